Background: an optimization exercise with open tools, aiming at small area. Do not read the settings as production practice.
Where RTL was checked, it was by simulation tests only, not by an equivalence proof against the original.
Order is by start time. A run may have started before the one above it ended, and the first run may already hold edits.
The series may have gaps, and a smaller design here may also do less where the tests do not look.
Function not checked in runs 3 to 5, 8 to 13, 15 to 17 and 26: the RTL went through the layout flow alone.
Power is estimated from default activity; no workload was simulated.

## design/flow/config.mk

```make
export PLATFORM = sky130hd
export DESIGN_NAME = car
export DESIGN_NICKNAME = car
export VERILOG_FILES = /design/flow/design.v
export SDC_FILE = /design/flow/constraint.sdc
export NUM_CORES = 4
export LEC_CHECK = 0
export CAP_MARGIN = 20
export CORE_MARGIN = 2
export CORE_UTILIZATION = 40
export SLEW_MARGIN = 20
```

## design/flow/constraint.sdc

```tcl
create_clock -name core_clock -period 20.0 [get_ports {clk}]
set_input_delay 4.0000 -clock core_clock [delete_from_list [all_inputs] [get_ports {clk}]]
set_output_delay 4.0000 -clock core_clock [all_outputs]
set_load 0.01 [all_outputs]
```

## design/flow/design.v

```verilog
module distribute(clk,out1,out2);
input clk;
output reg[3:0] out1;
output reg[3:0] out2;
always @(posedge clk)
begin
out1 <= 4'b1111;
out2 <= 4'b0000;
end
endmodule
module ultrasonic_new(iclk,rst,trigcenter,centerecho,data6,data7,distance);
input iclk,rst,centerecho;
output trigcenter;
output [3:0]data6;
output [7:0]data7;
reg trigcenter;
reg [20:0]centerdistance;
output reg [20:0]distance;
reg [9:0]cnt;               
reg [16:0] cnt1;            
reg [10:0]cntcenter3;
reg [3:0]                   
datacenter1,
datacenter2,
datacenter3,
datacenter4;
reg [3:0]data6;             
reg [7:0]data7;             
reg[1:0]cnt4;               
reg
echo_buf_center,
echo_rising_center,
echo_falling_center;
reg
flagcenter1;                
reg clk;                    
reg[19:0] cnt5;             
reg [3:0] qian,bai,shi,ge;
reg [12:0]cnt61,cnt62;
reg clk61,clk62;
wire en61   = (cnt61 == 1) && !clk61;           
wire en62   = en61 && (cnt62 == 4) && !clk62;   
wire endisp = (cnt5 == 20000) && !clk;          
function [7:0] dis;
input [3:0] d;
begin
case(d)
4'd0: dis = 8'b11111100;
4'd1: dis = 8'b01100000;
4'd2: dis = 8'b11011010;
4'd3: dis = 8'b11110010;
4'd4: dis = 8'b01100110;
4'd5: dis = 8'b10110110;
4'd6: dis = 8'b10111110;
4'd7: dis = 8'b11100000;
4'd8: dis = 8'b11111110;
4'd9: dis = 8'b11110110;
default: dis = 8'b00000000;
endcase
end
endfunction
always @(posedge iclk)
	 begin
	 if(rst)
		begin
		cnt61 <= 0;
		clk61 <= 0;
		end
	 else
		begin
		cnt61 <= cnt61 + 1;
		if(cnt61 == 1)
			begin
			clk61 <= ~clk61;
			cnt61 <= 0;
			end
		end
	 end
always @(posedge iclk)
	 begin
	 if(rst)
		begin
		cnt62 <= 0;
		clk62 <= 0;
		end
	 else if(en61)
		begin
		cnt62 <= cnt62 + 1;
		if(cnt62 == 4)
			begin
			clk62 <= ~clk62;
			cnt62 <= 0;
			end
		end
	 end
always @(posedge iclk)
	 begin
	 if(rst)
		distance <= 0;
	 else if(en62)
		distance <= centerdistance;
	 end
always@(posedge iclk)
	begin
		if(rst)
			cnt <= 0;
		else if(cnt == 624)
			cnt <= 1'b0;
		else
			cnt <= cnt +1;
	end
always@(posedge iclk)
	begin
		if(rst)
			begin
			trigcenter <= 1'b0;
			cnt1 <= 0;
			end
		else if(cnt == 624)
			if(cnt1 == 39999)
				begin
				trigcenter <= 1'b1;
				cnt1 <= 1'b0;
				end
			else
				begin
				trigcenter <= 1'b0;
				cnt1 <= cnt1 + 1'b1;
				end
	end
always@(posedge iclk)
begin
if(rst)
	begin
	echo_buf_center <= 1'b0;
	echo_rising_center <= 1'b0;
	echo_falling_center <= 1'b0;
	end
else
	begin
	echo_buf_center <= centerecho;
	echo_rising_center <= centerecho & (~echo_buf_center);
	echo_falling_center <= (~centerecho) & echo_buf_center;
	end
end
always@(posedge iclk)
begin
if(rst)
	flagcenter1 <= 1'b0;
else if(echo_rising_center == 1'b1)
	flagcenter1 <= 1'b1;
else if(echo_falling_center == 1'b1)
	flagcenter1 <= 1'b0;
end
always@(posedge iclk)
begin
if(rst)
cntcenter3 <= 0;
else if(flagcenter1 == 1'b1)
begin
if(cntcenter3 == 288)                      
cntcenter3 <= 1'b0;
else
cntcenter3 <= cntcenter3 + 1'b1;
end
else if(echo_rising_center == 1'b1)
cntcenter3 <= 1'b0;
end
always@(posedge iclk)
begin
if(rst)
datacenter1 <= 0;
else if(flagcenter1 == 1'b1)
begin
if(cntcenter3 == 288)
if(datacenter1 == 9)                       
datacenter1 <= 4'd0;
else
datacenter1 <= datacenter1 + 1'b1;
end
else if(echo_rising_center == 1'b1)
datacenter1 <= 1'b0;
end
always@(posedge iclk)
begin
if(rst)
datacenter2 <= 0;
else if(flagcenter1 == 1'b1)
begin
if(datacenter1 == 9 && cntcenter3 == 288)
if(datacenter2 == 9)                      
datacenter2 <= 1'b0;
else
datacenter2 <= datacenter2 + 1'b1;
end
else if(echo_rising_center == 1'b1)
datacenter2 <= 1'b0;
end
always@(posedge iclk)
begin
if(rst)
datacenter3 <= 0;
else if(flagcenter1 == 1'b1)
begin
if(datacenter2 == 9 && datacenter1 == 9 && cntcenter3 == 288)
if(datacenter3 == 9)                     
datacenter3 <= 1'b0;
else
datacenter3 <= datacenter3 + 1'b1;
end
else if(echo_rising_center == 1'b1)
datacenter3 <= 1'b0;
end
always@(posedge iclk)
begin
if(rst)
datacenter4 <= 0;
else if(flagcenter1 == 1'b1)
begin
if(datacenter3 == 9 && datacenter2 == 9 && datacenter1 == 9 && cntcenter3 == 288)
if(datacenter4 == 9)
datacenter4 <= 1'b0;
else
datacenter4 <= datacenter4 + 1'b1;
end
else if(echo_rising_center == 1'b1)
datacenter4 <= 1'b0;
end
always@(posedge iclk)
begin
if(rst)
	begin
	clk <= 1'b0;
	cnt5 <= 0;
	end
else if(cnt5 == 20000)
	begin
	clk <= ~clk;
	cnt5 <= 1'b0;
	end
else
	cnt5 <= cnt5 + 1'b1;
end
always@(posedge iclk)
begin
if(rst)
	cnt4 <= 2'b00;
else if(endisp)
	cnt4 <= cnt4 + 1'b1;
end
always @(*)
begin
ge  = ((centerdistance % 1000) % 100) % 10;
shi = ((centerdistance % 1000) % 100)/10;
bai = (centerdistance % 1000)/100;
qian = datacenter4;
end
always@(posedge iclk)
begin
	if(rst)
	begin
		data7 <= 8'b00000000;
		data6 <= 4'b0000;
		centerdistance <= 0;
	end
	else if(endisp)
	begin
	if(flagcenter1 == 1'b0)
	begin
		case(cnt4)
		2'b00:
			begin
			data7 <= dis(ge);
			data6 <= 4'b0001;
			end
		2'b01:
			begin
			data7 <= dis(shi);
			data6 <= 4'b0010;
			end
		2'b10:
			begin
			data7 <= dis(bai);
			data6 <= 4'b0100;
			end
		2'b11:
			begin
			centerdistance <= 1000 * datacenter4 + 100 * datacenter3 + 10 * datacenter2 + datacenter1;
			data7 <= dis(qian);
			data6 <= 4'b1000;
			end
		default: ;
		endcase
	end
	else
		begin
		data7 <= dis(4'd0);
		data6 <= 4'b1111;
		centerdistance <= 0;
		end
	end
end
endmodule
module bizhang(clk,rst,left_wheel_PWM_OUT,right_wheel_PWM_OUT,left_echo,right_echo,mid_echo,fire,steering_engine_PWM_OUT,switch);
		input		clk;
		input		rst;
		input		[20:0]left_echo;
		input 	[20:0]right_echo;
		input    [20:0]mid_echo;
		input		[3:0]switch;
		input		[3:0]fire;
		output reg right_wheel_PWM_OUT;
		output reg left_wheel_PWM_OUT;
		output reg steering_engine_PWM_OUT;
		reg   [19:0] 	steering_PWM_counter;
		reg   [19:0] 	steering_PWM_counter_out;
		reg   [9:0]		wheel_PWM_OUT;
always @(posedge clk)
begin
	if(rst)
		begin
		wheel_PWM_OUT <= 10'b0;
		right_wheel_PWM_OUT <= 1'b0;
		left_wheel_PWM_OUT  <= 1'b0;
		end
	else if(wheel_PWM_OUT <= 10'd904 )
		begin
		wheel_PWM_OUT <= wheel_PWM_OUT + 1'b1;
		if((mid_echo< 150) || (fire == 4'b1111))
			begin
			if(wheel_PWM_OUT<=10'd300)
					begin
						right_wheel_PWM_OUT <= 1'b0;
						left_wheel_PWM_OUT  <= 1'b1;
					end
				else
					begin
						right_wheel_PWM_OUT <= 1'b0;
						left_wheel_PWM_OUT  <= 1'b0;
					end
			end
			else
				begin
					if(switch==4'b0000)
					begin
							if(wheel_PWM_OUT<=10'd440)
								begin
									right_wheel_PWM_OUT <= 1'b1;
									left_wheel_PWM_OUT  <= 1'b0;
								end
							else
								begin
								right_wheel_PWM_OUT <=1'b0;
								left_wheel_PWM_OUT  <= 1'b0;
								end
					end
					else if(switch==4'b0001)
					begin
							if(wheel_PWM_OUT<=10'd450)
								begin
									right_wheel_PWM_OUT <= 1'b1;
									left_wheel_PWM_OUT  <= 1'b0;
								end
							else
								begin
								right_wheel_PWM_OUT <=1'b0;
								left_wheel_PWM_OUT  <= 1'b0;
								end
					end
					else if(switch==4'b0011)
					begin
							if(wheel_PWM_OUT<=10'd460)
								begin
									right_wheel_PWM_OUT <= 1'b1;
									left_wheel_PWM_OUT  <= 1'b0;
								end
							else
								begin
								right_wheel_PWM_OUT <=1'b0;
								left_wheel_PWM_OUT  <= 1'b0;
								end
					end
					else if(switch==4'b0111)
					begin
							if(wheel_PWM_OUT<=10'd470)
								begin
									right_wheel_PWM_OUT <= 1'b1;
									left_wheel_PWM_OUT  <= 1'b0;
								end
							else
								begin
								right_wheel_PWM_OUT <=1'b0;
								left_wheel_PWM_OUT  <= 1'b0;
								end
					end
					else if(switch==4'b1111)
					begin
							if(wheel_PWM_OUT<=10'd480)
								begin
									right_wheel_PWM_OUT <= 1'b1;
									left_wheel_PWM_OUT  <= 1'b0;
								end
							else
								begin
								right_wheel_PWM_OUT <=1'b0;
								left_wheel_PWM_OUT  <= 1'b0;
								end
					end
					else
					begin
						if(wheel_PWM_OUT<=10'd200)
							begin
								right_wheel_PWM_OUT <= 1'b1;
								left_wheel_PWM_OUT  <= 1'b0;
							end
						else begin
							right_wheel_PWM_OUT <= 1'b0;
							left_wheel_PWM_OUT  <= 1'b0;
						end
				end
			end
			end
			else
			wheel_PWM_OUT <= 10'b0;
		 end
always @(posedge clk)
	begin
	if(rst)
		begin
		steering_PWM_counter <= 20'b0;
		steering_PWM_counter_out <= 20'b0;
		steering_engine_PWM_OUT <= 1'b0;
		end
	else if(steering_PWM_counter <=20'd100_0000)
			begin
				steering_PWM_counter <= steering_PWM_counter + 1'b1;
				if((left_echo>150) && (right_echo>150))
					begin
						steering_PWM_counter_out <= 20'd72000	;
					if(steering_PWM_counter <= steering_PWM_counter_out)
						steering_engine_PWM_OUT <= 1'b1;
					else
						steering_engine_PWM_OUT <= 1'b0;
				if(fire[1]==1'b0 || fire[2]==1'b0)
					begin
						steering_PWM_counter_out <= 20'd70000	;
					if(steering_PWM_counter <= steering_PWM_counter_out)
						steering_engine_PWM_OUT <= 1'b1;
					else
						steering_engine_PWM_OUT <= 1'b0;
					end
				else if(fire[0]==1'b0)
					begin
						steering_PWM_counter_out <= 20'd80000	;
						if(steering_PWM_counter <= steering_PWM_counter_out)
							steering_engine_PWM_OUT <= 1'b1;
						else
							steering_engine_PWM_OUT <= 1'b0;
						end
				else if(fire[3]==1'b0)
					begin
						steering_PWM_counter_out <= 20'd55000	;
						if(steering_PWM_counter <= steering_PWM_counter_out)
							steering_engine_PWM_OUT <= 1'b1;
						else
							steering_engine_PWM_OUT <= 1'b0;
					end
					else
					begin
						steering_PWM_counter_out <= 20'd70000	;
						if(steering_PWM_counter <= steering_PWM_counter_out)
							steering_engine_PWM_OUT <= 1'b1;
						else
							steering_engine_PWM_OUT <= 1'b0;
					end
					end
				else if((left_echo<150) && (right_echo<150) )
					begin
						steering_PWM_counter_out <= 20'd55000	;
					if(steering_PWM_counter <= steering_PWM_counter_out)
						steering_engine_PWM_OUT <= 1'b1;
					else
						steering_engine_PWM_OUT <= 1'b0;
					end
				else if((left_echo<150) && (right_echo>=150))
						begin
						steering_PWM_counter_out <= 20'd55000	;
						if(steering_PWM_counter <= steering_PWM_counter_out)
							steering_engine_PWM_OUT <= 1'b1;
						else
							steering_engine_PWM_OUT <= 1'b0;
						end
				else if((left_echo>=150) && (right_echo<150))
							begin
							steering_PWM_counter_out <= 20'd85000	;
							if(steering_PWM_counter <= steering_PWM_counter_out)
								steering_engine_PWM_OUT <= 1'b1;
							else
								steering_engine_PWM_OUT <= 1'b0;
							end
			end
		else
				steering_PWM_counter  <= 20'b0;
		end
endmodule
module car(
	input        clk,
	input        rst,
	input        left_echo,
	input        right_echo,
	input        mid_echo,
	input  [3:0] switch,
	input  [3:0] fire,
	output       left_trig,
	output       right_trig,
	output       mid_trig,
	output       left_pwm,
	output       right_pwn,
	output       duoji,
	output [3:0] select,
	output [7:0] digit,
	output [3:0] pin_name1,
	output [7:0] pin_name2,
	output [3:0] pin_name3,
	output [7:0] pin_name4,
	output [3:0] out1,
	output [3:0] out2
);
wire [20:0] left_distance, right_distance, mid_distance;
ultrasonic_new inst8(
	.iclk(clk), .rst(rst), .trigcenter(left_trig), .centerecho(left_echo),
	.data6(pin_name1), .data7(pin_name2), .distance(left_distance));
ultrasonic_new inst11(
	.iclk(clk), .rst(rst), .trigcenter(right_trig), .centerecho(right_echo),
	.data6(pin_name3), .data7(pin_name4), .distance(right_distance));
ultrasonic_new inst(
	.iclk(clk), .rst(rst), .trigcenter(mid_trig), .centerecho(mid_echo),
	.data6(select), .data7(digit), .distance(mid_distance));
distribute inst1(.clk(clk), .out1(out1), .out2(out2));
bizhang inst2(
	.clk(clk), .rst(rst),
	.left_wheel_PWM_OUT(left_pwm), .right_wheel_PWM_OUT(right_pwn),
	.left_echo(left_distance), .right_echo(right_distance), .mid_echo(mid_distance),
	.fire(fire), .steering_engine_PWM_OUT(duoji), .switch(switch));
endmodule
```

## design/flow/run.sh

```bash
#!/bin/bash
# synth_recipe.tcl (not shown) runs the flow's synth.tcl, then flattens the netlist and writes it again
# the make line also repeats each setting of config.mk as NAME=value (left out here)
make -C /OpenROAD-flow-scripts/flow DESIGN_CONFIG=/design/flow/config.mk WORK_HOME=/design/flow/orfs CLKGATE_MAP_FILE= SYNTH_SCRIPT=/design/flow/synth_recipe.tcl finish
```

==> results of run 1 <==
[worst reg2reg max path: cells and delay by family, from the launching register on]
kind	cells	cell delay (ns)
AOI/OAI and AO/OA	19	5.65
xor gates and xnor gates	3	1.42
adders and majority gates	2	0.56
buffers and inverters	1	0.11
DFF	1	0.51
muxes	4	1.75
and+or+nand+nor	9	2.31
[metal layers]
| metal | up-vias | global-route usage, % | share of wire [%] |
|---|---|---|---|
| met5 | - | 0 | 0 |
| met4 | 0 | 3.86 | 1.7 |
| met3 | 119 | 1.87 | 3.7 |
| met2 | 655 | 29.0 | 45 |
| met1 | 16400 | 24.4 | 49 |
| li1 | 17900 | - | - |
[path summary, 6_finish.rpt]
kind	start	to	slack, ns	cells past startpoint
setup / recovery	inst8.centerdistance[11]$_SDFFE_PP0P_	inst8.data7[3]$_SDFFE_PP0P_	7.61	38
hold / removal	inst8.echo_buf_center$_SDFF_PP0_	inst8.echo_rising_center$_SDFF_PP0_	0.40	1
setup reg to reg	inst8.centerdistance[11]$_SDFFE_PP0P_	inst8.data7[3]$_SDFFE_PP0P_	7.61	38
hold reg to reg	inst8.echo_buf_center$_SDFF_PP0_	inst8.echo_rising_center$_SDFF_PP0_	0.40	1
[registers in the layout, summed over array words and instances, names as in the netlist, 17 cells and up, named ones only]
name / cells
inst2.steering_PWM_counter: 20
inst11.cnt1: 17
inst.cnt1: 17
inst8.cnt1: 17
inst8.cnt5: 20
inst11.cnt5: 20
inst.cnt5: 20
[placed cells by master (no fill, tap or decap), types with 51 or more instances in the layout]
cell type,netlist,routed
dfxtp_1,515,515
nand3_1,205,205
fa_1,51,51
and2_1,54,54
nor2_1,683,681
xnor2_1,195,195
mux2i_1,101,101
a21o_1,53,53
xor2_1,176,176
nand2b_1,68,68
nor3_1,119,118
inv_1,276,276
and3_1,84,84
ha_1,298,298
nand4_1,83,83
a21oi_1,296,296
a31oi_1,63,63
o21ai_0,203,203
nand2_1,380,380
clkbuf_16,0,61
[power by group through the flow]
stage / logic, mW / clock network (mW) / registers [mW]
2_1_floorplan: 0.0772 / 0 / 1.08
3_3_place_gp: 0.0977 / 0 / 1.08
3_5_place_dp: 0.0987 / 0 / 1.08
4_1_cts: 0.0997 / 1.24 / 1.06
5_1_grt: 0.113 / 1.28 / 1.06
6_report: 0.0974 / 1.20 / 1.06
[cell families after synthesis]
logic type,after synthesis,share of synthesized area (%)
flops,515,25.9
compound gates,1220,21.7
mux,120,3.12
other cells,2,0.0188
buf+inv,499,5.20
xor+xnor,376,8.37
simple gates,1953,23.6
fa+ha+maj,359,12.2
[cell type report]
class	instances	area [sq um]	area share, %
tap	1287	1610	3.71
timing repair buffer	75	696	1.60
clock inverter	34	487	1.12
multi-input combinational	4039	27600	63.5
clock buffer	78	1710	3.94
sequential	515	10300	23.8
inverter	276	1040	2.39
==> summary.txt, run 1 <==
status=complete, no violations; most common cell in the netlist=nor2_1; maxcap violations=0; startpoint types=register; number of fill cells in the layout=9924; Net Sw Frac=22.6%; Comb pwr share=4.1%; synth warn=3; setup ws final=7.61 ns; worst rel slew slack=29.8%; synthesized cell area=39900 sq um; Ports=63; Crit Path Class=reg -> reg; H-tree depth=2; Post-synth EDFFs=0; Vias=35000; fin nets=5328; number of global-route vias before repair=32100; clock sinks=515; Row Count=115; hold slack=0.402 ns; unrepaired setup endpoints after global routing=false; first-pass GRT wire length=157 mm; slowest CP cell=mux2i_1; final instance area=43400 sq um; die span in x=320 um; post-synthesis sequential area ratio=25.9%; share of flip-flops with an asynchronous set or reset=0%; gr ovfl total=0; min cycle time layout=12.39 ns; fmax=0.0807 GHz; cts bufs inserted=59; fin. max-slew vios=0; Detailed Route Iter0 Violations=2180; Cell variety after synth=143; clk slew on worst S/H paths=0.06 ns; CP endpoint kind=register; wire per inst=14.7 um; dpl hpwl=68.6 mm; Final Util=44.0%; Die H=320 um; Worst Path Buf+Inv=1; Final Cycle Share=61.9%; I/O Buffers=51; flops & latches, synth=515; layout cell share with drive strength beyond 1=6.34%; largest net degree at the start of global routing=86; Worst EP required=20.51 ns; Cells after Synth=5044; overall power=2.35 mW; CTS resizes=0; RePlAce Congestion=0.881; initial antenna violation count=1; Post-CTS Setup Inserts=0; Post-Route WL=92.9 mm; Initial Util=40.5%; clock skew=0.0252 ns; Detail Route Antenna Nets=0; number of remaining DRC errors=0; top post-synthesis cells by area=dfxtp_1 (26%), ha_1 (9.3%), nor2_1 (6.4%); worst hold path class=reg -> reg; DR vias/cell=5.56; VDD IR max=0.0000770 V; Place WS=7.95 ns; Synth area leader=dfxtp_1; Worst Max-Slew Pin Slew=1.02 ns; Power Density=54.2 nW/um^2; Worst Path Arrival=12.90 ns; fin cells=6304; Final Hold Fails=0; clk latency of the worst-skew pair=0.63 ns; clk root buf=clkbuf_16; Tot GR Track Use=17.5%; setup TNS=0 ns; clock network power share=50.9%; Placed Area=41200 sq um; Setup Viol. Count Final=0; Max clock buf depth=3; area of the die=102000 sq um; syn avg cell area=7.91 sq um; Post-CTS Hold Buffers=0; switching power total=0.531 mW; internal power contribution=1.82 mW; n_diodes=0; core box area=98600 sq um; Most used DFF post-synth=dfxtp_1; Placed Cells=6192; Worst Path Max Fanout=14; top cells by count, synth=nor2_1 (683), dfxtp_1 (515), nand2_1 (380), ha_1 (298), a21oi_1 (296); delay-heaviest family, CP=compound AO/OA/AOI/OAI gates; TritonCTS clock tree=yes; post-synth top area share=25.9%; area grow syn2layout=8.84%; Seq pwr share=44.9%; drt pass-1 iters=6; Pleak=17.1 nW; biggest cell delay along the critical path=0.88 ns
==> run 2: changes to the inputs <==
==> design/flow/design.v (replaced) <==
module distribute(out1,out2);
output [3:0] out1;
output [3:0] out2;
assign out1 = 4'b1111;
assign out2 = 4'b0000;
endmodule
module ultrasonic_new(clk,rst,echo,en62,endisp,latch,cur,valid,sel,seg,lt,eq);
input        clk, rst, echo;
input        en62;         
input        endisp;       
input        latch;        
input  [1:0] cur;          
input        valid;        
output [3:0] sel;
output [7:0] seg;
output reg   lt;           
output reg   eq;           
function [7:0] dis;
input [3:0] d;
begin
case(d)
4'd0: dis = 8'b11111100;
4'd1: dis = 8'b01100000;
4'd2: dis = 8'b11011010;
4'd3: dis = 8'b11110010;
4'd4: dis = 8'b01100110;
4'd5: dis = 8'b10110110;
4'd6: dis = 8'b10111110;
4'd7: dis = 8'b11100000;
4'd8: dis = 8'b11111110;
4'd9: dis = 8'b11110110;
default: dis = 8'b00000000;
endcase
end
endfunction
reg ebuf, flag;
always @(posedge clk)
	if (rst) begin
		ebuf <= 1'b0;
		flag <= 1'b0;
	end else begin
		ebuf <= echo;
		flag <= ebuf;
	end
wire rising = ebuf & ~flag;
reg  [8:0] c289;
wire       mm = (c289 == 9'h080);
always @(posedge clk)
	if (rising | mm) c289 <= 9'h0;
	else             c289 <= {c289[7:0], ~(c289[8] ^ c289[4])};
reg [3:0] d1, d2, d3, d4;
wire i1 = flag & mm;
wire i2 = i1 & (d1 == 4'd9);
wire i3 = i2 & (d2 == 4'd9);
wire i4 = i3 & (d3 == 4'd9);
always @(posedge clk)
	if (rst | rising) begin
		d1 <= 4'd0; d2 <= 4'd0; d3 <= 4'd0; d4 <= 4'd0;
	end else begin
		if (i1) d1 <= (d1 == 4'd9) ? 4'd0 : d1 + 4'd1;
		if (i2) d2 <= (d2 == 4'd9) ? 4'd0 : d2 + 4'd1;
		if (i3) d3 <= (d3 == 4'd9) ? 4'd0 : d3 + 4'd1;
		if (i4) d4 <= (d4 == 4'd9) ? 4'd0 : d4 + 4'd1;
	end
reg [3:0] l1, l2, l3, l4;
reg       all;
always @(posedge clk)
	if (rst) begin
		l1 <= 4'd0; l2 <= 4'd0; l3 <= 4'd0; l4 <= 4'd0;
		all <= 1'b0;
	end else if (endisp) begin
		all <= flag;
		if (flag) begin
			l1 <= 4'd0; l2 <= 4'd0; l3 <= 4'd0; l4 <= 4'd0;
		end else if (latch) begin
			l1 <= d1; l2 <= d2; l3 <= d3; l4 <= d4;
		end
	end
wire clt = (l4 == 4'd0) && ((l3 == 4'd0) || ((l3 == 4'd1) && (l2 < 4'd5)));
wire ceq = (l4 == 4'd0) && (l3 == 4'd1) && (l2 == 4'd5) && (l1 == 4'd0);
always @(posedge clk)
	if (rst) begin
		lt <= 1'b1;
		eq <= 1'b0;
	end else if (en62) begin
		lt <= clt;
		eq <= ceq;
	end
reg [3:0] shown;
always @(*)
	case (cur)
	2'd0: shown = l1;
	2'd1: shown = l2;
	2'd2: shown = l3;
	default: shown = l4;
	endcase
assign seg = valid ? dis(shown) : 8'b0;
assign sel = valid ? (all ? 4'b1111 : (4'b0001 << cur)) : 4'b0000;
endmodule
module bizhang(clk,rst,left_wheel_PWM_OUT,right_wheel_PWM_OUT,l_lt,l_eq,r_lt,r_eq,m_lt,fire,steering_engine_PWM_OUT,switch);
		input		clk;
		input		rst;
		input		l_lt, l_eq;      
		input		r_lt, r_eq;      
		input		m_lt;            
		input		[3:0]switch;
		input		[3:0]fire;
		output reg right_wheel_PWM_OUT;
		output reg left_wheel_PWM_OUT;
		output reg steering_engine_PWM_OUT;
reg [9:0] w;
reg [9:0] wlim;
always @(*)
	case (switch)
	4'b0000: wlim = 10'd440;
	4'b0001: wlim = 10'd450;
	4'b0011: wlim = 10'd460;
	4'b0111: wlim = 10'd470;
	4'b1111: wlim = 10'd480;
	default: wlim = 10'd200;
	endcase
wire rev = m_lt || (fire == 4'b1111);
always @(posedge clk)
	if (rst) begin
		w <= 10'd0;
		right_wheel_PWM_OUT <= 1'b0;
		left_wheel_PWM_OUT  <= 1'b0;
	end else if (w <= 10'd904) begin
		w <= w + 10'd1;
		right_wheel_PWM_OUT <= ~rev & (w <= wlim);
		left_wheel_PWM_OUT  <= rev & (w <= 10'd300);
	end else
		w <= 10'd0;
localparam K0 = 3'd0, K55 = 3'd1, K70 = 3'd2, K80 = 3'd3, K85 = 3'd4;
reg [19:0] s;
reg [2:0]  k;
reg        hi;
always @(*)
	case (k)
	K55:     hi = (s <= 20'd55000);
	K70:     hi = (s <= 20'd70000);
	K80:     hi = (s <= 20'd80000);
	K85:     hi = (s <= 20'd85000);
	default: hi = (s == 20'd0);
	endcase
wire l_gt = ~l_lt & ~l_eq;
wire r_gt = ~r_lt & ~r_eq;
always @(posedge clk)
	if (rst) begin
		s <= 20'd0;
		k <= K0;
		steering_engine_PWM_OUT <= 1'b0;
	end else if (s <= 20'd1000000) begin
		s <= s + 20'd1;
		if (l_lt) begin
			k <= K55;
			steering_engine_PWM_OUT <= hi;
		end else if (r_lt) begin
			k <= K85;
			steering_engine_PWM_OUT <= hi;
		end else if (l_gt && r_gt) begin
			if (~fire[1] | ~fire[2]) k <= K70;
			else if (~fire[0])       k <= K80;
			else if (~fire[3])       k <= K55;
			else                     k <= K70;
			steering_engine_PWM_OUT <= hi;
		end
	end else
		s <= 20'd0;
endmodule
module car(
	input        clk,
	input        rst,
	input        left_echo,
	input        right_echo,
	input        mid_echo,
	input  [3:0] switch,
	input  [3:0] fire,
	output       left_trig,
	output       right_trig,
	output       mid_trig,
	output       left_pwm,
	output       right_pwn,
	output       duoji,
	output [3:0] select,
	output [7:0] digit,
	output [3:0] pin_name1,
	output [7:0] pin_name2,
	output [3:0] pin_name3,
	output [7:0] pin_name4,
	output [3:0] out1,
	output [3:0] out2
);
reg  [5:0] p40;
wire       en62 = (p40 == 6'h1d);                  
always @(posedge clk)
	if (rst)       p40 <= 6'h00;
	else if (en62) p40 <= 6'h34;                   
	else           p40 <= {p40[4:0], ~(p40[5] ^ p40[4])};
reg [24:0] tcnt;
reg        trig;
wire       twrap = (tcnt == 25'h1e83f9b);          
wire       tfall = (tcnt == 25'h05fff34);          
always @(posedge clk)
	if (rst | twrap) tcnt <= 25'h0;
	else             tcnt <= {tcnt[23:0], ~(tcnt[24] ^ tcnt[21])};
always @(posedge clk)
	if (rst)        trig <= 1'b0;
	else if (twrap) trig <= 1'b1;
	else if (tfall) trig <= 1'b0;
assign left_trig  = trig;
assign right_trig = trig;
assign mid_trig   = trig;
reg [15:0] dcnt;
wire       endisp = (dcnt == 16'h36c8);            
always @(posedge clk)
	if (rst)         dcnt <= 16'h0;
	else if (endisp) dcnt <= 16'ha692;             
	else             dcnt <= {dcnt[14:0], ~(dcnt[15] ^ dcnt[14] ^ dcnt[12] ^ dcnt[3])};
reg [1:0] cur;
reg       valid;
always @(posedge clk)
	if (rst) begin
		cur   <= 2'd3;
		valid <= 1'b0;
	end else if (endisp) begin
		cur   <= cur + 2'd1;
		valid <= 1'b1;
	end
wire latch = endisp & (cur == 2'd2);
wire l_lt, l_eq, r_lt, r_eq, m_lt, m_eq;
ultrasonic_new inst8(
	.clk(clk), .rst(rst), .echo(left_echo), .en62(en62), .endisp(endisp),
	.latch(latch), .cur(cur), .valid(valid),
	.sel(pin_name1), .seg(pin_name2), .lt(l_lt), .eq(l_eq));
ultrasonic_new inst11(
	.clk(clk), .rst(rst), .echo(right_echo), .en62(en62), .endisp(endisp),
	.latch(latch), .cur(cur), .valid(valid),
	.sel(pin_name3), .seg(pin_name4), .lt(r_lt), .eq(r_eq));
ultrasonic_new inst(
	.clk(clk), .rst(rst), .echo(mid_echo), .en62(en62), .endisp(endisp),
	.latch(latch), .cur(cur), .valid(valid),
	.sel(select), .seg(digit), .lt(m_lt), .eq(m_eq));
distribute inst1(.out1(out1), .out2(out2));
bizhang inst2(
	.clk(clk), .rst(rst),
	.left_wheel_PWM_OUT(left_pwm), .right_wheel_PWM_OUT(right_pwn),
	.l_lt(l_lt), .l_eq(l_eq), .r_lt(r_lt), .r_eq(r_eq), .m_lt(m_lt),
	.fire(fire), .steering_engine_PWM_OUT(duoji), .switch(switch));
endmodule
==> run 2 against run 1 <==
Net effect:
- still clean on timing, DRC and antenna
- setup slack better by 4.5 ns
- critical path depth is 29 lower
- utilization is 1.9 points higher
- via count is 76% lower
- sequential cell count is 291 lower
- die area is 73% lower
- fmax is 56% higher
- largest cell class unchanged
- largest power group is now sequential cells
==> summary.txt, run 2 <==
drt pass-1 iters=8; status=complete, no violations; Power Density=79.8 nW/um^2; Most used DFF post-synth=dfxtp_1; Setup Viol. Count Final=0; largest net degree at the start of global routing=88; Cell variety after synth=67; Placed Area=11000 sq um; min cycle time layout=7.92 ns; hold endpoint=inst11.c289[8]$_SDFF_PP0_; final instance area=11800 sq um; multiplexer share of the synthesized area=1.83%; clk root buf=clkbuf_16; layout cell share with drive strength beyond 1=4.77%; Place WS=12.62 ns; most common cell after layout, fill and taps aside=dfxtp_1; area of the die=27300 sq um; Worst EP required=16.00 ns; startpoint types=register; worst rel slew slack=28.4%; Detail Route Antenna Nets=0; Detailed Route Iter0 Violations=562; top post-synthesis cells by area=dfxtp_1 (43%), nor2_1 (6.0%), ha_1 (3.8%); synthesized cell area=10400 sq um; Post-Synth XOR/XNOR Area=4.63%; CP endpoint kind=output pin; clk latency of the worst-skew pair=0.51 ns; synth warn=3; post-synthesis simple-gate area fraction=26.4%; fin. max-slew vios=0; Cells after Synth=1203; fin nets=1265; Post-synth EDFFs=0; cell count of the worst reg-to-reg path=8; flops & latches, synth=224; Post-CTS Setup Inserts=0; dpl hpwl=15.5 mm; Worst Max-Slew Pin Slew=1.07 ns; Pleak=4.58 nW; TritonCTS clock tree=yes; Row Count=59; share of flip-flops with an asynchronous set or reset=0%; syn avg cell area=8.65 sq um; Synth Area in Adders=3.85%; Critical R2R Capture=inst11.l4[0]$_SDFFE_PP0P_; maxcap violations=0; top cells by count, synth=dfxtp_1 (224), nor2_1 (165), nand2_1 (74), nor2b_1 (58), clkbuf_1 (55); Post-Route WL=22.7 mm; Initial Util=40.4%; most common cell in the netlist=dfxtp_1; clock skew=0.00898 ns; H-tree depth=1; area grow syn2layout=13.8%; gr ovfl total=0; setup TNS=0 ns; reg2reg setup slack=17.15 ns; biggest regs=tcnt (25), inst2.s (20), dcnt (16); DR vias/cell=5.31; I/O Buffers=51; unrepaired setup endpoints after global routing=false; n_diodes=0; number of global-route vias before repair=7717; Hold Crit Start=inst11.c289[7]$_SDFF_PP0_; Synth Area in Compound Gates=15.3%; VDD IR max=0.0000622 V; Synth area leader=dfxtp_1; Final Hold Fails=0; wire per inst=14.4 um; initial antenna violation count=0; most frequent cells in the layout=dfxtp_1 (223), nor2_1 (165), nand2_1 (74), nor2b_1 (58), a22oi_1 (51); largest family of logic cells by synthesized area=simple AND/OR/NAND/NOR gates; cts bufs inserted=25; origin of the critical flop-to-flop path=dcnt[14]$_SDFF_PP0_; Max clock buf depth=3; die span in x=165 um; Hold Path Stages=1; Ports=63; CTS resizes=0; first-pass GRT wire length=38.5 mm; Crit Path Class=reg -> out; RePlAce Congestion=0.860; Tot GR Track Use=17.0%; Post-CTS Hold Buffers=0; Vias=8344; setup ws final=12.08 ns; Placed Cells=1528; clock sinks=224; Top reg by flops=tcnt; Worst Path Max Fanout=18; core box area=25800 sq um; Die H=165 um; fin cells=1572; number of flip-flops in the largest register=25; Worst Path Arrival=3.92 ns; post-synthesis sequential area ratio=43.1%; number of fill cells in the layout=2517; number of remaining DRC errors=0; worst hold path class=reg -> reg; Final Cycle Share=39.6%; post-synth top area share=43.1%; fmax=0.126 GHz; clk slew on worst S/H paths=0.06 ns
run 2: report_power, final:
| group | switching [mW] | internal, mW |
|---|---|---|
| Clock | 0.178 | 0.264 |
| Combinational | 0.0197 | 0.0159 |
| Sequential | 0.00822 | 0.459 |
| Total | 0.206 | 0.739 |
run 2: area by class of cell:
type	instances	area, sq um	area share [%]
clock inverters	9	78.8	0.666
repair buffers	55	536	4.52
flip-flops and latches	224	4490	37.9
well taps	335	419	3.54
inverters	38	143	1.21
clock buffers	35	723	6.11
multi-input cells	876	5450	46.1
run 2: worst max-delay path by stage:
| stage | cells after the start | slack, ns | startpoint | to |
|---|---|---|---|---|
| after detailed placement | 9 | 12.62 | cur[0]$_SDFFE_PP1P_ | digit[2] |
| after CTS | 9 | 12.05 | cur[0]$_SDFFE_PP1P_ | digit[2] |
| final | 9 | 12.08 | cur[0]$_SDFFE_PP1P_ | digit[2] |
| after floorplan | 10 | 13.67 | cur[0]$_SDFFE_PP1P_ | digit[2] |
| after global routing | 9 | 11.84 | cur[0]$_SDFFE_PP1P_ | digit[2] |
| after global placement | 9 | 12.81 | cur[0]$_SDFFE_PP1P_ | digit[2] |
run 2: metal layers:
metal	up-vias	wire, um	global-route usage (%)	part of all wire [%]
li1	4263	-	-	-
met1	3899	11200	23.7	49
met2	147	9970	27.2	44
met3	35	1060	3.17	4.7
met4	0	410	3.91	1.8
met5	-	0	0	0
run 2: cells by family after synthesis:
| kind of cell | count (synthesis) |
|---|---|
| xor gates and xnor gates | 55 |
| DFF | 224 |
| other | 2 |
| adders and majority gates | 32 |
| buffers and inverters | 112 |
| muxes | 19 |
| and+or+nand+nor | 525 |
| AOI/OAI and AO/OA | 234 |
run 2: metrics by stage:
step                total power [mW]  utilization, %  hold slack, ns
detailed placement             0.513            42.8           0.442
global placement               0.512            42.8           0.436
global route                   0.984            45.9           0.466
finish                         0.945            45.9           0.454
CTS                            0.959            45.9           0.456
floorplan                      0.503               -           0.421
run 2: critical path, stage by stage (launching register included):
cell	delay [ns]
dfxtp_1	0.38
ha_1	0.42
clkinv_1	0.49
o21ai_0	0.76
inv_1	0.15
ha_1	0.25
o21ai_0	0.16
a21oi_1	0.09
nor2b_1	0.16
clkdlybuf4s50_1	0.55
==> run 3: changes to the inputs <==
--- a/design/flow/design.v
+++ b/design/flow/design.v
@@ -132,26 +132,36 @@
 	end else
 		w <= 10'd0;
 localparam K0 = 3'd0, K55 = 3'd1, K70 = 3'd2, K80 = 3'd3, K85 = 3'd4;
-reg [19:0] s;
+reg [9:0]  sh;
+reg [9:0]  sl;
 reg [2:0]  k;
 reg        hi;
+wire       sl0   = (sl == 10'h000);
+wire       swrap = (sh == 10'd1001);               
 always @(*)
 	case (k)
-	K55:     hi = (s <= 20'd55000);
-	K70:     hi = (s <= 20'd70000);
-	K80:     hi = (s <= 20'd80000);
-	K85:     hi = (s <= 20'd85000);
-	default: hi = (s == 20'd0);
+	K55:     hi = (sh <= 10'd55);
+	K70:     hi = (sh <= 10'd70);
+	K80:     hi = (sh <= 10'd80);
+	K85:     hi = (sh <= 10'd85);
+	default: hi = (sh == 10'd0);
 	endcase
 wire l_gt = ~l_lt & ~l_eq;
 wire r_gt = ~r_lt & ~r_eq;
 always @(posedge clk)
-	if (rst) begin
-		s <= 20'd0;
+	if (rst | swrap) begin
+		sh <= 10'd0;
+		sl <= 10'h0;
+	end else if (sl0) begin
+		sh <= sh + 10'd1;
+		sl <= 10'h008;
+	end else
+		sl <= {sl[8:0], ~(sl[9] ^ sl[6])};
+always @(posedge clk)
+	if (rst) begin
 		k <= K0;
 		steering_engine_PWM_OUT <= 1'b0;
-	end else if (s <= 20'd1000000) begin
-		s <= s + 20'd1;
+	end else if (~swrap) begin
 		if (l_lt) begin
 			k <= K55;
 			steering_engine_PWM_OUT <= hi;
@@ -165,8 +175,7 @@
 			else                     k <= K70;
 			steering_engine_PWM_OUT <= hi;
 		end
-	end else
-		s <= 20'd0;
+	end
 endmodule
 module car(
 	input        clk,
--- a/design/flow/config.mk
+++ b/design/flow/config.mk
@@ -8,4 +8,6 @@
 export CAP_MARGIN = 20
 export CORE_MARGIN = 2
 export CORE_UTILIZATION = 40
+export CTS_BUF_LIST = sky130_fd_sc_hd__clkbuf_2
+export CTS_CLUSTER_SIZE = 30
 export SLEW_MARGIN = 20
==> run 3 against run 2 <==
Net effect:
- still clean on timing, DRC and antenna
- utilization down 0.86 points
- wire length up 7.9%
- hold slack better by 0.010 ns
- global-route usage up 0.41 points
- combinational power up about 70%
- setup slack worse by 0.19 ns
- sequential share of layout area up 0.49 points
- fmax down 2.4%
- register-to-register slack better by 0.06 ns
- synthesized cell count down 2.2%
- cell count up 2.3%
==> summary.txt, run 3 <==
status=complete, no violations; flops & latches, synth=224; core box area=25900 sq um; clock network power share=36.6%; Crit Path Class=reg -> out; clk slew on worst S/H paths=0.10 ns; Power Density=72.2 nW/um^2; Max clock buf depth=3; clock skew=0.0414 ns; Cell variety after synth=65; synthesized cell area=10500 sq um; internal power contribution=0.608 mW; unrepaired setup endpoints after global routing=false; Final Hold Fails=0; dpl hpwl=16.2 mm; most common cell after layout, fill and taps aside=dfxtp_1; Worst Max-Slew Pin Slew=1.05 ns; Worst Path Arrival=4.12 ns; number of flip-flops in the largest register=25; fin. max-slew vios=0; wire per inst=15.2 um; Worst Path Max Fanout=20; Worst EP required=16.00 ns; I/O Buffers=51; worst rel slew slack=29.7%; Row Count=59; clk root buf=clkbuf_2; Post-Route WL=24.4 mm; min cycle time layout=8.12 ns; most common cell in the netlist=dfxtp_1; H-tree depth=2; TritonCTS clock tree=yes; number of remaining DRC errors=0; Detailed Route Iter0 Violations=610; synth warn=3; top post-synthesis cells by area=dfxtp_1 (43%), nor2_1 (4.6%), ha_1 (4.1%); post-synth top area share=42.7%; Initial Util=40.5%; Synth area leader=dfxtp_1; Final Cycle Share=40.6%; slowest CP cell=ha_1; DR vias/cell=5.37; number of global-route vias before repair=8194; Tot GR Track Use=17.4%; multi-input logic area=5450 sq um; Cells after Synth=1177; delay-heaviest family, CP=adder cells; drt pass-1 iters=7; clock sinks=224; Post-CTS Hold Buffers=0; syn avg cell area=8.92 sq um; RePlAce Congestion=0.804; Pleak=4.66 nW; biggest cell delay along the critical path=0.89 ns; largest net degree at the start of global routing=84; Net Sw Frac=27.9%; Post-CTS Setup Inserts=0; VDD IR max=0.0000375 V; overall power=0.844 mW; biggest regs=tcnt (25), dcnt (16); initial antenna violation count=1; critical path cell sequence=ha_1 -> mux2i_1 -> inv_1 -> ha_1 -> mux2i_1 -> a21oi_1 -> nor2b_1 -> clkdlybuf4s50_1; most frequent cells in the layout=dfxtp_1 (224), nor2_1 (129), clkbuf_2 (78), inv_1 (69), and3_1 (58); Storage cell area=4480 sq um; Detail Route Antenna Nets=0; startpoint types=register; top cells by count, synth=dfxtp_1 (224), nor2_1 (129), inv_1 (69), and3_1 (58), nand2_1 (49); cts bufs inserted=58; maxcap violations=0; Vias=8638; first-pass GRT wire length=40.7 mm; final instance area=11700 sq um; layout cell share with drive strength beyond 1=8.96%; clk latency of the worst-skew pair=0.84 ns; area grow syn2layout=11.3%; hold slack=0.465 ns; CTS resizes=0; number of fill cells in the layout=2533; area of the die=27500 sq um; Top reg by flops=tcnt; share of flip-flops with an asynchronous set or reset=0%; Ports=63; post-synthesis sequential area ratio=42.7%; die span in x=166 um; setup TNS=0 ns; Worst Path Buf+Inv=2; fmax=0.123 GHz; switching power total=0.236 mW; Placed Area=11200 sq um; worst hold path class=reg -> reg; Die H=166 um; Seq pwr share=56.3%; Most used DFF post-synth=dfxtp_1; gr ovfl total=0; Setup Viol. Count Final=0; fin nets=1276; CP endpoint kind=output pin; Comb pwr share=7.2%; Post-synth EDFFs=0
[run 3: cell count changes after synthesis, moves of 8 or more]
cell,change
o32ai_1,+23
nor2_1,-36
inv_1,+32
and2_1,-8
mux2i_1,+17
a22o_1,-12
and3_1,+14
nand4_1,+9
nor2b_1,-12
o21ai_0,-16
nand2_1,-25
buf_2,+8
[run 3: power groups by stage]
stage | sequential [mW] | combinational [mW] | clock, mW
2_1_floorplan | 0.481 | 0.0478 | 0
3_3_place_gp | 0.485 | 0.0595 | 0
3_5_place_dp | 0.485 | 0.0607 | 0
4_1_cts | 0.475 | 0.0610 | 0.322
5_1_grt | 0.477 | 0.0679 | 0.347
6_report | 0.475 | 0.0604 | 0.308
[run 3: final timing paths]
path,start,endpoint,slack [ns],cells past startpoint
max,cur[0]$_SDFFE_PP1P_,pin_name4[4],11.88,8
min,inst.c289[0]$_SDFF_PP0_,inst.c289[1]$_SDFF_PP0_,0.46,1
max reg2reg,cur[0]$_SDFFE_PP1P_,inst.l1[1]$_SDFFE_PP0P_,17.21,6
min reg2reg,inst.c289[0]$_SDFF_PP0_,inst.c289[1]$_SDFF_PP0_,0.46,1
[run 3: metal layers]
| layer | vias up | share of wire, % | GRT usage [%] |
|---|---|---|---|
| li1 | 4344 | - | - |
| met1 | 4057 | 48 | 23.8 |
| met2 | 185 | 44 | 26.9 |
| met3 | 52 | 6.0 | 4.27 |
| met4 | 0 | 2.1 | 5.82 |
| met5 | - | 0 | 0 |
[run 3: through the flow]
stage / util [%] / setup slack [ns] / instances
after floorplan: - / 13.77 / 1186
after global placement: 43.1 / 12.83 / 1504
after detailed placement: 43.1 / 12.74 / 1504
after CTS: 45.1 / 11.80 / 1607
after global routing: 45.1 / 11.55 / 1608
final: 45.1 / 11.88 / 1608
[run 3: final cells by class]
cell class	count	share of cell area, %
flip-flops and latches	224	38.4
diodes	1	0.0214
multi-input cells	818	46.6
inverters	70	2.25
well taps	335	3.59
clock buffers	78	3.34
clock inverters	25	1.06
repair buffers	57	4.71
[run 3: cell families after synthesis]
group | count (synthesis) | synth area share (%)
fa+ha+maj | 34 | 4.05
simple gates | 469 | 24.8
compound gates | 214 | 14.5
buf+inv | 144 | 5.71
mux | 43 | 4.19
other cells | 2 | 0.0716
xor+xnor | 47 | 3.92
flops | 224 | 42.7
[run 3: worst register-to-register path, cell delays in order (launching register included)]
cell and delay (ns):
dfxtp_1 0.36, inv_1 0.09, ha_1 0.66, inv_2 0.47, nor3_2 0.87, a22oi_1 0.14
nor2_1 0.13
==> run 4: changes to the inputs <==
--- a/design/flow/design.v
+++ b/design/flow/design.v
@@ -4,32 +4,45 @@
 assign out1 = 4'b1111;
 assign out2 = 4'b0000;
 endmodule
-module ultrasonic_new(clk,rst,echo,en62,endisp,latch,cur,valid,sel,seg,lt,eq);
+module ultrasonic_new(clk,rst,echo,en62,endisp,latch,cur,oh,sel,seg,lt,eq);
 input        clk, rst, echo;
 input        en62;         
 input        endisp;       
 input        latch;        
 input  [1:0] cur;          
-input        valid;        
+input  [3:0] oh;           
 output [3:0] sel;
 output [7:0] seg;
 output reg   lt;           
 output reg   eq;           
+function [3:0] inc;
+input [3:0] d;
+inc = {d[3] ^ (d[2] & ~d[0]), d[1] & d[0], d[0], ~d[2]};
+endfunction
+function is9;
+input [3:0] d;
+is9 = d[3] & d[2] & ~d[0];
+endfunction
 function [7:0] dis;
 input [3:0] d;
 begin
 case(d)
-4'd0: dis = 8'b11111100;
-4'd1: dis = 8'b01100000;
-4'd2: dis = 8'b11011010;
-4'd3: dis = 8'b11110010;
-4'd4: dis = 8'b01100110;
-4'd5: dis = 8'b10110110;
-4'd6: dis = 8'b10111110;
-4'd7: dis = 8'b11100000;
-4'd8: dis = 8'b11111110;
-4'd9: dis = 8'b11110110;
-default: dis = 8'b00000000;
+4'b0000: dis = 8'b11111100;
+4'b0001: dis = 8'b01100000;
+4'b0010: dis = 8'b00000000;
+4'b0011: dis = 8'b11011010;
+4'b0100: dis = 8'b11111110;
+4'b0101: dis = 8'b01100010;
+4'b0110: dis = 8'b01100110;
+4'b0111: dis = 8'b11110010;
+4'b1000: dis = 8'b10110110;
+4'b1001: dis = 8'b10111110;
+4'b1010: dis = 8'b10100000;
+4'b1011: dis = 8'b11100000;
+4'b1100: dis = 8'b11110110;
+4'b1101: dis = 8'b11111110;
+4'b1110: dis = 8'b11110110;
+4'b1111: dis = 8'b11111110;
 endcase
 end
 endfunction
@@ -44,40 +57,43 @@
 	end
 wire rising = ebuf & ~flag;
 reg  [8:0] c289;
-wire       mm = (c289 == 9'h080);
+wire       mm = (c289 == 9'h07f);
 always @(posedge clk)
 	if (rising | mm) c289 <= 9'h0;
-	else             c289 <= {c289[7:0], ~(c289[8] ^ c289[4])};
+	else             c289 <= {~c289[7:0], ~(c289[8] ^ c289[4])};
 reg [3:0] d1, d2, d3, d4;
 wire i1 = flag & mm;
-wire i2 = i1 & (d1 == 4'd9);
-wire i3 = i2 & (d2 == 4'd9);
-wire i4 = i3 & (d3 == 4'd9);
+wire i2 = i1 & is9(d1);
+wire i3 = i2 & is9(d2);
+wire i4 = i3 & is9(d3);
 always @(posedge clk)
 	if (rst | rising) begin
-		d1 <= 4'd0; d2 <= 4'd0; d3 <= 4'd0; d4 <= 4'd0;
+		d1 <= 4'b0000; d2 <= 4'b0000; d3 <= 4'b0000; d4 <= 4'b0000;
 	end else begin
-		if (i1) d1 <= (d1 == 4'd9) ? 4'd0 : d1 + 4'd1;
-		if (i2) d2 <= (d2 == 4'd9) ? 4'd0 : d2 + 4'd1;
-		if (i3) d3 <= (d3 == 4'd9) ? 4'd0 : d3 + 4'd1;
-		if (i4) d4 <= (d4 == 4'd9) ? 4'd0 : d4 + 4'd1;
+		if (i1) d1 <= inc(d1);
+		if (i2) d2 <= inc(d2);
+		if (i3) d3 <= inc(d3);
+		if (i4) d4 <= inc(d4);
 	end
 reg [3:0] l1, l2, l3, l4;
 reg       all;
 always @(posedge clk)
 	if (rst) begin
-		l1 <= 4'd0; l2 <= 4'd0; l3 <= 4'd0; l4 <= 4'd0;
+		l1 <= 4'b0000; l2 <= 4'b0000; l3 <= 4'b0000; l4 <= 4'b0010;
 		all <= 1'b0;
 	end else if (endisp) begin
 		all <= flag;
 		if (flag) begin
-			l1 <= 4'd0; l2 <= 4'd0; l3 <= 4'd0; l4 <= 4'd0;
+			l1 <= 4'b0000; l2 <= 4'b0000; l3 <= 4'b0000; l4 <= 4'b0000;
 		end else if (latch) begin
 			l1 <= d1; l2 <= d2; l3 <= d3; l4 <= d4;
 		end
 	end
-wire clt = (l4 == 4'd0) && ((l3 == 4'd0) || ((l3 == 4'd1) && (l2 < 4'd5)));
-wire ceq = (l4 == 4'd0) && (l3 == 4'd1) && (l2 == 4'd5) && (l1 == 4'd0);
+wire l4z  = ~l4[3] & ~l4[2] & ~l4[0];              
+wire l3lo = ~l3[3] & ~l3[2] & ~l3[1];              
+wire clt  = l4z & l3lo & (~l3[0] | ~l2[3]);        
+wire ceq  = l4z & l3lo & l3[0] & l2[3] & ~l2[2] & ~l2[0]
+            & ~l1[3] & ~l1[2] & ~l1[0];            
 always @(posedge clk)
 	if (rst) begin
 		lt <= 1'b1;
@@ -94,8 +110,8 @@
 	2'd2: shown = l3;
 	default: shown = l4;
 	endcase
-assign seg = valid ? dis(shown) : 8'b0;
-assign sel = valid ? (all ? 4'b1111 : (4'b0001 << cur)) : 4'b0000;
+assign seg = dis(shown);
+assign sel = {4{all}} | oh;
 endmodule
 module bizhang(clk,rst,left_wheel_PWM_OUT,right_wheel_PWM_OUT,l_lt,l_eq,r_lt,r_eq,m_lt,fire,steering_engine_PWM_OUT,switch);
 		input		clk;
@@ -154,9 +170,9 @@
 		sl <= 10'h0;
 	end else if (sl0) begin
 		sh <= sh + 10'd1;
-		sl <= 10'h008;
+		sl <= 10'h3f0;
 	end else
-		sl <= {sl[8:0], ~(sl[9] ^ sl[6])};
+		sl <= {~sl[8:0], sl[9] ^ sl[6]};
 always @(posedge clk)
 	if (rst) begin
 		k <= K0;
@@ -201,18 +217,18 @@
 	output [3:0] out2
 );
 reg  [5:0] p40;
-wire       en62 = (p40 == 6'h1d);                  
+wire       en62 = (p40 == 6'h16);                  
 always @(posedge clk)
 	if (rst)       p40 <= 6'h00;
-	else if (en62) p40 <= 6'h34;                   
-	else           p40 <= {p40[4:0], ~(p40[5] ^ p40[4])};
+	else if (en62) p40 <= 6'h27;                   
+	else           p40 <= {~p40[4:0], p40[5] ^ p40[4]};
 reg [24:0] tcnt;
 reg        trig;
-wire       twrap = (tcnt == 25'h1e83f9b);          
-wire       tfall = (tcnt == 25'h05fff34);          
+wire       twrap = (tcnt == 25'h0b02aed);          
+wire       tfall = (tcnt == 25'h06aaa27);          
 always @(posedge clk)
 	if (rst | twrap) tcnt <= 25'h0;
-	else             tcnt <= {tcnt[23:0], ~(tcnt[24] ^ tcnt[21])};
+	else             tcnt <= {~tcnt[23:0], tcnt[24] ^ tcnt[21]};
 always @(posedge clk)
 	if (rst)        trig <= 1'b0;
 	else if (twrap) trig <= 1'b1;
@@ -221,11 +237,11 @@
 assign right_trig = trig;
 assign mid_trig   = trig;
 reg [15:0] dcnt;
-wire       endisp = (dcnt == 16'h36c8);            
+wire       endisp = (dcnt == 16'h1247);            
 always @(posedge clk)
 	if (rst)         dcnt <= 16'h0;
-	else if (endisp) dcnt <= 16'ha692;             
-	else             dcnt <= {dcnt[14:0], ~(dcnt[15] ^ dcnt[14] ^ dcnt[12] ^ dcnt[3])};
+	else if (endisp) dcnt <= 16'h6271;             
+	else             dcnt <= {~dcnt[14:0], ~(dcnt[15] ^ dcnt[14] ^ dcnt[12] ^ dcnt[3])};
 reg [1:0] cur;
 reg       valid;
 always @(posedge clk)
@@ -237,18 +253,19 @@
 		valid <= 1'b1;
 	end
 wire latch = endisp & (cur == 2'd2);
+wire [3:0] oh = valid ? (4'b0001 << cur) : 4'b0000;
 wire l_lt, l_eq, r_lt, r_eq, m_lt, m_eq;
 ultrasonic_new inst8(
 	.clk(clk), .rst(rst), .echo(left_echo), .en62(en62), .endisp(endisp),
-	.latch(latch), .cur(cur), .valid(valid),
+	.latch(latch), .cur(cur), .oh(oh),
 	.sel(pin_name1), .seg(pin_name2), .lt(l_lt), .eq(l_eq));
 ultrasonic_new inst11(
 	.clk(clk), .rst(rst), .echo(right_echo), .en62(en62), .endisp(endisp),
-	.latch(latch), .cur(cur), .valid(valid),
+	.latch(latch), .cur(cur), .oh(oh),
 	.sel(pin_name3), .seg(pin_name4), .lt(r_lt), .eq(r_eq));
 ultrasonic_new inst(
 	.clk(clk), .rst(rst), .echo(mid_echo), .en62(en62), .endisp(endisp),
-	.latch(latch), .cur(cur), .valid(valid),
+	.latch(latch), .cur(cur), .oh(oh),
 	.sel(select), .seg(digit), .lt(m_lt), .eq(m_eq));
 distribute inst1(.out1(out1), .out2(out2));
 bizhang inst2(
==> design/flow/flow/run.sh (new file) <==
#!/bin/bash
# Own layout flow: the standard synthesis, then the combinational logic
# between the (unchanged) registers is re-mapped by ABC for area, then the
# standard ORFS layout steps. Each tool's output goes to a log file here.
set -euo pipefail
W=$(pwd)
R=$W/orfs/results/$FLOW_PLATFORM/car/base
LIB=$FLOW_HOME/platforms/$FLOW_PLATFORM/lib/sky130_fd_sc_hd__tt_025C_1v80.lib

# 1. standard synthesis
bash standard.sh synth > $W/flow_synth.log 2>&1

# 2. area re-mapping of the logic; registers and tie cells are kept as they are
DU=$(sed -n '/^export DONT_USE_CELLS/,/^$/p' $FLOW_HOME/platforms/$FLOW_PLATFORM/config.mk \
     | tr -d '\\' | tr ' \t' '\n\n' | grep '^sky130' | sed 's/^/-dont_use /' | tr '\n' ' ')
cp $R/1_2_yosys.v $W/std_synth.v
cat > $W/remap.ys <<EOT
read_liberty -ignore_miss_func $LIB
blackbox sky130_fd_sc_hd__df* sky130_fd_sc_hd__conb_1
read_verilog $W/std_synth.v
hierarchy -top $FLOW_TOP
flatten
delete t:\$scopeinfo
opt_clean
opt
abc -liberty $LIB $DU
opt_clean -purge
read_liberty -lib -overwrite $LIB
hilomap -singleton -hicell sky130_fd_sc_hd__conb_1 HI -locell sky130_fd_sc_hd__conb_1 LO
splitnets
opt_clean -purge
tee -o $W/remap_stat.txt stat -liberty $LIB
check -assert -mapped
write_verilog -noattr -nohex -nodec $W/remap.v
EOT
yosys -s $W/remap.ys > $W/flow_remap.log 2>&1
cp $W/remap.v $R/1_2_yosys.v
touch $R/1_2_yosys.v

# 3. layout
export BUFFER_PORTS_ARGS="-buffer_cell sky130_fd_sc_hd__buf_1"
export CTS_ARGS="-sink_clustering_enable -repair_clock_nets -dont_use_dummy_load -buf_list sky130_fd_sc_hd__clkbuf_4 -sink_clustering_size 10 -sink_clustering_max_diameter 40"
bash standard.sh finish > $W/flow_finish.log 2>&1
==> design/flow/standard.sh (new file) <==
#!/bin/bash
# synth_recipe.tcl (not shown) runs the flow's synth.tcl, then flattens the netlist and writes it again
# the make line also repeats each setting of config.mk as NAME=value (left out here)
make -C /OpenROAD-flow-scripts/flow DESIGN_CONFIG=/design/flow/config.mk WORK_HOME=/design/flow/orfs CLKGATE_MAP_FILE= SYNTH_SCRIPT=/design/flow/synth_recipe.tcl "${@:-finish}"
--- a/design/flow/config.mk
+++ b/design/flow/config.mk
@@ -8,6 +8,4 @@
 export CAP_MARGIN = 20
 export CORE_MARGIN = 2
 export CORE_UTILIZATION = 40
-export CTS_BUF_LIST = sky130_fd_sc_hd__clkbuf_2
-export CTS_CLUSTER_SIZE = 30
 export SLEW_MARGIN = 20
removed: design/flow/run.sh
==> run 4 against run 3 <==
Net effect:
- setup slack better by 0.53 ns
- non-clock buffer count increased by 1
- via count decreased by 20%
- hold slack worse by 0.069 ns
- utilization grew 0.12 points
- power is 12% lower
- count of clock-buffer cells in the layout decreased by 47
- critical endpoint is now digit[3]
- fmax grew 7.0%
- highest routed layer unchanged
- sequential share of layout area increased by 10 points
==> summary.txt, run 4 <==
Setup Viol. Count Final=0; Initial Util=41.0%; cts bufs inserted=31; Ports=63; Cells after Synth=910; H-tree depth=1; gr ovfl total=0; critical path cell sequence=nor2b_2 -> a22oi_1 -> a21oi_1 -> and2_0 -> nor2_1 -> a21oi_1 -> a21oi_1 -> buf_1; most common cell after layout, fill and taps aside=dfxtp_1; Top reg by flops=tcnt; most frequent cells in the layout=dfxtp_1 (224), nor2_1 (155), a21oi_1 (60), nand2_1 (57), buf_1 (50); biggest regs=tcnt (25), dcnt (16); overall power=0.745 mW; Final Cycle Share=37.9%; clk root buf=clkbuf_4; worst hold path class=reg -> reg; Pleak=3.52 nW; I/O Buffers=51; number of remaining DRC errors=0; Power Density=80.9 nW/um^2; Final Util=45.2%; die span in x=149 um; fin. max-slew vios=0; biggest cell delay along the critical path=0.85 ns; Row Count=52; startpoint types=register; clock sinks=224; setup TNS=0 ns; status=complete, no violations; fin nets=1023; Post-Route WL=18.8 mm; clk latency of the worst-skew pair=0.68 ns; drt pass-1 iters=5; syn avg cell area=9.18 sq um; Post-CTS Setup Inserts=0; synthesized cell area=8350 sq um; VDD IR max=0.0000484 V; Detail Route Antenna Nets=0; CP dominant cell by count=a21oi_1; busiest grt layer=met2; initial antenna violation count=1; largest net degree at the start of global routing=46; Worst Path Max Fanout=24; Tot GR Track Use=16.9%; number of flip-flops in the largest register=25; Storage cell area=4480 sq um; wire per inst=14.7 um; unrepaired setup endpoints after global routing=false; Crit Path Class=reg -> out; Die H=149 um; multi-input logic area=3810 sq um; fmax=0.132 GHz; core box area=20400 sq um; synth warn=3; number of fill cells in the layout=2034; RePlAce Congestion=0.796; DR vias/cell=5.43; first-pass GRT wire length=31.2 mm; number of global-route vias before repair=6165; Worst EP required=16.00 ns; area of the die=22100 sq um; met2 GRT Util=25.5%; Post-CTS Hold Buffers=0; CP endpoint kind=output pin; clk slew on worst S/H paths=0.11 ns; area grow syn2layout=10.2%; TritonCTS clock tree=yes; Vias=6948; Worst Max-Slew Pin Slew=0.990 ns; worst rel slew slack=33.4%; layout cell share with drive strength beyond 1=3.97%; Final Hold Fails=0; Detailed Route Iter0 Violations=442; CTS resizes=0; grt met1 use=25.1%; dpl hpwl=13.1 mm; slowest CP cell=nor2b_2; GRT met3 Usage=2.91%; Max clock buf depth=3; Worst Path Arrival=3.59 ns; maxcap violations=0; min cycle time layout=7.59 ns; clock skew=0.0581 ns
## run 4: layout make-up
class                      instances  share of cell area (%)
antenna                            1                  0.0272
tap                              270                    3.67
inverter                          26                    1.06
timing repair buffer              58                    2.64
sequential                       224                    48.7
multi-input combinational        669                    41.4
clock buffer                      31                    2.53
## run 4: critical path: cells and delay by family (launching register included)
family | cells | cell delay, ns
AO/OA/AOI/OAI | 4 | 0.89
buffers and inverters | 1 | 0.17
flip-flops | 1 | 0.63
AND/OR/NAND/NOR | 3 | 1.20
## run 4: power breakdown
part | leakage [nW] | total [mW] | internal [mW] | switching [mW]
Clock | 0.143 | 0.210 | 0.0706 | 0.140
Sequential | 1.84 | 0.484 | 0.468 | 0.0153
Combinational | 1.54 | 0.0510 | 0.0198 | 0.0311
## run 4: path summary, 6_finish.rpt
path | startpoint | end | slack (ns) | cells past startpoint
hold / removal | tcnt[2]$_SDFF_PP0_ | tcnt[3]$_SDFF_PP0_ | 0.40 | 1
setup reg to reg | inst.flag$_SDFF_PP0_ | inst.d4[2]$_SDFFE_PP0P_ | 16.97 | 7
hold reg to reg | tcnt[2]$_SDFF_PP0_ | tcnt[3]$_SDFF_PP0_ | 0.40 | 1
setup / recovery | cur[1]$_SDFFE_PP1P_ | digit[3] | 12.41 | 8
## run 4: metal layers
| layer | up-vias | wire (um) |
|---|---|---|
| met5 | - | 0 |
| li1 | 3529 | - |
| met4 | 0 | 385 |
| met1 | 3219 | 9520 |
| met3 | 36 | 911 |
| met2 | 164 | 8010 |
## run 4: metrics by stage
stage	cell area [sq um]	hold slack, ns	setup slack [ns]	std cells
floorplan	8390	0.380	13.53	919
global placement	8960	0.391	13.35	1246
detailed placement	8960	0.393	13.21	1246
CTS	9200	0.398	12.44	1277
global route	9210	0.416	12.09	1279
finish	9210	0.395	12.41	1279
==> run 5: changes to the inputs <==
--- a/design/flow/flow/run.sh
+++ b/design/flow/flow/run.sh
@@ -39,5 +39,5 @@
 
 # 3. layout
 export BUFFER_PORTS_ARGS="-buffer_cell sky130_fd_sc_hd__buf_1"
-export CTS_ARGS="-sink_clustering_enable -repair_clock_nets -dont_use_dummy_load -buf_list sky130_fd_sc_hd__clkbuf_4 -sink_clustering_size 10 -sink_clustering_max_diameter 40"
+export CTS_ARGS="-sink_clustering_enable -repair_clock_nets -dont_use_dummy_load -buf_list sky130_fd_sc_hd__clkbuf_8 -sink_clustering_size 20 -sink_clustering_max_diameter 50"
 bash standard.sh finish > $W/flow_finish.log 2>&1
==> run 5 against run 4 <==
Net effect:
- still clean on timing, DRC and antenna
- clock skew fell by 0.014 ns
- critical path depth did not move
- clock power rose by 16%
- sequential share of layout area fell by 0.43 points
- count of clock-buffer cells in the layout fell by 8
- cell area rose by 0.88%
- non-clock buffer count did not move
- synthesized cell count did not move
- critical endpoint unchanged
==> summary.txt, run 5 <==
VDD IR max=0.0000472 V; Row Count=52; final instance area=9290 sq um; syn avg cell area=9.18 sq um; core box area=20400 sq um; drt pass-1 iters=5; Max clock buf depth=3; fin nets=1015; synth warn=3; number of remaining DRC errors=0; Pleak=3.55 nW; Critical R2R Capture=inst.d4[2]$_SDFFE_PP0P_; most common cell after layout, fill and taps aside=dfxtp_1; Final Hold Fails=0; gr ovfl total=0; biggest regs=tcnt (25), dcnt (16); maxcap violations=0; Die H=149 um; cts bufs inserted=23; Initial Util=41.0%; area of the die=22100 sq um; Worst Path Max Fanout=24; min cycle time layout=7.41 ns; Worst Max-Slew Pin Slew=0.991 ns; wire per inst=14.8 um; DR vias/cell=5.41; initial antenna violation count=0; Crit Path Class=reg -> out; overall power=0.778 mW; Post-Route WL=18.8 mm; clk root buf=clkbuf_8; Worst EP required=16.00 ns; switching power total=0.187 mW; n_diodes=0; Comb pwr share=6.6%; Placed Area=8960 sq um; Detailed Route Iter0 Violations=460; die span in x=149 um; cell count of the worst reg-to-reg path=7; largest net degree at the start of global routing=46; clk latency of the worst-skew pair=0.53 ns; Net Sw Frac=24.1%; reg2reg setup slack=16.95 ns; CTS resizes=0; Post-CTS Setup Inserts=0; clock sinks=224; Critical path origin=cur[1]$_SDFFE_PP1P_; origin of the critical flop-to-flop path=inst.flag$_SDFF_PP0_; worst hold path class=reg -> reg; status=complete, no violations; crit path to=digit[3]; Ports=63; area grow syn2layout=11.2%; Top reg by flops=tcnt; first-pass GRT wire length=30.9 mm; synthesized cell area=8350 sq um; Cells after Synth=910; number of global-route vias before repair=6121; TritonCTS clock tree=yes; startpoint types=register; number of flip-flops in the largest register=25; number of fill cells in the layout=2009; layout cell share with drive strength beyond 1=3.20%; setup TNS=0 ns; Tot GR Track Use=16.8%; Post-CTS Hold Buffers=0; unrepaired setup endpoints after global routing=false; Vias=6877; I/O Buffers=51; RePlAce Congestion=0.796; fin. max-slew vios=0; Detail Route Antenna Nets=0; Hold Crit Start=tcnt[2]$_SDFF_PP0_; Final Util=45.6%; clock network power share=31.3%; fmax=0.135 GHz; worst rel slew slack=33.3%; Seq pwr share=62.2%; Final Cycle Share=37.0%; dpl hpwl=13.1 mm; internal power contribution=0.591 mW; clock skew=0.0437 ns; Power Density=83.8 nW/um^2; most frequent cells in the layout=dfxtp_1 (224), nor2_1 (155), a21oi_1 (60), nand2_1 (57), buf_1 (50); Worst Path Arrival=3.41 ns; hold slack=0.392 ns; Setup Viol. Count Final=0; CP endpoint kind=output pin; clk slew on worst S/H paths=0.10 ns; H-tree depth=1
run 5: area by class of cell:
type	count	area [sq um]	area share, %
timing repair buffer	58	243	2.61
sequential	224	4480	48.3
clock buffer	23	317	3.41
multi-input combinational	669	3810	41.0
inverter	26	97.6	1.05
tap	270	338	3.64
run 5: per-stage QoR:
stage | setup slack [ns] | instances
floorplan | 13.53 | 919
global placement | 13.35 | 1246
detailed placement | 13.21 | 1246
CTS | 12.62 | 1269
global route | 12.28 | 1270
finish | 12.59 | 1270
run 5: critical path, cell delays in order, from the launching register on:
cell and delay, ns:
dfxtp_1 0.63, nor2b_2 0.85, a22oi_1 0.23, a21oi_1 0.46, and2_0 0.28, nor2_1 0.07, a21oi_1 0.14, a21oi_1 0.05
buf_1 0.17
run 5: metal layers:
| layer | GRT usage (%) | vias to the layer above | part of all wire, % | wire length (um) |
|---|---|---|---|---|
| met2 | 25.6 | 162 | 43 | 7990 |
| met4 | 3.90 | 0 | 1.6 | 301 |
| met3 | 2.70 | 28 | 5.4 | 1020 |
| li1 | - | 3489 | - | - |
| met1 | 25.1 | 3198 | 50 | 9490 |
| met5 | 0 | - | 0 | 0 |
run 5: worst min-delay path by stage:
| stage | endpoint | cells past startpoint |
|---|---|---|
| global placement | tcnt[14]$_SDFF_PP0_ | 1 |
| CTS | tcnt[3]$_SDFF_PP0_ | 1 |
| global route | inst8.c289[3]$_SDFF_PP0_ | 1 |
| floorplan | p40[1]$_SDFF_PP0_ | 1 |
| detailed placement | p40[1]$_SDFF_PP0_ | 1 |
| finish | tcnt[3]$_SDFF_PP0_ | 1 |
run 5: power by group through the flow:
stage / sequential [mW] / combinational, mW / clock [mW]
floorplan: 0.490 / 0.0365 / 0
global placement: 0.494 / 0.0506 / 0
detailed placement: 0.494 / 0.0511 / 0
CTS: 0.484 / 0.0514 / 0.254
global route: 0.487 / 0.0584 / 0.272
finish: 0.484 / 0.0510 / 0.243
==> run 6: changes to the inputs <==
--- a/design/flow/design.v
+++ b/design/flow/design.v
@@ -147,7 +147,7 @@
 		left_wheel_PWM_OUT  <= rev & (w <= 10'd300);
 	end else
 		w <= 10'd0;
-localparam K0 = 3'd0, K55 = 3'd1, K70 = 3'd2, K80 = 3'd3, K85 = 3'd4;
+localparam K0 = 3'd6, K55 = 3'd0, K70 = 3'd1, K80 = 3'd3, K85 = 3'd2;
 reg [9:0]  sh;
 reg [9:0]  sl;
 reg [2:0]  k;
--- a/design/flow/flow/run.sh
+++ b/design/flow/flow/run.sh
@@ -23,7 +23,7 @@
 delete t:\$scopeinfo
 opt_clean
 opt
-abc -liberty $LIB $DU
+abc -script $W/flow/area.abc -liberty $LIB $DU
 opt_clean -purge
 read_liberty -lib -overwrite $LIB
 hilomap -singleton -hicell sky130_fd_sc_hd__conb_1 HI -locell sky130_fd_sc_hd__conb_1 LO
@@ -39,5 +39,5 @@
 
 # 3. layout
 export BUFFER_PORTS_ARGS="-buffer_cell sky130_fd_sc_hd__buf_1"
-export CTS_ARGS="-sink_clustering_enable -repair_clock_nets -dont_use_dummy_load -buf_list sky130_fd_sc_hd__clkbuf_8 -sink_clustering_size 20 -sink_clustering_max_diameter 50"
+export CTS_ARGS="$(cat $W/flow/cts.args)"
 bash standard.sh finish > $W/flow_finish.log 2>&1
==> design/flow/flow/area.abc (new file) <==
strash
&get -n
&fraig -x
&put
scorr
dc2
strash
&get -n
&dch -f
&nf -R 1000
&put
strash
&get -n
&dch -f
&nf -R 1000
&put
==> design/flow/flow/cts.args (new file) <==
-sink_clustering_enable -repair_clock_nets -dont_use_dummy_load -buf_list sky130_fd_sc_hd__clkbuf_4 -sink_clustering_size 10 -sink_clustering_max_diameter 40
==> run 6 against run 5 <==
Net effect:
- clock skew is 0.012 ns higher
- utilization is essentially flat
- cell count fell by 2.4%
- power is 4.4% lower
- first-iteration DRC count is 16% lower
- largest power group unchanged
==> summary.txt, run 6 <==
Detail Route Antenna Nets=0; largest net degree at the start of global routing=51; startpoint types=register; CP endpoint kind=output pin; Pleak=3.50 nW; most frequent cells in the layout=dfxtp_1 (224), nor2_1 (172), nand2_1 (56), a21oi_1 (54), buf_1 (50); Placed Area=8650 sq um; Final Cycle Share=36.3%; area of the die=21300 sq um; synthesized cell area=8040 sq um; Power Density=83.4 nW/um^2; Final Util=45.6%; Initial Util=41.0%; syn avg cell area=9.22 sq um; n_diodes=0; reg2reg setup slack=16.78 ns; origin of the critical flop-to-flop path=inst8.flag$_SDFF_PP0_; Post-CTS Hold Buffers=0; Die H=146 um; Post-Route WL=17.8 mm; Hold Crit Start=dcnt[9]$_SDFF_PP0_; drt pass-1 iters=5; Post-CTS Setup Inserts=0; Critical R2R Capture=inst8.d4[3]$_SDFFE_PP0P_; clock skew=0.0556 ns; area grow syn2layout=11.0%; fmax=0.138 GHz; fin cells=1240; clk root buf=clkbuf_4; I/O Buffers=51; initial antenna violation count=0; Vias=6598; cell count of the worst reg-to-reg path=11; Worst Path Max Fanout=14; clk slew on worst S/H paths=0.10 ns; Max clock buf depth=3; Tot GR Track Use=16.6%; DR vias/cell=5.32; unrepaired setup endpoints after global routing=false; Final Hold Fails=0; Top reg by flops=tcnt; clock sinks=224; VDD IR max=0.0000575 V; status=complete, no violations; Metal-1 WL=8.66 mm; maxcap violations=0; dpl hpwl=12.4 mm; fin nets=990; core box area=19600 sq um; number of fill cells in the layout=1984; Worst EP required=16.00 ns; RePlAce Congestion=0.859; TritonCTS clock tree=yes; Cells after Synth=872; Ports=63; setup TNS=0 ns; Worst Path Arrival=3.26 ns; number of remaining DRC errors=0; first-pass GRT wire length=29.7 mm; die span in x=146 um; cts bufs inserted=36; number of global-route vias before repair=6196; worst rel slew slack=28.8%; biggest regs=tcnt (25), dcnt (16); wire per inst=14.3 um; hold endpoint=dcnt[10]$_SDFF_PP0_; gr ovfl total=0; final instance area=8920 sq um; DR WL met2=7.79 mm; min cycle time layout=7.26 ns; layout cell share with drive strength beyond 1=4.62%; Placed Cells=1204; met3 routed wirelength=900 um; hold slack=0.381 ns; Crit Path Class=reg -> out; worst hold path class=reg -> reg; most common cell after layout, fill and taps aside=dfxtp_1; Setup Viol. Count Final=0; Detailed Route Iter0 Violations=385; Worst Max-Slew Pin Slew=1.06 ns; H-tree depth=2; clk latency of the worst-skew pair=0.62 ns; Hold Path Stages=1; synth warn=3; Row Count=51; uppermost layer routed=met4; CTS resizes=0; fin. max-slew vios=0; number of flip-flops in the largest register=25
==> run 6: power by group <==
group	leakage (nW)	internal [mW]	switching, mW	total, mW
Clock	0.166	0.0832	0.144	0.227
Combinational	1.50	0.0136	0.0197	0.0334
Sequential	1.84	0.469	0.0147	0.484
Total	3.50	0.566	0.179	0.744
==> run 6: critical path, cell delays in order, from the launching register on <==
cell and delay [ns]:
dfxtp_1 0.51, nor2b_1 0.86, a22oi_1 0.15, a22oi_1 0.41
nand2_1 0.12, nand2_1 0.10, o21bai_1 0.13, a21boi_0 0.22
buf_1 0.17
==> run 6: worst max path at each step <==
stage	slack, ns	endpoint	start
finish	12.74	digit[4]	cur[0]$_SDFFE_PP1P_
floorplan	13.85	pin_name4[4]	cur[1]$_SDFFE_PP1P_
CTS	12.70	digit[4]	cur[0]$_SDFFE_PP1P_
detailed placement	13.38	digit[4]	cur[0]$_SDFFE_PP1P_
global route	12.39	digit[4]	cur[0]$_SDFFE_PP1P_
global placement	13.50	digit[4]	cur[0]$_SDFFE_PP1P_
==> run 6: per-stage QoR <==
step                      worst slack (ns)  total power, mW
final                                12.74            0.744
after detailed placement             13.38            0.528
after floorplan                      13.85            0.514
after CTS                            12.70            0.756
after global placement               13.50            0.527
after global routing                 12.39            0.783
==> run 6: final cells by class <==
type                       instances  area (sq um)  share of cell area (%)
inverter                          14          52.6                   0.589
multi-input combinational        643          3540                    39.7
clock buffer                      36           270                    3.03
timing repair buffer              58           245                    2.75
sequential                       224          4480                    50.3
tap                              265           332                    3.72
==> run 6: metal layers <==
metal	GRT usage, %	up-vias
met3	3.45	38
met1	22.8	3046
li1	-	3363
met4	5.64	0
met5	0	-
met2	26.0	151
==> run 7: changes to the inputs <==
==> design/flow/flow/cts.args (replaced) <==
-sink_clustering_enable -repair_clock_nets -dont_use_dummy_load -buf_list sky130_fd_sc_hd__clkbuf_8 -sink_clustering_size 16 -sink_clustering_max_diameter 40
==> run 7 against run 6 <==
Net effect:
- still clean
- utilization up 1.1 points
- power up 12%
- sequential share of layout area down 1.2 points
- setup slack better by 0.090 ns
- synthesized cell count unchanged
- sequential power about the same
- critical path depth unchanged
- global-route usage about the same
- largest cell class unchanged
==> summary.txt, run 7 <==
synthesized cell area=8040 sq um; synth warn=3; n_diodes=0; fmax=0.140 GHz; Net Sw Frac=22.7%; DR vias/cell=5.28; CTS resizes=0; dpl hpwl=12.4 mm; Cells after Synth=872; Worst Max-Slew Pin Slew=1.10 ns; Setup Viol. Count Final=0; Placed Cells=1204; Max clock buf depth=3; Power Density=90.9 nW/um^2; Post-CTS Setup Inserts=0; status=complete, no violations; Worst Path Buf+Inv=1; RePlAce Congestion=0.859; Initial Util=41.0%; internal power contribution=0.643 mW; area of the die=21300 sq um; clock network power share=37.7%; Worst EP required=16.00 ns; Post-Route WL=17.8 mm; Worst Path Max Fanout=14; Row Count=51; maxcap violations=0; VDD IR max=0.0000536 V; Final Cycle Share=35.8%; clock skew=0.0287 ns; startpoint types=register; unrepaired setup endpoints after global routing=false; fin. max-slew vios=0; setup TNS=0 ns; Hold Crit Start=dcnt[11]$_SDFF_PP0_; clk root buf=clkbuf_8; Die H=146 um; clock sinks=224; layout cell share with drive strength beyond 1=4.62%; origin of the critical flop-to-flop path=inst8.flag$_SDFF_PP0_; Seq pwr share=58.3%; delay-heaviest family, CP=simple AND/OR/NAND/NOR gates; biggest regs=tcnt (25), dcnt (16); Vias=6553; Comb pwr share=4.0%; Crit Path Class=reg -> out; cts bufs inserted=36; drt pass-1 iters=5; fin nets=990; core box area=19600 sq um; die span in x=146 um; critical path cell sequence=nor2b_1 -> a22oi_1 -> a22oi_1 -> nand2_1 -> nand2_1 -> o21bai_1 -> a21boi_0 -> buf_1; I/O Buffers=51; TritonCTS clock tree=yes; number of remaining DRC errors=0; fin cells=1240; wire per inst=14.4 um; Critical path origin=cur[0]$_SDFFE_PP1P_; biggest cell delay along the critical path=0.85 ns; initial antenna violation count=0; Worst Path Arrival=3.17 ns; Pleak=3.59 nW; Tot GR Track Use=16.6%; area grow syn2layout=13.8%; min cycle time layout=7.17 ns; worst rel slew slack=26.7%; switching power total=0.189 mW; number of flip-flops in the largest register=25; number of global-route vias before repair=6198; most frequent cells in the layout=dfxtp_1 (224), nor2_1 (172), nand2_1 (56), a21oi_1 (54), buf_1 (50); CP endpoint kind=output pin; Detail Route Antenna Nets=0; Final Hold Fails=0; H-tree depth=2; Detailed Route Iter0 Violations=391; clk latency of the worst-skew pair=0.52 ns; first-pass GRT wire length=29.6 mm; gr ovfl total=0; Ports=63; slowest CP cell=nor2b_1; largest net degree at the start of global routing=51; Post-CTS Hold Buffers=0; most common cell after layout, fill and taps aside=dfxtp_1; worst hold path class=reg -> reg; reg2reg setup slack=16.79 ns; Top reg by flops=tcnt; clk slew on worst S/H paths=0.07 ns; number of fill cells in the layout=1961; syn avg cell area=9.22 sq um
==> run 7: layer usage <==
metal	GRT usage (%)	share of wire, %
met1	22.7	49
met2	26.0	44
met3	3.35	4.8
met4	6.03	2.0
met5	0	0
==> run 7: cell type report <==
| class | instances | area (sq um) | share of cell area (%) |
|---|---|---|---|
| Timing Repair Buffer | 58 | 245 | 2.68 |
| Sequential cell | 224 | 4480 | 49.0 |
| Clock buffer | 36 | 495 | 5.42 |
| Multi-Input combinational cell | 643 | 3540 | 38.7 |
| Inverter | 14 | 52.6 | 0.574 |
| Tap cell | 265 | 332 | 3.62 |
==> run 7: worst paths after layout <==
check	endpoint	cells after the start
worst min-delay path	dcnt[12]$_SDFF_PP0_	1
worst max-delay path	digit[4]	8
worst max register to register	inst8.d4[3]$_SDFFE_PP0P_	11
worst min register to register	dcnt[12]$_SDFF_PP0_	1
==> run 7: per-stage QoR <==
step	util, %	hold WS (ns)	setup slack (ns)	power [mW]	area [sq um]
3_3_place_gp	44.2	0.391	13.50	0.527	8650
5_1_grt	46.7	0.415	12.50	0.870	9150
3_5_place_dp	44.2	0.396	13.38	0.528	8650
6_report	46.7	0.386	12.83	0.831	9150
2_1_floorplan	-	0.377	13.85	0.514	8070
4_1_cts	46.7	0.387	12.81	0.845	9150
==> run 7: worst reg2reg max path, stage by stage, from the launching register on <==
cell      delay (ns)
dfxtp_1         0.41
clkinv_1        0.14
nor4_1          0.63
nand2_1         0.11
nor2_1          0.13
and2_0          0.30
and3_1          0.22
and2_0          0.29
and3_1          0.24
and2_0          0.32
and4_1          0.24
nor3_1          0.04
==> run 7: power groups by stage <==
stage / registers, mW / clock network [mW] / logic, mW
3_5_place_dp: 0.494 / 0 / 0.0339
4_1_cts: 0.485 / 0.326 / 0.0339
6_report: 0.485 / 0.313 / 0.0334
2_1_floorplan: 0.490 / 0 / 0.0244
3_3_place_gp: 0.494 / 0 / 0.0330
5_1_grt: 0.488 / 0.344 / 0.0386
==> run 8: changes to the inputs <==
--- a/design/flow/design.v
+++ b/design/flow/design.v
@@ -224,10 +224,11 @@
 	else           p40 <= {~p40[4:0], p40[5] ^ p40[4]};
 reg [24:0] tcnt;
 reg        trig;
-wire       twrap = (tcnt == 25'h0b02aed);          
-wire       tfall = (tcnt == 25'h06aaa27);          
-always @(posedge clk)
-	if (rst | twrap) tcnt <= 25'h0;
+wire       tmatch = ({tcnt[24:23], tcnt[21:0]} == {2'b11, 22'h04bceb});
+wire       twrap  = tmatch & ~tcnt[22];            
+wire       tfall  = tmatch &  tcnt[22];            
+always @(posedge clk)
+	if (rst | twrap) tcnt <= 25'h15f2a82;
 	else             tcnt <= {~tcnt[23:0], tcnt[24] ^ tcnt[21]};
 always @(posedge clk)
 	if (rst)        trig <= 1'b0;
--- a/design/flow/flow/run.sh
+++ b/design/flow/flow/run.sh
@@ -39,5 +39,6 @@
 
 # 3. layout
 export BUFFER_PORTS_ARGS="-buffer_cell sky130_fd_sc_hd__buf_1"
+export SKIP_REPAIR_TIE_FANOUT=1
 export CTS_ARGS="$(cat $W/flow/cts.args)"
 bash standard.sh finish > $W/flow_finish.log 2>&1
==> design/flow/flow/cts.args (replaced) <==
-sink_clustering_enable -repair_clock_nets -dont_use_dummy_load -buf_list sky130_fd_sc_hd__clkbuf_4 -sink_clustering_size 10 -sink_clustering_max_diameter 40
--- a/design/flow/config.mk
+++ b/design/flow/config.mk
@@ -8,4 +8,5 @@
 export CAP_MARGIN = 20
 export CORE_MARGIN = 2
 export CORE_UTILIZATION = 40
+export GPL_TIMING_DRIVEN = 0
 export SLEW_MARGIN = 20
==> run 8 against run 7 <==
Net effect:
- still clean on timing, DRC and antenna
- register-to-register slack improved by 0.10 ns
- hold slack got worse by 0.044 ns
- non-clock buffer count shrank 1
- power shrank 14%
- count of clock-buffer cells in the layout shrank 6
- die area up 1.2%
- combinational power decreased by 3%
- cell area down 1.5%
- first-iteration DRC count is 1.5% lower
- sequential cell count did not move
- critical endpoint is now pin_name2[4]
- highest routed layer unchanged
==> summary.txt, run 8 <==
status=complete, no violations; fmax=0.134 GHz; Worst Max-Slew Pin Slew=1.02 ns; setup TNS=0 ns; Vias=6584; Worst Path Max Fanout=18; CP endpoint kind=output pin; most frequent cells in the layout=dfxtp_1 (224), nor2_1 (158), nand2_1 (93), a21oi_1 (57), o21ai_0 (53); Detail Route Antenna Nets=0; Worst EP required=16.00 ns; synthesized cell area=8140 sq um; worst hold path class=reg -> reg; clk root buf=clkbuf_4; clk latency of the worst-skew pair=0.67 ns; Top reg by flops=tcnt; VDD IR max=0.0000392 V; Power Density=79.6 nW/um^2; initial antenna violation count=1; area of the die=21500 sq um; multi-input logic area=3650 sq um; H-tree depth=1; I/O Buffers=51; clock sinks=224; Storage cell area=4480 sq um; number of flip-flops in the largest register=25; most common cell after layout, fill and taps aside=dfxtp_1; startpoint types=register; Initial Util=40.5%; area grow syn2layout=10.7%; CTS resizes=0; dpl hpwl=12.3 mm; Cells after Synth=901; Seq pwr share=66.8%; Pleak=3.48 nW; largest net degree at the start of global routing=42; wire per inst=14.2 um; Setup Viol. Count Final=0; Die H=147 um; layout cell share with drive strength beyond 1=4.55%; cts bufs inserted=30; TritonCTS clock tree=yes; min cycle time layout=7.47 ns; Post-CTS Setup Inserts=0; Ports=63; die span in x=147 um; RePlAce Congestion=0.797; reg2reg setup slack=16.89 ns; synth warn=3; Final Hold Fails=0; clock skew=0.0585 ns; Post-CTS Hold Buffers=0; Post-Route WL=17.8 mm; drt pass-1 iters=4; switching power total=0.169 mW; syn avg cell area=9.03 sq um; Placed Area=8780 sq um; internal power contribution=0.548 mW; Worst Path Arrival=3.47 ns; unrepaired setup endpoints after global routing=false; final instance area=9010 sq um; Detailed Route Iter0 Violations=385; gr ovfl total=0; Row Count=52; Net Sw Frac=23.6%; Comb pwr share=4.5%; Max clock buf depth=3; worst rel slew slack=31.5%; first-pass GRT wire length=29.8 mm; Tot GR Track Use=16.6%; number of fill cells in the layout=1985; DR vias/cell=5.23; fin. max-slew vios=0; number of global-route vias before repair=6024; clk slew on worst S/H paths=0.10 ns; Final Cycle Share=37.4%; Crit Path Class=reg -> out; maxcap violations=0; biggest regs=tcnt (25), dcnt (16); fin nets=1003; clock network power share=28.7%; core box area=20100 sq um; number of remaining DRC errors=0
==> run 8: routing by layer <==
layer  global-route usage (%)  routed length [um]
met2                     26.5                8000
met3                     3.66                 831
met4                     4.71                 395
met5                        0                   0
met1                     22.6                8600
==> run 8: critical path, cell delays in order (launching register included) <==
cell and delay [ns]:
dfxtp_1 0.69, and2_0 0.86, a222oi_1 0.38, nand2_1 0.23
nor2_1 0.07, o21ai_0 0.23, and2_0 0.20, buf_1 0.17
==> run 8: power by group through the flow <==
stage	sequential (mW)	combinational, mW	clock (mW)
2_1_floorplan	0.486	0.0224	0
4_1_cts	0.479	0.0330	0.215
6_report	0.479	0.0325	0.206
5_1_grt	0.482	0.0376	0.234
3_3_place_gp	0.489	0.0315	0
3_5_place_dp	0.489	0.0329	0
==> run 8: path summary, 6_finish.rpt <==
check                            from                        to  depth (start not counted)
min reg2reg       tcnt[16]$_SDFF_PP1_       tcnt[17]$_SDFF_PP1_                          1
max               cur[0]$_SDFFE_PP1P_              pin_name2[4]                          7
min               tcnt[16]$_SDFF_PP1_       tcnt[17]$_SDFF_PP1_                          1
max reg2reg  inst8.c289[7]$_SDFF_PP0_  inst8.d4[3]$_SDFFE_PP0P_                         14
==> run 8: area by class of cell <==
cell class | instances | share of cell area, %
antenna | 1 | 0.0278
clock buffer | 30 | 2.50
inverter | 12 | 0.500
multi-input combinational | 665 | 40.5
sequential | 224 | 49.8
tap | 270 | 3.75
timing repair buffer | 57 | 2.94
==> run 8: per-stage QoR <==
stage                     worst slack [ns]  std cells  utilization, %  hold slack, ns  power, mW
after floorplan                      13.66        901               -           0.353      0.508
after detailed placement             13.21       1228            43.7           0.369      0.522
after global routing                 12.25       1259            44.8           0.356      0.754
after CTS                            12.47       1258            44.8           0.352      0.727
after global placement               11.67       1222            43.1           0.366      0.521
final                                12.53       1259            44.8           0.342      0.717
==> run 9: changes to the inputs <==
--- a/design/flow/config.mk
+++ b/design/flow/config.mk
@@ -7,6 +7,6 @@
 export LEC_CHECK = 0
 export CAP_MARGIN = 20
 export CORE_MARGIN = 2
-export CORE_UTILIZATION = 40
+export CORE_UTILIZATION = 65
 export GPL_TIMING_DRIVEN = 0
 export SLEW_MARGIN = 20
==> run 9 against run 8 <==
Net effect:
- still clean on timing, DRC and antenna
- synthesized cell count stayed put
- register-to-register slack got worse by 0.09 ns
- power down 0.54%
- first-iteration DRC count up 73%
- wire length decreased by 0.84%
- critical endpoint is now digit[3]
- largest cell class unchanged
==> summary.txt, run 9 <==
VDD IR max=0.0000656 V; min cycle time layout=7.47 ns; number of remaining DRC errors=0; first-pass GRT wire length=29.1 mm; maxcap violations=0; TritonCTS clock tree=yes; setup TNS=0 ns; Ports=63; DR vias/cell=6.03; area of the die=13400 sq um; Vias=6975; multi-input logic area=3630 sq um; biggest cell delay along the critical path=0.88 ns; most common cell after layout, fill and taps aside=dfxtp_1; fin. max-slew vios=0; RePlAce Congestion=0.909; Tot GR Track Use=26.4%; die span in x=116 um; Die H=116 um; Worst Path Max Fanout=18; synth warn=3; Setup Viol. Count Final=0; Post-Route WL=17.7 mm; Worst Max-Slew Pin Slew=1.07 ns; largest net degree at the start of global routing=36; gr ovfl total=0; Post-CTS Hold Buffers=0; Worst Path Buf+Inv=1; Crit Path Class=reg -> out; delay-heaviest family, CP=simple AND/OR/NAND/NOR gates; Top reg by flops=tcnt; Worst EP required=16.00 ns; Max clock buf depth=3; number of fill cells in the layout=973; dpl hpwl=12.6 mm; CTS resizes=0; clk root buf=clkbuf_4; clock skew=0.0700 ns; layout cell share with drive strength beyond 1=4.05%; I/O Buffers=51; fmax=0.134 GHz; Final Cycle Share=37.4%; unrepaired setup endpoints after global routing=false; cts bufs inserted=29; Worst Path Arrival=3.47 ns; clk latency of the worst-skew pair=0.65 ns; area grow syn2layout=8.90%; CP endpoint kind=output pin; Placed Area=8640 sq um; final instance area=8860 sq um; Storage cell area=4480 sq um; Cells after Synth=901; number of flip-flops in the largest register=25; biggest regs=tcnt (25), dcnt (16); core box area=12100 sq um; Detailed Route Iter0 Violations=667; Detail Route Antenna Nets=0; startpoint types=register; worst hold path class=reg -> reg; wire per inst=15.3 um; number of global-route vias before repair=6395; Power Density=80.4 nW/um^2; syn avg cell area=9.03 sq um; worst rel slew slack=28.3%; Post-CTS Setup Inserts=0; synthesized cell area=8140 sq um; fin nets=1002; slowest CP cell=nor2b_1; H-tree depth=1; Row Count=40; clk slew on worst S/H paths=0.10 ns; status=complete, no violations; Initial Util=67.2%; drt pass-1 iters=5; clock sinks=224; critical path cell sequence=nor2b_1 -> a222oi_1 -> a21boi_0 -> and2_0 -> a221oi_1 -> buf_1; most frequent cells in the layout=dfxtp_1 (224), nor2_1 (160), nand2_1 (93), a21oi_1 (57), o21ai_0 (53); initial antenna violation count=1; Pleak=3.47 nW; Final Hold Fails=0
-- run 9: final timing paths --
path                               endpoint  cells after the start  slack [ns]                       from
hold / removal      inst.c289[4]$_SDFF_PP0_                      1        0.37    inst.c289[3]$_SDFF_PP0_
setup / recovery                   digit[3]                      6       12.53        cur[0]$_SDFFE_PP1P_
hold reg to reg     inst.c289[4]$_SDFF_PP0_                      1        0.37    inst.c289[3]$_SDFF_PP0_
setup reg to reg  inst11.d4[3]$_SDFFE_PP0P_                     14       16.80  inst11.c289[7]$_SDFF_PP0_
-- run 9: report_power, final --
part	switching [mW]	internal [mW]	leakage (nW)	total [mW]
clock network	0.134	0.0664	0.133	0.201
registers	0.0129	0.467	1.83	0.479
logic	0.0199	0.0132	1.50	0.0331
total	0.167	0.546	3.47	0.713
-- run 9: stage by stage --
stage          util, %  total power, mW  cells  worst slack, ns  hold WS, ns
5_1_grt           73.2            0.742   1156            12.31        0.401
6_report          73.2            0.713   1156            12.53        0.369
2_1_floorplan        -            0.508    901            13.66        0.353
3_3_place_gp      70.5            0.518   1120            12.10        0.361
3_5_place_dp      71.4            0.523   1126            13.28        0.367
4_1_cts           73.2            0.717   1155            12.56        0.374
-- run 9: area by class of cell --
cell class	count	share of cell area, %
Tap cell	168	2.37
Timing Repair Buffer	57	3.11
Clock buffer	29	2.46
Multi-Input combinational cell	665	40.9
Inverter	12	0.508
Sequential cell	224	50.6
Antenna cell	1	0.0282
-- run 9: layer usage --
| metal | vias up | wire, um | part of all wire [%] | global-route usage, % |
|---|---|---|---|---|
| li1 | 3415 | - | - | - |
| met1 | 3269 | 7860 | 44 | 34.2 |
| met2 | 248 | 8260 | 47 | 45.2 |
| met3 | 43 | 1130 | 6.4 | 3.92 |
| met4 | 0 | 418 | 2.4 | 9.13 |
| met5 | - | 0 | 0 | 0 |
==> run 10: changes to the inputs <==
==> design/flow/flow/run.sh (replaced) <==
#!/bin/bash
# Own layout flow: the standard synthesis; then the combinational logic
# between the (unchanged) registers is re-mapped by ABC for area (several
# ABC runs in parallel, the smallest result kept); then the standard ORFS
# layout steps with 1x port buffers, no tie-cell fanout repair and the
# clock tree settings in cts.args. Each tool's output goes to a log file here.
set -euo pipefail
W=$(pwd)
R=$W/orfs/results/$FLOW_PLATFORM/car/base
LIB=$FLOW_HOME/platforms/$FLOW_PLATFORM/lib/sky130_fd_sc_hd__tt_025C_1v80.lib

# 1. standard synthesis
bash standard.sh synth > $W/flow_synth.log 2>&1

# 2. area re-mapping of the logic; registers and tie cells are kept as they are
DU=$(sed -n '/^export DONT_USE_CELLS/,/^$/p' $FLOW_HOME/platforms/$FLOW_PLATFORM/config.mk \
     | tr -d '\\' | tr ' \t' '\n\n' | grep '^sky130' | sed 's/^/-dont_use /' | tr '\n' ' ')
cp $R/1_2_yosys.v $W/std_synth.v
for i in 0 1 2 3; do
  if [[ $i == 3 ]]; then cp $W/flow/area_fast.abc $W/area_$i.abc
  else sed "s/@SEED@/$i/" $W/flow/area.abc > $W/area_$i.abc; fi
  cat > $W/remap_$i.ys <<EOT
read_liberty -ignore_miss_func $LIB
blackbox sky130_fd_sc_hd__df* sky130_fd_sc_hd__conb_1
read_verilog $W/std_synth.v
hierarchy -top $FLOW_TOP
flatten
delete t:\$scopeinfo
opt_clean
opt
abc -script $W/area_$i.abc -liberty $LIB $DU
opt_clean -purge
read_liberty -lib -overwrite $LIB
hilomap -singleton -hicell sky130_fd_sc_hd__conb_1 HI -locell sky130_fd_sc_hd__conb_1 LO
splitnets
opt_clean -purge
tee -o $W/remap_stat_$i.txt stat -liberty $LIB
check -assert -mapped
write_verilog -noattr -nohex -nodec $W/remap_$i.v
EOT
  yosys -s $W/remap_$i.ys > $W/flow_remap_$i.log 2>&1 &
done
wait
best=""; barea=""
for i in 0 1 2 3; do
  if [[ -s $W/remap_$i.v ]] && grep -q "Chip area" $W/remap_stat_$i.txt; then
    a=$(grep "Chip area" $W/remap_stat_$i.txt | awk '{print $NF}')
    echo "remap $i: $a" >> $W/remap_choice.txt
    if [[ -z "$best" ]] || awk -v a="$a" -v b="$barea" 'BEGIN{exit !(a<b)}'; then best=$i; barea=$a; fi
  fi
done
echo "kept remap $best ($barea)" >> $W/remap_choice.txt
cp $W/remap_$best.v $R/1_2_yosys.v
touch $R/1_2_yosys.v

# 3. layout
export BUFFER_PORTS_ARGS="-buffer_cell sky130_fd_sc_hd__buf_1"
export SKIP_REPAIR_TIE_FANOUT=1
export CTS_ARGS="$(cat $W/flow/cts.args)"
bash standard.sh finish > $W/flow_finish.log 2>&1
==> design/flow/flow/area.abc (replaced) <==
strash
&get -n
&fraig -x
&put
scorr
dc2
strash
&get -n
&deepsyn -T 90 -S @SEED@
&put
strash
&get -n
&dch -f
&nf -R 1000
&put
==> design/flow/flow/area_fast.abc (new file) <==
strash
&get -n
&fraig -x
&put
scorr
dc2
strash
&get -n
&dch -f
&nf -R 1000
&put
strash
&get -n
&dch -f
&nf -R 1000
&put
--- a/design/flow/config.mk
+++ b/design/flow/config.mk
@@ -7,6 +7,6 @@
 export LEC_CHECK = 0
 export CAP_MARGIN = 20
 export CORE_MARGIN = 2
-export CORE_UTILIZATION = 65
+export CORE_UTILIZATION = 60
 export GPL_TIMING_DRIVEN = 0
 export SLEW_MARGIN = 20
==> run 10 against run 9 <==
Net effect:
- sequential power barely moved
- sequential cell count unchanged
- non-clock buffer count fell by 2
- via count down 10%
- cell count shrank 6.1%
- critical path type unchanged
- largest cell class unchanged
==> summary.txt, run 10 <==
status=complete, no violations; Worst Path Buf+Inv=1; Final Hold Fails=0; Top reg by flops=tcnt; delay-heaviest family, CP=compound AO/OA/AOI/OAI gates; Tot GR Track Use=23.2%; fin nets=929; layout cell share with drive strength beyond 1=4.27%; gr ovfl total=0; die span in x=119 um; Place WS=13.27 ns; RePlAce Congestion=0.823; number of flip-flops in the largest register=25; Post-CTS Hold Buffers=0; Power Density=83.2 nW/um^2; most common cell after layout, fill and taps aside=dfxtp_1; CP endpoint kind=output pin; min cycle time layout=7.08 ns; Worst Path Max Fanout=10; syn avg cell area=9.51 sq um; number of fill cells in the layout=1086; cell count of the worst reg-to-reg path=16; wire per inst=15.1 um; worst rel slew slack=25.0%; unrepaired setup endpoints after global routing=false; slowest CP cell=or2_0; setup ws final=12.92 ns; critical path cell sequence=or2_0 -> o22a_1 -> o221ai_1 -> and2_0 -> a21oi_1 -> a21oi_1 -> a21o_1 -> o211ai_1 -> buf_1; reg2reg setup slack=16.87 ns; Cells after Synth=829; first-pass GRT wire length=27.6 mm; clk slew on worst S/H paths=0.10 ns; Die H=119 um; biggest cell delay along the critical path=0.56 ns; Worst Max-Slew Pin Slew=1.12 ns; Critical R2R Capture=inst8.d4[3]$_SDFFE_PP0P_; Worst Path Arrival=3.08 ns; clk root buf=clkbuf_4; n_diodes=0; crit path to=digit[1]; Crit Path Class=reg -> out; Setup Viol. Count Final=0; CP dominant cell by count=a21oi_1; Worst EP required=16.00 ns; Critical path origin=cur[0]$_SDFFE_PP1P_; startpoint types=register; clock sinks=224; fmax=0.141 GHz; biggest regs=tcnt (25), dcnt (16); setup TNS=0 ns; multi-input logic area=3370 sq um; Initial Util=62.0%; TritonCTS clock tree=yes; number of global-route vias before repair=6059; Detailed Route Iter0 Violations=369; critical path depth=9; I/O Buffers=51; clk latency of the worst-skew pair=0.63 ns; Post-Route WL=16.4 mm; Storage cell area=4480 sq um; DR vias/cell=5.76; Vias=6256; maxcap violations=0; Ports=63; Hold Crit Start=tcnt[6]$_SDFF_PP0_; area of the die=14100 sq um; Final Cycle Share=35.4%; dpl hpwl=11.8 mm; origin of the critical flop-to-flop path=inst8.c289[7]$_SDFF_PP0_; Detail Route Antenna Nets=0; number of remaining DRC errors=0; CTS resizes=0; most frequent cells in the layout=dfxtp_1 (224), nor2_1 (135), nand2_1 (93), a22o_1 (51), buf_1 (50); VDD IR max=0.0000589 V; Pleak=3.51 nW; synthesized cell area=7890 sq um; fin. max-slew vios=0; Post-CTS Setup Inserts=0; synth warn=3; largest net degree at the start of global routing=35; clock skew=0.0416 ns; initial antenna violation count=0; Row Count=41; H-tree depth=1; drt pass-1 iters=5; worst hold path class=reg -> reg; cts bufs inserted=30; area grow syn2layout=8.74%; Max clock buf depth=3; core box area=12700 sq um
run 10: where the power goes:
part / leakage, nW / total, mW / internal [mW] / switching, mW
Combinational: 1.54 / 0.0350 / 0.0136 / 0.0215
Sequential: 1.83 / 0.480 / 0.467 / 0.0125
Clock: 0.138 / 0.199 / 0.0686 / 0.130
run 10: worst min-delay path by stage:
stage | cells after the start | end | slack [ns]
finish | 1 | tcnt[7]$_SDFF_PP1_ | 0.39
global route | 1 | tcnt[7]$_SDFF_PP1_ | 0.41
CTS | 1 | tcnt[1]$_SDFF_PP1_ | 0.39
detailed placement | 1 | tcnt[7]$_SDFF_PP1_ | 0.37
global placement | 1 | tcnt[7]$_SDFF_PP1_ | 0.36
floorplan | 1 | tcnt[17]$_SDFF_PP1_ | 0.35
run 10: worst register-to-register path: cells and delay by family (launching register included):
| kind | cells | cell delay, ns |
|---|---|---|
| AND/OR/NAND/NOR | 14 | 2.55 |
| flip-flops | 1 | 0.31 |
| AO/OA/AOI/OAI | 2 | 0.23 |
run 10: through the flow:
step / power [mW] / std cells / utilization [%] / area, sq um / hold WS (ns)
2_1_floorplan: 0.511 / 829 / - / 7890 / 0.353
3_3_place_gp: 0.522 / 1052 / 65.2 / 8290 / 0.364
3_5_place_dp: 0.525 / 1056 / 65.6 / 8350 / 0.366
4_1_cts: 0.723 / 1086 / 67.4 / 8570 / 0.393
5_1_grt: 0.751 / 1086 / 67.4 / 8580 / 0.408
6_report: 0.714 / 1086 / 67.4 / 8580 / 0.390
run 10: final cells by class:
class                      instances  share of cell area (%)
multi-input combinational        591                    39.3
sequential                       224                    52.3
timing repair buffer              55                    2.66
clock buffer                      30                    2.63
tap                              172                    2.51
inverter                          14                   0.613
run 10: routing by layer:
| metal | wire, um | share of wire, % | global-route usage (%) |
|---|---|---|---|
| met5 | 0 | 0 | 0 |
| met1 | 7380 | 45 | 29.0 |
| met4 | 478 | 2.9 | 8.04 |
| met3 | 653 | 4.0 | 4.05 |
| met2 | 7850 | 48 | 40.4 |
==> run 11: changes to the inputs <==
==> design/flow/config.mk (replaced) <==
export PLATFORM = sky130hd
export DESIGN_NAME = car
export DESIGN_NICKNAME = car
export VERILOG_FILES = /design/flow/design.v
export SDC_FILE = /design/flow/constraint.sdc
export NUM_CORES = 4
export LEC_CHECK = 0
export CAP_MARGIN = 0
export CORE_MARGIN = 2
export CORE_UTILIZATION = 60
export GPL_TIMING_DRIVEN = 0
export SLEW_MARGIN = 0
==> run 11 against run 10 <==
Net effect:
- first-iteration DRC count rose by 4.9%
- cell count shrank 0.37%
- sequential power about the same
- setup slack improved by 0.057 ns
- synthesized cell count unchanged
- sequential cell count unchanged
- register-to-register slack is essentially flat
- synthesized area stayed put
- count of clock-buffer cells in the layout shrank 2
- critical path type unchanged
- largest cell class unchanged
==> summary.txt, run 11 <==
Row Count=41; clock skew=0.0263 ns; setup ws final=12.98 ns; area of the die=14100 sq um; setup TNS=0 ns; Worst Max-Slew Pin Slew=1.17 ns; number of global-route vias before repair=6014; maxcap violations=0; origin of the critical flop-to-flop path=inst8.c289[7]$_SDFF_PP0_; Tot GR Track Use=23.3%; Die H=119 um; VDD IR max=0.0000524 V; most common cell after layout, fill and taps aside=dfxtp_1; Max clock buf depth=3; Vias=6321; clk slew on worst S/H paths=0.10 ns; wire per inst=15.2 um; area grow syn2layout=8.20%; initial antenna violation count=0; clk latency of the worst-skew pair=0.63 ns; I/O Buffers=51; Detailed Route Iter0 Violations=387; Setup Viol. Count Final=0; Post-CTS Hold Buffers=0; dpl hpwl=11.8 mm; TritonCTS clock tree=yes; Final Cycle Share=35.1%; number of flip-flops in the largest register=25; cts bufs inserted=28; clk root buf=clkbuf_4; H-tree depth=1; Power Density=83.1 nW/um^2; Final Hold Fails=0; Detail Route Antenna Nets=0; number of remaining DRC errors=0; clock sinks=224; multi-input logic area=3360 sq um; worst hold path class=reg -> reg; Pleak=3.49 nW; Worst EP required=16.00 ns; fmax=0.142 GHz; unrepaired setup endpoints after global routing=false; fin. max-slew vios=0; Critical R2R Capture=inst8.d4[3]$_SDFFE_PP0P_; Crit Path Class=reg -> out; syn avg cell area=9.51 sq um; hold endpoint=tcnt[7]$_SDFF_PP1_; fin nets=925; Post-Route WL=16.5 mm; Storage cell area=4480 sq um; biggest regs=tcnt (25), dcnt (16); Cells after Synth=829; status=complete, no violations; gr ovfl total=0; Place WS=13.23 ns; cell count of the worst reg-to-reg path=16; min cycle time layout=7.02 ns; reg2reg setup slack=16.86 ns; number of fill cells in the layout=1103; n_diodes=0; largest net degree at the start of global routing=42; RePlAce Congestion=0.823; synth warn=3; synthesized cell area=7890 sq um; CTS resizes=0; Hold Path Stages=1; DR vias/cell=5.84; Post-CTS Setup Inserts=0; core box area=12700 sq um; worst rel slew slack=21.8%; most frequent cells in the layout=dfxtp_1 (224), nor2_1 (135), nand2_1 (93), a22o_1 (51), buf_1 (50); Top reg by flops=tcnt; first-pass GRT wire length=27.6 mm; Worst Path Max Fanout=10; Ports=63; layout cell share with drive strength beyond 1=3.63%; die span in x=119 um; CP endpoint kind=output pin; Hold Crit Start=tcnt[6]$_SDFF_PP0_; drt pass-1 iters=6; Initial Util=62.0%; Worst Path Arrival=3.02 ns; startpoint types=register
[run 11: power breakdown]
group	internal, mW	switching (mW)	total [mW]
registers	0.467	0.0125	0.480
logic	0.0132	0.0213	0.0345
clock network	0.0643	0.131	0.195
[run 11: routing by layer]
metal,wire (um),up-vias,share of wire (%),GRT usage (%)
li1,-,3141,-,-
met1,7250,2961,44,28.9
met2,7960,175,48,40.2
met3,781,44,4.7,4.01
met4,467,0,2.8,9.00
met5,0,-,0,0
[run 11: cell type report]
type	count	share of cell area [%]
flip-flops and latches	224	52.6
multi-input cells	591	39.4
well taps	172	2.52
clock buffers	28	2.46
repair buffers	53	2.43
inverters	14	0.616
[run 11: how the worst max path moves through the flow]
stage,endpoint,startpoint
detailed placement,inst11.l3[2]$_SDFFE_PP0P_,rst
global route,pin_name2[1],cur[0]$_SDFFE_PP1P_
finish,digit[1],cur[0]$_SDFFE_PP1P_
CTS,digit[1],cur[0]$_SDFFE_PP1P_
global placement,inst11.l2[0]$_SDFFE_PP0P_,rst
floorplan,inst.l4[1]$_SDFFE_PP1P_,rst
[run 11: critical path: stages, from the launching register on]
cell	delay, ns
dfxtp_1	0.47
or2_0	0.54
o22a_1	0.24
o221ai_1	0.15
and2_0	0.25
a21oi_1	0.19
a21oi_1	0.08
a21o_1	0.20
o211ai_1	0.09
buf_1	0.19
[run 11: stage by stage]
stage / utilization (%) / power, mW / instance area [sq um] / std cells / hold slack, ns
6_report: 67.1 / 0.709 / 8530 / 1082 / 0.390
5_1_grt: 67.1 / 0.743 / 8530 / 1082 / 0.404
4_1_cts: 67.1 / 0.716 / 8530 / 1082 / 0.391
3_5_place_dp: 65.4 / 0.525 / 8320 / 1054 / 0.367
3_3_place_gp: 65.2 / 0.522 / 8290 / 1052 / 0.364
2_1_floorplan: - / 0.511 / 7890 / 829 / 0.353
==> run 12: changes to the inputs <==
--- a/design/flow/design.v
+++ b/design/flow/design.v
@@ -59,7 +59,7 @@
 reg  [8:0] c289;
 wire       mm = (c289 == 9'h07f);
 always @(posedge clk)
-	if (rising | mm) c289 <= 9'h0;
+	if (rst | rising | mm) c289 <= 9'h0;
 	else             c289 <= {~c289[7:0], ~(c289[8] ^ c289[4])};
 reg [3:0] d1, d2, d3, d4;
 wire i1 = flag & mm;
==> design/flow/flow/cts.args (replaced) <==
-sink_clustering_enable -repair_clock_nets -dont_use_dummy_load -buf_list sky130_fd_sc_hd__clkbuf_4 -sink_clustering_size 12 -sink_clustering_max_diameter 45
==> run 12 against run 11 <==
Net effect:
- cell area fell by 0.57%
- register-to-register slack worse by 0.13 ns
- clock skew up 0.020 ns
- critical endpoint is now digit[4]
- sequential cell count unchanged
- sequential power shrank 3%
- power fell by 4.1%
==> summary.txt, run 12 <==
status=complete, no violations; Worst Max-Slew Pin Slew=1.21 ns; synth warn=3; wire per inst=14.8 um; biggest regs=tcnt (25), dcnt (16); Post-Route WL=16.1 mm; Worst EP required=16.00 ns; VDD IR max=0.0000708 V; area grow syn2layout=7.65%; drt pass-1 iters=6; min cycle time layout=7.38 ns; Final Hold Fails=0; I/O Buffers=51; Cells after Synth=839; most common cell after layout, fill and taps aside=dfxtp_1; clock network power share=27.3%; DR vias/cell=5.74; gr ovfl total=0; CP dominant cell by count=a21boi_0; maxcap violations=0; Top reg by flops=tcnt; Worst Path Max Fanout=11; number of flip-flops in the largest register=25; fin nets=930; Place WS=13.12 ns; switching power total=0.156 mW; Final Cycle Share=36.9%; Crit Path Class=reg -> out; overall power=0.680 mW; Setup Viol. Count Final=0; syn avg cell area=9.39 sq um; Hold Path Stages=1; number of remaining DRC errors=0; internal power contribution=0.524 mW; fmax=0.136 GHz; slowest CP cell=a21boi_0; Final Util=66.7%; critical path cell sequence=nor2b_1 -> a222oi_1 -> a21boi_0 -> clkinv_1 -> nand2_1 -> o21ai_0 -> o211ai_1 -> a21boi_0 -> buf_1; Detail Route Antenna Nets=0; Post-CTS Setup Inserts=0; initial antenna violation count=0; Worst Path Arrival=3.37 ns; Placed Area=8300 sq um; die span in x=119 um; Storage cell area=4480 sq um; startpoint types=register; Net Sw Frac=22.9%; Pleak=3.37 nW; CTS resizes=0; number of global-route vias before repair=5761; worst hold path class=reg -> reg; cts bufs inserted=24; setup ws final=12.63 ns; final instance area=8480 sq um; dpl hpwl=11.3 mm; H-tree depth=1; Row Count=41; biggest cell delay along the critical path=0.57 ns; worst rel slew slack=19.3%; TritonCTS clock tree=yes; largest net degree at the start of global routing=39; Max clock buf depth=3; Ports=63; Initial Util=61.9%; synthesized cell area=7880 sq um; first-pass GRT wire length=27.3 mm; Post-CTS Hold Buffers=0; Vias=6244; setup TNS=0 ns; unrepaired setup endpoints after global routing=false; Tot GR Track Use=23.0%; Power Density=80.1 nW/um^2; clock sinks=224; clk root buf=clkbuf_4; layout cell share with drive strength beyond 1=2.95%; number of fill cells in the layout=1108; Die H=119 um; Detailed Route Iter0 Violations=407; CP endpoint kind=output pin; Seq pwr share=68.9%; cell count of the worst reg-to-reg path=15; core box area=12700 sq um; clock skew=0.0463 ns; n_diodes=0; clk slew on worst S/H paths=0.12 ns; most frequent cells in the layout=dfxtp_1 (224), nor2_1 (129), nand2_1 (95), buf_1 (50); Comb pwr share=3.8%; multi-input logic area=3310 sq um; RePlAce Congestion=0.873; clk latency of the worst-skew pair=0.62 ns; fin. max-slew vios=0; area of the die=14100 sq um
## run 12: changes by cell type in the layout (fill, tap and decap cells not counted), sizes merged, moves of 6 or more
| cell | delta |
|---|---|
| nor2 | -6 |
| nand2b | +7 |
| clkinv | +11 |
| nor4 | -6 |
| nand3 | +9 |
| a21oi | +7 |
| a22o | -6 |
## run 12: layout make-up
type | instances | share of cell area, %
Timing Repair Buffer | 52 | 2.36
Multi-Input combinational cell | 590 | 39.0
Clock buffer | 24 | 2.12
Tap cell | 172 | 2.54
Inverter | 25 | 1.11
Sequential cell | 224 | 52.9
## run 12: path summary, 6_finish.rpt
path | from | slack (ns) | to
worst max register to register | inst.c289[7]$_SDFF_PP0_ | 16.73 | inst.d4[3]$_SDFFE_PP0P_
worst min register to register | dcnt[8]$_SDFF_PP0_ | 0.34 | dcnt[9]$_SDFF_PP0_
worst max-delay path | cur[0]$_SDFFE_PP1P_ | 12.63 | digit[4]
worst min-delay path | dcnt[8]$_SDFF_PP0_ | 0.34 | dcnt[9]$_SDFF_PP0_
## run 12: critical path, delay by kind of cell, from the launching register on
family,cells,cell delay [ns]
compound gates,5,1.57
flops,1,0.49
simple gates,2,0.39
buf+inv,2,0.31
## run 12: layer usage
layer | track usage, % | vias up | routed length [um] | share of wire [%]
li1 | - | 3139 | - | -
met1 | 31.8 | 2922 | 7530 | 47
met2 | 37.0 | 156 | 7370 | 46
met3 | 4.05 | 27 | 888 | 5.5
met4 | 7.07 | 0 | 338 | 2.1
met5 | 0 | - | 0 | 0
## run 12: per-stage QoR
step | instances | hold slack [ns]
after floorplan | 839 | 0.353
after CTS | 1087 | 0.335
final | 1087 | 0.344
after detailed placement | 1063 | 0.366
after global routing | 1087 | 0.376
after global placement | 1062 | 0.362
## run 12: power by group through the flow
stage | Sequential [mW] | Combinational [mW] | Clock (mW)
3_3_place_gp | 0.478 | 0.0243 | 0
6_report | 0.468 | 0.0258 | 0.186
2_1_floorplan | 0.476 | 0.0180 | 0
3_5_place_dp | 0.478 | 0.0258 | 0
4_1_cts | 0.468 | 0.0258 | 0.192
5_1_grt | 0.470 | 0.0293 | 0.209
==> run 13: changes to the inputs <==
==> design/flow/flow/cts.args (replaced) <==
-sink_clustering_enable -repair_clock_nets -dont_use_dummy_load -buf_list sky130_fd_sc_hd__clkbuf_2 -sink_clustering_size 6 -sink_clustering_max_diameter 30
==> run 13 against run 12 <==
Net effect:
- synthesized area stayed put
- highest routed layer unchanged
- non-clock buffer count stayed put
- global-route usage is 0.72 points higher
- count of clock-buffer cells in the layout is 24 higher
- synthesized cell count stayed put
- cell count is 2.2% higher
- sequential share of layout area is 0.37 points lower
- sequential cell count stayed put
- still clean on timing, DRC and antenna
- critical path depth stayed put
- register-to-register slack better by 0.02 ns
- setup slack worse by 0.16 ns
- utilization is 0.47 points higher
==> summary.txt, run 13 <==
status=complete, no violations; critical path cell sequence=nor2b_1 -> a222oi_1 -> a21boi_0 -> clkinv_1 -> nand2_1 -> o21ai_0 -> o211ai_1 -> a21boi_0 -> buf_1; Row Count=41; biggest regs=tcnt (25), dcnt (16); GRT met3 Usage=4.83%; DR vias/cell=5.76; I/O Buffers=51; number of remaining DRC errors=0; reg2reg setup slack=16.75 ns; CP endpoint kind=output pin; most common cell after layout, fill and taps aside=dfxtp_1; clock skew=0.0461 ns; clk slew on worst S/H paths=0.11 ns; clk root buf=clkbuf_2; origin of the critical flop-to-flop path=inst11.c289[7]$_SDFF_PP0_; area grow syn2layout=8.41%; Comb pwr share=3.7%; switching power total=0.171 mW; Setup Viol. Count Final=0; maxcap violations=0; Pleak=3.46 nW; Cells after Synth=839; Worst Path Max Fanout=11; Worst Path Arrival=3.53 ns; worst hold path class=reg -> reg; Post-CTS Setup Inserts=0; Crit Path Class=reg -> out; startpoint types=register; Tot GR Track Use=23.8%; Top reg by flops=tcnt; Final Cycle Share=37.7%; Vias=6400; area of the die=14100 sq um; clock network power share=29.6%; number of global-route vias before repair=6004; CP dominant cell by count=a21boi_0; wire per inst=14.7 um; Worst EP required=16.00 ns; met2 GRT Util=37.6%; syn avg cell area=9.39 sq um; Initial Util=61.9%; Net Sw Frac=24.4%; layout cell share with drive strength beyond 1=5.43%; fin nets=954; number of fill cells in the layout=1106; Detailed Route Iter0 Violations=310; slowest CP cell=a21boi_0; grt met1 use=31.5%; Storage cell area=4480 sq um; unrepaired setup endpoints after global routing=false; Seq pwr share=66.7%; number of flip-flops in the largest register=25; Hold Crit Start=tcnt[19]$_SDFF_PP1_; min cycle time layout=7.53 ns; cts bufs inserted=48; Worst Max-Slew Pin Slew=1.20 ns; gr ovfl total=0; worst rel slew slack=20.3%; core box area=12700 sq um; Power Density=82.1 nW/um^2; Detail Route Antenna Nets=0; Post-Route WL=16.4 mm; VDD IR max=0.0000466 V; initial antenna violation count=0; Max clock buf depth=3; fin. max-slew vios=0; first-pass GRT wire length=27.8 mm; RePlAce Congestion=0.873; Critical path origin=cur[0]$_SDFFE_PP1P_; internal power contribution=0.531 mW; largest net degree at the start of global routing=39; dpl hpwl=11.3 mm; H-tree depth=2; multi-input logic area=3310 sq um; fmax=0.133 GHz; clock sinks=224; TritonCTS clock tree=yes; setup TNS=0 ns; busiest grt layer=met2; drt pass-1 iters=5; synthesized cell area=7880 sq um; Ports=63; biggest cell delay along the critical path=0.61 ns; clk latency of the worst-skew pair=0.74 ns; Die H=119 um; Post-CTS Hold Buffers=0; CTS resizes=0; die span in x=119 um; n_diodes=0; synth warn=3; most frequent cells in the layout=dfxtp_1 (224), nor2_1 (129), nand2_1 (95), buf_1 (50), clkbuf_2 (48); Final Hold Fails=0; overall power=0.702 mW
## run 13: cell count changes in the layout (fill, tap and decap cells not counted)
cell      delta
clkbuf_4    -24
clkbuf_2    +48
## run 13: worst max-delay path: cells and delay by family (launching register included)
kind                   cells  cell delay (ns)
AOI/OAI and AO/OA          5             1.60
DFF                        1             0.49
and+or+nand+nor            2             0.39
buffers and inverters      2             0.31
## run 13: routing by layer
layer  vias to the layer above  wire (um)
met5                         -          0
li1                       3193          -
met1                      2970       7530
met3                        41        987
met4                         0        401
met2                       196       7450
## run 13: layout make-up
cell class                      instances  area share [%]
Multi-Input combinational cell        590            38.7
Tap cell                              172            2.52
Clock buffer                           48            2.81
Timing Repair Buffer                   52            2.34
Sequential cell                       224            52.5
Inverter                               25            1.10
## run 13: worst paths after layout
kind,end,cells after the start
worst min register to register,tcnt[20]$_SDFF_PP1_,1
worst min-delay path,tcnt[20]$_SDFF_PP1_,1
worst max register to register,inst11.d4[3]$_SDFFE_PP0P_,15
worst max-delay path,digit[4],9
## run 13: power by group through the flow
stage,clock (mW),combinational [mW],sequential (mW)
after CTS,0.216,0.0259,0.468
final,0.208,0.0258,0.468
after global routing,0.237,0.0293,0.470
after detailed placement,0,0.0258,0.478
after global placement,0,0.0243,0.478
after floorplan,0,0.0180,0.476
## run 13: metrics by stage
step                      instance area (sq um)  utilization, %  std cells  hold slack, ns  worst slack (ns)
after CTS                                  8540            67.2       1111           0.372             12.49
after global placement                     8290            65.1       1062           0.362             12.25
final                                      8540            67.2       1111           0.372             12.47
after detailed placement                   8300            65.3       1063           0.366             13.12
after floorplan                            7880               -        839           0.353             13.71
after global routing                       8540            67.2       1111           0.378             12.21
==> run 14: changes to the inputs <==
--- a/design/flow/design.v
+++ b/design/flow/design.v
@@ -124,29 +124,38 @@
 		output reg right_wheel_PWM_OUT;
 		output reg left_wheel_PWM_OUT;
 		output reg steering_engine_PWM_OUT;
-reg [9:0] w;
-reg [9:0] wlim;
+reg [3:0] wl;
+reg [6:0] wh;
+reg [6:0] wlim;
 always @(*)
 	case (switch)
-	4'b0000: wlim = 10'd440;
-	4'b0001: wlim = 10'd450;
-	4'b0011: wlim = 10'd460;
-	4'b0111: wlim = 10'd470;
-	4'b1111: wlim = 10'd480;
-	default: wlim = 10'd200;
+	4'b0000: wlim = 7'd44;
+	4'b0001: wlim = 7'd45;
+	4'b0011: wlim = 7'd46;
+	4'b0111: wlim = 7'd47;
+	4'b1111: wlim = 7'd48;
+	default: wlim = 7'd20;
 	endcase
-wire rev = m_lt || (fire == 4'b1111);
-always @(posedge clk)
-	if (rst) begin
-		w <= 10'd0;
+wire rev   = m_lt || (fire == 4'b1111);
+wire wl0   = (wl == 4'h0);
+wire wwrap = (wh == 7'd91) & (wl == 4'hc);         
+always @(posedge clk)
+	if (rst | wwrap) begin
+		wl <= 4'h0;
+		wh <= 7'd0;
+	end else if (wl0) begin
+		wl <= 4'hd;
+		wh <= wh + 7'd1;
+	end else
+		wl <= {~wl[2:0], wl[3] ^ wl[2]};
+always @(posedge clk)
+	if (rst) begin
 		right_wheel_PWM_OUT <= 1'b0;
 		left_wheel_PWM_OUT  <= 1'b0;
-	end else if (w <= 10'd904) begin
-		w <= w + 10'd1;
-		right_wheel_PWM_OUT <= ~rev & (w <= wlim);
-		left_wheel_PWM_OUT  <= rev & (w <= 10'd300);
-	end else
-		w <= 10'd0;
+	end else if (~wwrap) begin
+		right_wheel_PWM_OUT <= ~rev & (wh <= wlim);
+		left_wheel_PWM_OUT  <= rev & (wh <= 7'd30);
+	end
 localparam K0 = 3'd6, K55 = 3'd0, K70 = 3'd1, K80 = 3'd3, K85 = 3'd2;
 reg [9:0]  sh;
 reg [9:0]  sl;
==> design/flow/flow/cts.args (replaced) <==
-sink_clustering_enable -repair_clock_nets -dont_use_dummy_load -buf_list sky130_fd_sc_hd__clkbuf_4 -sink_clustering_size 10 -sink_clustering_max_diameter 40
==> run 14 against run 13 <==
Net effect:
- still clean
- hold slack gained 0.017 ns
- cell count shrank 2.3%
- combinational power grew 5%
- global-route usage shrank 0.57 points
- sequential share of layout area grew 0.80 points
- die area shrank 0.88%
- count of clock-buffer cells in the layout shrank 18
- synthesized cell count shrank 0.83%
- clock skew grew 0.0086 ns
- sequential power grew 0.9%
- first-iteration DRC count grew 58%
- cell area shrank 1.1%
- highest routed layer unchanged
==> summary.txt, run 14 <==
Final Util=66.7%; Final Cycle Share=37.3%; Comb pwr share=3.9%; setup TNS=0 ns; CP endpoint kind=output pin; fin. max-slew vios=0; delay-heaviest family, CP=simple AND/OR/NAND/NOR gates; Final Hold Fails=0; number of flip-flops in the largest register=25; critical path cell sequence=nor2b_1 -> a222oi_1 -> a21boi_0 -> nor2b_1 -> a21o_1 -> nand3b_1 -> nor2b_1 -> buf_1; hold endpoint=tcnt[18]$_SDFF_PP1_; Worst EP required=16.00 ns; n_diodes=0; synth warn=3; worst hold path class=reg -> reg; core box area=12700 sq um; CTS resizes=0; Setup Viol. Count Final=0; setup ws final=12.54 ns; Vias=6294; slowest CP cell=nor2b_1; fmax=0.134 GHz; origin of the critical flop-to-flop path=inst8.flag$_SDFF_PP0_; area of the die=13900 sq um; Power Density=83.2 nW/um^2; overall power=0.703 mW; number of fill cells in the layout=1076; Max clock buf depth=3; Initial Util=61.6%; clock network power share=29.0%; I/O Buffers=51; layout cell share with drive strength beyond 1=3.50%; switching power total=0.163 mW; most common cell after layout, fill and taps aside=dfxtp_1; wire per inst=14.8 um; Worst Path Max Fanout=15; TritonCTS clock tree=yes; maxcap violations=0; Hold Path Stages=1; Post-CTS Hold Buffers=0; dpl hpwl=11.4 mm; Worst Max-Slew Pin Slew=1.24 ns; Worst Path Buf+Inv=1; H-tree depth=1; Critical R2R Capture=inst8.d4[3]$_SDFFE_PP0P_; gr ovfl total=0; worst rel slew slack=16.2%; number of remaining DRC errors=0; clock skew=0.0547 ns; Net Sw Frac=23.1%; internal power contribution=0.541 mW; Tot GR Track Use=23.2%; status=complete, no violations; startpoint types=register; DR vias/cell=5.80; largest net degree at the start of global routing=41; biggest cell delay along the critical path=0.97 ns; Crit Path Class=reg -> out; fin nets=929; VDD IR max=0.0000496 V; cts bufs inserted=30; Top reg by flops=tcnt; clk latency of the worst-skew pair=0.66 ns; clk root buf=clkbuf_4; Seq pwr share=67.2%; number of global-route vias before repair=6021; initial antenna violation count=0; syn avg cell area=9.39 sq um; Hold Crit Start=tcnt[17]$_SDFF_PP1_; Worst Path Arrival=3.46 ns; Post-Route WL=16.0 mm; Detail Route Antenna Nets=0; Post-CTS Setup Inserts=0; CP dominant cell by count=nor2b_1; reg2reg setup slack=16.76 ns; drt pass-1 iters=7; cell count of the worst reg-to-reg path=14; Place WS=13.22 ns; area grow syn2layout=8.25%; Cells after Synth=832; first-pass GRT wire length=27.4 mm; min cycle time layout=7.46 ns; clk slew on worst S/H paths=0.11 ns; RePlAce Congestion=0.832; synthesized cell area=7810 sq um; Detailed Route Iter0 Violations=491; unrepaired setup endpoints after global routing=false; die span in x=118 um; Ports=63; Die H=118 um; Pleak=3.46 nW; clock sinks=225; biggest regs=tcnt (25), dcnt (16); hold slack=0.389 ns; Row Count=41; most frequent cells in the layout=dfxtp_1 (225), nor2_1 (132), nand2_1 (117), buf_1 (50), a22o_1 (48)
-- run 14: cell count changes in the layout (fill, tap and decap cells not counted), sizes merged, moves of 4 or more --
cell	before	now
clkbuf	48	30
nand3	22	17
nand2b	13	1
o21ai	35	31
a222oi	7	12
o22a	6	0
nand2	95	117
a21o	14	7
o22ai	6	1
o211a	0	4
or2	6	2
-- run 14: worst max-delay path by stage --
stage | cells past startpoint | to | from | slack [ns]
after detailed placement | 6 | inst11.l3[1]$_SDFFE_PP0P_ | rst | 13.22
final | 8 | digit[4] | cur[1]$_SDFFE_PP1P_ | 12.54
after global routing | 8 | digit[4] | cur[1]$_SDFFE_PP1P_ | 12.32
after floorplan | 7 | pin_name2[4] | cur[1]$_SDFFE_PP1P_ | 13.95
after CTS | 8 | digit[4] | cur[1]$_SDFFE_PP1P_ | 12.61
after global placement | 7 | inst2.k[0]$_SDFFE_PP0P_ | rst | 11.99
-- run 14: area by class of cell --
cell class                      count  area, sq um  share of cell area (%)
Timing Repair Buffer               52          204                    2.41
Tap cell                          172          215                    2.55
Inverter                           28          105                    1.24
Clock buffer                       30          225                    2.66
Sequential cell                   225         4500                    53.3
Multi-Input combinational cell    579         3200                    37.9
-- run 14: per-layer routing --
metal,vias to the layer above,GRT usage (%),part of all wire (%)
li1,3121,-,-
met1,2959,29.5,45
met2,180,39.8,48
met3,34,4.51,5.4
met4,0,7.00,2.1
met5,-,0,0
-- run 14: per-stage QoR --
step	instance area (sq um)	cells
after floorplan	7810	832
after global placement	8220	1055
after detailed placement	8230	1056
after CTS	8450	1086
after global routing	8450	1086
final	8450	1086
-- run 14: power groups by stage --
stage,Clock (mW),Sequential (mW),Combinational [mW]
after floorplan,0,0.480,0.0194
after global placement,0,0.482,0.0257
after detailed placement,0,0.483,0.0273
after CTS,0.208,0.472,0.0274
after global routing,0.227,0.474,0.0310
final,0.204,0.472,0.0272
==> run 15: changes to the inputs <==
--- a/design/flow/design.v
+++ b/design/flow/design.v
@@ -124,38 +124,29 @@
 		output reg right_wheel_PWM_OUT;
 		output reg left_wheel_PWM_OUT;
 		output reg steering_engine_PWM_OUT;
-reg [3:0] wl;
-reg [6:0] wh;
-reg [6:0] wlim;
+reg [9:0] w;
+reg [9:0] wlim;
 always @(*)
 	case (switch)
-	4'b0000: wlim = 7'd44;
-	4'b0001: wlim = 7'd45;
-	4'b0011: wlim = 7'd46;
-	4'b0111: wlim = 7'd47;
-	4'b1111: wlim = 7'd48;
-	default: wlim = 7'd20;
+	4'b0000: wlim = 10'd440;
+	4'b0001: wlim = 10'd450;
+	4'b0011: wlim = 10'd460;
+	4'b0111: wlim = 10'd470;
+	4'b1111: wlim = 10'd480;
+	default: wlim = 10'd200;
 	endcase
-wire rev   = m_lt || (fire == 4'b1111);
-wire wl0   = (wl == 4'h0);
-wire wwrap = (wh == 7'd91) & (wl == 4'hc);         
-always @(posedge clk)
-	if (rst | wwrap) begin
-		wl <= 4'h0;
-		wh <= 7'd0;
-	end else if (wl0) begin
-		wl <= 4'hd;
-		wh <= wh + 7'd1;
-	end else
-		wl <= {~wl[2:0], wl[3] ^ wl[2]};
-always @(posedge clk)
-	if (rst) begin
+wire rev = m_lt || (fire == 4'b1111);
+always @(posedge clk)
+	if (rst) begin
+		w <= 10'd0;
 		right_wheel_PWM_OUT <= 1'b0;
 		left_wheel_PWM_OUT  <= 1'b0;
-	end else if (~wwrap) begin
-		right_wheel_PWM_OUT <= ~rev & (wh <= wlim);
-		left_wheel_PWM_OUT  <= rev & (wh <= 7'd30);
-	end
+	end else if (w <= 10'd904) begin
+		w <= w + 10'd1;
+		right_wheel_PWM_OUT <= ~rev & (w <= wlim);
+		left_wheel_PWM_OUT  <= rev & (w <= 10'd300);
+	end else
+		w <= 10'd0;
 localparam K0 = 3'd6, K55 = 3'd0, K70 = 3'd1, K80 = 3'd3, K85 = 3'd2;
 reg [9:0]  sh;
 reg [9:0]  sl;
==> run 15 against run 14 <==
Net effect:
- still clean
- non-clock buffer count unchanged
- hold slack worse by 0.032 ns
- power down 0.49%
- sequential share of layout area down 0.77 points
- cell area up 1.0%
- utilization up 0.40 points
- critical path depth unchanged
- fmax up 4.9%
- synthesized cell count unchanged
- critical path type unchanged
- critical endpoint is now digit[3]
- largest cell class unchanged
- largest power group unchanged
==> summary.txt, run 15 <==
most common cell after layout, fill and taps aside=dfxtp_1; Ports=63; most frequent cells in the layout=dfxtp_1 (224), nor2_1 (132), nand2_1 (87), a22o_1 (51), buf_1 (50); clk latency of the worst-skew pair=0.63 ns; VDD IR max=0.0000569 V; unrepaired setup endpoints after global routing=false; Detail Route Antenna Nets=0; biggest cell delay along the critical path=0.72 ns; hold slack=0.357 ns; fmax=0.141 GHz; CTS resizes=0; Metal-1 WL=7.40 mm; layout cell share with drive strength beyond 1=3.61%; Final Cycle Share=35.6%; Post-Route WL=16.4 mm; clk root buf=clkbuf_4; wire per inst=15.1 um; DR vias/cell=5.91; DR WL met2=7.81 mm; critical path cell sequence=or2_0 -> o22ai_1 -> or2_0 -> o21ai_0 -> o21ai_0 -> nand2_1 -> nand2_1 -> buf_1; Post-CTS Hold Buffers=0; Post-CTS Setup Inserts=0; drt pass-1 iters=5; clock sinks=224; Placed Area=8320 sq um; final instance area=8540 sq um; Pleak=3.44 nW; number of global-route vias before repair=6055; number of fill cells in the layout=1080; Vias=6408; Detailed Route Iter0 Violations=361; number of flip-flops in the largest register=25; Comb pwr share=4.5%; Cells after Synth=832; cts bufs inserted=29; clock network power share=28.5%; Max clock buf depth=3; Place WS=12.91 ns; area of the die=14100 sq um; Worst EP required=16.00 ns; number of remaining DRC errors=0; H-tree depth=1; die span in x=119 um; Net Sw Frac=23.2%; uppermost layer routed=met4; fin nets=928; clock skew=0.0586 ns; fin cells=1085; Seq pwr share=67.0%; biggest regs=tcnt (25), dcnt (16); internal power contribution=0.538 mW; switching power total=0.162 mW; CP endpoint kind=output pin; initial antenna violation count=0; TritonCTS clock tree=yes; Worst Path Arrival=3.11 ns; maxcap violations=0; first-pass GRT wire length=27.5 mm; Crit Path Class=reg -> out; n_diodes=0; fin. max-slew vios=0; largest net degree at the start of global routing=40; Placed Cells=1056; status=complete, no violations; RePlAce Congestion=0.839; Top reg by flops=tcnt; min cycle time layout=7.11 ns; Final Hold Fails=0; startpoint types=register; overall power=0.700 mW; Die H=119 um; worst hold path class=reg -> reg; dpl hpwl=11.6 mm; setup ws final=12.89 ns; setup TNS=0 ns; Setup Viol. Count Final=0; synth warn=3; Tot GR Track Use=23.2%; Worst Max-Slew Pin Slew=1.25 ns; Initial Util=62.0%; gr ovfl total=0; worst rel slew slack=16.7%; Final Util=67.1%; slowest CP cell=or2_0; syn avg cell area=9.49 sq um; synthesized cell area=7890 sq um; area grow syn2layout=8.20%; met3 routed wirelength=869 um; core box area=12700 sq um; Row Count=41; I/O Buffers=51; Power Density=82.0 nW/um^2; Worst Path Max Fanout=12; clk slew on worst S/H paths=0.10 ns
-- run 15: worst paths after layout --
path	slack, ns	from	cells after the start	to
max	12.89	cur[1]$_SDFFE_PP1P_	8	digit[3]
min	0.36	inst.c289[1]$_SDFF_PP0_	1	inst.c289[2]$_SDFF_PP0_
max reg2reg	16.82	dcnt[4]$_SDFF_PP0_	7	inst.l4[1]$_SDFFE_PP1P_
min reg2reg	0.36	inst.c289[1]$_SDFF_PP0_	1	inst.c289[2]$_SDFF_PP0_
-- run 15: worst max-delay path: cells and delay by family, from the launching register on --
family / cells / cell delay, ns
flops: 1 / 0.51
simple gates: 4 / 1.22
compound gates: 3 / 0.63
buf+inv: 1 / 0.12
-- run 15: area by class of cell --
type                       count  area, sq um  share of cell area (%)
sequential                   224         4480                    52.5
multi-input combinational    590         3350                    39.3
clock buffer                  29          218                    2.55
tap                          172          215                    2.52
timing repair buffer          52          200                    2.34
inverter                      18         67.6                   0.791
-- run 15: routing by layer --
layer | track usage (%) | vias to the layer above
met3 | 4.01 | 28
met1 | 30.1 | 3038
li1 | - | 3175
met2 | 39.5 | 167
met5 | 0 | -
met4 | 6.85 | 0
-- run 15: power groups by stage --
stage | Clock (mW) | Sequential, mW | Combinational [mW]
floorplan | 0 | 0.477 | 0.0221
global placement | 0 | 0.478 | 0.0300
detailed placement | 0 | 0.479 | 0.0317
CTS | 0.204 | 0.469 | 0.0318
global route | 0.225 | 0.471 | 0.0356
finish | 0.200 | 0.469 | 0.0317
==> run 16: changes to the inputs <==
--- a/design/flow/design.v
+++ b/design/flow/design.v
@@ -4,12 +4,11 @@
 assign out1 = 4'b1111;
 assign out2 = 4'b0000;
 endmodule
-module ultrasonic_new(clk,rst,echo,en62,endisp,latch,cur,oh,sel,seg,lt,eq);
+module ultrasonic_new(clk,rst,echo,en62,endisp,latch,oh,sel,seg,lt,eq);
 input        clk, rst, echo;
 input        en62;         
 input        endisp;       
 input        latch;        
-input  [1:0] cur;          
 input  [3:0] oh;           
 output [3:0] sel;
 output [7:0] seg;
@@ -17,28 +16,33 @@
 output reg   eq;           
 function [3:0] inc;
 input [3:0] d;
-inc = {d[3] ^ (d[2] & ~d[0]), d[1] & d[0], d[0], ~d[2]};
+begin : incb
+reg [3:0] r, n;
+r = d ^ 4'd2;
+n = {r[3] ^ (r[2] & ~r[0]), r[1] & r[0], r[0], ~r[2]};
+inc = n ^ 4'd2;
+end
 endfunction
 function is9;
 input [3:0] d;
-is9 = d[3] & d[2] & ~d[0];
+is9 = (d ^ 4'd2) == 4'b1110;
 endfunction
 function [7:0] dis;
 input [3:0] d;
 begin
 case(d)
-4'b0000: dis = 8'b11111100;
-4'b0001: dis = 8'b01100000;
-4'b0010: dis = 8'b00000000;
-4'b0011: dis = 8'b11011010;
-4'b0100: dis = 8'b11111110;
-4'b0101: dis = 8'b01100010;
-4'b0110: dis = 8'b01100110;
-4'b0111: dis = 8'b11110010;
-4'b1000: dis = 8'b10110110;
-4'b1001: dis = 8'b10111110;
-4'b1010: dis = 8'b10100000;
-4'b1011: dis = 8'b11100000;
+4'b0000: dis = 8'b00000000;
+4'b0001: dis = 8'b11011010;
+4'b0010: dis = 8'b11111100;
+4'b0011: dis = 8'b01100000;
+4'b0100: dis = 8'b01100110;
+4'b0101: dis = 8'b11110010;
+4'b0110: dis = 8'b11111110;
+4'b0111: dis = 8'b01100010;
+4'b1000: dis = 8'b10100000;
+4'b1001: dis = 8'b11100000;
+4'b1010: dis = 8'b10110110;
+4'b1011: dis = 8'b10111110;
 4'b1100: dis = 8'b11110110;
 4'b1101: dis = 8'b11111110;
 4'b1110: dis = 8'b11110110;
@@ -68,7 +72,7 @@
 wire i4 = i3 & is9(d3);
 always @(posedge clk)
 	if (rst | rising) begin
-		d1 <= 4'b0000; d2 <= 4'b0000; d3 <= 4'b0000; d4 <= 4'b0000;
+		d1 <= 4'd2; d2 <= 4'd2; d3 <= 4'd2; d4 <= 4'd2;
 	end else begin
 		if (i1) d1 <= inc(d1);
 		if (i2) d2 <= inc(d2);
@@ -79,21 +83,22 @@
 reg       all;
 always @(posedge clk)
 	if (rst) begin
-		l1 <= 4'b0000; l2 <= 4'b0000; l3 <= 4'b0000; l4 <= 4'b0010;
+		l1 <= 4'd2; l2 <= 4'd2; l3 <= 4'd2; l4 <= 4'd2;
 		all <= 1'b0;
 	end else if (endisp) begin
 		all <= flag;
 		if (flag) begin
-			l1 <= 4'b0000; l2 <= 4'b0000; l3 <= 4'b0000; l4 <= 4'b0000;
+			l1 <= 4'd2; l2 <= 4'd2; l3 <= 4'd2; l4 <= 4'd2;
 		end else if (latch) begin
 			l1 <= d1; l2 <= d2; l3 <= d3; l4 <= d4;
 		end
 	end
-wire l4z  = ~l4[3] & ~l4[2] & ~l4[0];              
-wire l3lo = ~l3[3] & ~l3[2] & ~l3[1];              
-wire clt  = l4z & l3lo & (~l3[0] | ~l2[3]);        
-wire ceq  = l4z & l3lo & l3[0] & l2[3] & ~l2[2] & ~l2[0]
-            & ~l1[3] & ~l1[2] & ~l1[0];            
+wire [3:0] r1 = l1 ^ 4'd2, r2 = l2 ^ 4'd2, r3 = l3 ^ 4'd2, r4 = l4 ^ 4'd2;
+wire l4z  = ~r4[3] & ~r4[2] & ~r4[0];              
+wire l3lo = ~r3[3] & ~r3[2] & ~r3[1];              
+wire clt  = l4z & l3lo & (~r3[0] | ~r2[3]);        
+wire ceq  = l4z & l3lo & r3[0] & r2[3] & ~r2[2] & ~r2[0]
+            & ~r1[3] & ~r1[2] & ~r1[0];            
 always @(posedge clk)
 	if (rst) begin
 		lt <= 1'b1;
@@ -102,14 +107,7 @@
 		lt <= clt;
 		eq <= ceq;
 	end
-reg [3:0] shown;
-always @(*)
-	case (cur)
-	2'd0: shown = l1;
-	2'd1: shown = l2;
-	2'd2: shown = l3;
-	default: shown = l4;
-	endcase
+wire [3:0] shown = ({4{oh[0]}} & l1) | ({4{oh[1]}} & l2) | ({4{oh[2]}} & l3) | ({4{oh[3]}} & l4);
 assign seg = dis(shown);
 assign sel = {4{all}} | oh;
 endmodule
@@ -124,29 +122,38 @@
 		output reg right_wheel_PWM_OUT;
 		output reg left_wheel_PWM_OUT;
 		output reg steering_engine_PWM_OUT;
-reg [9:0] w;
-reg [9:0] wlim;
+reg [3:0] wl;
+reg [6:0] wh;
+reg [6:0] wlim;
 always @(*)
 	case (switch)
-	4'b0000: wlim = 10'd440;
-	4'b0001: wlim = 10'd450;
-	4'b0011: wlim = 10'd460;
-	4'b0111: wlim = 10'd470;
-	4'b1111: wlim = 10'd480;
-	default: wlim = 10'd200;
+	4'b0000: wlim = 7'd44;
+	4'b0001: wlim = 7'd45;
+	4'b0011: wlim = 7'd46;
+	4'b0111: wlim = 7'd47;
+	4'b1111: wlim = 7'd48;
+	default: wlim = 7'd20;
 	endcase
-wire rev = m_lt || (fire == 4'b1111);
-always @(posedge clk)
-	if (rst) begin
-		w <= 10'd0;
+wire rev   = m_lt || (fire == 4'b1111);
+wire wl0   = (wl == 4'h0);
+wire wwrap = (wh == 7'd91) & (wl == 4'hc);         
+always @(posedge clk)
+	if (rst | wwrap) begin
+		wl <= 4'h0;
+		wh <= 7'd0;
+	end else if (wl0) begin
+		wl <= 4'hd;
+		wh <= wh + 7'd1;
+	end else
+		wl <= {~wl[2:0], wl[3] ^ wl[2]};
+always @(posedge clk)
+	if (rst) begin
 		right_wheel_PWM_OUT <= 1'b0;
 		left_wheel_PWM_OUT  <= 1'b0;
-	end else if (w <= 10'd904) begin
-		w <= w + 10'd1;
-		right_wheel_PWM_OUT <= ~rev & (w <= wlim);
-		left_wheel_PWM_OUT  <= rev & (w <= 10'd300);
-	end else
-		w <= 10'd0;
+	end else if (~wwrap) begin
+		right_wheel_PWM_OUT <= ~rev & (wh <= wlim);
+		left_wheel_PWM_OUT  <= rev & (wh <= 7'd30);
+	end
 localparam K0 = 3'd6, K55 = 3'd0, K70 = 3'd1, K80 = 3'd3, K85 = 3'd2;
 reg [9:0]  sh;
 reg [9:0]  sl;
@@ -258,15 +265,15 @@
 wire l_lt, l_eq, r_lt, r_eq, m_lt, m_eq;
 ultrasonic_new inst8(
 	.clk(clk), .rst(rst), .echo(left_echo), .en62(en62), .endisp(endisp),
-	.latch(latch), .cur(cur), .oh(oh),
+	.latch(latch), .oh(oh),
 	.sel(pin_name1), .seg(pin_name2), .lt(l_lt), .eq(l_eq));
 ultrasonic_new inst11(
 	.clk(clk), .rst(rst), .echo(right_echo), .en62(en62), .endisp(endisp),
-	.latch(latch), .cur(cur), .oh(oh),
+	.latch(latch), .oh(oh),
 	.sel(pin_name3), .seg(pin_name4), .lt(r_lt), .eq(r_eq));
 ultrasonic_new inst(
 	.clk(clk), .rst(rst), .echo(mid_echo), .en62(en62), .endisp(endisp),
-	.latch(latch), .cur(cur), .oh(oh),
+	.latch(latch), .oh(oh),
 	.sel(select), .seg(digit), .lt(m_lt), .eq(m_eq));
 distribute inst1(.out1(out1), .out2(out2));
 bizhang inst2(
==> run 16 against run 15 <==
Net effect:
- highest routed layer unchanged
- critical endpoint is now pin_name4[3]
- sequential share of layout area rose by 0.30 points
- setup slack lost 0.28 ns
- largest cell class unchanged
- wire length rose by 0.69%
- critical path type unchanged
- hold slack worse by 0.0035 ns
- synthesized area increased by 0.13%
==> summary.txt, run 16 <==
Row Count=41; drt pass-1 iters=5; fin. max-slew vios=0; most frequent cells in the layout=dfxtp_1 (225), nor2_1 (143), nand2_1 (87), o21ai_0 (60), a21oi_1 (58); clk slew on worst S/H paths=0.11 ns; met2 GRT Util=40.9%; syn avg cell area=9.30 sq um; n_diodes=0; Worst Max-Slew Pin Slew=1.05 ns; Initial Util=62.1%; Vias=6430; most common cell after layout, fill and taps aside=dfxtp_1; initial antenna violation count=0; area grow syn2layout=7.92%; area of the die=14100 sq um; Placed Cells=1073; fin nets=945; TritonCTS clock tree=yes; layout cell share with drive strength beyond 1=3.23%; Crit Path Class=reg -> out; startpoint types=register; die span in x=119 um; dpl hpwl=11.8 mm; wire per inst=15.0 um; GRT met3 Usage=3.96%; origin of the critical flop-to-flop path=inst8.c289[8]$_SDFF_PP0_; hold endpoint=inst.c289[1]$_SDFF_PP0_; Hold Path Stages=1; Detail Route Antenna Nets=0; I/O Buffers=51; Top reg by flops=tcnt; number of flip-flops in the largest register=25; VDD IR max=0.0000498 V; H-tree depth=1; cts bufs inserted=29; worst rel slew slack=29.7%; maxcap violations=0; Hold Crit Start=inst.c289[0]$_SDFF_PP0_; setup ws final=12.61 ns; CTS resizes=0; Die H=119 um; Cells after Synth=850; cell count of the worst reg-to-reg path=18; RePlAce Congestion=0.841; core box area=12700 sq um; Worst EP required=16.00 ns; Post-Route WL=16.5 mm; reg2reg setup slack=16.26 ns; largest net degree at the start of global routing=54; fin cells=1102; Worst Path Arrival=3.39 ns; unrepaired setup endpoints after global routing=false; first-pass GRT wire length=28.0 mm; synthesized cell area=7900 sq um; Critical R2R Capture=inst8.d4[3]$_SDFFE_PP0P_; number of global-route vias before repair=6052; CP endpoint kind=output pin; Setup Viol. Count Final=0; fmax=0.135 GHz; Post-CTS Hold Buffers=0; biggest cell delay along the critical path=0.83 ns; Pleak=3.20 nW; clk root buf=clkbuf_4; Post-CTS Setup Inserts=0; grt met1 use=30.6%; Tot GR Track Use=23.7%; number of fill cells in the layout=1064; Place WS=13.27 ns; setup TNS=0 ns; Ports=63; busiest grt layer=met2; Worst Path Max Fanout=15; Detailed Route Iter0 Violations=376; number of remaining DRC errors=0; multi-input logic area=3340 sq um; DR vias/cell=5.83; Final Cycle Share=37.0%; status=complete, no violations; worst hold path class=reg -> reg; gr ovfl total=0; synth warn=3; clk latency of the worst-skew pair=0.66 ns; critical path cell sequence=or2_0 -> o22ai_1 -> nor2_1 -> or2_0 -> o21ai_0 -> a21oi_1 -> o21ai_0 -> a31oi_1 -> buf_1; min cycle time layout=7.39 ns; clock sinks=225; Power Density=82.0 nW/um^2; Final Hold Fails=0; Storage cell area=4500 sq um; Max clock buf depth=3; overall power=0.699 mW; clock skew=0.0475 ns; slowest CP cell=or2_0; biggest regs=tcnt (25), dcnt (16)
run 16: power by group:
group	internal (mW)	switching, mW
clock network	0.0663	0.133
registers	0.463	0.00918
logic	0.00992	0.0176
total	0.539	0.160
run 16: metrics by stage:
stage	util (%)	hold slack (ns)	area, sq um
after floorplan	-	0.354	7900
after global placement	65.3	0.360	8310
after detailed placement	65.3	0.364	8310
after CTS	67.0	0.368	8530
after global routing	67.0	0.387	8530
final	67.0	0.353	8530
run 16: worst max-delay path: cells and delay by family (launching register included):
family	cells	cell delay, ns
buffers and inverters	1	0.17
and+or+nand+nor	3	1.36
AOI/OAI and AO/OA	5	0.80
DFF	1	0.42
run 16: how the worst max path moves through the flow:
stage                        start  slack (ns)                         to
2_1_floorplan  cur[0]$_SDFFE_PP1P_       13.88               pin_name4[3]
3_3_place_gp                   rst       12.49  inst11.l2[0]$_SDFFE_PP0P_
3_5_place_dp   cur[0]$_SDFFE_PP1P_       13.27               pin_name4[3]
4_1_cts        cur[0]$_SDFFE_PP1P_       12.57               pin_name4[3]
5_1_grt        cur[0]$_SDFFE_PP1P_       12.32               pin_name2[1]
6_report       cur[0]$_SDFFE_PP1P_       12.61               pin_name4[3]
run 16: final cells by class:
cell class	count	area share, %
inverters	15	0.660
clock buffers	29	2.55
flip-flops and latches	225	52.8
well taps	172	2.52
multi-input cells	610	39.2
repair buffers	51	2.26
run 16: routing by layer:
metal	routed length [um]	vias up
li1	-	3230
met1	7300	3014
met2	7980	150
met3	839	36
met4	394	0
met5	0	-
==> run 17: changes to the inputs <==
--- a/design/flow/design.v
+++ b/design/flow/design.v
@@ -223,20 +223,27 @@
 	output [3:0] out1,
 	output [3:0] out2
 );
-reg  [5:0] p40;
-wire       en62 = (p40 == 6'h16);                  
-always @(posedge clk)
-	if (rst)       p40 <= 6'h00;
-	else if (en62) p40 <= 6'h27;                   
-	else           p40 <= {~p40[4:0], p40[5] ^ p40[4]};
-reg [24:0] tcnt;
+reg [5:0]  c64;
+reg [2:0]  c5;
+always @(posedge clk)
+	if (rst) begin
+		c64 <= 6'd0;
+		c5  <= 3'b000;
+	end else begin
+		c64 <= c64 + 6'd1;
+		c5  <= {c5[1] & c5[0], c5[0], ~c5[2]};
+	end
+wire       en62 = (c64[2:0] == 3'd1) & (c5 == 3'b011);   
+reg [18:0] b19;
+wire       bmatch = ({b19[18:3], b19[1:0]} == {16'ha502, 2'b01});
+wire       bwrap  = bmatch & ~b19[2];              
+wire       b624   = bmatch &  b19[2];              
+always @(posedge clk)
+	if (rst | bwrap) b19 <= 19'h1dbb2;
+	else             b19 <= {~b19[17:0], ~(b19[18] ^ b19[5] ^ b19[1] ^ b19[0])};
 reg        trig;
-wire       tmatch = ({tcnt[24:23], tcnt[21:0]} == {2'b11, 22'h04bceb});
-wire       twrap  = tmatch & ~tcnt[22];            
-wire       tfall  = tmatch &  tcnt[22];            
-always @(posedge clk)
-	if (rst | twrap) tcnt <= 25'h15f2a82;
-	else             tcnt <= {~tcnt[23:0], tcnt[24] ^ tcnt[21]};
+wire       twrap = bwrap & (c64 == 6'd63);         
+wire       tfall = b624  & (c64 == 6'd48);         
 always @(posedge clk)
 	if (rst)        trig <= 1'b0;
 	else if (twrap) trig <= 1'b1;
@@ -244,12 +251,12 @@
 assign left_trig  = trig;
 assign right_trig = trig;
 assign mid_trig   = trig;
-reg [15:0] dcnt;
-wire       endisp = (dcnt == 16'h1247);            
-always @(posedge clk)
-	if (rst)         dcnt <= 16'h0;
-	else if (endisp) dcnt <= 16'h6271;             
-	else             dcnt <= {~dcnt[14:0], ~(dcnt[15] ^ dcnt[14] ^ dcnt[12] ^ dcnt[3])};
+reg [14:0] d15;
+wire       dwrap  = (d15 == 15'h06bb);             
+wire       endisp = dwrap & ~c64[0];
+always @(posedge clk)
+	if (rst | dwrap) d15 <= 15'h0;
+	else             d15 <= {~d15[13:0], d15[14] ^ d15[13]};
 reg [1:0] cur;
 reg       valid;
 always @(posedge clk)
--- a/design/flow/flow/run.sh
+++ b/design/flow/flow/run.sh
@@ -16,8 +16,10 @@
 DU=$(sed -n '/^export DONT_USE_CELLS/,/^$/p' $FLOW_HOME/platforms/$FLOW_PLATFORM/config.mk \
      | tr -d '\\' | tr ' \t' '\n\n' | grep '^sky130' | sed 's/^/-dont_use /' | tr '\n' ' ')
 cp $R/1_2_yosys.v $W/std_synth.v
-for i in 0 1 2 3; do
-  if [[ $i == 3 ]]; then cp $W/flow/area_fast.abc $W/area_$i.abc
+NR=8
+remap_one() {
+  local i=$1
+  if [[ $i == 0 ]]; then cp $W/flow/area_fast.abc $W/area_$i.abc
   else sed "s/@SEED@/$i/" $W/flow/area.abc > $W/area_$i.abc; fi
   cat > $W/remap_$i.ys <<EOT
 read_liberty -ignore_miss_func $LIB
@@ -38,11 +40,16 @@
 check -assert -mapped
 write_verilog -noattr -nohex -nodec $W/remap_$i.v
 EOT
-  yosys -s $W/remap_$i.ys > $W/flow_remap_$i.log 2>&1 &
+  yosys -s $W/remap_$i.ys > $W/flow_remap_$i.log 2>&1 || true
+}
+# ABC runs, four at a time (run 0 is a quick fixed script, the others use
+# &deepsyn with different seeds)
+for wave in "0 1 2 3" "4 5 6 7"; do
+  for i in $wave; do remap_one $i & done
+  wait
 done
-wait
 best=""; barea=""
-for i in 0 1 2 3; do
+for i in $(seq 0 $((NR-1))); do
   if [[ -s $W/remap_$i.v ]] && grep -q "Chip area" $W/remap_stat_$i.txt; then
     a=$(grep "Chip area" $W/remap_stat_$i.txt | awk '{print $NF}')
     echo "remap $i: $a" >> $W/remap_choice.txt
==> design/flow/config.mk (replaced) <==
export PLATFORM = sky130hd
export DESIGN_NAME = car
export DESIGN_NICKNAME = car
export VERILOG_FILES = /design/flow/design.v
export SDC_FILE = /design/flow/constraint.sdc
export NUM_CORES = 4
export LEC_CHECK = 0
export CAP_MARGIN = 20
export CORE_MARGIN = 2
export CORE_UTILIZATION = 60
export GPL_TIMING_DRIVEN = 0
export SLEW_MARGIN = 20
==> run 17 against run 16 <==
Net effect:
- cell area rose by 0.10%
- register-to-register slack barely moved
- global-route usage is 0.18 points lower
- hold slack better by 0.034 ns
- wire length about the same
- sequential share of layout area decreased by 0.99 points
- fmax down 4.3%
- combinational power rose by 6%
- synthesized cell count down 0.47%
- count of clock-buffer cells in the layout is 2 lower
- critical path type unchanged
==> summary.txt, run 17 <==
Final Util=67.1%; synth warn=3; CP endpoint kind=output pin; clk slew on worst S/H paths=0.11 ns; unrepaired setup endpoints after global routing=false; layout cell share with drive strength beyond 1=4.09%; Placed Cells=1074; clock skew=0.0589 ns; worst hold path class=reg -> reg; Crit Path Class=reg -> out; Setup Viol. Count Final=0; Worst Path Arrival=3.72 ns; Place WS=13.05 ns; setup ws final=12.28 ns; Post-CTS Hold Buffers=0; Detailed Route Iter0 Violations=470; min cycle time layout=7.72 ns; number of global-route vias before repair=6103; Cells after Synth=846; number of remaining DRC errors=0; overall power=0.686 mW; Vias=6419; synthesized cell area=7850 sq um; Power Density=80.4 nW/um^2; fin. max-slew vios=0; origin of the critical flop-to-flop path=inst8.c289[7]$_SDFF_PP0_; biggest cell delay along the critical path=0.69 ns; I/O Buffers=51; VDD IR max=0.0000517 V; clk latency of the worst-skew pair=0.64 ns; Post-CTS Setup Inserts=0; Die H=118 um; fin cells=1102; drt pass-1 iters=8; syn avg cell area=9.28 sq um; area of the die=14000 sq um; CTS resizes=0; TritonCTS clock tree=yes; Worst Max-Slew Pin Slew=1.04 ns; Ports=63; most frequent cells in the layout=dfxtp_1 (221), nor2_1 (139), nand2_1 (97), a21oi_1 (52); dpl hpwl=11.7 mm; Critical path origin=cur[0]$_SDFFE_PP1P_; Final Cycle Share=38.6%; cts bufs inserted=27; maxcap violations=0; Hold Crit Start=c5[2]$_SDFF_PP0_; Tot GR Track Use=23.5%; Max clock buf depth=3; fmax=0.129 GHz; area grow syn2layout=8.72%; H-tree depth=1; DR vias/cell=5.82; fin nets=944; Worst EP required=16.00 ns; reg2reg setup slack=16.25 ns; core box area=12700 sq um; final instance area=8540 sq um; Top reg by flops=b19; Placed Area=8330 sq um; number of flip-flops in the largest register=19; hold slack=0.388 ns; most common cell after layout, fill and taps aside=dfxtp_1; startpoint types=register; first-pass GRT wire length=28.0 mm; RePlAce Congestion=0.849; die span in x=118 um; gr ovfl total=0; setup TNS=0 ns; clk root buf=clkbuf_4; Final Hold Fails=0; critical path cell sequence=and2_0 -> a222oi_1 -> a21boi_0 -> clkinv_1 -> o31ai_1 -> clkinv_1 -> buf_1; clock sinks=221; status=complete, no violations; Pleak=3.33 nW; Worst Path Max Fanout=13; worst rel slew slack=30.7%; largest net degree at the start of global routing=33; Post-Route WL=16.5 mm; wire per inst=15.0 um; Detail Route Antenna Nets=0; CP dominant cell by count=clkinv_1; biggest regs=b19 (19), d15 (15); slowest CP cell=a21boi_0; Initial Util=61.7%; initial antenna violation count=1; Row Count=41
==> run 17: cell types whose count changed in the layout (fill, tap and decap cells not counted), sizes merged, moves of 9 or more <==
cell / previous run / this run
o22ai: 16 / 2
and2: 6 / 16
a21boi: 0 / 9
a21o: 5 / 15
a222oi: 0 / 12
o21ai: 60 / 50
nand2: 87 / 97
==> run 17: per-layer routing <==
| metal | global-route usage, % | routed length [um] | up-vias |
|---|---|---|---|
| li1 | - | - | 3228 |
| met1 | 29.4 | 7600 | 2998 |
| met2 | 41.0 | 7700 | 163 |
| met3 | 4.63 | 892 | 30 |
| met4 | 7.44 | 324 | 0 |
| met5 | 0 | 0 | - |
==> run 17: area by class of cell <==
cell class | instances | area, sq um
sequential | 221 | 4420
fill | 1089 | 4190
multi-input combinational | 614 | 3410
timing repair buffer | 56 | 244
tap | 172 | 215
clock buffer | 27 | 203
inverter | 11 | 41.3
antenna | 1 | 2.50
==> run 17: path summary, 6_finish.rpt <==
check / endpoint / cells after the start
setup / recovery: digit[7] / 7
hold reg to reg: c5[0]$_SDFF_PP0_ / 1
hold / removal: c5[0]$_SDFF_PP0_ / 1
setup reg to reg: inst8.d4[3]$_SDFFE_PP0P_ / 18
==> run 17: where the power goes <==
group          leakage, nW  total (mW)  internal (mW)  switching, mW
Combinational         1.40      0.0292         0.0110         0.0181
Sequential            1.81       0.465          0.455         0.0104
Clock                0.124       0.192         0.0620          0.130
Total                 3.33       0.686          0.528          0.158
==> run 17: worst max-delay path: cells and delay by family, from the launching register on <==
kind / cells / cell delay [ns]
flops: 1 / 0.40
buf+inv: 3 / 0.61
compound gates: 3 / 1.59
simple gates: 1 / 0.48
==> run 18: changes to the inputs <==
--- a/design/flow/design.v
+++ b/design/flow/design.v
@@ -66,35 +66,45 @@
 	if (rst | rising | mm) c289 <= 9'h0;
 	else             c289 <= {~c289[7:0], ~(c289[8] ^ c289[4])};
 reg [3:0] d1, d2, d3, d4;
+reg       stale;
 wire i1 = flag & mm;
 wire i2 = i1 & is9(d1);
 wire i3 = i2 & is9(d2);
 wire i4 = i3 & is9(d3);
+wire keep4 = latch | (oh[3] & ~endisp);            
 always @(posedge clk)
 	if (rst | rising) begin
-		d1 <= 4'd2; d2 <= 4'd2; d3 <= 4'd2; d4 <= 4'd2;
+		d1 <= 4'd2; d2 <= 4'd2; d3 <= 4'd2;
 	end else begin
 		if (i1) d1 <= inc(d1);
 		if (i2) d2 <= inc(d2);
 		if (i3) d3 <= inc(d3);
-		if (i4) d4 <= inc(d4);
-	end
-reg [3:0] l1, l2, l3, l4;
+	end
+always @(posedge clk)
+	if (rst | (rising & ~keep4) | (endisp & stale))
+		d4 <= 4'd2;
+	else if (i4)
+		d4 <= inc(d4);
+always @(posedge clk)
+	if (rst)                   stale <= 1'b0;
+	else if (rising & keep4)   stale <= 1'b1;
+	else if (endisp)           stale <= 1'b0;
+reg [3:0] l1, l2, l3;
+reg       l4z;
 reg       all;
 always @(posedge clk)
 	if (rst) begin
-		l1 <= 4'd2; l2 <= 4'd2; l3 <= 4'd2; l4 <= 4'd2;
+		l1 <= 4'd2; l2 <= 4'd2; l3 <= 4'd2; l4z <= 1'b1;
 		all <= 1'b0;
 	end else if (endisp) begin
 		all <= flag;
 		if (flag) begin
-			l1 <= 4'd2; l2 <= 4'd2; l3 <= 4'd2; l4 <= 4'd2;
+			l1 <= 4'd2; l2 <= 4'd2; l3 <= 4'd2; l4z <= 1'b1;
 		end else if (latch) begin
-			l1 <= d1; l2 <= d2; l3 <= d3; l4 <= d4;
+			l1 <= d1; l2 <= d2; l3 <= d3; l4z <= (d4 == 4'd2);
 		end
 	end
-wire [3:0] r1 = l1 ^ 4'd2, r2 = l2 ^ 4'd2, r3 = l3 ^ 4'd2, r4 = l4 ^ 4'd2;
-wire l4z  = ~r4[3] & ~r4[2] & ~r4[0];              
+wire [3:0] r1 = l1 ^ 4'd2, r2 = l2 ^ 4'd2, r3 = l3 ^ 4'd2;
 wire l3lo = ~r3[3] & ~r3[2] & ~r3[1];              
 wire clt  = l4z & l3lo & (~r3[0] | ~r2[3]);        
 wire ceq  = l4z & l3lo & r3[0] & r2[3] & ~r2[2] & ~r2[0]
@@ -107,6 +117,7 @@
 		lt <= clt;
 		eq <= ceq;
 	end
+wire [3:0] l4 = all ? 4'd2 : d4;               
 wire [3:0] shown = ({4{oh[0]}} & l1) | ({4{oh[1]}} & l2) | ({4{oh[2]}} & l3) | ({4{oh[3]}} & l4);
 assign seg = dis(shown);
 assign sel = {4{all}} | oh;
==> run 18 against run 17 <==
Net effect:
- first-iteration DRC count is 18% lower
- cell count rose by 0.45%
- clock skew fell by 0.013 ns
- non-clock buffer count down 3
- critical path type unchanged
==> summary.txt, run 18 <==
status=complete, no violations; Worst Max-Slew Pin Slew=0.949 ns; area grow syn2layout=8.46%; critical path cell sequence=nand2_1 -> nor2_1 -> a21boi_0 -> and2_0 -> mux2i_1 -> o21ai_0 -> o21ai_0 -> buf_1; most frequent cells in the layout=dfxtp_1 (215), nor2_1 (158), nand2_1 (98), buf_1 (50), o21ai_0 (45); Crit Path Class=reg -> out; Die H=118 um; CP dominant cell by count=o21ai_0; CP endpoint kind=output pin; drt pass-1 iters=6; number of remaining DRC errors=0; initial antenna violation count=0; core box area=12700 sq um; overall power=0.677 mW; Ports=63; dpl hpwl=11.8 mm; most common cell after layout, fill and taps aside=dfxtp_1; Worst EP required=16.00 ns; Worst Path Buf+Inv=1; Row Count=41; gr ovfl total=0; Final Hold Fails=0; Tot GR Track Use=22.8%; wire per inst=14.6 um; VDD IR max=0.0000510 V; Worst Path Max Fanout=12; Final Cycle Share=37.6%; fin nets=950; synth warn=3; min cycle time layout=7.52 ns; die span in x=118 um; RePlAce Congestion=0.808; grt met1 use=29.6%; Detail Route Antenna Nets=0; Post-CTS Hold Buffers=0; setup ws final=12.48 ns; Top reg by flops=b19; I/O Buffers=51; area of the die=13900 sq um; biggest cell delay along the critical path=0.75 ns; DR vias/cell=5.84; n_diodes=0; busiest grt layer=met2; hold slack=0.375 ns; Pleak=3.26 nW; GRT met3 Usage=4.02%; fin. max-slew vios=0; Power Density=80.1 nW/um^2; Vias=6464; worst rel slew slack=36.5%; H-tree depth=1; slowest CP cell=nor2_1; TritonCTS clock tree=yes; clk latency of the worst-skew pair=0.65 ns; clk root buf=clkbuf_4; unrepaired setup endpoints after global routing=false; worst hold path class=reg -> reg; layout cell share with drive strength beyond 1=3.53%; number of fill cells in the layout=1113; Cells after Synth=854; cts bufs inserted=28; Post-CTS Setup Inserts=0; Worst Path Arrival=3.52 ns; CTS resizes=0; first-pass GRT wire length=27.1 mm; clock sinks=215; clock skew=0.0460 ns; startpoint types=register; met2 GRT Util=39.4%; delay-heaviest family, CP=simple AND/OR/NAND/NOR gates; fmax=0.133 GHz; largest net degree at the start of global routing=47; biggest regs=b19 (19), d15 (15); syn avg cell area=9.12 sq um; Post-Route WL=16.2 mm; Place WS=12.84 ns; Setup Viol. Count Final=0; clk slew on worst S/H paths=0.10 ns; synthesized cell area=7790 sq um; number of global-route vias before repair=5995; maxcap violations=0; Max clock buf depth=3; Detailed Route Iter0 Violations=387; number of flip-flops in the largest register=19; setup TNS=0 ns; Initial Util=61.5%
==> run 18: cell types whose count changed in the layout (fill, tap and decap cells not counted), sizes merged, moves of 4 or more <==
cell,previous run,this run
nor2,140,158
a21o,15,2
nor3b,0,7
nand2b,6,10
a21oi,52,35
nor2b,11,16
or2,3,14
a22o,36,31
o21ai,50,45
dfxtp,221,215
==> run 18: power by group <==
group / total (mW) / internal (mW) / switching [mW]
Sequential: 0.453 / 0.443 / 0.0101
Combinational: 0.0299 / 0.0115 / 0.0183
Clock: 0.194 / 0.0641 / 0.130
Total: 0.677 / 0.519 / 0.159
==> run 18: metrics by stage <==
step	area, sq um	utilization [%]	instances
6_report	8450	66.7	1107
5_1_grt	8450	66.7	1107
4_1_cts	8450	66.7	1107
3_5_place_dp	8240	65.0	1079
3_3_place_gp	8200	64.7	1077
2_1_floorplan	7790	-	854
==> run 18: cell type report <==
cell class	instances	area (sq um)	share of cell area (%)
repair buffers	53	224	2.65
flip-flops and latches	215	4300	50.9
multi-input cells	627	3450	40.9
inverters	12	45.0	0.533
clock buffers	28	210	2.49
well taps	172	215	2.55
==> run 18: worst paths after layout <==
path                                               start                        to  slack (ns)  cells after the start
worst max register to register  inst8.c289[8]$_SDFF_PP0_  inst8.d4[3]$_SDFFE_PP0P_       16.41                     18
worst max-delay path                 cur[1]$_SDFFE_PP1P_                  digit[1]       12.48                      8
worst min register to register   inst.c289[3]$_SDFF_PP0_   inst.c289[4]$_SDFF_PP0_        0.37                      1
worst min-delay path             inst.c289[3]$_SDFF_PP0_   inst.c289[4]$_SDFF_PP0_        0.37                      1
==> run 18: layer usage <==
metal,share of wire [%],vias up
met5,0,-
met4,2.0,0
met3,5.2,31
met2,47,164
met1,46,3049
li1,-,3220
==> run 18: worst reg2reg max path: stages (launching register included) <==
cell	delay [ns]
dfxtp_1	0.33
nand4b_1	0.18
nor4_1	0.29
and2_0	0.32
nand2_1	0.09
nor2_1	0.15
nand2_1	0.08
nor2_1	0.28
nand2_1	0.09
nor2_1	0.17
nand2_1	0.09
nor2_1	0.29
nand2_1	0.10
nor2_1	0.17
nand2_1	0.10
nor2_1	0.23
nand2_1	0.10
or3_1	0.30
a21boi_0	0.15
==> run 19: changes to the inputs <==
--- a/design/flow/flow/run.sh
+++ b/design/flow/flow/run.sh
@@ -16,7 +16,7 @@
 DU=$(sed -n '/^export DONT_USE_CELLS/,/^$/p' $FLOW_HOME/platforms/$FLOW_PLATFORM/config.mk \
      | tr -d '\\' | tr ' \t' '\n\n' | grep '^sky130' | sed 's/^/-dont_use /' | tr '\n' ' ')
 cp $R/1_2_yosys.v $W/std_synth.v
-NR=8
+NR=12
 remap_one() {
   local i=$1
   if [[ $i == 0 ]]; then cp $W/flow/area_fast.abc $W/area_$i.abc
@@ -44,7 +44,7 @@
 }
 # ABC runs, four at a time (run 0 is a quick fixed script, the others use
 # &deepsyn with different seeds)
-for wave in "0 1 2 3" "4 5 6 7"; do
+for wave in "0 1 2 3" "4 5 6 7" "8 9 10 11"; do
   for i in $wave; do remap_one $i & done
   wait
 done
==> run 19 against run 18 <==
Net effect:
- global-route usage is 0.78 points higher
- sequential share of layout area down 0.11 points
- first-iteration DRC count grew 2.8%
- synthesized cell count up 0.12%
- count of clock-buffer cells in the layout unchanged
- sequential cell count unchanged
- cell count is 0.36% higher
- power about the same
- largest power group unchanged
==> summary.txt, run 19 <==
unrepaired setup endpoints after global routing=false; status=complete, no violations; clock skew=0.0950 ns; wire per inst=14.9 um; Vias=6447; Detailed Route Iter0 Violations=398; H-tree depth=1; Worst EP required=16.00 ns; Crit Path Class=reg -> out; drt pass-1 iters=5; worst rel slew slack=23.3%; Post-CTS Setup Inserts=0; origin of the critical flop-to-flop path=inst.c289[7]$_SDFF_PP0_; clk latency of the worst-skew pair=0.67 ns; Worst Path Max Fanout=15; cts bufs inserted=28; most frequent cells in the layout=dfxtp_1 (215), nor2_1 (140), nand2_1 (106), o21ai_0 (52); Pleak=3.23 nW; clock sinks=215; synth warn=3; Hold Path Stages=1; Ports=63; RePlAce Congestion=0.868; initial antenna violation count=0; n_diodes=0; Final Cycle Share=37.9%; fin nets=954; core box area=12600 sq um; fmax=0.132 GHz; I/O Buffers=51; area of the die=13900 sq um; dpl hpwl=11.9 mm; setup TNS=0 ns; startpoint types=register; clk root buf=clkbuf_4; clk slew on worst S/H paths=0.10 ns; die span in x=118 um; worst hold path class=reg -> reg; Tot GR Track Use=23.6%; DR vias/cell=5.80; layout cell share with drive strength beyond 1=3.94%; area grow syn2layout=8.88%; fin. max-slew vios=0; Row Count=41; Cells after Synth=855; Power Density=79.9 nW/um^2; first-pass GRT wire length=28.0 mm; biggest regs=b19 (19), d15 (15); TritonCTS clock tree=yes; Die H=118 um; Initial Util=61.6%; syn avg cell area=9.10 sq um; reg2reg setup slack=16.68 ns; VDD IR max=0.0000469 V; Final Util=67.1%; synthesized cell area=7780 sq um; Final Hold Fails=0; most common cell after layout, fill and taps aside=dfxtp_1; number of flip-flops in the largest register=19; Top reg by flops=b19; maxcap violations=0; largest net degree at the start of global routing=37; Critical R2R Capture=inst.d4[2]$_SDFFE_PP0P_; number of remaining DRC errors=0; hold slack=0.366 ns; number of global-route vias before repair=6029; Post-Route WL=16.6 mm; Max clock buf depth=3; Critical path origin=cur[0]$_SDFFE_PP1P_; Post-CTS Hold Buffers=0; min cycle time layout=7.58 ns; gr ovfl total=0; CTS resizes=0; Worst Path Arrival=3.58 ns; CP endpoint kind=output pin; Detail Route Antenna Nets=0; crit path to=pin_name4[4]; Setup Viol. Count Final=0; Worst Max-Slew Pin Slew=1.13 ns; cell count of the worst reg-to-reg path=18
run 19: final cells by class:
class	instances	area, sq um
sequential	215	4300
fill	1063	4150
multi-input combinational	623	3430
timing repair buffer	56	248
tap	172	215
clock buffer	28	210
inverter	17	63.8
run 19: critical path, cell delays in order, from the launching register on:
cell      delay (ns)
dfxtp_1         0.46
clkinv_1        0.19
and3_1          0.43
a222oi_1        0.41
a21boi_0        0.66
nand2_1         0.17
nor2_1          0.15
or3b_1          0.16
o31a_1          0.13
buf_1           0.15
run 19: per-stage QoR:
step                power [mW]  setup WS (ns)  std cells  instance area, sq um
floorplan                0.482          13.36        855                  7780
global placement         0.491          11.42       1078                  8190
detailed placement       0.494          13.15       1083                  8260
CTS                      0.683          12.44       1111                  8470
global route             0.706          12.16       1111                  8470
finish                   0.677          12.42       1111                  8470
run 19: worst min path at each step:
| stage | start | endpoint |
|---|---|---|
| 6_report | b19[6]$_SDFF_PP0_ | b19[7]$_SDFF_PP1_ |
| 5_1_grt | b19[6]$_SDFF_PP0_ | b19[7]$_SDFF_PP1_ |
| 4_1_cts | b19[6]$_SDFF_PP0_ | b19[7]$_SDFF_PP1_ |
| 3_5_place_dp | b19[11]$_SDFF_PP1_ | b19[12]$_SDFF_PP1_ |
| 3_3_place_gp | b19[13]$_SDFF_PP0_ | b19[14]$_SDFF_PP1_ |
| 2_1_floorplan | b19[11]$_SDFF_PP1_ | b19[12]$_SDFF_PP1_ |
run 19: report_power, final:
part | internal [mW] | total, mW | switching (mW)
sequential | 0.443 | 0.454 | 0.0107
clock | 0.0642 | 0.193 | 0.129
combinational | 0.0116 | 0.0300 | 0.0184
run 19: per-layer routing:
| layer | global-route usage (%) | vias to the layer above | part of all wire [%] |
|---|---|---|---|
| li1 | - | 3242 | - |
| met1 | 31.6 | 3026 | 46 |
| met2 | 39.5 | 153 | 47 |
| met3 | 4.41 | 26 | 5.0 |
| met4 | 5.65 | 0 | 1.6 |
| met5 | 0 | - | 0 |
==> run 20: changes to the inputs <==
--- a/design/flow/flow/run.sh
+++ b/design/flow/flow/run.sh
@@ -16,7 +16,7 @@
 DU=$(sed -n '/^export DONT_USE_CELLS/,/^$/p' $FLOW_HOME/platforms/$FLOW_PLATFORM/config.mk \
      | tr -d '\\' | tr ' \t' '\n\n' | grep '^sky130' | sed 's/^/-dont_use /' | tr '\n' ' ')
 cp $R/1_2_yosys.v $W/std_synth.v
-NR=12
+NR=8
 remap_one() {
   local i=$1
   if [[ $i == 0 ]]; then cp $W/flow/area_fast.abc $W/area_$i.abc
@@ -44,7 +44,7 @@
 }
 # ABC runs, four at a time (run 0 is a quick fixed script, the others use
 # &deepsyn with different seeds)
-for wave in "0 1 2 3" "4 5 6 7" "8 9 10 11"; do
+for wave in "0 1 2 3" "4 5 6 7"; do
   for i in $wave; do remap_one $i & done
   wait
 done
==> design/flow/flow/cts.args (replaced) <==
-sink_clustering_enable -repair_clock_nets -dont_use_dummy_load -buf_list sky130_fd_sc_hd__clkbuf_4 -sink_clustering_size 12 -sink_clustering_max_diameter 40
==> run 20 against run 19 <==
Net effect:
- highest routed layer unchanged
- setup slack gained 0.10 ns
- cell count down 0.36%
- still clean
- hold slack gained 0.031 ns
- fmax increased by 1.3%
- largest power group unchanged
==> summary.txt, run 20 <==
overall power=0.672 mW; most frequent cells in the layout=dfxtp_1 (215), nor2_1 (158), nand2_1 (98), buf_1 (50), o21ai_0 (45); biggest cell delay along the critical path=0.75 ns; Final Util=66.7%; core box area=12700 sq um; Setup Viol. Count Final=0; Final Cycle Share=37.4%; Top reg by flops=b19; Power Density=79.6 nW/um^2; Post-CTS Setup Inserts=0; drt pass-1 iters=6; Initial Util=61.5%; Detail Route Antenna Nets=0; Row Count=41; area grow syn2layout=8.40%; I/O Buffers=51; DR vias/cell=5.83; delay-heaviest family, CP=simple AND/OR/NAND/NOR gates; Crit Path Class=reg -> out; number of flip-flops in the largest register=19; Ports=63; synth warn=3; fmax=0.134 GHz; Tot GR Track Use=23.1%; Post-CTS Hold Buffers=0; Detailed Route Iter0 Violations=375; status=complete, no violations; Final Hold Fails=0; multi-input logic area=3450 sq um; startpoint types=register; Worst Path Max Fanout=12; Storage cell area=4300 sq um; Worst Path Buf+Inv=1; fin nets=949; CTS resizes=0; VDD IR max=0.0000503 V; largest net degree at the start of global routing=47; CP dominant cell by count=o21ai_0; cts bufs inserted=27; gr ovfl total=0; number of global-route vias before repair=6010; Cells after Synth=854; wire per inst=14.6 um; slowest CP cell=nor2_1; number of remaining DRC errors=0; Worst Max-Slew Pin Slew=0.954 ns; clk latency of the worst-skew pair=0.65 ns; H-tree depth=1; number of fill cells in the layout=1105; first-pass GRT wire length=27.3 mm; Die H=118 um; clk root buf=clkbuf_4; Worst EP required=16.00 ns; unrepaired setup endpoints after global routing=false; Pleak=3.26 nW; syn avg cell area=9.12 sq um; TritonCTS clock tree=yes; maxcap violations=0; min cycle time layout=7.48 ns; Worst Path Arrival=3.48 ns; worst rel slew slack=36.2%; reg2reg setup slack=16.44 ns; Post-Route WL=16.2 mm; clk slew on worst S/H paths=0.11 ns; die span in x=118 um; clock skew=0.0553 ns; RePlAce Congestion=0.808; area of the die=13900 sq um; fin. max-slew vios=0; clock sinks=215; most common cell after layout, fill and taps aside=dfxtp_1; dpl hpwl=11.8 mm; critical path cell sequence=nand2_1 -> nor2_1 -> a21boi_0 -> and2_0 -> mux2i_1 -> o21ai_0 -> o21ai_0 -> buf_1; synthesized cell area=7790 sq um; worst hold path class=reg -> reg; setup TNS=0 ns; CP endpoint kind=output pin; Max clock buf depth=3; Vias=6457; biggest regs=b19 (19), d15 (15); initial antenna violation count=1; layout cell share with drive strength beyond 1=3.43%
[run 20: changes by cell type in the layout (fill, tap and decap cells not counted), sizes merged, moves of 7 or more]
| cell | delta |
|---|---|
| a21oi | -15 |
| nand2 | -8 |
| nand3 | +9 |
| nor2 | +18 |
| o21ai | -7 |
| nor2b | +8 |
[run 20: stage by stage]
| step | cells | instance area [sq um] | hold slack, ns | worst slack (ns) |
|---|---|---|---|---|
| 3_3_place_gp | 1077 | 8200 | 0.362 | 11.86 |
| 6_report | 1107 | 8450 | 0.396 | 12.52 |
| 4_1_cts | 1106 | 8440 | 0.394 | 12.54 |
| 3_5_place_dp | 1079 | 8240 | 0.374 | 12.84 |
| 5_1_grt | 1107 | 8450 | 0.410 | 12.23 |
| 2_1_floorplan | 854 | 7790 | 0.353 | 13.42 |
[run 20: where the power goes]
part           total (mW)  switching [mW]  internal (mW)
Combinational      0.0299          0.0184         0.0115
Sequential          0.453          0.0103          0.443
Clock               0.189           0.127         0.0619
[run 20: layer usage]
metal  GRT usage, %  up-vias  part of all wire (%)
li1               -     3216                     -
met3           4.12       32                   5.4
met5              0        -                     0
met4           6.17        0                   2.3
met2           39.8      187                    48
met1           29.9     3022                    45
[run 20: layout make-up]
type	instances	area share, %
timing repair buffer	53	2.65
multi-input combinational	627	40.9
inverter	12	0.533
clock buffer	27	2.40
antenna	1	0.0296
sequential	215	51.0
tap	172	2.55
[run 20: path summary, 6_finish.rpt]
check                           startpoint  depth (start not counted)                  endpoint
setup reg to reg  inst8.c289[8]$_SDFF_PP0_                         18  inst8.d4[3]$_SDFFE_PP0P_
setup / recovery       cur[1]$_SDFFE_PP1P_                          8                  digit[1]
hold / removal     inst.c289[3]$_SDFF_PP0_                          1   inst.c289[4]$_SDFF_PP0_
hold reg to reg    inst.c289[3]$_SDFF_PP0_                          1   inst.c289[4]$_SDFF_PP0_
==> run 21: changes to the inputs <==
--- a/design/flow/design.v
+++ b/design/flow/design.v
@@ -122,9 +122,10 @@
 assign seg = dis(shown);
 assign sel = {4{all}} | oh;
 endmodule
-module bizhang(clk,rst,left_wheel_PWM_OUT,right_wheel_PWM_OUT,l_lt,l_eq,r_lt,r_eq,m_lt,fire,steering_engine_PWM_OUT,switch);
+module bizhang(clk,rst,t0,left_wheel_PWM_OUT,right_wheel_PWM_OUT,l_lt,l_eq,r_lt,r_eq,m_lt,fire,steering_engine_PWM_OUT,switch);
 		input		clk;
 		input		rst;
+		input		t0;              
 		input		l_lt, l_eq;      
 		input		r_lt, r_eq;      
 		input		m_lt;            
@@ -133,7 +134,7 @@
 		output reg right_wheel_PWM_OUT;
 		output reg left_wheel_PWM_OUT;
 		output reg steering_engine_PWM_OUT;
-reg [3:0] wl;
+reg [2:0] w5;
 reg [6:0] wh;
 reg [6:0] wlim;
 always @(*)
@@ -146,17 +147,17 @@
 	default: wlim = 7'd20;
 	endcase
 wire rev   = m_lt || (fire == 4'b1111);
-wire wl0   = (wl == 4'h0);
-wire wwrap = (wh == 7'd91) & (wl == 4'hc);         
+wire w50   = (w5 == 3'b000);
+wire wl0   = w50 & ~t0;                            
+wire wwrap = (wh == 7'd91) & w50 & t0;             
 always @(posedge clk)
 	if (rst | wwrap) begin
-		wl <= 4'h0;
+		w5 <= 3'b000;
 		wh <= 7'd0;
-	end else if (wl0) begin
-		wl <= 4'hd;
-		wh <= wh + 7'd1;
-	end else
-		wl <= {~wl[2:0], wl[3] ^ wl[2]};
+	end else begin
+		w5 <= {w5[1] & w5[0], w5[0], ~w5[2]};
+		if (wl0) wh <= wh + 7'd1;
+	end
 always @(posedge clk)
 	if (rst) begin
 		right_wheel_PWM_OUT <= 1'b0;
@@ -165,10 +166,10 @@
 		right_wheel_PWM_OUT <= ~rev & (wh <= wlim);
 		left_wheel_PWM_OUT  <= rev & (wh <= 7'd30);
 	end
-localparam K0 = 3'd6, K55 = 3'd0, K70 = 3'd1, K80 = 3'd3, K85 = 3'd2;
+localparam K55 = 2'd0, K70 = 2'd1, K80 = 2'd3, K85 = 2'd2;
 reg [9:0]  sh;
 reg [9:0]  sl;
-reg [2:0]  k;
+reg [1:0]  k;
 reg        hi;
 wire       sl0   = (sl == 10'h000);
 wire       swrap = (sh == 10'd1001);               
@@ -177,8 +178,7 @@
 	K55:     hi = (sh <= 10'd55);
 	K70:     hi = (sh <= 10'd70);
 	K80:     hi = (sh <= 10'd80);
-	K85:     hi = (sh <= 10'd85);
-	default: hi = (sh == 10'd0);
+	default: hi = (sh <= 10'd85);
 	endcase
 wire l_gt = ~l_lt & ~l_eq;
 wire r_gt = ~r_lt & ~r_eq;
@@ -193,7 +193,7 @@
 		sl <= {~sl[8:0], sl[9] ^ sl[6]};
 always @(posedge clk)
 	if (rst) begin
-		k <= K0;
+		k <= K55;
 		steering_engine_PWM_OUT <= 1'b0;
 	end else if (~swrap) begin
 		if (l_lt) begin
@@ -295,7 +295,7 @@
 	.sel(select), .seg(digit), .lt(m_lt), .eq(m_eq));
 distribute inst1(.out1(out1), .out2(out2));
 bizhang inst2(
-	.clk(clk), .rst(rst),
+	.clk(clk), .rst(rst), .t0(c64[0]),
 	.left_wheel_PWM_OUT(left_pwm), .right_wheel_PWM_OUT(right_pwn),
 	.l_lt(l_lt), .l_eq(l_eq), .r_lt(r_lt), .r_eq(r_eq), .m_lt(m_lt),
 	.fire(fire), .steering_engine_PWM_OUT(duoji), .switch(switch));
--- a/design/flow/flow/run.sh
+++ b/design/flow/flow/run.sh
@@ -16,7 +16,7 @@
 DU=$(sed -n '/^export DONT_USE_CELLS/,/^$/p' $FLOW_HOME/platforms/$FLOW_PLATFORM/config.mk \
      | tr -d '\\' | tr ' \t' '\n\n' | grep '^sky130' | sed 's/^/-dont_use /' | tr '\n' ' ')
 cp $R/1_2_yosys.v $W/std_synth.v
-NR=8
+NR=12
 remap_one() {
   local i=$1
   if [[ $i == 0 ]]; then cp $W/flow/area_fast.abc $W/area_$i.abc
@@ -44,7 +44,7 @@
 }
 # ABC runs, four at a time (run 0 is a quick fixed script, the others use
 # &deepsyn with different seeds)
-for wave in "0 1 2 3" "4 5 6 7"; do
+for wave in "0 1 2 3" "4 5 6 7" "8 9 10 11"; do
   for i in $wave; do remap_one $i & done
   wait
 done
==> design/flow/flow/cts.args (replaced) <==
-sink_clustering_enable -repair_clock_nets -dont_use_dummy_load -buf_list sky130_fd_sc_hd__clkbuf_4 -sink_clustering_size 10 -sink_clustering_max_diameter 40
==> run 21 against run 20 <==
Net effect:
- still clean
- cell area shrank 1.5%
- global-route usage grew 0.22 points
- die area shrank 1.8%
- fmax grew 3.3%
- synthesized cell count shrank 2.2%
- hold slack lost 0.0020 ns
- via count shrank 3.3%
- combinational power shrank 4%
- critical path depth shrank 1
- sequential power shrank 1%
- synthesized area shrank 1.8%
- critical path type unchanged
- critical endpoint is now digit[4]
- largest cell class unchanged
==> summary.txt, run 21 <==
TritonCTS clock tree=yes; delay-heaviest family, CP=compound AO/OA/AOI/OAI gates; final instance area=8320 sq um; die span in x=117 um; overall power=0.663 mW; Post-Route WL=16.0 mm; Worst Max-Slew Pin Slew=0.880 ns; Worst Path Max Fanout=15; hold slack=0.394 ns; synthesized cell area=7650 sq um; switching power total=0.152 mW; Final Util=66.5%; slowest CP cell=a21boi_0; Worst EP required=16.00 ns; area grow syn2layout=8.78%; Crit Path Class=reg -> out; clock network power share=28.1%; biggest regs=b19 (19), d15 (15); Net Sw Frac=23.0%; worst hold path class=reg -> reg; synth warn=3; fin nets=932; status=complete, no violations; Initial Util=61.1%; Tot GR Track Use=23.3%; setup ws final=12.76 ns; unrepaired setup endpoints after global routing=false; layout cell share with drive strength beyond 1=3.93%; Row Count=41; cts bufs inserted=27; Die H=117 um; initial antenna violation count=0; largest net degree at the start of global routing=37; most common cell after layout, fill and taps aside=dfxtp_1; Post-CTS Hold Buffers=0; Placed Cells=1062; number of global-route vias before repair=5635; clock sinks=213; Final Hold Fails=0; number of flip-flops in the largest register=19; I/O Buffers=51; maxcap violations=0; wire per inst=14.7 um; fin. max-slew vios=0; Detail Route Antenna Nets=0; Place WS=12.85 ns; Setup Viol. Count Final=0; startpoint types=register; number of remaining DRC errors=0; fmax=0.138 GHz; clk root buf=clkbuf_4; Comb pwr share=4.3%; Seq pwr share=67.5%; drt pass-1 iters=6; CP endpoint kind=output pin; Max clock buf depth=3; critical path cell sequence=and3b_1 -> a222oi_1 -> a21boi_0 -> nand2_1 -> o21ai_0 -> nor2b_1 -> buf_1; DR vias/cell=5.73; Post-CTS Setup Inserts=0; clk latency of the worst-skew pair=0.61 ns; gr ovfl total=0; Pleak=3.20 nW; syn avg cell area=9.16 sq um; Vias=6242; Detailed Route Iter0 Violations=512; worst rel slew slack=41.3%; Final Cycle Share=36.2%; VDD IR max=0.0000681 V; clk slew on worst S/H paths=0.10 ns; n_diodes=0; biggest cell delay along the critical path=0.63 ns; most frequent cells in the layout=dfxtp_1 (213), nor2_1 (139), nand2_1 (104), o21ai_0 (50), buf_1 (50); fin cells=1089; Cells after Synth=835; CTS resizes=0; clock skew=0.0477 ns; Worst Path Arrival=3.24 ns; H-tree depth=1; Placed Area=8110 sq um; Top reg by flops=b19; setup TNS=0 ns; min cycle time layout=7.24 ns; Ports=63; core box area=12500 sq um; internal power contribution=0.511 mW; first-pass GRT wire length=25.8 mm; dpl hpwl=11.5 mm; RePlAce Congestion=0.793; area of the die=13700 sq um; Power Density=79.7 nW/um^2; Worst Path Buf+Inv=1
==> run 21: power groups by stage <==
stage	Clock [mW]	Combinational (mW)	Sequential, mW
3_3_place_gp	0	0.0265	0.457
3_5_place_dp	0	0.0288	0.457
5_1_grt	0.211	0.0328	0.450
4_1_cts	0.193	0.0290	0.448
6_report	0.186	0.0288	0.448
2_1_floorplan	0	0.0199	0.455
==> run 21: per-layer routing <==
metal / track usage [%] / part of all wire (%) / wire (um) / up-vias
met5: 0 / 0 / 0 / -
met1: 31.8 / 47 / 7500 / 2913
met2: 38.5 / 47 / 7450 / 144
met4: 6.04 / 1.6 / 252 / 0
li1: - / - / - / 3159
met3: 4.27 / 5.1 / 815 / 26
==> run 21: final timing paths <==
check | start | end | slack [ns] | cells after the start
worst max-delay path | cur[0]$_SDFFE_PP1P_ | digit[4] | 12.76 | 7
worst min-delay path | b19[4]$_SDFF_PP1_ | b19[5]$_SDFF_PP1_ | 0.39 | 1
worst max register to register | inst.c289[8]$_SDFF_PP0_ | inst.d4[3]$_SDFFE_PP0P_ | 16.61 | 17
worst min register to register | b19[4]$_SDFF_PP1_ | b19[5]$_SDFF_PP1_ | 0.39 | 1
==> run 21: layout make-up <==
| cell class | instances | area (sq um) |
|---|---|---|
| flip-flops and latches | 213 | 4260 |
| well taps | 172 | 215 |
| fillers | 1072 | 4200 |
| clock buffers | 27 | 203 |
| inverters | 15 | 56.3 |
| repair buffers | 55 | 234 |
| multi-input cells | 607 | 3350 |
==> run 22: changes to the inputs <==
==> design/flow/config.mk (replaced) <==
export PLATFORM = sky130hd
export DESIGN_NAME = car
export DESIGN_NICKNAME = car
export VERILOG_FILES = /design/flow/design.v
export SDC_FILE = /design/flow/constraint.sdc
export NUM_CORES = 4
export LEC_CHECK = 0
export CAP_MARGIN = 10
export CORE_MARGIN = 2
export CORE_UTILIZATION = 60
export GPL_TIMING_DRIVEN = 0
export SLEW_MARGIN = 10
==> run 22 against run 21 <==
Net effect:
- synthesized cell count stayed put
- power rose by 1.3%
- die area unchanged
- sequential cell count unchanged
- still clean on timing, DRC and antenna
==> summary.txt, run 22 <==
most common cell after layout, fill and taps aside=dfxtp_1; Final Hold Fails=0; fin cells=1089; min cycle time layout=7.26 ns; most frequent cells in the layout=dfxtp_1 (213), nor2_1 (140), nand2_1 (104), o21ai_0 (50), buf_1 (50); gr ovfl total=0; number of fill cells in the layout=1101; clk root buf=clkbuf_4; Pleak=3.19 nW; Post-CTS Hold Buffers=0; Ports=63; dpl hpwl=11.4 mm; status=complete, no violations; layout cell share with drive strength beyond 1=3.71%; worst rel slew slack=20.8%; n_diodes=0; fmax=0.138 GHz; biggest regs=b19 (19), d15 (15); Tot GR Track Use=23.5%; Max clock buf depth=3; Setup Viol. Count Final=0; wire per inst=14.8 um; initial antenna violation count=0; clk slew on worst S/H paths=0.10 ns; multi-input logic area=3340 sq um; Detail Route Antenna Nets=0; Worst Max-Slew Pin Slew=1.18 ns; Worst Path Arrival=3.26 ns; first-pass GRT wire length=26.0 mm; VDD IR max=0.0000674 V; fin. max-slew vios=0; CTS resizes=0; Row Count=41; worst hold path class=reg -> reg; unrepaired setup endpoints after global routing=false; Initial Util=61.1%; Post-CTS Setup Inserts=0; fin nets=932; number of global-route vias before repair=5739; startpoint types=register; CP endpoint kind=output pin; synth warn=3; Detailed Route Iter0 Violations=390; Worst Path Max Fanout=15; syn avg cell area=9.16 sq um; synthesized cell area=7650 sq um; maxcap violations=0; Placed Cells=1060; drt pass-1 iters=5; largest net degree at the start of global routing=43; Crit Path Class=reg -> out; Die H=117 um; Top reg by flops=b19; Power Density=80.9 nW/um^2; DR vias/cell=5.78; clock sinks=213; setup TNS=0 ns; Vias=6291; TritonCTS clock tree=yes; Final Cycle Share=36.3%; clk latency of the worst-skew pair=0.64 ns; core box area=12500 sq um; clock skew=0.0503 ns; RePlAce Congestion=0.793; Worst EP required=16.00 ns; cts bufs inserted=29; number of remaining DRC errors=0; number of flip-flops in the largest register=19; Post-Route WL=16.1 mm; Cells after Synth=835; area of the die=13700 sq um; area grow syn2layout=8.59%; H-tree depth=1; Storage cell area=4260 sq um; I/O Buffers=51; die span in x=117 um
run 22: metal layers:
metal	vias up	track usage (%)	share of wire [%]
met5	-	0	0
met4	0	7.92	2.2
met3	38	4.02	5.2
met2	169	38.8	46
met1	2928	31.5	47
li1	3156	-	-
run 22: power breakdown:
part	total, mW	switching, mW	internal [mW]	leakage (nW)
registers	0.448	0.00948	0.438	1.74
logic	0.0282	0.0181	0.0100	1.32
clock network	0.196	0.130	0.0663	0.133
run 22: worst max-delay path: stages (launching register included):
cell and delay (ns):
dfxtp_1 0.45, nand2_1 0.07, nor2_1 0.85, a222oi_1 0.27, a21boi_0 0.21, and2_0 0.28, nor2b_1 0.17, o21ai_0 0.14
buf_1 0.17
run 22: final timing paths:
| path | cells past startpoint | slack (ns) | to | startpoint |
|---|---|---|---|---|
| worst min register to register | 1 | 0.38 | b19[12]$_SDFF_PP1_ | b19[11]$_SDFF_PP1_ |
| worst max register to register | 9 | 16.30 | inst11.l3[0]$_SDFFE_PP0P_ | d15[6]$_SDFF_PP0_ |
| worst min-delay path | 1 | 0.38 | b19[12]$_SDFF_PP1_ | b19[11]$_SDFF_PP1_ |
| worst max-delay path | 8 | 12.74 | pin_name4[1] | cur[0]$_SDFFE_PP1P_ |
run 22: area by class of cell:
type | instances | area share (%)
Sequential cell | 213 | 51.3
Multi-Input combinational cell | 607 | 40.2
Clock buffer | 29 | 2.62
Tap cell | 172 | 2.59
Timing Repair Buffer | 53 | 2.55
Inverter | 15 | 0.678
run 22: per-stage QoR:
step	instance area [sq um]	hold slack, ns	power (mW)	setup WS (ns)	utilization, %
floorplan	7650	0.353	0.475	13.74	-
CTS	8310	0.391	0.678	12.66	66.4
finish	8310	0.383	0.672	12.74	66.4
global placement	8060	0.362	0.483	11.86	64.4
detailed placement	8090	0.373	0.485	12.71	64.6
global route	8310	0.409	0.702	12.37	66.4
==> run 23: changes to the inputs <==
==> design/flow/config.mk (replaced) <==
export PLATFORM = sky130hd
export DESIGN_NAME = car
export DESIGN_NICKNAME = car
export VERILOG_FILES = /design/flow/design.v
export SDC_FILE = /design/flow/constraint.sdc
export NUM_CORES = 4
export LEC_CHECK = 0
export CAP_MARGIN = 0
export CORE_MARGIN = 2
export CORE_UTILIZATION = 60
export GPL_TIMING_DRIVEN = 0
export SLEW_MARGIN = 0
==> run 23 against run 22 <==
Net effect:
- critical path depth unchanged
- clock power about the same
- sequential power about the same
- critical path type unchanged
==> summary.txt, run 23 <==
status=complete, no violations; initial antenna violation count=0; Detail Route Antenna Nets=0; Final Hold Fails=0; number of fill cells in the layout=1101; Top reg by flops=b19; Vias=6291; Worst Max-Slew Pin Slew=1.18 ns; maxcap violations=0; startpoint types=register; CP endpoint kind=output pin; number of global-route vias before repair=5739; Final Cycle Share=36.3%; gr ovfl total=0; Worst Path Arrival=3.26 ns; area of the die=13700 sq um; Critical path origin=cur[0]$_SDFFE_PP1P_; most common cell after layout, fill and taps aside=dfxtp_1; origin of the critical flop-to-flop path=d15[6]$_SDFF_PP0_; Post-CTS Hold Buffers=0; clock sinks=213; clock network power share=29.2%; setup ws final=12.74 ns; Final Util=66.4%; synthesized cell area=7650 sq um; cts bufs inserted=29; number of flip-flops in the largest register=19; worst rel slew slack=20.8%; largest net degree at the start of global routing=43; Die H=117 um; clk latency of the worst-skew pair=0.64 ns; CTS resizes=0; Post-Route WL=16.1 mm; Hold Crit Start=b19[11]$_SDFF_PP1_; Place WS=12.71 ns; biggest regs=b19 (19), d15 (15); Post-CTS Setup Inserts=0; drt pass-1 iters=5; Comb pwr share=4.2%; area grow syn2layout=8.59%; fin nets=932; clk slew on worst S/H paths=0.10 ns; Detailed Route Iter0 Violations=390; Power Density=80.9 nW/um^2; syn avg cell area=9.16 sq um; number of remaining DRC errors=0; Cells after Synth=835; fin cells=1089; clk root buf=clkbuf_4; Seq pwr share=66.7%; min cycle time layout=7.26 ns; dpl hpwl=11.4 mm; Placed Cells=1060; worst hold path class=reg -> reg; Net Sw Frac=23.4%; wire per inst=14.8 um; Worst EP required=16.00 ns; Tot GR Track Use=23.5%; die span in x=117 um; Setup Viol. Count Final=0; fin. max-slew vios=0; I/O Buffers=51; Ports=63; fmax=0.138 GHz; synth warn=3; setup TNS=0 ns; most frequent cells in the layout=dfxtp_1 (213), nor2_1 (140), nand2_1 (104), o21ai_0 (50), buf_1 (50); Row Count=41; H-tree depth=1; first-pass GRT wire length=26.0 mm; clock skew=0.0503 ns; Max clock buf depth=3; VDD IR max=0.0000674 V; core box area=12500 sq um; Worst Path Max Fanout=15; DR vias/cell=5.78; internal power contribution=0.514 mW; unrepaired setup endpoints after global routing=false; switching power total=0.157 mW; layout cell share with drive strength beyond 1=3.71%; TritonCTS clock tree=yes; Initial Util=61.1%; RePlAce Congestion=0.793; Pleak=3.19 nW; n_diodes=0; Crit Path Class=reg -> out
-- run 23: final timing paths --
kind	endpoint	slack (ns)	cells after the start
setup / recovery	pin_name4[1]	12.74	8
hold / removal	b19[12]$_SDFF_PP1_	0.38	1
setup reg to reg	inst11.l3[0]$_SDFFE_PP0P_	16.30	9
hold reg to reg	b19[12]$_SDFF_PP1_	0.38	1
-- run 23: cell type report --
type,count,area [sq um],share of cell area (%)
Timing Repair Buffer,53,211,2.55
Clock buffer,29,218,2.62
Multi-Input combinational cell,607,3340,40.2
Inverter,15,56.3,0.678
Sequential cell,213,4260,51.3
Tap cell,172,215,2.59
-- run 23: power by group through the flow --
stage / Combinational (mW) / Clock, mW / Sequential, mW
floorplan: 0.0199 / 0 / 0.455
global placement: 0.0265 / 0 / 0.457
detailed placement: 0.0280 / 0 / 0.458
CTS: 0.0282 / 0.202 / 0.448
global route: 0.0322 / 0.220 / 0.450
finish: 0.0282 / 0.196 / 0.448
-- run 23: worst max-delay path: stages (launching register included) --
cell	delay [ns]
dfxtp_1	0.45
nand2_1	0.07
nor2_1	0.85
a222oi_1	0.27
a21boi_0	0.21
and2_0	0.28
nor2b_1	0.17
o21ai_0	0.14
buf_1	0.17
-- run 23: metal layers --
metal	wire [um]	track usage (%)	up-vias
met5	0	0	-
met4	351	7.92	0
met3	836	4.02	38
met2	7350	38.8	169
met1	7560	31.5	2928
li1	-	-	3156
-- run 23: metrics by stage --
step | instance area, sq um | power, mW | hold slack, ns
detailed placement | 8090 | 0.485 | 0.373
global route | 8310 | 0.702 | 0.409
global placement | 8060 | 0.483 | 0.362
floorplan | 7650 | 0.475 | 0.353
CTS | 8310 | 0.678 | 0.391
finish | 8310 | 0.672 | 0.383
==> run 24: changes to the inputs <==
==> design/flow/flow/cts.args (replaced) <==
-sink_clustering_enable -repair_clock_nets -dont_use_dummy_load -buf_list sky130_fd_sc_hd__clkbuf_4 -sink_clustering_size 11 -sink_clustering_max_diameter 40
==> design/flow/config.mk (replaced) <==
export PLATFORM = sky130hd
export DESIGN_NAME = car
export DESIGN_NICKNAME = car
export VERILOG_FILES = /design/flow/design.v
export SDC_FILE = /design/flow/constraint.sdc
export NUM_CORES = 4
export LEC_CHECK = 0
export CAP_MARGIN = 10
export CORE_MARGIN = 2
export CORE_UTILIZATION = 60
export GPL_TIMING_DRIVEN = 0
export SLEW_MARGIN = 10
==> run 24 against run 23 <==
Net effect:
- global-route usage down 0.12 points
- power fell by 0.77%
- first-iteration DRC count is 10% higher
- synthesized cell count unchanged
- sequential share of layout area about the same
- die area did not move
- clock power down 3%
- cell count about the same
- sequential power barely moved
- hold slack got worse by 0.025 ns
- critical endpoint unchanged
- fmax shrank 0.28%
- setup slack lost 0.020 ns
==> summary.txt, run 24 <==
status=complete, no violations; Placed Cells=1060; clock skew=0.0602 ns; Setup Viol. Count Final=0; GRT met3 Usage=4.38%; Initial Util=61.1%; Post-Route WL=15.9 mm; biggest regs=b19 (19), d15 (15); DR vias/cell=5.72; critical path cell sequence=nand2_1 -> nor2_1 -> a222oi_1 -> a21boi_0 -> and2_0 -> nor2b_1 -> o21ai_0 -> buf_1; fin nets=931; drt pass-1 iters=7; fmax=0.137 GHz; worst hold path class=reg -> reg; Final Cycle Share=36.4%; grt met1 use=31.1%; Die H=117 um; CTS resizes=0; first-pass GRT wire length=25.9 mm; n_diodes=0; CP endpoint kind=output pin; number of global-route vias before repair=5750; syn avg cell area=9.16 sq um; Pleak=3.19 nW; number of flip-flops in the largest register=19; most frequent cells in the layout=dfxtp_1 (213), nor2_1 (140), nand2_1 (104), o21ai_0 (50), buf_1 (50); Worst Path Buf+Inv=1; gr ovfl total=0; area grow syn2layout=8.49%; number of fill cells in the layout=1102; wire per inst=14.7 um; Final Hold Fails=0; synthesized cell area=7650 sq um; Final Util=66.3%; Max clock buf depth=3; delay-heaviest family, CP=simple AND/OR/NAND/NOR gates; Crit Path Class=reg -> out; maxcap violations=0; origin of the critical flop-to-flop path=d15[6]$_SDFF_PP0_; Worst Max-Slew Pin Slew=1.18 ns; Top reg by flops=b19; clk slew on worst S/H paths=0.12 ns; fin cells=1088; layout cell share with drive strength beyond 1=3.60%; TritonCTS clock tree=yes; area of the die=13700 sq um; cts bufs inserted=28; biggest cell delay along the critical path=0.89 ns; Worst Path Max Fanout=15; clk root buf=clkbuf_4; Post-CTS Hold Buffers=0; Worst EP required=16.00 ns; setup TNS=0 ns; Power Density=80.3 nW/um^2; dpl hpwl=11.4 mm; busiest grt layer=met2; clock sinks=213; VDD IR max=0.0000706 V; overall power=0.666 mW; Row Count=41; synth warn=3; Detailed Route Iter0 Violations=430; Detail Route Antenna Nets=0; slowest CP cell=nor2_1; Post-CTS Setup Inserts=0; clk latency of the worst-skew pair=0.65 ns; I/O Buffers=51; startpoint types=register; die span in x=117 um; initial antenna violation count=0; H-tree depth=1; Critical path origin=cur[0]$_SDFFE_PP1P_; Vias=6224; number of remaining DRC errors=0; fin. max-slew vios=0; Cells after Synth=835; Worst Path Arrival=3.28 ns; core box area=12500 sq um; min cycle time layout=7.28 ns; met2 GRT Util=38.8%; unrepaired setup endpoints after global routing=false; Tot GR Track Use=23.4%; Hold Crit Start=b19[13]$_SDFF_PP0_; RePlAce Congestion=0.793; worst rel slew slack=20.8%; Ports=63; largest net degree at the start of global routing=43; most common cell after layout, fill and taps aside=dfxtp_1
-- run 24: area by class of cell --
type / instances / area [sq um] / share of cell area (%)
multi-input cells: 607 / 3340 / 40.3
repair buffers: 53 / 211 / 2.55
well taps: 172 / 215 / 2.59
flip-flops and latches: 213 / 4260 / 51.4
clock buffers: 28 / 210 / 2.53
inverters: 15 / 56.3 / 0.679
-- run 24: path summary, 6_finish.rpt --
path	to	slack [ns]	cells past startpoint
setup / recovery	pin_name4[1]	12.72	8
hold / removal	b19[14]$_SDFF_PP1_	0.36	1
setup reg to reg	inst11.l3[0]$_SDFFE_PP0P_	16.25	9
hold reg to reg	b19[14]$_SDFF_PP1_	0.36	1
-- run 24: power by group --
part           switching [mW]  internal, mW
clock                   0.127        0.0641
combinational          0.0181        0.0100
sequential            0.00945         0.438
-- run 24: stage by stage --
step	hold WS, ns	setup slack, ns	cell area (sq um)
finish	0.358	12.72	8300
detailed placement	0.373	12.71	8090
CTS	0.366	12.67	8300
floorplan	0.353	13.74	7650
global placement	0.362	11.86	8060
global route	0.383	12.38	8300
-- run 24: metal layers --
metal | part of all wire (%) | wire [um] | vias up
met4 | 1.7 | 267 | 0
met1 | 47 | 7490 | 2896
met5 | 0 | 0 | -
li1 | - | - | 3156
met2 | 46 | 7310 | 141
met3 | 5.5 | 873 | 31
==> run 25: changes to the inputs <==
==> design/flow/flow/cts.args (replaced) <==
-sink_clustering_enable -repair_clock_nets -dont_use_dummy_load -buf_list sky130_fd_sc_hd__clkbuf_4 -sink_clustering_size 10 -sink_clustering_max_diameter 50
==> run 25 against run 24 <==
Net effect:
- highest routed layer unchanged
- via count up 0.27%
- critical path depth unchanged
- fmax down 0.44%
- sequential share of layout area up 0.14 points
- still clean on timing, DRC and antenna
- register-to-register slack better by 0.03 ns
- non-clock buffer count unchanged
- critical endpoint is now pin_name4[3]
- clock power down 4%
- cell area down 0.27%
- setup slack worse by 0.032 ns
- wire length up 0.83%
- combinational power about the same
==> summary.txt, run 25 <==
Initial Util=61.1%; fin. max-slew vios=0; biggest regs=b19 (19), d15 (15); Setup Viol. Count Final=0; worst hold path class=reg -> reg; clock skew=0.0569 ns; H-tree depth=1; number of remaining DRC errors=0; drt pass-1 iters=5; Die H=117 um; Worst Path Arrival=3.32 ns; n_diodes=0; Worst Path Max Fanout=15; Detailed Route Iter0 Violations=417; Worst EP required=16.00 ns; cell count of the worst reg-to-reg path=9; Critical path origin=cur[0]$_SDFFE_PP1P_; clk latency of the worst-skew pair=0.64 ns; Cells after Synth=835; Final Cycle Share=36.6%; startpoint types=register; synth warn=3; fin nets=928; Ports=63; clk slew on worst S/H paths=0.11 ns; Post-CTS Setup Inserts=0; unrepaired setup endpoints after global routing=false; setup TNS=0 ns; reg2reg setup slack=16.28 ns; origin of the critical flop-to-flop path=d15[6]$_SDFF_PP0_; synthesized cell area=7650 sq um; Power Density=79.6 nW/um^2; Tot GR Track Use=23.3%; slowest CP cell=nor2_1; DR vias/cell=5.75; status=complete, no violations; Top reg by flops=b19; number of global-route vias before repair=5681; maxcap violations=0; Worst Max-Slew Pin Slew=1.19 ns; most frequent cells in the layout=dfxtp_1 (213), nor2_1 (140), nand2_1 (104), o21ai_0 (50), buf_1 (50); crit path to=pin_name4[3]; Critical R2R Capture=inst11.l3[2]$_SDFFE_PP0P_; min cycle time layout=7.32 ns; number of fill cells in the layout=1092; initial antenna violation count=0; clock sinks=213; dpl hpwl=11.4 mm; fin cells=1085; TritonCTS clock tree=yes; clk root buf=clkbuf_4; largest net degree at the start of global routing=43; RePlAce Congestion=0.793; CP endpoint kind=output pin; critical path cell sequence=nand2_1 -> nor2_1 -> a222oi_1 -> a21boi_0 -> and2_0 -> xor2_1 -> a31oi_1 -> buf_1; cts bufs inserted=25; core box area=12500 sq um; die span in x=117 um; CTS resizes=0; layout cell share with drive strength beyond 1=3.29%; wire per inst=14.8 um; Final Hold Fails=0; worst rel slew slack=20.7%; I/O Buffers=51; number of flip-flops in the largest register=19; Detail Route Antenna Nets=0; Vias=6241; Placed Cells=1060; area of the die=13700 sq um; most common cell after layout, fill and taps aside=dfxtp_1; Max clock buf depth=3; Pleak=3.18 nW; biggest cell delay along the critical path=0.89 ns; fmax=0.137 GHz; gr ovfl total=0; syn avg cell area=9.16 sq um; Crit Path Class=reg -> out; VDD IR max=0.0000537 V; area grow syn2layout=8.20%; Post-CTS Hold Buffers=0; Post-Route WL=16.1 mm; first-pass GRT wire length=25.8 mm; Hold Crit Start=b19[11]$_SDFF_PP1_; Row Count=41
==> run 25: cell types whose count changed in the layout (fill, tap and decap cells not counted), sizes merged <==
cell and delta:
clkbuf -3
==> run 25: where the power goes <==
| part | switching [mW] | total, mW | leakage (nW) | internal [mW] |
|---|---|---|---|---|
| registers | 0.00945 | 0.448 | 1.74 | 0.438 |
| clock network | 0.125 | 0.183 | 0.115 | 0.0576 |
| logic | 0.0182 | 0.0282 | 1.32 | 0.0100 |
| total | 0.153 | 0.658 | 3.18 | 0.506 |
==> run 25: worst min path at each step <==
stage	cells past startpoint	slack [ns]	to
floorplan	1	0.35	b19[12]$_SDFF_PP1_
global placement	1	0.36	b19[5]$_SDFF_PP1_
detailed placement	1	0.37	b19[14]$_SDFF_PP1_
CTS	1	0.35	b19[12]$_SDFF_PP1_
global route	1	0.37	b19[16]$_SDFF_PP1_
finish	1	0.35	b19[12]$_SDFF_PP1_
==> run 25: area by class of cell <==
cell class              count  area [sq um]  share of cell area, %
repair buffers             53           211                   2.56
multi-input cells         607          3340                   40.4
well taps                 172           215                   2.60
flip-flops and latches    213          4260                   51.5
clock buffers              25           188                   2.27
inverters                  15          56.3                  0.680
==> run 25: through the flow <==
stage / utilization (%) / area (sq um) / power, mW / hold WS (ns) / setup WS (ns)
after floorplan: - / 7650 / 0.475 / 0.353 / 13.74
after global placement: 64.4 / 8060 / 0.483 / 0.362 / 11.86
after detailed placement: 64.6 / 8090 / 0.485 / 0.373 / 12.71
after CTS: 66.1 / 8280 / 0.665 / 0.349 / 12.67
after global routing: 66.1 / 8280 / 0.689 / 0.372 / 12.40
final: 66.1 / 8280 / 0.658 / 0.347 / 12.68
==> run 25: worst max-delay path: cells and delay by family (launching register included) <==
family	cells	cell delay, ns
flops	1	0.45
compound gates	3	0.63
buf+inv	1	0.17
xor+xnor	1	0.17
simple gates	3	1.24
==> run 25: per-layer routing <==
layer / GRT usage [%] / up-vias / part of all wire [%]
met3: 4.53 / 24 / 5.1
met2: 38.7 / 154 / 46
li1: - / 3149 / -
met4: 6.51 / 0 / 1.6
met5: 0 / - / 0
met1: 31.4 / 2914 / 47
==> run 26: changes to the inputs <==
--- a/design/flow/design.v
+++ b/design/flow/design.v
@@ -166,7 +166,7 @@
 		right_wheel_PWM_OUT <= ~rev & (wh <= wlim);
 		left_wheel_PWM_OUT  <= rev & (wh <= 7'd30);
 	end
-localparam K55 = 2'd0, K70 = 2'd1, K80 = 2'd3, K85 = 2'd2;
+localparam K55 = 2'd2, K70 = 2'd3, K80 = 2'd1, K85 = 2'd0;
 reg [9:0]  sh;
 reg [9:0]  sl;
 reg [1:0]  k;
==> run 26 against run 25 <==
Net effect:
- clock power barely moved
- synthesized cell count rose by 2.8%
- sequential cell count did not move
- clock skew rose by 0.010 ns
- hold slack improved by 0.043 ns
- largest power group unchanged
- highest routed layer unchanged
- largest cell class unchanged
- sequential power barely moved
- via count rose by 3.0%
- sequential share of layout area fell by 0.31 points
- utilization rose by 0.13 points
==> summary.txt, run 26 <==
status=complete, no violations; worst rel slew slack=35.6%; clk root buf=clkbuf_4; CP endpoint kind=output pin; final instance area=8330 sq um; Placed Area=8130 sq um; min cycle time layout=7.46 ns; Post-CTS Hold Buffers=0; RePlAce Congestion=0.850; fmax=0.134 GHz; Detail Route Antenna Nets=0; fin. max-slew vios=0; drt pass-1 iters=5; Final Hold Fails=0; fin nets=950; largest net degree at the start of global routing=40; area grow syn2layout=7.97%; first-pass GRT wire length=28.1 mm; die span in x=117 um; number of flip-flops in the largest register=19; CTS resizes=0; number of fill cells in the layout=1073; reg2reg setup slack=16.23 ns; Hold Crit Start=b19[11]$_SDFF_PP1_; Power Density=79.2 nW/um^2; n_diodes=0; Ports=63; Die H=117 um; Post-Route WL=16.6 mm; Hold Path Stages=1; Post-CTS Setup Inserts=0; Initial Util=61.4%; I/O Buffers=51; unrepaired setup endpoints after global routing=false; DR vias/cell=5.81; wire per inst=15.0 um; clk latency of the worst-skew pair=0.63 ns; most frequent cells in the layout=dfxtp_1 (213), nor2_1 (157), nand2_1 (110), buf_1 (50), o21ai_0 (48); number of global-route vias before repair=6166; Row Count=41; most common cell after layout, fill and taps aside=dfxtp_1; Pleak=3.24 nW; gr ovfl total=0; biggest regs=b19 (19), d15 (15); Final Util=66.2%; setup TNS=0 ns; clk slew on worst S/H paths=0.10 ns; clock skew=0.0669 ns; Worst Max-Slew Pin Slew=0.963 ns; H-tree depth=1; initial antenna violation count=0; synthesized cell area=7710 sq um; core box area=12600 sq um; Top reg by flops=b19; clock sinks=213; Worst Path Max Fanout=11; Setup Viol. Count Final=0; maxcap violations=0; Vias=6431; syn avg cell area=8.99 sq um; worst hold path class=reg -> reg; dpl hpwl=11.9 mm; Crit Path Class=reg -> out; Critical R2R Capture=inst.d4[3]$_SDFFE_PP0P_; Max clock buf depth=3; number of remaining DRC errors=0; layout cell share with drive strength beyond 1=3.10%; hold endpoint=b19[12]$_SDFF_PP1_; VDD IR max=0.0000645 V; TritonCTS clock tree=yes; Worst Path Arrival=3.46 ns; Cells after Synth=858; synth warn=3; Worst EP required=16.00 ns; Detailed Route Iter0 Violations=397; cell count of the worst reg-to-reg path=18; area of the die=13800 sq um; Tot GR Track Use=24.0%; cts bufs inserted=25; origin of the critical flop-to-flop path=inst.c289[7]$_SDFF_PP0_; startpoint types=register; Final Cycle Share=37.3%
==> run 26: where the power goes <==
| part | leakage [nW] | total [mW] | internal, mW | switching, mW |
|---|---|---|---|---|
| logic | 1.38 | 0.0290 | 0.0108 | 0.0183 |
| clock network | 0.115 | 0.182 | 0.0576 | 0.124 |
| registers | 1.74 | 0.448 | 0.438 | 0.0100 |
| total | 3.24 | 0.659 | 0.507 | 0.153 |
==> run 26: stage by stage <==
stage,hold WS (ns),power (mW),cells,worst slack [ns]
after floorplan,0.353,0.476,858,13.72
after global placement,0.360,0.485,1081,11.63
after detailed placement,0.368,0.487,1082,12.56
after CTS,0.394,0.667,1107,12.56
after global routing,0.411,0.689,1107,12.25
final,0.390,0.659,1107,12.54
==> run 26: layout make-up <==
cell class              count  area [sq um]  share of cell area (%)
well taps                 172           215                    2.58
flip-flops and latches    213          4260                    51.2
inverters                  17          63.8                   0.766
multi-input cells         628          3400                    40.8
clock buffers              25           188                    2.25
repair buffers             52           198                    2.37
==> run 26: worst max-delay path by stage <==
stage,slack (ns),to,startpoint,cells past startpoint
after CTS,12.56,pin_name2[3],cur[0]$_SDFFE_PP1P_,9
final,12.54,pin_name2[3],cur[0]$_SDFFE_PP1P_,9
after floorplan,13.72,pin_name2[3],cur[0]$_SDFFE_PP1P_,8
after global placement,11.63,inst8.l1[3]$_SDFFE_PP0P_,rst,7
after detailed placement,12.56,inst8.l1[0]$_SDFFE_PP0P_,rst,7
after global routing,12.25,digit[3],cur[1]$_SDFFE_PP1P_,11
==> run 26: worst max-delay path, stage by stage (launching register included) <==
cell and delay, ns:
dfxtp_1 0.51, nor2b_1 0.28, a222oi_1 0.40, a21boi_0 0.71
nand2_1 0.17, nand2_1 0.12, clkinv_1 0.08, a31oi_1 0.22
o211a_1 0.19, buf_1 0.15
==> run 26: routing by layer <==
metal | vias to the layer above | wire length, um | part of all wire (%) | GRT usage (%)
met5 | - | 0 | 0 | 0
met4 | 0 | 360 | 2.2 | 6.93
met3 | 32 | 776 | 4.7 | 4.04
met2 | 166 | 8090 | 49 | 42.7
met1 | 3012 | 7380 | 44 | 30.0
li1 | 3221 | - | - | -
==> run 27: changes to the inputs <==
--- a/design/flow/design.v
+++ b/design/flow/design.v
@@ -166,7 +166,7 @@
 		right_wheel_PWM_OUT <= ~rev & (wh <= wlim);
 		left_wheel_PWM_OUT  <= rev & (wh <= 7'd30);
 	end
-localparam K55 = 2'd2, K70 = 2'd3, K80 = 2'd1, K85 = 2'd0;
+localparam K55 = 2'd0, K70 = 2'd1, K80 = 2'd3, K85 = 2'd2;
 reg [9:0]  sh;
 reg [9:0]  sl;
 reg [1:0]  k;
--- a/design/flow/flow/run.sh
+++ b/design/flow/flow/run.sh
@@ -16,7 +16,7 @@
 DU=$(sed -n '/^export DONT_USE_CELLS/,/^$/p' $FLOW_HOME/platforms/$FLOW_PLATFORM/config.mk \
      | tr -d '\\' | tr ' \t' '\n\n' | grep '^sky130' | sed 's/^/-dont_use /' | tr '\n' ' ')
 cp $R/1_2_yosys.v $W/std_synth.v
-NR=12
+NR=20
 remap_one() {
   local i=$1
   if [[ $i == 0 ]]; then cp $W/flow/area_fast.abc $W/area_$i.abc
@@ -44,7 +44,7 @@
 }
 # ABC runs, four at a time (run 0 is a quick fixed script, the others use
 # &deepsyn with different seeds)
-for wave in "0 1 2 3" "4 5 6 7" "8 9 10 11"; do
+for wave in "0 1 2 3" "4 5 6 7" "8 9 10 11" "12 13 14 15" "16 17 18 19"; do
   for i in $wave; do remap_one $i & done
   wait
 done
==> run 27 against run 26 <==
Net effect:
- synthesized area fell by 1.1%
- largest power group unchanged
- clock power about the same
- sequential power about the same
- die area shrank 1.1%
- utilization decreased by 0.31 points
- via count down 2.5%
- critical endpoint is now digit[3]
- count of clock-buffer cells in the layout unchanged
==> summary.txt, run 27 <==
Pleak=3.22 nW; Detailed Route Iter0 Violations=377; Critical R2R Capture=inst11.d4[3]$_SDFFE_PP0P_; final instance area=8250 sq um; worst hold path class=reg -> reg; Placed Area=8060 sq um; first-pass GRT wire length=26.7 mm; syn avg cell area=9.21 sq um; setup ws final=12.53 ns; Initial Util=60.9%; Die H=117 um; min cycle time layout=7.47 ns; Max clock buf depth=3; area grow syn2layout=8.26%; number of flip-flops in the largest register=19; core box area=12500 sq um; clock sinks=213; DR vias/cell=5.81; Top reg by flops=b19; status=complete, no violations; fin cells=1079; unrepaired setup endpoints after global routing=false; Worst Path Arrival=3.47 ns; setup TNS=0 ns; number of remaining DRC errors=0; H-tree depth=1; Placed Cells=1053; Vias=6273; die span in x=117 um; clk slew on worst S/H paths=0.10 ns; hold endpoint=b19[17]$_SDFF_PP0_; layout cell share with drive strength beyond 1=3.31%; Setup Viol. Count Final=0; wire per inst=15.2 um; Place WS=12.91 ns; fmax=0.134 GHz; Tot GR Track Use=24.3%; I/O Buffers=51; reg2reg setup slack=16.45 ns; clk latency of the worst-skew pair=0.64 ns; Cells after Synth=828; Final Hold Fails=0; origin of the critical flop-to-flop path=inst11.c289[4]$_SDFF_PP0_; most frequent cells in the layout=dfxtp_1 (213), nor2_1 (140), nand2_1 (105), o21ai_0 (56), buf_1 (50); clk root buf=clkbuf_4; number of fill cells in the layout=1070; synthesized cell area=7620 sq um; fin nets=921; Post-Route WL=16.4 mm; cts bufs inserted=25; VDD IR max=0.0000537 V; cell count of the worst reg-to-reg path=18; Worst EP required=16.00 ns; CP endpoint kind=output pin; most common cell after layout, fill and taps aside=dfxtp_1; Post-CTS Hold Buffers=0; biggest regs=b19 (19), d15 (15); CTS resizes=0; maxcap violations=0; Ports=63; Detail Route Antenna Nets=0; worst rel slew slack=26.7%; fin. max-slew vios=0; initial antenna violation count=1; Crit Path Class=reg -> out; hold slack=0.368 ns; synth warn=3; largest net degree at the start of global routing=37; dpl hpwl=11.6 mm; RePlAce Congestion=0.866; number of global-route vias before repair=5674; Worst Max-Slew Pin Slew=1.10 ns; area of the die=13600 sq um; Row Count=41; clock skew=0.0554 ns; Hold Path Stages=1; Worst Path Max Fanout=11; Hold Crit Start=b19[16]$_SDFF_PP1_; Final Cycle Share=37.3%; startpoint types=register; drt pass-1 iters=5; overall power=0.659 mW; TritonCTS clock tree=yes; gr ovfl total=0; Final Util=65.9%; Post-CTS Setup Inserts=0; Power Density=79.8 nW/um^2
-- run 27: critical path, stage by stage (launching register included) --
cell	delay [ns]
dfxtp_1	0.44
nand3_1	0.48
nor2_1	0.18
a222oi_1	0.36
a21boi_0	0.71
nand2b_1	0.21
o21ai_0	0.11
a31oi_1	0.18
buf_1	0.17
-- run 27: layout make-up --
type,count,area (sq um),area share (%)
flip-flops and latches,213,4260,51.7
multi-input cells,598,3310,40.1
well taps,172,215,2.61
repair buffers,53,211,2.56
clock buffers,25,188,2.27
inverters,17,63.8,0.773
diodes,1,2.50,0.0303
-- run 27: report_power, final --
part           switching (mW)  total (mW)  leakage, nW  internal, mW
combinational          0.0178      0.0280         1.36        0.0103
clock                   0.126       0.183        0.115        0.0575
sequential            0.00947       0.448         1.74         0.438
total                   0.153       0.659         3.22         0.506
-- run 27: worst max path at each step --
stage	end	depth (start not counted)	slack, ns	startpoint
after floorplan	digit[3]	7	13.68	cur[0]$_SDFFE_PP1P_
after global placement	inst2.k[1]$_SDFFE_PP0P_	6	11.54	rst
after detailed placement	inst.d4[0]$_SDFFE_PP0P_	6	12.91	rst
after CTS	digit[3]	8	12.56	cur[0]$_SDFFE_PP1P_
after global routing	digit[3]	8	12.19	cur[0]$_SDFFE_PP1P_
final	digit[3]	8	12.53	cur[0]$_SDFFE_PP1P_
-- run 27: routing by layer --
| layer | vias up | wire, um | track usage, % |
|---|---|---|---|
| li1 | 3135 | - | - |
| met1 | 2956 | 7620 | 32.9 |
| met2 | 159 | 7610 | 40.3 |
| met3 | 23 | 936 | 4.26 |
| met4 | 0 | 282 | 6.90 |
| met5 | - | 0 | 0 |

==> separate check: timing with driven ports <==
In the flow no input, the clock included, has a driving cell. The finished layouts below were timed again as built, in two steps. Step 1, drivers: a clkbuf_16 drives clk and a buf_2 each remaining input, both assumed. Step 2, shift: input delay + t, output delay - t, t = (earliest + latest rising clock arrival at the registers) / 2. This alone moves slack from input paths to output paths. Slacks: no drivers / after step 1 / after step 2; pairs: no drivers / after step 1.
run | t, ns | setup WS [ns] | clock arrival spread, ns | slew at the worst register clock pin (ns)
run 1 | 0.680 | 7.610 / 7.610 / 7.610 | 0.025 / 0.025 | 0.07 / 0.07
run 2 | 0.552 | 12.079 / 12.031 / 12.583 | 0.013 / 0.013 | 0.06 / 0.06
run 3 | 0.865 | 11.885 / 11.844 / 12.709 | 0.047 / 0.047 | 0.11 / 0.11
run 4 | 0.688 | 12.413 / 12.378 / 13.066 | 0.062 / 0.062 | 0.11 / 0.11
run 5 | 0.545 | 12.593 / 12.557 / 13.102 | 0.046 / 0.046 | 0.10 / 0.10
run 6 | 0.630 | 12.744 / 12.708 / 13.338 | 0.056 / 0.056 | 0.10 / 0.10
run 7 | 0.539 | 12.834 / 12.798 / 13.337 | 0.031 / 0.030 | 0.07 / 0.07
run 8 | 0.676 | 12.528 / 12.490 / 13.167 | 0.059 / 0.059 | 0.10 / 0.10
run 9 | 0.657 | 12.527 / 12.490 / 13.148 | 0.074 / 0.075 | 0.11 / 0.11
run 10 | 0.649 | 12.920 / 12.885 / 13.197 | 0.047 / 0.046 | 0.11 / 0.11
run 11 | 0.649 | 12.977 / 12.942 / 13.220 | 0.028 / 0.028 | 0.10 / 0.10
run 12 | 0.636 | 12.625 / 12.588 / 13.113 | 0.051 / 0.052 | 0.12 / 0.12
run 13 | 0.761 | 12.468 / 12.432 / 13.091 | 0.056 / 0.056 | 0.12 / 0.12
run 14 | 0.663 | 12.536 / 12.502 / 13.157 | 0.055 / 0.055 | 0.11 / 0.11
run 15 | 0.647 | 12.885 / 12.850 / 12.925 | 0.077 / 0.076 | 0.10 / 0.10
run 16 | 0.664 | 12.607 / 12.571 / 13.235 | 0.060 / 0.061 | 0.11 / 0.11
run 17 | 0.647 | 12.278 / 12.240 / 12.886 | 0.059 / 0.059 | 0.11 / 0.11
run 18 | 0.664 | 12.483 / 12.448 / 13.112 | 0.050 / 0.050 | 0.11 / 0.11
run 19 | 0.654 | 12.416 / 12.381 / 13.036 | 0.095 / 0.095 | 0.11 / 0.11
run 20 | 0.652 | 12.517 / 12.478 / 13.059 | 0.064 / 0.064 | 0.12 / 0.12
run 21 | 0.628 | 12.758 / 12.724 / 13.133 | 0.054 / 0.054 | 0.10 / 0.10
run 22 | 0.655 | 12.736 / 12.700 / 12.645 | 0.052 / 0.053 | 0.11 / 0.11
run 23 | 0.655 | 12.736 / 12.700 / 12.645 | 0.052 / 0.053 | 0.11 / 0.11
run 24 | 0.652 | 12.716 / 12.680 / 12.598 | 0.060 / 0.060 | 0.12 / 0.12
run 25 | 0.643 | 12.684 / 12.649 / 12.643 | 0.057 / 0.057 | 0.11 / 0.11
run 26 | 0.634 | 12.542 / 12.506 / 12.480 | 0.068 / 0.068 | 0.11 / 0.11
run 27 | 0.648 | 12.533 / 12.498 / 12.835 | 0.061 / 0.062 | 0.11 / 0.11
After both steps setup and hold are still met in every run listed. The setup slack of run 24, which loses most, moves by -0.036 ns with the drivers and by -0.118 ns with both steps.
